Background: an optimization exercise with open tools, aiming at small area. Do not read the settings as production practice. In this exercise RTL edits were held to simulation tests only and were not proved equivalent to the original. Runs are listed by start time; runs that overlapped did not see each other's results, and the first one shown may already differ from the original design. The series may have gaps, and a smaller design here may also do less where the tests do not look. The clock cells of runs 14 to 20 come from the design's own scripts or RTL, not from TritonCTS. The clock port is modelled as an ideal driver, which makes a skipped or thinned clock tree look cheaper than it is; a real chip needs a root buffer or a tree. Power figures rest on the tool's default switching activity, not on a simulated workload.

===== flow/config.mk =====
export PLATFORM = sky130hd
export DESIGN_NAME = FFT
export DESIGN_NICKNAME = FFT
export VERILOG_FILES = /design/flow/design.v
export SDC_FILE = /design/flow/constraint.sdc
export NUM_CORES = 4
export LEC_CHECK = 0
export CAP_MARGIN = 20
export CORE_MARGIN = 2
export CORE_UTILIZATION = 40
export SLEW_MARGIN = 20

===== flow/constraint.sdc =====
create_clock -name core_clock -period 5.0 [get_ports {Clock}]
set_input_delay 1.0000 -clock core_clock [delete_from_list [all_inputs] [get_ports {Clock}]]
set_output_delay 1.0000 -clock core_clock [all_outputs]
set_load 0.01 [all_outputs]

===== flow/design.v =====
module FFT (input wire [3:0] x_in0, input wire [3:0] x_in1, input wire [3:0] x_in2, input wire [3:0] x_in3,
				input wire [3:0] x_in4, input wire [3:0] x_in5, input wire [3:0] x_in6, input wire [3:0] x_in7,
				input wire Clock, input wire Reset,
output reg [6:0] X_out0, output reg [11:0] X_out1, output reg [11:0] X_out2, output reg [17:0] X_out3,
output reg [9:0] X_out4, output reg [15:0] X_out5, output reg [15:0] X_out6, output reg [21:0] X_out7);
	localparam integer W2 = 16;  
	localparam integer W4 = 4; 
	localparam integer W8 = 2;
	integer i;  
	reg [3:0] x [0:7];  
	reg [3:0] y [0:3];
	reg [3:0] z [0:3];
	reg [3:0] y$ [0:1];
	reg [3:0] y$$ [0:1];
	reg [3:0] z$ [0:1];
	reg [3:0] z$$ [0:1];
	reg [3:0] a,b,c,d,e,f,g,h;
	reg [25:0] A,B,C,D,E,F,G,H;  
	reg [25:0] Y$ [0:1];
	reg [25:0] Y$$ [0:1];
	reg [25:0] Z$ [0:1];
	reg [25:0] Z$$ [0:1];
	reg [25:0] Y [0:3];
	reg [25:0] Z [0:3];
	reg [25:0] X [0:7];
	always @ (posedge Clock or negedge Reset)
		begin
			if (!Reset)
				begin
					X_out0 <= 'b0000;
					X_out1 <= 'b0000;
					X_out2 <= 'b0000;
					X_out3 <= 'b0000;
					X_out4 <= 'b0000;
					X_out5 <= 'b0000;
					X_out6 <= 'b0000;
					X_out7 <= 'b0000;
				end
			else 
				begin			
					x[0] = x_in0;
					x[1] = x_in1;
					x[2] = x_in2;
					x[3] = x_in3;
					x[4] = x_in4;
					x[5] = x_in5;
					x[6] = x_in6;
					x[7] = x_in7;
					for (i=0; i<8; i=i+2)
						y[i/2] = x[i];
					for (i=1; i<8; i=i+2)		
						z[(i-1)/2] = x[i];	
					for (i=0; i<4; i=i+2)
						begin
							y$[i/2] = y[i];
							z$[i/2] = z[i];
						end	
					for (i=1; i<4; i=i+2)
						begin
							y$$[(i-1)/2] = y[i];
							z$$[(i-1)/2] = z[i];
						end
					a = y$[0];
					b = y$[1];
					c = y$$[0];
					d = y$$[1];
					e = z$[0];
					f = z$[1];
					g = z$$[0];
					h = z$$[1];
					A = a;
					B = b;
					C = c;
					D = d;
					E = e;
					F = f;
					G = g;
					H = h;
					for (i=0; i<2; i=i+1)
						begin
							Y$[i] = A + B*(W2**i);
							Y$$[i] = C + D*(W2**i);
							Z$[i] = E + F*(W2**i);
							Z$$[i] = G + H*(W2**i);
						end
					for (i=0; i<4; i=i+1)
						begin
							if (i<2)
								begin
									Y[i] = Y$[i] + Y$$[i]*(W4**i); 
									Z[i] = Z$[i] + Z$$[i]*(W4**i);
								end
							else
								begin
									Y[i] = Y$[i-2] + Y$$[i-2]*(W4**i); 
									Z[i] = Z$[i-2] + Z$$[i-2]*(W4**i);
								end
						end
					for (i=0; i<8; i=i+1)
						begin
							if (i<4)
								X[i] = Y[i] + Z[i]*(W8**i);
							else
								X[i] = Y[i-4] + Z[i-4]*(W8**i); 
						end
					X_out0 = X[0][6:0];
					X_out1 = X[1][11:0];
					X_out2 = X[2][11:0];
					X_out3 = X[3][17:0];
					X_out4 = X[4][9:0];
					X_out5 = X[5][15:0];
					X_out6 = X[6][15:0];
					X_out7 = X[7][21:0];
				end
		end
endmodule

===== flow/run.sh =====
#!/bin/bash
# synth_recipe.tcl (not shown) runs the flow's synth.tcl, then flattens the netlist and writes it again
# the make line also repeats each setting of config.mk as NAME=value (left out here)
make -C /OpenROAD-flow-scripts/flow DESIGN_CONFIG=/design/flow/config.mk WORK_HOME=/design/flow/orfs CLKGATE_MAP_FILE= SYNTH_SCRIPT=/design/flow/synth_recipe.tcl finish

==> impl_metrics.ini, run 1 <==
[timing]
slew_viol_final = 0
tns_ns = 0
fin_crit_ns = 4.52
hold_viol = 0
rsz0062_at_grt = false
fin_ws_ns = 0.476
timing.final.crit_share = 0.905
setup_viol = 0
worst_pin_slew_ns = 0.828
max_freq_ghz = 0.221
max-slew-margin-rel = 0.448

[route]
drt_iter0_markers = 233
first_pass_iters = 4
postRouteAntennaNets = 0
vias = 5309
routedWlPerCell_um = 17.0
post_drt_via_cell_ratio = 5.01
drc_errors = 0
totalWireLength_um = 18000

[floorplanning]
die_h_um = 137
coreArea_um2 = 17400
die_area_um2 = 18800
die_w_um = 137
fp-row-count = 48
pin_count = 147
start_util = 0.409

[clock_tree]
path_clk_slew_ns = 0.08
post-cts-setup-buffer-count = 0
cts_sinks = 105
cts_root_buf = clkbuf_16
cts_resized = 0
cts_max_path_buffers = 2
cts-buffers-inserted = 9
htree_levels = 3
cts_tree = yes
cts_hold_buf = 0

[logic_synthesis]
synthCells = 675
yosysWarnings = 15
yosys.area.top_type = dfrtp_1
synthTopCellsByCount = dfrtp_1, ha_1, xnor2_1
synth_fp_nets = 828
synth-edff-count = 0
async_flop_share = 1.00
synth_top_area_frac = 0.370
synth_area_um2 = 7100
synth.distinct_cells = 55
ys_ff_latch = 105
yosys.cell_count.top_type = dfrtp_1
synth.avg_cell_area_um2 = 10.5
synthFlopType = dfrtp_1
seq_area_frac_synth = 0.370
netlist_top_cells_area = dfrtp_1, ha_1, xnor2_1

[place]
io_buffers = 146
placedCellCount = 1044
dp_slack_ns = 0.193
dpl.hpwl_um = 14700
dpl-instance-area_um2 = 8840
place.gp.congestion = 0.882

[global_route]
overflow = 0
antenna_found_initial = 0
grt_pass1_vias = 5424
grt_max_degree = 67
grt_pass1_wl_um = 28500
grt_usage = 0.200

[setup_path]
crit_path_end_kind = flop
crit_required_ns = 5.25
worstSetupPathType = primary input to flop
start_kind = primary input
path_max_fanout = 6
cp_data_arrival_time_ns = 4.78

[flow_run]
drv_cap = 0

[pwr]
fin_total_pwr_mw = 4.08
irDropWorstVdd_uv = 213
p_leak_nw = 4.18
power.density_nw_per_um2 = 447

[cells_and_area]
area_growth_syn_to_layout_pct = 28.6
final_area_um2 = 9130
final_cells = 1060
n_antenna_cell = 0
drive_gt1_frac = 0.0443
finalNetCount = 983

[min_path]
min_path_type = primary input to asynchronous set/reset pin

[outcome]
outcome = timing/DRC/antenna clean
worst max-delay path: stages:
cell,delay [ns]
clkdlybuf4s50_1,0.54
ha_1,0.29
fa_1,0.62
inv_1,0.10
fa_1,0.46
xor2_1,0.30
inv_1,0.14
ha_1,0.37
a21oi_1,0.26
o21bai_1,0.13
maj3_1,0.40
xor2_1,0.15
per-stage QoR:
step | util | hold slack, ns
after floorplan | - | 0.704
after global placement | 0.509 | 1.14
after detailed placement | 0.509 | 1.15
after CTS | 0.526 | 0.758
after global routing | 0.526 | 0.782
final | 0.526 | 0.711
flip-flops by register name, indices dropped and copies added (netlist names):
signal	cells
X_out7	22
X_out6	16
X_out3	15
X_out5	14
X_out1	11
X_out2	10
X_out4	10
X_out0	7
where the power goes:
part | internal, mW | leakage, nW | switching [mW]
combinational | 1.09 | 2.80 | 1.06
clock | 0.353 | 0.142 | 0.359
sequential | 1.13 | 1.24 | 0.0843
metal layers:
layer,vias up,GRT usage,share of wire
met5,-,0,0
met4,0,0.0693,0.019
met3,22,0.0243,0.037
met2,111,0.320,0.46
met1,2532,0.281,0.48
li1,2644,-,-
worst max path at each step:
stage | cells past startpoint | start | end | slack (ns)
after floorplan | 16 | x_in0[0] | X_out6[14] | 1.07
after global placement | 13 | x_in7[1] | X_out0[6] | 0.27
after detailed placement | 12 | x_in7[0] | X_out0[5] | 0.19
after CTS | 12 | x_in7[0] | X_out0[5] | 0.51
after global routing | 12 | x_in7[0] | X_out0[5] | 0.32
final | 12 | x_in7[0] | X_out0[5] | 0.48
final cells by class:
type,instances,area [µm²]
clock inverters,7,70.1
repair buffers,154,1520
fillers,1568,8230
multi-input cells,508,4210
well taps,225,282
clock buffers,9,225
flip-flops and latches,105,2630
inverters,52,195
kinds of logic after synthesis:
family	after synthesis	synth area share
AOI/OAI and AO/OA	165	0.153
xor gates and xnor gates	100	0.126
adders and majority gates	121	0.231
buffers and inverters	62	0.0370
DFF	105	0.370
muxes	1	0.00141
and+or+nand+nor	121	0.0808
layout by cell type, fill, tap and decap left out, drive strengths merged, types with 9 or more instances in the layout:
| cell | Yosys | final |
|---|---|---|
| o21a | 11 | 11 |
| nand2 | 31 | 31 |
| dfrtp | 105 | 105 |
| inv | 52 | 57 |
| clkdlybuf4s50 | 0 | 145 |
| o21ai | 26 | 26 |
| clkbuf | 1 | 9 |
| xnor2 | 67 | 67 |
| nand3 | 11 | 11 |
| a21o | 31 | 31 |
| ha | 101 | 101 |
| nor2b | 14 | 14 |
| xor2 | 33 | 33 |
| a21oi | 56 | 56 |
| nor2 | 39 | 39 |
| o21bai | 9 | 9 |
| fa | 18 | 18 |
| buf | 9 | 9 |
==> inputs of run 2 (changes only) <==
==> flow/design.v (replaced) <==
module FFT (input wire [3:0] x_in0, input wire [3:0] x_in1, input wire [3:0] x_in2, input wire [3:0] x_in3,
            input wire [3:0] x_in4, input wire [3:0] x_in5, input wire [3:0] x_in6, input wire [3:0] x_in7,
            input wire Clock, input wire Reset,
            output wire [6:0] X_out0, output wire [11:0] X_out1, output wire [11:0] X_out2, output wire [17:0] X_out3,
            output wire [9:0] X_out4, output wire [15:0] X_out5, output wire [15:0] X_out6, output wire [21:0] X_out7);
  reg [3:0] a, b, c, d, e, f, g, h;
  always @(posedge Clock or negedge Reset)
    if (!Reset) begin
      a <= 4'd0; b <= 4'd0; c <= 4'd0; d <= 4'd0; e <= 4'd0; f <= 4'd0; g <= 4'd0; h <= 4'd0;
    end else begin
      a <= x_in0; b <= x_in4; c <= x_in2; d <= x_in6; e <= x_in1; f <= x_in5; g <= x_in3; h <= x_in7;
    end
  wire [4:0] ys0 = a + b, yss0 = c + d, zs0 = e + f, zss0 = g + h;
  wire [7:0] ys1 = {b, a}, yss1 = {d, c}, zs1 = {f, e}, zss1 = {h, g};
  wire [21:0] y0 = ys0 + yss0;
  wire [21:0] y1 = ys1 + (yss1 << 2);
  wire [21:0] y2 = ys0 + (yss0 << 4);
  wire [21:0] y3 = ys1 + (yss1 << 6);
  wire [21:0] z0 = zs0 + zss0;
  wire [21:0] z1 = zs1 + (zss1 << 2);
  wire [21:0] z2 = zs0 + (zss0 << 4);
  wire [21:0] z3 = zs1 + (zss1 << 6);
  wire [21:0] x0 = y0 + z0;
  wire [21:0] x1 = y1 + (z1 << 1);
  wire [21:0] x2 = y2 + (z2 << 2);
  wire [21:0] x3 = y3 + (z3 << 3);
  wire [21:0] x4 = y0 + (z0 << 4);
  wire [21:0] x5 = y1 + (z1 << 5);
  wire [21:0] x6 = y2 + (z2 << 6);
  wire [21:0] x7 = y3 + (z3 << 7);
  assign X_out0 = x0[6:0];
  assign X_out1 = x1[11:0];
  assign X_out2 = x2[11:0];
  assign X_out3 = x3[17:0];
  assign X_out4 = x4[9:0];
  assign X_out5 = x5[15:0];
  assign X_out6 = x6[15:0];
  assign X_out7 = x7[21:0];
endmodule
==> flow/flow/run.sh (new file) <==
#!/bin/bash
# The standard layout, with the smallest buffer on every input and output port
# (the standard flow picks a 10 um2 delay buffer for them).
set -euo pipefail
export BUFFER_PORTS_ARGS="-buffer_cell sky130_fd_sc_hd__buf_1"
bash standard.sh > standard.log 2>&1
==> flow/standard.sh (new file) <==
#!/bin/bash
# synth_recipe.tcl (not shown) runs the flow's synth.tcl, then flattens the netlist and writes it again
# the make line also repeats each setting of config.mk as NAME=value (left out here)
make -C /OpenROAD-flow-scripts/flow DESIGN_CONFIG=/design/flow/config.mk WORK_HOME=/design/flow/orfs CLKGATE_MAP_FILE= SYNTH_SCRIPT=/design/flow/synth_recipe.tcl "${@:-finish}"
removed: flow/run.sh
==> impl_metrics.ini, run 2 <==
[cells_and_area]
n_antenna_cell = 0
area_growth_syn_to_layout_pct = 19.5
drive_gt1_frac = 0.0979
layout_common_cells = buf_1, ha_1, xnor2_1
final_common_cell = buf_1
finalNetCount = 909

[timing]
worst_pin_slew_ns = 0.778
timing.hold.ws_ns = 0.795
max-slew-margin-rel = 0.481
tns_ns = 0
fin_crit_ns = 4.86
max_freq_ghz = 0.206
hold_viol = 0
setup_viol = 0
timing.final.crit_share = 0.972
slew_viol_final = 0

[floorplanning]
die_area_um2 = 14400
die_h_um = 120
die_w_um = 120
coreArea_um2 = 13200
fp-row-count = 42
pin_count = 147
start_util = 0.408

[route]
post_drt_via_cell_ratio = 5.29
vias = 4934
first_pass_iters = 4
totalWireLength_um = 15400
routedWlPerCell_um = 16.5
drc_errors = 0
postRouteAntennaNets = 0
drt_iter0_markers = 214

[logic_synthesis]
seq_area_frac_synth = 0.149
synth.avg_cell_area_um2 = 8.93
yosys.cell_count.top_type = ha_1
synth_fp_nets = 756
synthTopCellsByCount = ha_1, xnor2_1, a21oi_1
ys_ff_latch = 32
yosys.area.top_type = ha_1
synthFlopType = dfrtp_1
synth.distinct_cells = 69
netlist_top_cells_area = ha_1, dfrtp_1, xnor2_1
synthCells = 603
synth_area_um2 = 5380
yosysWarnings = 1
synth-edff-count = 0
synth_top_area_frac = 0.235
async_flop_share = 1.00

[setup_path]
crit_path_end_kind = primary output
start_kind = flop
cp_data_arrival_time_ns = 3.86
worstSetupPathType = flop to primary output
crit_required_ns = 4.00
path_max_fanout = 5

[clock_tree]
cts_root_buf = clkbuf_16
cts_tree = yes
path_clk_slew_ns = 0.05
cts_sinks = 32
htree_levels = 2
cts_max_path_buffers = 2
cts-buffers-inserted = 5

[global_route]
grt_max_degree = 33
overflow = 0
grt_pass1_wl_um = 24500
grt_usage = 0.211
grt_pass1_vias = 4930
antenna_found_initial = 0

[pwr]
seqPwrFrac = 0.118
irDropWorstVdd_uv = 234
switching_share = 0.503
p_leak_nw = 2.97
p_sw_mw = 1.26
p_int_mw = 1.25
power.share.combinational = 0.768
pwr-share-clk = 0.114
power.density_nw_per_um2 = 390

[place]
dpl.hpwl_um = 13300
place.gp.congestion = 0.952
io_buffers = 146

[flow_run]
drv_cap = 0

[min_path]
min_path_type = primary input to asynchronous set/reset pin

[outcome]
outcome = timing/DRC/antenna clean
## run 2: logic make-up (layout without fill, tap and decap cells)
family | count (synthesis) | count (layout) | synth area share
AO/OA/AOI/OAI | 161 | 161 | 0.210
flip-flops | 32 | 32 | 0.149
adder cells (fa/ha/maj) | 119 | 119 | 0.302
multiplexers | 2 | 2 | 0.00465
AND/OR/NAND/NOR | 131 | 131 | 0.120
buffers and inverters | 58 | 211 | 0.0474
XOR/XNOR | 100 | 100 | 0.167
## run 2: per-stage QoR
stage / setup slack (ns) / power (mW) / instances / util / area [µm²]
floorplan: 0.470 / 1.63 / 603 / - / 5380
finish: 0.141 / 2.51 / 932 / 0.488 / 6430
CTS: 0.0378 / 2.49 / 929 / 0.477 / 6300
detailed placement: 0.189 / 2.18 / 922 / 0.466 / 6150
global route: -0.0120 / 2.73 / 932 / 0.488 / 6430
global placement: 0.294 / 2.14 / 922 / 0.466 / 6150
## run 2: timing repair
item	in CTS	in global routing
endpoints found under the hold margin	0	0
resized for setup	3	25
hold buffers	0	0
pin swaps	0	6
setup buffers	0	3
setup endpoints to repair	3	8
## run 2: worst paths after layout
path                          start  slack (ns)         end  depth (start not counted)
max in group asynchronous     Reset        3.66        f[1]                          1
worst min-delay path          Reset        0.79        d[2]                          1
min in group core_clock    x_in4[0]        0.82        b[0]                          1
worst max-delay path           b[0]        0.14  X_out6[10]                         13
## run 2: power by group through the flow
stage / logic [mW] / registers, mW / clock network [mW]
after floorplan: 1.33 / 0.295 / 0
after global placement: 1.84 / 0.299 / 0
after detailed placement: 1.88 / 0.300 / 0
after CTS: 1.90 / 0.296 / 0.293
after global routing: 2.13 / 0.299 / 0.301
final: 1.93 / 0.296 / 0.287
## run 2: layout make-up
cell class	count	area (µm²)
Clock inverter	2	12.5
Inverter	43	161
Timing Repair Buffer	161	663
Multi-Input combinational cell	513	4450
Fill cell	1300	6760
Tap cell	176	220
Sequential cell	32	807
Clock buffer	5	125
## run 2: critical path, stage by stage (launching register included)
cell,delay [ns]
dfrtp_2,0.45
ha_1,0.23
fa_1,0.41
a21o_1,0.17
a21o_1,0.20
ha_1,0.21
ha_1,0.24
xor2_2,0.22
ha_1,0.29
fa_1,0.46
a21o_1,0.19
a21oi_1,0.17
xnor2_1,0.15
buf_1,0.19
## run 2: routing by layer
layer,up-vias,track usage,part of all wire
li1,2446,-,-
met1,2352,0.272,0.45
met5,-,0,0
met4,0,0.0647,0.019
met3,19,0.0176,0.039
met2,117,0.375,0.49
==> inputs of run 3 (changes only) <==
==> flow/design.v (replaced) <==
module FFT (input wire [3:0] x_in0, input wire [3:0] x_in1, input wire [3:0] x_in2, input wire [3:0] x_in3,
            input wire [3:0] x_in4, input wire [3:0] x_in5, input wire [3:0] x_in6, input wire [3:0] x_in7,
            input wire Clock, input wire Reset,
            output wire [6:0] X_out0, output wire [11:0] X_out1, output wire [11:0] X_out2, output wire [17:0] X_out3,
            output wire [9:0] X_out4, output wire [15:0] X_out5, output wire [15:0] X_out6, output wire [21:0] X_out7);
  reg [3:0] a, b, c, d, e, f, g, h;
  always @(posedge Clock or negedge Reset)
    if (!Reset) begin
      a <= 4'd0; b <= 4'd0; c <= 4'd0; d <= 4'd0; e <= 4'd0; f <= 4'd0; g <= 4'd0; h <= 4'd0;
    end else begin
      a <= x_in0; b <= x_in4; c <= x_in2; d <= x_in6; e <= x_in1; f <= x_in5; g <= x_in3; h <= x_in7;
    end
  wire n229, n230; fa1 un229 (.a(a[0]), .b(b[0]), .ci(c[0]), .s(n229), .co(n230));
  wire n231, n232; fa1 un231 (.a(a[1]), .b(b[1]), .ci(c[1]), .s(n231), .co(n232));
  wire n233, n234; fa1 un233 (.a(d[1]), .b(n230), .ci(n231), .s(n233), .co(n234));
  wire n235, n236; fa1 un235 (.a(a[2]), .b(b[2]), .ci(c[2]), .s(n235), .co(n236));
  wire n237, n238; fa1 un237 (.a(d[2]), .b(n232), .ci(n235), .s(n237), .co(n238));
  wire n239, n240; fa1 un239 (.a(a[3]), .b(b[3]), .ci(c[3]), .s(n239), .co(n240));
  wire n241, n242; fa1 un241 (.a(d[3]), .b(n236), .ci(n239), .s(n241), .co(n242));
  wire n243, n244; ha1 un243 (.a(d[0]), .b(n229), .s(n243), .co(n244));
  wire n245; x2 un245 (.a(n233), .b(n244), .y(n245));
  wire n246; nd2 un246 (.a(n233), .b(n244), .y(n246));
  wire n247; x2 un247 (.a(n234), .b(n237), .y(n247));
  wire n248, n249; ng un248 (.a(n234), .b(n237), .gn(n248), .tn(n249));
  wire n250; xn2 un250 (.a(n247), .b(n246), .y(n250));
  wire n251; oai un251 (.a(n249), .b(n246), .c(n248), .y(n251));
  wire n252, n253; ha1 un252 (.a(n238), .b(n241), .s(n252), .co(n253));
  wire n254; x2 un254 (.a(n252), .b(n251), .y(n254));
  wire n255; aoi un255 (.a(n252), .b(n251), .c(n253), .y(n255));
  wire n256; x2 un256 (.a(n240), .b(n242), .y(n256));
  wire n257, n258; ng un257 (.a(n240), .b(n242), .gn(n257), .tn(n258));
  wire n259; xn2 un259 (.a(n256), .b(n255), .y(n259));
  wire n260; oai un260 (.a(n258), .b(n255), .c(n257), .y(n260));
  wire n489, n490; fa1 un489 (.a(e[0]), .b(f[0]), .ci(g[0]), .s(n489), .co(n490));
  wire n491, n492; fa1 un491 (.a(e[1]), .b(f[1]), .ci(g[1]), .s(n491), .co(n492));
  wire n493, n494; fa1 un493 (.a(h[1]), .b(n490), .ci(n491), .s(n493), .co(n494));
  wire n495, n496; fa1 un495 (.a(e[2]), .b(f[2]), .ci(g[2]), .s(n495), .co(n496));
  wire n497, n498; fa1 un497 (.a(h[2]), .b(n492), .ci(n495), .s(n497), .co(n498));
  wire n499, n500; fa1 un499 (.a(e[3]), .b(f[3]), .ci(g[3]), .s(n499), .co(n500));
  wire n501, n502; fa1 un501 (.a(h[3]), .b(n496), .ci(n499), .s(n501), .co(n502));
  wire n503, n504; ha1 un503 (.a(h[0]), .b(n489), .s(n503), .co(n504));
  wire n505; x2 un505 (.a(n493), .b(n504), .y(n505));
  wire n506; nd2 un506 (.a(n493), .b(n504), .y(n506));
  wire n507; x2 un507 (.a(n494), .b(n497), .y(n507));
  wire n508, n509; ng un508 (.a(n494), .b(n497), .gn(n508), .tn(n509));
  wire n510; xn2 un510 (.a(n507), .b(n506), .y(n510));
  wire n511; oai un511 (.a(n509), .b(n506), .c(n508), .y(n511));
  wire n512, n513; ha1 un512 (.a(n498), .b(n501), .s(n512), .co(n513));
  wire n514; x2 un514 (.a(n512), .b(n511), .y(n514));
  wire n515; aoi un515 (.a(n512), .b(n511), .c(n513), .y(n515));
  wire n516; x2 un516 (.a(n500), .b(n502), .y(n516));
  wire n517, n518; ng un517 (.a(n500), .b(n502), .gn(n517), .tn(n518));
  wire n519; xn2 un519 (.a(n516), .b(n515), .y(n519));
  wire n520; oai un520 (.a(n518), .b(n515), .c(n517), .y(n520));
  wire n949; x2 un949 (.a(a[0]), .b(b[0]), .y(n949));
  wire n950; nd2 un950 (.a(a[0]), .b(b[0]), .y(n950));
  wire n951; x2 un951 (.a(a[1]), .b(b[1]), .y(n951));
  wire n952, n953; ng un952 (.a(a[1]), .b(b[1]), .gn(n952), .tn(n953));
  wire n954; xn2 un954 (.a(n951), .b(n950), .y(n954));
  wire n955; oai un955 (.a(n953), .b(n950), .c(n952), .y(n955));
  wire n956, n957; ha1 un956 (.a(a[2]), .b(b[2]), .s(n956), .co(n957));
  wire n958; x2 un958 (.a(n956), .b(n955), .y(n958));
  wire n959; aoi un959 (.a(n956), .b(n955), .c(n957), .y(n959));
  wire n960; x2 un960 (.a(a[3]), .b(b[3]), .y(n960));
  wire n961, n962; ng un961 (.a(a[3]), .b(b[3]), .gn(n961), .tn(n962));
  wire n963; xn2 un963 (.a(n960), .b(n959), .y(n963));
  wire n964; oai un964 (.a(n962), .b(n959), .c(n961), .y(n964));
  wire n965, n966; ha1 un965 (.a(c[0]), .b(d[0]), .s(n965), .co(n966));
  wire n967; x2 un967 (.a(n965), .b(n964), .y(n967));
  wire n968; aoi un968 (.a(n965), .b(n964), .c(n966), .y(n968));
  wire n969; x2 un969 (.a(c[1]), .b(d[1]), .y(n969));
  wire n970, n971; ng un970 (.a(c[1]), .b(d[1]), .gn(n970), .tn(n971));
  wire n972; xn2 un972 (.a(n969), .b(n968), .y(n972));
  wire n973; oai un973 (.a(n971), .b(n968), .c(n970), .y(n973));
  wire n974, n975; ha1 un974 (.a(c[2]), .b(d[2]), .s(n974), .co(n975));
  wire n976; x2 un976 (.a(n974), .b(n973), .y(n976));
  wire n977; aoi un977 (.a(n974), .b(n973), .c(n975), .y(n977));
  wire n978; x2 un978 (.a(c[3]), .b(d[3]), .y(n978));
  wire n979, n980; ng un979 (.a(c[3]), .b(d[3]), .gn(n979), .tn(n980));
  wire n981; xn2 un981 (.a(n978), .b(n977), .y(n981));
  wire n982; oai un982 (.a(n980), .b(n977), .c(n979), .y(n982));
  wire n1411; x2 un1411 (.a(e[0]), .b(f[0]), .y(n1411));
  wire n1412; nd2 un1412 (.a(e[0]), .b(f[0]), .y(n1412));
  wire n1413; x2 un1413 (.a(e[1]), .b(f[1]), .y(n1413));
  wire n1414, n1415; ng un1414 (.a(e[1]), .b(f[1]), .gn(n1414), .tn(n1415));
  wire n1416; xn2 un1416 (.a(n1413), .b(n1412), .y(n1416));
  wire n1417; oai un1417 (.a(n1415), .b(n1412), .c(n1414), .y(n1417));
  wire n1418, n1419; ha1 un1418 (.a(e[2]), .b(f[2]), .s(n1418), .co(n1419));
  wire n1420; x2 un1420 (.a(n1418), .b(n1417), .y(n1420));
  wire n1421; aoi un1421 (.a(n1418), .b(n1417), .c(n1419), .y(n1421));
  wire n1422; x2 un1422 (.a(e[3]), .b(f[3]), .y(n1422));
  wire n1423, n1424; ng un1423 (.a(e[3]), .b(f[3]), .gn(n1423), .tn(n1424));
  wire n1425; xn2 un1425 (.a(n1422), .b(n1421), .y(n1425));
  wire n1426; oai un1426 (.a(n1424), .b(n1421), .c(n1423), .y(n1426));
  wire n1427, n1428; ha1 un1427 (.a(g[0]), .b(h[0]), .s(n1427), .co(n1428));
  wire n1429; x2 un1429 (.a(n1427), .b(n1426), .y(n1429));
  wire n1430; aoi un1430 (.a(n1427), .b(n1426), .c(n1428), .y(n1430));
  wire n1431; x2 un1431 (.a(g[1]), .b(h[1]), .y(n1431));
  wire n1432, n1433; ng un1432 (.a(g[1]), .b(h[1]), .gn(n1432), .tn(n1433));
  wire n1434; xn2 un1434 (.a(n1431), .b(n1430), .y(n1434));
  wire n1435; oai un1435 (.a(n1433), .b(n1430), .c(n1432), .y(n1435));
  wire n1436, n1437; ha1 un1436 (.a(g[2]), .b(h[2]), .s(n1436), .co(n1437));
  wire n1438; x2 un1438 (.a(n1436), .b(n1435), .y(n1438));
  wire n1439; aoi un1439 (.a(n1436), .b(n1435), .c(n1437), .y(n1439));
  wire n1440; x2 un1440 (.a(g[3]), .b(h[3]), .y(n1440));
  wire n1441, n1442; ng un1441 (.a(g[3]), .b(h[3]), .gn(n1441), .tn(n1442));
  wire n1443; xn2 un1443 (.a(n1440), .b(n1439), .y(n1443));
  wire n1444; oai un1444 (.a(n1442), .b(n1439), .c(n1441), .y(n1444));
  wire n1813, n1814; ha1 un1813 (.a(n243), .b(n503), .s(n1813), .co(n1814));
  wire n1815, n1816; fa1 un1815 (.a(n245), .b(n505), .ci(n1814), .s(n1815), .co(n1816));
  wire n1817, n1818; fa1 un1817 (.a(n250), .b(n510), .ci(n1816), .s(n1817), .co(n1818));
  wire n1819, n1820; fa1 un1819 (.a(n254), .b(n514), .ci(n1818), .s(n1819), .co(n1820));
  wire n1821, n1822; ha1 un1821 (.a(n259), .b(n519), .s(n1821), .co(n1822));
  wire n1823; x2 un1823 (.a(n1821), .b(n1820), .y(n1823));
  wire n1824; aoi un1824 (.a(n1821), .b(n1820), .c(n1822), .y(n1824));
  wire n1825; x2 un1825 (.a(n260), .b(n520), .y(n1825));
  wire n1826, n1827; ng un1826 (.a(n260), .b(n520), .gn(n1826), .tn(n1827));
  wire n1828; xn2 un1828 (.a(n1825), .b(n1824), .y(n1828));
  wire n1829; oai un1829 (.a(n1827), .b(n1824), .c(n1826), .y(n1829));
  wire n2066, n2067; ha1 un2066 (.a(n503), .b(n259), .s(n2066), .co(n2067));
  wire n2068, n2069; fa1 un2068 (.a(n505), .b(n260), .ci(n2067), .s(n2068), .co(n2069));
  wire n2070; x2 un2070 (.a(n510), .b(n2069), .y(n2070));
  wire n2071; nd2 un2071 (.a(n510), .b(n2069), .y(n2071));
  wire n2072; iv un2072 (.a(n514), .y(n2072));
  wire n2073; xn2 un2073 (.a(n514), .b(n2071), .y(n2073));
  wire n2074; nr2 un2074 (.a(n2072), .b(n2071), .y(n2074));
  wire n2075; x2 un2075 (.a(n519), .b(n2074), .y(n2075));
  wire n2076; nd2 un2076 (.a(n519), .b(n2074), .y(n2076));
  wire n2077; xn2 un2077 (.a(n520), .b(n2076), .y(n2077));
  wire n3154, n3155; ha1 un3154 (.a(n1411), .b(n958), .s(n3154), .co(n3155));
  wire n3156, n3157; fa1 un3156 (.a(n1416), .b(n963), .ci(n3155), .s(n3156), .co(n3157));
  wire n3158, n3159; fa1 un3158 (.a(n1420), .b(n967), .ci(n3157), .s(n3158), .co(n3159));
  wire n3160, n3161; fa1 un3160 (.a(n1425), .b(n972), .ci(n3159), .s(n3160), .co(n3161));
  wire n3162, n3163; ha1 un3162 (.a(n1429), .b(n976), .s(n3162), .co(n3163));
  wire n3164; x2 un3164 (.a(n3162), .b(n3161), .y(n3164));
  wire n3165; aoi un3165 (.a(n3162), .b(n3161), .c(n3163), .y(n3165));
  wire n3166; x2 un3166 (.a(n1434), .b(n981), .y(n3166));
  wire n3167, n3168; ng un3167 (.a(n1434), .b(n981), .gn(n3167), .tn(n3168));
  wire n3169; xn2 un3169 (.a(n3166), .b(n3165), .y(n3169));
  wire n3170; oai un3170 (.a(n3168), .b(n3165), .c(n3167), .y(n3170));
  wire n3171, n3172; ha1 un3171 (.a(n1438), .b(n982), .s(n3171), .co(n3172));
  wire n3173; x2 un3173 (.a(n3171), .b(n3170), .y(n3173));
  wire n3174; aoi un3174 (.a(n3171), .b(n3170), .c(n3172), .y(n3174));
  wire n3175; iv un3175 (.a(n1443), .y(n3175));
  wire n3176; xn2 un3176 (.a(n1443), .b(n3174), .y(n3176));
  wire n3177; nr2 un3177 (.a(n3175), .b(n3174), .y(n3177));
  wire n3178; x2 un3178 (.a(n1444), .b(n3177), .y(n3178));
  wire n3179; nd2 un3179 (.a(n1444), .b(n3177), .y(n3179));
  wire n3180; iv un3180 (.a(n3179), .y(n3180));
  wire n3859, n3860; ha1 un3859 (.a(n1411), .b(n976), .s(n3859), .co(n3860));
  wire n3861, n3862; fa1 un3861 (.a(n1416), .b(n981), .ci(n3860), .s(n3861), .co(n3862));
  wire n3863, n3864; ha1 un3863 (.a(n1420), .b(n982), .s(n3863), .co(n3864));
  wire n3865; x2 un3865 (.a(n3863), .b(n3862), .y(n3865));
  wire n3866; aoi un3866 (.a(n3863), .b(n3862), .c(n3864), .y(n3866));
  wire n3867; iv un3867 (.a(n1425), .y(n3867));
  wire n3868; xn2 un3868 (.a(n1425), .b(n3866), .y(n3868));
  wire n3869; nr2 un3869 (.a(n3867), .b(n3866), .y(n3869));
  wire n3870; x2 un3870 (.a(n1429), .b(n3869), .y(n3870));
  wire n3871; nd2 un3871 (.a(n1429), .b(n3869), .y(n3871));
  wire n3872; iv un3872 (.a(n1434), .y(n3872));
  wire n3873; xn2 un3873 (.a(n1434), .b(n3871), .y(n3873));
  wire n3874; nr2 un3874 (.a(n3872), .b(n3871), .y(n3874));
  wire n3875; x2 un3875 (.a(n1438), .b(n3874), .y(n3875));
  wire n3876; nd2 un3876 (.a(n1438), .b(n3874), .y(n3876));
  wire n3877; iv un3877 (.a(n1443), .y(n3877));
  wire n3878; xn2 un3878 (.a(n1443), .b(n3876), .y(n3878));
  wire n3879; nr2 un3879 (.a(n3877), .b(n3876), .y(n3879));
  wire n3880; x2 un3880 (.a(n1444), .b(n3879), .y(n3880));
  wire n3881; nd2 un3881 (.a(n1444), .b(n3879), .y(n3881));
  wire n3882; iv un3882 (.a(n3881), .y(n3882));
  wire n5077, n5078; fa1 un5077 (.a(a[2]), .b(c[0]), .ci(e[1]), .s(n5077), .co(n5078));
  wire n5079, n5080; fa1 un5079 (.a(a[3]), .b(c[1]), .ci(e[2]), .s(n5079), .co(n5080));
  wire n5081, n5082; fa1 un5081 (.a(g[0]), .b(n5078), .ci(n5079), .s(n5081), .co(n5082));
  wire n5083, n5084; fa1 un5083 (.a(b[0]), .b(c[2]), .ci(e[3]), .s(n5083), .co(n5084));
  wire n5085, n5086; fa1 un5085 (.a(g[1]), .b(n5080), .ci(n5083), .s(n5085), .co(n5086));
  wire n5087, n5088; fa1 un5087 (.a(b[1]), .b(c[3]), .ci(f[0]), .s(n5087), .co(n5088));
  wire n5089, n5090; fa1 un5089 (.a(g[2]), .b(n5084), .ci(n5087), .s(n5089), .co(n5090));
  wire n5091, n5092; fa1 un5091 (.a(b[2]), .b(d[0]), .ci(f[1]), .s(n5091), .co(n5092));
  wire n5093, n5094; fa1 un5093 (.a(g[3]), .b(n5088), .ci(n5091), .s(n5093), .co(n5094));
  wire n5095, n5096; fa1 un5095 (.a(b[3]), .b(d[1]), .ci(f[2]), .s(n5095), .co(n5096));
  wire n5097, n5098; fa1 un5097 (.a(h[0]), .b(n5092), .ci(n5095), .s(n5097), .co(n5098));
  wire n5099, n5100; fa1 un5099 (.a(d[2]), .b(f[3]), .ci(h[1]), .s(n5099), .co(n5100));
  wire n5101, n5102; fa1 un5101 (.a(n5096), .b(n5099), .ci(n5098), .s(n5101), .co(n5102));
  wire n5103, n5104; fa1 un5103 (.a(d[3]), .b(h[2]), .ci(n5100), .s(n5103), .co(n5104));
  wire n5105, n5106; ha1 un5105 (.a(a[1]), .b(e[0]), .s(n5105), .co(n5106));
  wire n5107, n5108; ha1 un5107 (.a(n5077), .b(n5106), .s(n5107), .co(n5108));
  wire n5109, n5110; ha1 un5109 (.a(n5081), .b(n5108), .s(n5109), .co(n5110));
  wire n5111, n5112; fa1 un5111 (.a(n5082), .b(n5085), .ci(n5110), .s(n5111), .co(n5112));
  wire n5113, n5114; fa1 un5113 (.a(n5086), .b(n5089), .ci(n5112), .s(n5113), .co(n5114));
  wire n5115, n5116; fa1 un5115 (.a(n5090), .b(n5093), .ci(n5114), .s(n5115), .co(n5116));
  wire n5117, n5118; ha1 un5117 (.a(n5094), .b(n5097), .s(n5117), .co(n5118));
  wire n5119; x2 un5119 (.a(n5117), .b(n5116), .y(n5119));
  wire n5120; aoi un5120 (.a(n5117), .b(n5116), .c(n5118), .y(n5120));
  wire n5121; iv un5121 (.a(n5101), .y(n5121));
  wire n5122; xn2 un5122 (.a(n5101), .b(n5120), .y(n5122));
  wire n5123; nr2 un5123 (.a(n5121), .b(n5120), .y(n5123));
  wire n5124, n5125; ha1 un5124 (.a(n5103), .b(n5102), .s(n5124), .co(n5125));
  wire n5126; x2 un5126 (.a(n5124), .b(n5123), .y(n5126));
  wire n5127; aoi un5127 (.a(n5124), .b(n5123), .c(n5125), .y(n5127));
  wire n5128; x2 un5128 (.a(h[3]), .b(n5104), .y(n5128));
  wire n5129, n5130; ng un5129 (.a(h[3]), .b(n5104), .gn(n5129), .tn(n5130));
  wire n5131; xn2 un5131 (.a(n5128), .b(n5127), .y(n5131));
  wire n5132; oai un5132 (.a(n5130), .b(n5127), .c(n5129), .y(n5132));
  wire n7521, n7522; fa1 un7521 (.a(b[1]), .b(c[3]), .ci(e[0]), .s(n7521), .co(n7522));
  wire n7523, n7524; fa1 un7523 (.a(b[2]), .b(d[0]), .ci(e[1]), .s(n7523), .co(n7524));
  wire n7525, n7526; fa1 un7525 (.a(b[3]), .b(d[1]), .ci(e[2]), .s(n7525), .co(n7526));
  wire n7527, n7528; fa1 un7527 (.a(g[0]), .b(n7524), .ci(n7525), .s(n7527), .co(n7528));
  wire n7529, n7530; fa1 un7529 (.a(d[2]), .b(e[3]), .ci(g[1]), .s(n7529), .co(n7530));
  wire n7531, n7532; fa1 un7531 (.a(n7526), .b(n7529), .ci(n7528), .s(n7531), .co(n7532));
  wire n7533, n7534; fa1 un7533 (.a(d[3]), .b(f[0]), .ci(g[2]), .s(n7533), .co(n7534));
  wire n7535, n7536; fa1 un7535 (.a(n7530), .b(n7533), .ci(n7532), .s(n7535), .co(n7536));
  wire n7537, n7538; fa1 un7537 (.a(f[1]), .b(g[3]), .ci(n7534), .s(n7537), .co(n7538));
  wire n7539, n7540; fa1 un7539 (.a(f[2]), .b(h[0]), .ci(n7538), .s(n7539), .co(n7540));
  wire n7541, n7542; fa1 un7541 (.a(f[3]), .b(h[1]), .ci(n7540), .s(n7541), .co(n7542));
  wire n7543, n7544; ha1 un7543 (.a(a[2]), .b(c[0]), .s(n7543), .co(n7544));
  wire n7545, n7546; fa1 un7545 (.a(a[3]), .b(c[1]), .ci(n7544), .s(n7545), .co(n7546));
  wire n7547, n7548; fa1 un7547 (.a(b[0]), .b(c[2]), .ci(n7546), .s(n7547), .co(n7548));
  wire n7549, n7550; ha1 un7549 (.a(n7521), .b(n7548), .s(n7549), .co(n7550));
  wire n7551, n7552; fa1 un7551 (.a(n7522), .b(n7523), .ci(n7550), .s(n7551), .co(n7552));
  wire n7553; x2 un7553 (.a(n7527), .b(n7552), .y(n7553));
  wire n7554; nd2 un7554 (.a(n7527), .b(n7552), .y(n7554));
  wire n7555; iv un7555 (.a(n7531), .y(n7555));
  wire n7556; xn2 un7556 (.a(n7531), .b(n7554), .y(n7556));
  wire n7557; nr2 un7557 (.a(n7555), .b(n7554), .y(n7557));
  wire n7558; x2 un7558 (.a(n7535), .b(n7557), .y(n7558));
  wire n7559; nd2 un7559 (.a(n7535), .b(n7557), .y(n7559));
  wire n7560; iv un7560 (.a(n7559), .y(n7560));
  wire n7561, n7562; fa1 un7561 (.a(n7537), .b(n7536), .ci(n7560), .s(n7561), .co(n7562));
  wire n7563; x2 un7563 (.a(n7539), .b(n7562), .y(n7563));
  wire n7564; nd2 un7564 (.a(n7539), .b(n7562), .y(n7564));
  wire n7565; iv un7565 (.a(n7541), .y(n7565));
  wire n7566; xn2 un7566 (.a(n7541), .b(n7564), .y(n7566));
  wire n7567; nr2 un7567 (.a(n7565), .b(n7564), .y(n7567));
  wire n7568, n7569; ha1 un7568 (.a(h[2]), .b(n7542), .s(n7568), .co(n7569));
  wire n7570; x2 un7570 (.a(n7568), .b(n7567), .y(n7570));
  wire n7571; aoi un7571 (.a(n7568), .b(n7567), .c(n7569), .y(n7571));
  wire n7572; iv un7572 (.a(h[3]), .y(n7572));
  wire n7573; xn2 un7573 (.a(h[3]), .b(n7571), .y(n7573));
  wire n7574; nr2 un7574 (.a(n7572), .b(n7571), .y(n7574));
  wire n11294, n11295; fa1 un11294 (.a(b[2]), .b(c[0]), .ci(e[3]), .s(n11294), .co(n11295));
  wire n11296, n11297; fa1 un11296 (.a(b[3]), .b(c[1]), .ci(f[0]), .s(n11296), .co(n11297));
  wire n11298, n11299; fa1 un11298 (.a(c[2]), .b(f[1]), .ci(n11297), .s(n11298), .co(n11299));
  wire n11300, n11301; fa1 un11300 (.a(c[3]), .b(f[2]), .ci(g[0]), .s(n11300), .co(n11301));
  wire n11302, n11303; fa1 un11302 (.a(d[0]), .b(f[3]), .ci(g[1]), .s(n11302), .co(n11303));
  wire n11304, n11305; fa1 un11304 (.a(d[1]), .b(g[2]), .ci(n11303), .s(n11304), .co(n11305));
  wire n11306, n11307; fa1 un11306 (.a(d[2]), .b(g[3]), .ci(n11305), .s(n11306), .co(n11307));
  wire n11308, n11309; fa1 un11308 (.a(d[3]), .b(h[0]), .ci(n11307), .s(n11308), .co(n11309));
  wire n11310, n11311; ha1 un11310 (.a(a[3]), .b(e[0]), .s(n11310), .co(n11311));
  wire n11312, n11313; fa1 un11312 (.a(b[0]), .b(e[1]), .ci(n11311), .s(n11312), .co(n11313));
  wire n11314, n11315; fa1 un11314 (.a(b[1]), .b(e[2]), .ci(n11313), .s(n11314), .co(n11315));
  wire n11316, n11317; ha1 un11316 (.a(n11294), .b(n11315), .s(n11316), .co(n11317));
  wire n11318, n11319; ha1 un11318 (.a(n11295), .b(n11296), .s(n11318), .co(n11319));
  wire n11320; x2 un11320 (.a(n11318), .b(n11317), .y(n11320));
  wire n11321; aoi un11321 (.a(n11318), .b(n11317), .c(n11319), .y(n11321));
  wire n11322; iv un11322 (.a(n11298), .y(n11322));
  wire n11323; xn2 un11323 (.a(n11298), .b(n11321), .y(n11323));
  wire n11324; nr2 un11324 (.a(n11322), .b(n11321), .y(n11324));
  wire n11325, n11326; ha1 un11325 (.a(n11300), .b(n11299), .s(n11325), .co(n11326));
  wire n11327; x2 un11327 (.a(n11325), .b(n11324), .y(n11327));
  wire n11328; aoi un11328 (.a(n11325), .b(n11324), .c(n11326), .y(n11328));
  wire n11329; x2 un11329 (.a(n11301), .b(n11302), .y(n11329));
  wire n11330, n11331; ng un11330 (.a(n11301), .b(n11302), .gn(n11330), .tn(n11331));
  wire n11332; xn2 un11332 (.a(n11329), .b(n11328), .y(n11332));
  wire n11333; oai un11333 (.a(n11331), .b(n11328), .c(n11330), .y(n11333));
  wire n11334, n11335; ha1 un11334 (.a(n11304), .b(n11333), .s(n11334), .co(n11335));
  wire n11336; x2 un11336 (.a(n11306), .b(n11335), .y(n11336));
  wire n11337; nd2 un11337 (.a(n11306), .b(n11335), .y(n11337));
  wire n11338; iv un11338 (.a(n11308), .y(n11338));
  wire n11339; xn2 un11339 (.a(n11308), .b(n11337), .y(n11339));
  wire n11340; nr2 un11340 (.a(n11338), .b(n11337), .y(n11340));
  wire n11341, n11342; fa1 un11341 (.a(h[1]), .b(n11309), .ci(n11340), .s(n11341), .co(n11342));
  wire n11343; x2 un11343 (.a(h[2]), .b(n11342), .y(n11343));
  wire n11344; nd2 un11344 (.a(h[2]), .b(n11342), .y(n11344));
  wire n11345; iv un11345 (.a(h[3]), .y(n11345));
  wire n11346; xn2 un11346 (.a(h[3]), .b(n11344), .y(n11346));
  wire n11347; nr2 un11347 (.a(n11345), .b(n11344), .y(n11347));
  wire n12838, n12839; ha1 un12838 (.a(b[3]), .b(c[1]), .s(n12838), .co(n12839));
  wire n12840, n12841; ha1 un12840 (.a(c[2]), .b(e[1]), .s(n12840), .co(n12841));
  wire n12842, n12843; ha1 un12842 (.a(c[3]), .b(e[2]), .s(n12842), .co(n12843));
  wire n12844, n12845; ha1 un12844 (.a(d[0]), .b(e[3]), .s(n12844), .co(n12845));
  wire n12846, n12847; ha1 un12846 (.a(d[1]), .b(f[0]), .s(n12846), .co(n12847));
  wire n12848, n12849; ha1 un12848 (.a(d[2]), .b(f[1]), .s(n12848), .co(n12849));
  wire n12850, n12851; fa1 un12850 (.a(d[3]), .b(f[2]), .ci(g[0]), .s(n12850), .co(n12851));
  wire n12852, n12853; ha1 un12852 (.a(f[3]), .b(g[1]), .s(n12852), .co(n12853));
  wire n12854, n12855; ha1 un12854 (.a(b[2]), .b(c[0]), .s(n12854), .co(n12855));
  wire n12856, n12857; fa1 un12856 (.a(e[0]), .b(n12838), .ci(n12855), .s(n12856), .co(n12857));
  wire n12858, n12859; ha1 un12858 (.a(n12839), .b(n12840), .s(n12858), .co(n12859));
  wire n12860; x2 un12860 (.a(n12858), .b(n12857), .y(n12860));
  wire n12861; aoi un12861 (.a(n12858), .b(n12857), .c(n12859), .y(n12861));
  wire n12862; x2 un12862 (.a(n12841), .b(n12842), .y(n12862));
  wire n12863, n12864; ng un12863 (.a(n12841), .b(n12842), .gn(n12863), .tn(n12864));
  wire n12865; xn2 un12865 (.a(n12862), .b(n12861), .y(n12865));
  wire n12866; oai un12866 (.a(n12864), .b(n12861), .c(n12863), .y(n12866));
  wire n12867, n12868; ha1 un12867 (.a(n12843), .b(n12844), .s(n12867), .co(n12868));
  wire n12869; x2 un12869 (.a(n12867), .b(n12866), .y(n12869));
  wire n12870; aoi un12870 (.a(n12867), .b(n12866), .c(n12868), .y(n12870));
  wire n12871; x2 un12871 (.a(n12845), .b(n12846), .y(n12871));
  wire n12872, n12873; ng un12872 (.a(n12845), .b(n12846), .gn(n12872), .tn(n12873));
  wire n12874; xn2 un12874 (.a(n12871), .b(n12870), .y(n12874));
  wire n12875; oai un12875 (.a(n12873), .b(n12870), .c(n12872), .y(n12875));
  wire n12876, n12877; ha1 un12876 (.a(n12847), .b(n12848), .s(n12876), .co(n12877));
  wire n12878; x2 un12878 (.a(n12876), .b(n12875), .y(n12878));
  wire n12879; aoi un12879 (.a(n12876), .b(n12875), .c(n12877), .y(n12879));
  wire n12880; x2 un12880 (.a(n12849), .b(n12850), .y(n12880));
  wire n12881, n12882; ng un12881 (.a(n12849), .b(n12850), .gn(n12881), .tn(n12882));
  wire n12883; xn2 un12883 (.a(n12880), .b(n12879), .y(n12883));
  wire n12884; oai un12884 (.a(n12882), .b(n12879), .c(n12881), .y(n12884));
  wire n12885, n12886; fa1 un12885 (.a(n12852), .b(n12851), .ci(n12884), .s(n12885), .co(n12886));
  wire n12887, n12888; ha1 un12887 (.a(g[2]), .b(n12853), .s(n12887), .co(n12888));
  wire n12889; x2 un12889 (.a(n12887), .b(n12886), .y(n12889));
  wire n12890; aoi un12890 (.a(n12887), .b(n12886), .c(n12888), .y(n12890));
  wire n12891; iv un12891 (.a(g[3]), .y(n12891));
  wire n12892; xn2 un12892 (.a(g[3]), .b(n12890), .y(n12892));
  wire n12893; nr2 un12893 (.a(n12891), .b(n12890), .y(n12893));
  wire n12894; x2 un12894 (.a(h[0]), .b(n12893), .y(n12894));
  wire n12895; nd2 un12895 (.a(h[0]), .b(n12893), .y(n12895));
  wire n12896; iv un12896 (.a(h[1]), .y(n12896));
  wire n12897; xn2 un12897 (.a(h[1]), .b(n12895), .y(n12897));
  wire n12898; nr2 un12898 (.a(n12896), .b(n12895), .y(n12898));
  wire n12899; x2 un12899 (.a(h[2]), .b(n12898), .y(n12899));
  wire n12900; nd2 un12900 (.a(h[2]), .b(n12898), .y(n12900));
  wire n12901; iv un12901 (.a(h[3]), .y(n12901));
  wire n12902; xn2 un12902 (.a(h[3]), .b(n12900), .y(n12902));
  wire n12903; nr2 un12903 (.a(n12901), .b(n12900), .y(n12903));
  assign X_out0 = {n1829, n1828, n1823, n1819, n1817, n1815, n1813};
  assign X_out1 = {n5132, n5131, n5126, n5122, n5119, n5115, n5113, n5111, n5109, n5107, n5105, a[0]};
  assign X_out2 = {n3180, n3178, n3176, n3173, n3169, n3164, n3160, n3158, n3156, n3154, n954, n949};
  assign X_out3 = {n11347, n11346, n11343, n11341, n11339, n11336, n11334, n11332, n11327, n11323, n11320, n11316, n11314, n11312, n11310, a[2], a[1], a[0]};
  assign X_out4 = {n2077, n2075, n2073, n2070, n2068, n2066, n254, n250, n245, n243};
  assign X_out5 = {n7574, n7573, n7570, n7566, n7563, n7561, n7558, n7556, n7553, n7551, n7549, n7547, n7545, n7543, a[1], a[0]};
  assign X_out6 = {n3882, n3880, n3878, n3875, n3873, n3870, n3868, n3865, n3861, n3859, n972, n967, n963, n958, n954, n949};
  assign X_out7 = {n12903, n12902, n12899, n12897, n12894, n12892, n12889, n12885, n12883, n12878, n12874, n12869, n12865, n12860, n12856, n12854, b[1], b[0], a[3], a[2], a[1], a[0]};
endmodule
module fa1 (input wire a, input wire b, input wire ci, output wire s, output wire co);
  assign s = a ^ b ^ ci;
  assign co = (a & b) | (a & ci) | (b & ci);
endmodule
module ha1 (input wire a, input wire b, output wire s, output wire co);
  assign s = a ^ b;
  assign co = a & b;
endmodule
module x2 (input wire a, input wire b, output wire y);
  assign y = a ^ b;
endmodule
module xn2 (input wire a, input wire b, output wire y);
  assign y = ~(a ^ b);
endmodule
module nd2 (input wire a, input wire b, output wire y);
  assign y = ~(a & b);
endmodule
module nr2 (input wire a, input wire b, output wire y);
  assign y = ~(a | b);
endmodule
module iv (input wire a, output wire y);
  assign y = ~a;
endmodule
module ng (input wire a, input wire b, output wire gn, output wire tn);
  assign gn = ~(a & b);
  assign tn = ~(a | b);
endmodule
module aoi (input wire a, input wire b, input wire c, output wire y);
  assign y = ~((a & b) | c);
endmodule
module oai (input wire a, input wire b, input wire c, output wire y);
  assign y = ~((a | b) & c);
endmodule
--- a/flow/config.mk
+++ b/flow/config.mk
@@ -11 +11,2 @@
 export SLEW_MARGIN = 20
+export SYNTH_HIERARCHICAL = 1
==> impl_metrics.ini, run 3 <==
[flow_run]
drv_cap = 0

[cells_and_area]
n_antenna_cell = 0
finalNetCount = 686
drive_gt1_frac = 0.131
final_common_cell = buf_1
area_growth_syn_to_layout_pct = 5.93
final_cells = 689
layout_common_cells = buf_1, fa_1, xor2_1
final_util = 0.435
n_fill_cell = 1186
final_area_um2 = 5230

[route]
first_pass_iters = 4
vias = 3228
postRouteAntennaNets = 0
drc_errors = 0
drt_iter0_markers = 110
totalWireLength_um = 11300
post_drt_via_cell_ratio = 4.69
routedWlPerCell_um = 16.4

[logic_synthesis]
synth_area_um2 = 4930
synthTopCellsByCount = buf_4, fa_1, xor2_1
async_flop_share = 1.00
synth_top_family_by_area = adder cells
yosys.area_share.adder = 0.385
seq_area_frac_synth = 0.162
synthCells = 472
synth_fp_nets = 617
synth.distinct_cells = 11
yosysWarnings = 7
ys_ff_latch = 32
netlist_top_cells_area = fa_1, buf_4, dfrtp_1
synth_compound_area_frac = 0.0566
yosys.area_share.simple = 0.0533
synth_top_area_frac = 0.276
synth.avg_cell_area_um2 = 10.5
synth-xor-area-share = 0.163
synthFlopType = dfrtp_1
yosys.cell_count.top_type = buf_4
synthMuxAreaShare = 0
synth-edff-count = 0
yosys.area.top_type = fa_1

[clock_tree]
cts_max_path_buffers = 2
path_clk_slew_ns = 0.06
cts-buffers-inserted = 5
cts_sinks = 32
cts_root_buf = clkbuf_16
cts_tree = yes
htree_levels = 2
cts_hold_buf = 0

[setup_path]
start_kind = flop
cp_cell_sequence = buf_4, ha_1, fa_1, fa_1, ha_2, a21oi_2, nor2_1, a21oi_2, o21ai_1, ha_1, nand2_1, nor2_1, fa_1, nand2_1, xnor2_1, clkbuf_2
crit_path_end_kind = primary output
cp_data_arrival_time_ns = 3.81
path_max_fanout = 7
cp_slowest_cell = dfrtp_1
crit_required_ns = 4.00
worstSetupPathType = flop to primary output
critPathMostFrequentCell = fa_1
cp_slowest_stage_delay_ns = 0.39

[pwr]
irDropWorstVdd_uv = 201
p_leak_nw = 2.25
power.density_nw_per_um2 = 383
fin_total_pwr_mw = 2.00

[global_route]
grt_pass1_wl_um = 17700
grt_max_degree = 33
antenna_found_initial = 0
grt_pass1_vias = 3407
overflow = 0
grt_usage = 0.176

[timing]
max_freq_ghz = 0.208
hold_viol = 0
max-slew-margin-rel = 0.448
setup_viol = 0
fin_crit_ns = 4.81
worst_pin_slew_ns = 0.828
timing.final.crit_share = 0.962
timing.hold.ws_ns = 0.809
slew_viol_final = 0

[place]
io_buffers = 146
placedCellCount = 672
dpl-instance-area_um2 = 4970
place.gp.congestion = 0.873
dpl.hpwl_um = 9780

[outcome]
outcome = timing/DRC/antenna clean

[floorplanning]
start_util = 0.411
fp-row-count = 40
die_w_um = 115
die_h_um = 115
die_area_um2 = 13200
pin_count = 147
coreArea_um2 = 12000

[min_path]
min_path_type = primary input to asynchronous set/reset pin
run 3: logic make-up after synthesis:
kind of cell,Yosys count
AO/OA/AOI/OAI,40
XOR/XNOR,92
adder cells (fa/ha/maj),111
AND/OR/NAND/NOR,70
buffers and inverters,127
flip-flops,32
run 3: worst paths after layout:
kind	startpoint	slack [ns]	depth (start not counted)	to
max in group asynchronous	Reset	3.61	1	a[2]
min in group core_clock	x_in4[1]	0.82	1	b[1]
setup / recovery	a[3]	0.19	16	X_out3[16]
hold / removal	Reset	0.81	1	d[2]
run 3: area by class of cell:
class,count,area [µm²],share of cell area
clock buffers,5,125,0.0239
clock inverters,3,18.8,0.00359
inverters,18,67.6,0.0129
multi-input cells,313,3270,0.625
flip-flops and latches,32,811,0.155
well taps,147,184,0.0352
repair buffers,171,752,0.144
run 3: where the power goes:
part / internal (mW) / leakage (nW) / switching [mW]
logic: 0.557 / 1.81 / 0.844
clock network: 0.183 / 0.0736 / 0.115
registers: 0.273 / 0.365 / 0.0316
total: 1.01 / 2.25 / 0.991
run 3: routing by layer:
metal	track usage	wire length [µm]	share of wire	up-vias
met5	0	0	0	-
met1	0.236	4930	0.44	1586
met3	0.0264	498	0.044	11
li1	-	-	-	1519
met4	0.0289	126	0.011	0
met2	0.308	5720	0.51	112
run 3: critical path, delay by kind of cell, from the launching register on:
family | cells | cell delay, ns
compound gates | 3 | 0.46
xor+xnor | 1 | 0.13
fa+ha+maj | 6 | 1.80
buf+inv | 2 | 0.33
flops | 1 | 0.39
simple gates | 4 | 0.40
run 3: modules after synthesis, one instance, submodules excluded:
module / cell area [µm²] / cells inside / copies in the design / flops+latches
nr2: 3.75 / 1 / 15 / 0
FFT: 1620 / 141 / 1 / 32
ha1: 12.5 / 1 / 43 / 0
ng: 7.51 / 2 / 19 / 0
fa1: 20.0 / 1 / 68 / 0
iv: 3.75 / 1 / 18 / 0
x2: 8.76 / 1 / 57 / 0
xn2: 8.76 / 1 / 35 / 0
nd2: 3.75 / 1 / 17 / 0
oai: 5.00 / 1 / 19 / 0
aoi: 8.76 / 1 / 21 / 0
run 3: stage by stage:
stage          setup WS (ns)  setup TNS (ns)
3_3_place_gp           0.267               0
6_report               0.192               0
3_5_place_dp           0.239               0
4_1_cts               0.0178               0
2_1_floorplan          0.473               0
5_1_grt              -0.0100         -0.0100
run 3: repair_timing:
| item | CTS | global route |
|---|---|---|
| resized for setup | 1 | 15 |
| pin swaps | 0 | 8 |
| endpoints found under the setup margin | 2 | 12 |
| setup buffers | 0 | 9 |
| gates cloned | 0 | 0 |
==> inputs of run 4 (changes only) <==
--- a/flow/config.mk
+++ b/flow/config.mk
@@ -10,2 +10,5 @@
 export CORE_UTILIZATION = 40
+export CTS_BUF_LIST = sky130_fd_sc_hd__clkbuf_8
+export CTS_CLUSTER_DIAMETER = 200
+export CTS_CLUSTER_SIZE = 40
 export SLEW_MARGIN = 20
==> impl_metrics.ini, run 4 <==
[floorplanning]
die_h_um = 115
coreArea_um2 = 12000
pin_count = 147
die_area_um2 = 13200
start_util = 0.411
fp-row-count = 40
die_w_um = 115

[logic_synthesis]
yosys.area.top_type = fa_1
async_flop_share = 1.00
synthFlopType = dfrtp_1
yosys.cell_count.top_type = buf_4
synth.avg_cell_area_um2 = 10.5
synth_fp_nets = 617
synth_area_um2 = 4930
synth.distinct_cells = 11
netlist_top_cells_area = fa_1, buf_4, dfrtp_1
synthTopCellsByCount = buf_4, fa_1, xor2_1
yosysWarnings = 7
ys_ff_latch = 32
synthCells = 472
synth-edff-count = 0
seq_area_frac_synth = 0.162
synth_top_area_frac = 0.276

[cells_and_area]
final_cells = 689
n_fill_cell = 1192
final_common_cell = buf_1
layout_common_cells = buf_1, fa_1, xor2_1
final_util = 0.431
finalNetCount = 686
drive_gt1_frac = 0.137
area_growth_syn_to_layout_pct = 4.95
n_antenna_cell = 0

[clock_tree]
cts_hold_buf = 0
cts_tree = yes
cts_root_buf = clkbuf_8
cts_sinks = 32
cts-buffers-inserted = 5
cts_max_path_buffers = 2
htree_levels = 2
path_clk_slew_ns = 0.07

[timing]
slew_viol_final = 0
hold_viol = 0
setup_viol = 0
fin_ws_ns = 0.175
worst_pin_slew_ns = 0.823
max-slew-margin-rel = 0.451
max_freq_ghz = 0.207
timing.final.crit_share = 0.965
fin_crit_ns = 4.83
timing.hold.ws_ns = 0.794

[global_route]
antenna_found_initial = 0
grt_pass1_wl_um = 17600
overflow = 0
grt_pass1_vias = 3405
grt_usage = 0.174
grt_max_degree = 33

[route]
drc_errors = 0
post_drt_via_cell_ratio = 4.68
routedWlPerCell_um = 16.3
drt_iter0_markers = 104
postRouteAntennaNets = 0
totalWireLength_um = 11200
first_pass_iters = 4
vias = 3225

[setup_path]
path_max_fanout = 6
cp_data_arrival_time_ns = 3.83
worstSetupPathType = flop to primary output
crit_path_end_kind = primary output
start_kind = flop
crit_required_ns = 4.00

[place]
dp_slack_ns = 0.239
io_buffers = 146
place.gp.congestion = 0.873
dpl.hpwl_um = 9780
placedCellCount = 672

[flow_run]
drv_cap = 0

[pwr]
fin_total_pwr_mw = 1.91
power.density_nw_per_um2 = 368
irDropWorstVdd_uv = 164
p_leak_nw = 2.23

[min_path]
min_path_type = primary input to asynchronous set/reset pin

[outcome]
outcome = timing/DRC/antenna clean
## run 4: cell counts after synthesis
Identical to the previous run, type by type.
## run 4: where the power goes
group | leakage (nW) | internal, mW | switching, mW
Combinational | 1.81 | 0.557 | 0.843
Clock | 0.0479 | 0.0970 | 0.105
Sequential | 0.364 | 0.272 | 0.0316
Total | 2.23 | 0.927 | 0.980
## run 4: repair_timing
item,in CTS,in global routing
setup buffers,0,9
gates resized for setup,2,17
endpoints found under the setup margin,3,14
pin swaps,0,8
## run 4: modules after synthesis, one instance, submodules excluded
module / flops+latches / copies in the design / cell area (µm²) / cells
fa1: 0 / 68 / 20.0 / 1
xn2: 0 / 35 / 8.76 / 1
nd2: 0 / 17 / 3.75 / 1
iv: 0 / 18 / 3.75 / 1
FFT: 32 / 1 / 1620 / 141
ng: 0 / 19 / 7.51 / 2
x2: 0 / 57 / 8.76 / 1
aoi: 0 / 21 / 8.76 / 1
oai: 0 / 19 / 5.00 / 1
nr2: 0 / 15 / 3.75 / 1
ha1: 0 / 43 / 12.5 / 1
## run 4: kinds of logic after synthesis
logic type	synth area share
adders and majority gates	0.385
xor gates and xnor gates	0.163
DFF	0.162
AOI/OAI and AO/OA	0.0566
buffers and inverters	0.180
and+or+nand+nor	0.0533
## run 4: path summary, 6_finish.rpt
check	from	endpoint	depth (start not counted)
min in group core_clock	x_in4[1]	b[1]	1
worst max-delay path	a[2]	X_out1[10]	11
max in group asynchronous	Reset	a[2]	1
worst min-delay path	Reset	d[2]	1
## run 4: layer usage
layer / GRT usage / up-vias / part of all wire
li1: - / 1517 / -
met1: 0.232 / 1580 / 0.44
met2: 0.306 / 116 / 0.50
met3: 0.0274 / 12 / 0.045
met4: 0.0289 / 0 / 0.013
met5: 0 / - / 0
## run 4: critical path: stages, from the launching register on
cell and delay [ns]:
dfrtp_2 0.47, fa_1 0.47, fa_1 0.47, ha_1 0.23, fa_1 0.38, fa_1 0.39
fa_2 0.38, a21oi_2 0.19, nor2_1 0.10, a21oi_2 0.17, xnor2_1 0.13, buf_1 0.17
## run 4: area by class of cell
type	instances	area [µm²]	area share
timing repair buffer	171	752	0.145
sequential	32	812	0.157
clock buffer	5	68.8	0.0133
inverter	18	67.6	0.0130
tap	147	184	0.0355
clock inverter	3	18.8	0.00362
multi-input combinational	313	3270	0.632
## run 4: stage by stage
stage | setup TNS, ns | cell area, µm²
after global placement | 0 | 4970
after floorplan | 0 | 4930
after detailed placement | 0 | 4970
after CTS | 0 | 5060
after global routing | -0.0154 | 5180
final | 0 | 5180
==> inputs of run 5 (changes only) <==
--- a/flow/config.mk
+++ b/flow/config.mk
@@ -10,5 +10,3 @@
 export CORE_UTILIZATION = 40
-export CTS_BUF_LIST = sky130_fd_sc_hd__clkbuf_8
-export CTS_CLUSTER_DIAMETER = 200
-export CTS_CLUSTER_SIZE = 40
+export CTS_BUF_LIST = sky130_fd_sc_hd__clkbuf_4
 export SLEW_MARGIN = 20
==> impl_metrics.ini, run 5 <==
[logic_synthesis]
synth-edff-count = 0
synthFlopType = dfrtp_1
yosysWarnings = 7
synth_top_area_frac = 0.276
seq_area_frac_synth = 0.162
ys_ff_latch = 32
synthCells = 472
async_flop_share = 1.00
synth.avg_cell_area_um2 = 10.5
yosys.cell_count.top_type = buf_4
synth_fp_nets = 617
synth_area_um2 = 4930
netlist_top_cells_area = fa_1, buf_4, dfrtp_1
synth.distinct_cells = 11
yosys.area.top_type = fa_1
synthTopCellsByCount = buf_4, fa_1, xor2_1

[setup_path]
cp_cell_sequence = fa_1, fa_1, ha_1, fa_1, fa_1, fa_2, a21oi_2, nor2_1, a21oi_2, xnor2_1, clkbuf_2
cp_top_family = adder cells
crit_required_ns = 4.00
path_buf_inv = 1
cp_slowest_cell = fa_1
path_max_fanout = 2
critPathMostFrequentCell = fa_1
crit_path_end_kind = primary output
worstSetupPathType = flop to primary output
cp_data_arrival_time_ns = 3.84
cp_slowest_stage_delay_ns = 0.55
start_kind = flop

[global_route]
busiest_layer = met2
grtUsageMet2 = 0.309
overflow = 0
grt_max_degree = 33
antenna_found_initial = 0
grt_use_met1 = 0.232
use_met3 = 0.0269
grt_pass1_wl_um = 17600
grt_usage = 0.175
grt_pass1_vias = 3408

[floorplanning]
fp-row-count = 40
die_h_um = 115
start_util = 0.411
die_area_um2 = 13200
pin_count = 147
die_w_um = 115
coreArea_um2 = 12000

[route]
postRouteAntennaNets = 0
drc_errors = 0
vias = 3265
post_drt_via_cell_ratio = 4.69
first_pass_iters = 4
drt_iter0_markers = 97
totalWireLength_um = 11300
routedWlPerCell_um = 16.2

[timing]
rsz0062_at_grt = true
worst_pin_slew_ns = 0.841
setup_viol = 0
hold_viol = 0
tns_ns = 0
timing.final.crit_share = 0.968
max-slew-margin-rel = 0.440
slew_viol_final = 0
fin_crit_ns = 4.84
max_freq_ghz = 0.207

[place]
place.gp.congestion = 0.873
io_buffers = 146
dpl-instance-area_um2 = 4970
dpl.hpwl_um = 9780

[clock_tree]
cts-buffers-inserted = 5
cts_tree = yes
path_clk_slew_ns = 0.11
cts_hold_buf = 0
cts_root_buf = clkbuf_4
htree_levels = 2
cts_max_path_buffers = 2
cts_sinks = 32

[pwr]
switching_share = 0.520
power.share.combinational = 0.757
power.density_nw_per_um2 = 359
p_sw_mw = 0.978
irDropWorstVdd_uv = 169
seqPwrFrac = 0.161
p_leak_nw = 2.25
pwr-share-clk = 0.082
p_int_mw = 0.901

[cells_and_area]
final_common_cell = buf_1
finalNetCount = 693
layout_common_cells = buf_1, fa_1, xor2_1
drive_gt1_frac = 0.168
final_area_um2 = 5230
n_antenna_cell = 0
area_growth_syn_to_layout_pct = 6.01

[min_path]
min_path_type = primary input to asynchronous set/reset pin

[flow_run]
drv_cap = 0

[outcome]
outcome = timing/DRC/antenna clean
-- run 5: cell counts after synthesis --
Identical to the previous run, type by type.
-- run 5: cell type report --
class | count | area (µm²)
clock inverter | 3 | 18.8
multi-input combinational | 313 | 3300
timing repair buffer | 178 | 807
tap | 147 | 184
fill | 1180 | 6780
inverter | 18 | 67.6
clock buffer | 5 | 37.5
sequential | 32 | 813
-- run 5: what timing repair did --
item / CTS / global route
setup endpoints to repair: 4 / 22
cloned: 0 / 0
resized for setup: 4 / 26
pin swaps: 0 / 9
setup buffers: 3 / 13
hold endpoints to repair: 0 / 0
-- run 5: per-stage QoR --
| step | hold WS (ns) | cells | setup slack, ns | power (mW) | util |
|---|---|---|---|---|---|
| floorplan | 0.704 | 472 | 0.473 | 1.74 | - |
| detailed placement | 1.10 | 672 | 0.239 | 1.70 | 0.414 |
| global route | 0.726 | 696 | -0.0207 | 2.07 | 0.435 |
| global placement | 1.10 | 672 | 0.267 | 1.67 | 0.414 |
| finish | 0.742 | 696 | 0.159 | 1.88 | 0.435 |
| CTS | 0.734 | 683 | 0.000220 | 1.87 | 0.421 |
-- run 5: per-module statistics from Yosys (local to each module, per instance) --
| module | area, µm² | cells inside | flip-flops and latches |
|---|---|---|---|
| FFT | 1620 | 141 | 32 |
| fa1 | 20.0 | 1 | 0 |
| ha1 | 12.5 | 1 | 0 |
| aoi | 8.76 | 1 | 0 |
| x2 | 8.76 | 1 | 0 |
| xn2 | 8.76 | 1 | 0 |
| ng | 7.51 | 2 | 0 |
| oai | 5.00 | 1 | 0 |
| iv | 3.75 | 1 | 0 |
| nd2 | 3.75 | 1 | 0 |
| nr2 | 3.75 | 1 | 0 |
-- run 5: how the worst max path moves through the flow --
stage,endpoint,from,slack [ns],depth (start not counted)
after global placement,X_out6[14],b[0],0.27,17
after CTS,X_out1[10],a[2],0.0002,11
after global routing,X_out6[14],b[2],-0.02,16
after detailed placement,X_out6[14],b[0],0.24,17
final,X_out1[10],a[3],0.16,11
after floorplan,X_out1[10],a[3],0.47,11
-- run 5: per-layer routing --
| layer | wire length (µm) | share of wire |
|---|---|---|
| met5 | 0 | 0 |
| met3 | 568 | 0.050 |
| met2 | 5730 | 0.51 |
| met4 | 102 | 0.0091 |
| met1 | 4860 | 0.43 |
-- run 5: cell families after synthesis --
family	count (synthesis)	synth area share
buffers and inverters	127	0.180
DFF	32	0.162
and+or+nand+nor	70	0.0533
adders and majority gates	111	0.385
xor gates and xnor gates	92	0.163
AOI/OAI and AO/OA	40	0.0566
-- run 5: power by group through the flow --
| stage | Clock, mW | Sequential, mW | Combinational [mW] |
|---|---|---|---|
| after global placement | 0 | 0.310 | 1.36 |
| after detailed placement | 0 | 0.310 | 1.39 |
| after floorplan | 0 | 0.313 | 1.42 |
| after CTS | 0.160 | 0.305 | 1.40 |
| after global routing | 0.171 | 0.308 | 1.59 |
| final | 0.153 | 0.303 | 1.42 |
==> inputs of run 6 (changes only) <==
==> flow/design.v (replaced) <==
module FFT (input wire [3:0] x_in0, input wire [3:0] x_in1, input wire [3:0] x_in2, input wire [3:0] x_in3,
            input wire [3:0] x_in4, input wire [3:0] x_in5, input wire [3:0] x_in6, input wire [3:0] x_in7,
            input wire Clock, input wire Reset,
            output wire [6:0] X_out0, output wire [11:0] X_out1, output wire [11:0] X_out2, output wire [17:0] X_out3,
            output wire [9:0] X_out4, output wire [15:0] X_out5, output wire [15:0] X_out6, output wire [21:0] X_out7);
  reg [3:0] a, b, c, d, e, f, g, h;
  always @(posedge Clock or negedge Reset)
    if (!Reset) begin
      a <= 4'd0; b <= 4'd0; c <= 4'd0; d <= 4'd0; e <= 4'd0; f <= 4'd0; g <= 4'd0; h <= 4'd0;
    end else begin
      a <= x_in0; b <= x_in4; c <= x_in2; d <= x_in6; e <= x_in1; f <= x_in5; g <= x_in3; h <= x_in7;
    end
  wire n153467; x2 un153467 (.a(a[0]), .b(b[0]), .y(n153467));
  wire n153468; nd2 un153468 (.a(a[0]), .b(b[0]), .y(n153468));
  wire n153469; x2 un153469 (.a(a[1]), .b(b[1]), .y(n153469));
  wire n153470, n153471; ng un153470 (.a(a[1]), .b(b[1]), .gn(n153470), .tn(n153471));
  wire n153472; xn2 un153472 (.a(n153469), .b(n153468), .y(n153472));
  wire n153473; oai un153473 (.a(n153471), .b(n153468), .c(n153470), .y(n153473));
  wire n153474, n153475; ha1 un153474 (.a(a[2]), .b(b[2]), .s(n153474), .co(n153475));
  wire n153476; x2 un153476 (.a(n153474), .b(n153473), .y(n153476));
  wire n153477; aoi un153477 (.a(n153474), .b(n153473), .c(n153475), .y(n153477));
  wire n153478; x2 un153478 (.a(a[3]), .b(b[3]), .y(n153478));
  wire n153479, n153480; ng un153479 (.a(a[3]), .b(b[3]), .gn(n153479), .tn(n153480));
  wire n153481; xn2 un153481 (.a(n153478), .b(n153477), .y(n153481));
  wire n153482; oai un153482 (.a(n153480), .b(n153477), .c(n153479), .y(n153482));
  wire n153563; x2 un153563 (.a(c[0]), .b(d[0]), .y(n153563));
  wire n153564; nd2 un153564 (.a(c[0]), .b(d[0]), .y(n153564));
  wire n153565; x2 un153565 (.a(c[1]), .b(d[1]), .y(n153565));
  wire n153566, n153567; ng un153566 (.a(c[1]), .b(d[1]), .gn(n153566), .tn(n153567));
  wire n153568; xn2 un153568 (.a(n153565), .b(n153564), .y(n153568));
  wire n153569; oai un153569 (.a(n153567), .b(n153564), .c(n153566), .y(n153569));
  wire n153570, n153571; ha1 un153570 (.a(c[2]), .b(d[2]), .s(n153570), .co(n153571));
  wire n153572; x2 un153572 (.a(n153570), .b(n153569), .y(n153572));
  wire n153573; aoi un153573 (.a(n153570), .b(n153569), .c(n153571), .y(n153573));
  wire n153574; x2 un153574 (.a(c[3]), .b(d[3]), .y(n153574));
  wire n153575, n153576; ng un153575 (.a(c[3]), .b(d[3]), .gn(n153575), .tn(n153576));
  wire n153577; xn2 un153577 (.a(n153574), .b(n153573), .y(n153577));
  wire n153578; oai un153578 (.a(n153576), .b(n153573), .c(n153575), .y(n153578));
  wire n153659; x2 un153659 (.a(e[0]), .b(f[0]), .y(n153659));
  wire n153660; nd2 un153660 (.a(e[0]), .b(f[0]), .y(n153660));
  wire n153661; x2 un153661 (.a(e[1]), .b(f[1]), .y(n153661));
  wire n153662, n153663; ng un153662 (.a(e[1]), .b(f[1]), .gn(n153662), .tn(n153663));
  wire n153664; xn2 un153664 (.a(n153661), .b(n153660), .y(n153664));
  wire n153665; oai un153665 (.a(n153663), .b(n153660), .c(n153662), .y(n153665));
  wire n153666, n153667; ha1 un153666 (.a(e[2]), .b(f[2]), .s(n153666), .co(n153667));
  wire n153668; x2 un153668 (.a(n153666), .b(n153665), .y(n153668));
  wire n153669; aoi un153669 (.a(n153666), .b(n153665), .c(n153667), .y(n153669));
  wire n153670; x2 un153670 (.a(e[3]), .b(f[3]), .y(n153670));
  wire n153671, n153672; ng un153671 (.a(e[3]), .b(f[3]), .gn(n153671), .tn(n153672));
  wire n153673; xn2 un153673 (.a(n153670), .b(n153669), .y(n153673));
  wire n153674; oai un153674 (.a(n153672), .b(n153669), .c(n153671), .y(n153674));
  wire n153755; x2 un153755 (.a(g[0]), .b(h[0]), .y(n153755));
  wire n153756; nd2 un153756 (.a(g[0]), .b(h[0]), .y(n153756));
  wire n153757; x2 un153757 (.a(g[1]), .b(h[1]), .y(n153757));
  wire n153758, n153759; ng un153758 (.a(g[1]), .b(h[1]), .gn(n153758), .tn(n153759));
  wire n153760; xn2 un153760 (.a(n153757), .b(n153756), .y(n153760));
  wire n153761; oai un153761 (.a(n153759), .b(n153756), .c(n153758), .y(n153761));
  wire n153762, n153763; ha1 un153762 (.a(g[2]), .b(h[2]), .s(n153762), .co(n153763));
  wire n153764; x2 un153764 (.a(n153762), .b(n153761), .y(n153764));
  wire n153765; aoi un153765 (.a(n153762), .b(n153761), .c(n153763), .y(n153765));
  wire n153766; x2 un153766 (.a(g[3]), .b(h[3]), .y(n153766));
  wire n153767, n153768; ng un153767 (.a(g[3]), .b(h[3]), .gn(n153767), .tn(n153768));
  wire n153769; xn2 un153769 (.a(n153766), .b(n153765), .y(n153769));
  wire n153770; oai un153770 (.a(n153768), .b(n153765), .c(n153767), .y(n153770));
  wire n154051, n154052; fa1 un154051 (.a(n153467), .b(n153563), .ci(n153659), .s(n154051), .co(n154052));
  wire n154053, n154054; fa1 un154053 (.a(n153472), .b(n153568), .ci(n153664), .s(n154053), .co(n154054));
  wire n154055, n154056; fa1 un154055 (.a(n153476), .b(n153572), .ci(n153668), .s(n154055), .co(n154056));
  wire n154057, n154058; fa1 un154057 (.a(n153481), .b(n153577), .ci(n153673), .s(n154057), .co(n154058));
  wire n154059, n154060; fa1 un154059 (.a(n153482), .b(n153578), .ci(n153674), .s(n154059), .co(n154060));
  wire n154061, n154062; ha1 un154061 (.a(n153760), .b(n154052), .s(n154061), .co(n154062));
  wire n154063, n154064; fa1 un154063 (.a(n153764), .b(n154054), .ci(n154055), .s(n154063), .co(n154064));
  wire n154065, n154066; fa1 un154065 (.a(n153769), .b(n154056), .ci(n154057), .s(n154065), .co(n154066));
  wire n154067, n154068; fa1 un154067 (.a(n153770), .b(n154058), .ci(n154059), .s(n154067), .co(n154068));
  wire n154069, n154070; ha1 un154069 (.a(n153755), .b(n154051), .s(n154069), .co(n154070));
  wire n154071, n154072; fa1 un154071 (.a(n154053), .b(n154061), .ci(n154070), .s(n154071), .co(n154072));
  wire n154073, n154074; fa1 un154073 (.a(n154062), .b(n154063), .ci(n154072), .s(n154073), .co(n154074));
  wire n154075, n154076; fa1 un154075 (.a(n154064), .b(n154065), .ci(n154074), .s(n154075), .co(n154076));
  wire n154077, n154078; ha1 un154077 (.a(n154066), .b(n154067), .s(n154077), .co(n154078));
  wire n154079; x2 un154079 (.a(n154077), .b(n154076), .y(n154079));
  wire n154080; aoi un154080 (.a(n154077), .b(n154076), .c(n154078), .y(n154080));
  wire n154081; x2 un154081 (.a(n154060), .b(n154068), .y(n154081));
  wire n154082, n154083; ng un154082 (.a(n154060), .b(n154068), .gn(n154082), .tn(n154083));
  wire n154084; xn2 un154084 (.a(n154081), .b(n154080), .y(n154084));
  wire n154085; oai un154085 (.a(n154083), .b(n154080), .c(n154082), .y(n154085));
  wire n154750, n154751; fa1 un154750 (.a(n153659), .b(n153755), .ci(n153482), .s(n154750), .co(n154751));
  wire n154752, n154753; ha1 un154752 (.a(n153664), .b(n153760), .s(n154752), .co(n154753));
  wire n154754, n154755; ha1 un154754 (.a(n153668), .b(n153764), .s(n154754), .co(n154755));
  wire n154756, n154757; ha1 un154756 (.a(n153673), .b(n153769), .s(n154756), .co(n154757));
  wire n154758, n154759; ha1 un154758 (.a(n153674), .b(n153770), .s(n154758), .co(n154759));
  wire n154760, n154761; ha1 un154760 (.a(n153467), .b(n153563), .s(n154760), .co(n154761));
  wire n154762, n154763; fa1 un154762 (.a(n153472), .b(n153568), .ci(n154761), .s(n154762), .co(n154763));
  wire n154764, n154765; fa1 un154764 (.a(n153476), .b(n153572), .ci(n154763), .s(n154764), .co(n154765));
  wire n154766, n154767; ha1 un154766 (.a(n153481), .b(n153577), .s(n154766), .co(n154767));
  wire n154768; x2 un154768 (.a(n154766), .b(n154765), .y(n154768));
  wire n154769; aoi un154769 (.a(n154766), .b(n154765), .c(n154767), .y(n154769));
  wire n154770; x2 un154770 (.a(n153578), .b(n154750), .y(n154770));
  wire n154771, n154772; ng un154771 (.a(n153578), .b(n154750), .gn(n154771), .tn(n154772));
  wire n154773; xn2 un154773 (.a(n154770), .b(n154769), .y(n154773));
  wire n154774; oai un154774 (.a(n154772), .b(n154769), .c(n154771), .y(n154774));
  wire n154775, n154776; ha1 un154775 (.a(n154752), .b(n154751), .s(n154775), .co(n154776));
  wire n154777; x2 un154777 (.a(n154775), .b(n154774), .y(n154777));
  wire n154778; aoi un154778 (.a(n154775), .b(n154774), .c(n154776), .y(n154778));
  wire n154779; x2 un154779 (.a(n154753), .b(n154754), .y(n154779));
  wire n154780, n154781; ng un154780 (.a(n154753), .b(n154754), .gn(n154780), .tn(n154781));
  wire n154782; xn2 un154782 (.a(n154779), .b(n154778), .y(n154782));
  wire n154783; oai un154783 (.a(n154781), .b(n154778), .c(n154780), .y(n154783));
  wire n154784, n154785; fa1 un154784 (.a(n154755), .b(n154756), .ci(n154783), .s(n154784), .co(n154785));
  wire n154786, n154787; ha1 un154786 (.a(n154757), .b(n154758), .s(n154786), .co(n154787));
  wire n154788; x2 un154788 (.a(n154786), .b(n154785), .y(n154788));
  wire n154789; aoi un154789 (.a(n154786), .b(n154785), .c(n154787), .y(n154789));
  wire n154790; xn2 un154790 (.a(n154759), .b(n154789), .y(n154790));
  wire n155561, n155562; fa1 un155561 (.a(n153563), .b(n153668), .ci(n153482), .s(n155561), .co(n155562));
  wire n155563, n155564; fa1 un155563 (.a(n153568), .b(n153673), .ci(n155562), .s(n155563), .co(n155564));
  wire n155565, n155566; fa1 un155565 (.a(n153755), .b(n153572), .ci(n153674), .s(n155565), .co(n155566));
  wire n155567, n155568; fa1 un155567 (.a(n153760), .b(n153577), .ci(n155566), .s(n155567), .co(n155568));
  wire n155569, n155570; fa1 un155569 (.a(n153764), .b(n153578), .ci(n155568), .s(n155569), .co(n155570));
  wire n155571, n155572; ha1 un155571 (.a(n153659), .b(n153476), .s(n155571), .co(n155572));
  wire n155573, n155574; fa1 un155573 (.a(n153664), .b(n153481), .ci(n155572), .s(n155573), .co(n155574));
  wire n155575, n155576; ha1 un155575 (.a(n155561), .b(n155574), .s(n155575), .co(n155576));
  wire n155577; x2 un155577 (.a(n155563), .b(n155576), .y(n155577));
  wire n155578; nd2 un155578 (.a(n155563), .b(n155576), .y(n155578));
  wire n155579; x2 un155579 (.a(n155565), .b(n155564), .y(n155579));
  wire n155580, n155581; ng un155580 (.a(n155565), .b(n155564), .gn(n155580), .tn(n155581));
  wire n155582; xn2 un155582 (.a(n155579), .b(n155578), .y(n155582));
  wire n155583; oai un155583 (.a(n155581), .b(n155578), .c(n155580), .y(n155583));
  wire n155584, n155585; ha1 un155584 (.a(n155567), .b(n155583), .s(n155584), .co(n155585));
  wire n155586; x2 un155586 (.a(n155569), .b(n155585), .y(n155586));
  wire n155587; nd2 un155587 (.a(n155569), .b(n155585), .y(n155587));
  wire n155588; x2 un155588 (.a(n153769), .b(n155570), .y(n155588));
  wire n155589, n155590; ng un155589 (.a(n153769), .b(n155570), .gn(n155589), .tn(n155590));
  wire n155591; xn2 un155591 (.a(n155588), .b(n155587), .y(n155591));
  wire n155592; oai un155592 (.a(n155590), .b(n155587), .c(n155589), .y(n155592));
  wire n155593, n155594; ha1 un155593 (.a(n153770), .b(n155592), .s(n155593), .co(n155594));
  wire n157019; x2 un157019 (.a(n153563), .b(n153482), .y(n157019));
  wire n157020; nd2 un157020 (.a(n153563), .b(n153482), .y(n157020));
  wire n157021; iv un157021 (.a(n153568), .y(n157021));
  wire n157022; xn2 un157022 (.a(n153568), .b(n157020), .y(n157022));
  wire n157023; nr2 un157023 (.a(n157021), .b(n157020), .y(n157023));
  wire n157024, n157025; ha1 un157024 (.a(n153659), .b(n153572), .s(n157024), .co(n157025));
  wire n157026; x2 un157026 (.a(n157024), .b(n157023), .y(n157026));
  wire n157027; aoi un157027 (.a(n157024), .b(n157023), .c(n157025), .y(n157027));
  wire n157028; x2 un157028 (.a(n153664), .b(n153577), .y(n157028));
  wire n157029, n157030; ng un157029 (.a(n153664), .b(n153577), .gn(n157029), .tn(n157030));
  wire n157031; xn2 un157031 (.a(n157028), .b(n157027), .y(n157031));
  wire n157032; oai un157032 (.a(n157030), .b(n157027), .c(n157029), .y(n157032));
  wire n157033, n157034; fa1 un157033 (.a(n153668), .b(n153578), .ci(n157032), .s(n157033), .co(n157034));
  wire n157035; x2 un157035 (.a(n153673), .b(n157034), .y(n157035));
  wire n157036; nd2 un157036 (.a(n153673), .b(n157034), .y(n157036));
  wire n157037; x2 un157037 (.a(n153755), .b(n153674), .y(n157037));
  wire n157038, n157039; ng un157038 (.a(n153755), .b(n153674), .gn(n157038), .tn(n157039));
  wire n157040; xn2 un157040 (.a(n157037), .b(n157036), .y(n157040));
  wire n157041; oai un157041 (.a(n157039), .b(n157036), .c(n157038), .y(n157041));
  wire n157042, n157043; ha1 un157042 (.a(n153760), .b(n157041), .s(n157042), .co(n157043));
  wire n157044, n157045; ha1 un157044 (.a(n153764), .b(n157043), .s(n157044), .co(n157045));
  wire n157046; x2 un157046 (.a(n153769), .b(n157045), .y(n157046));
  wire n157047; nd2 un157047 (.a(n153769), .b(n157045), .y(n157047));
  wire n157048; iv un157048 (.a(n153770), .y(n157048));
  wire n157049; xn2 un157049 (.a(n153770), .b(n157047), .y(n157049));
  wire n157050; nr2 un157050 (.a(n157048), .b(n157047), .y(n157050));
  wire n157365; x2 un157365 (.a(a[2]), .b(c[0]), .y(n157365));
  wire n157366; nd2 un157366 (.a(a[2]), .b(c[0]), .y(n157366));
  wire n157367; x2 un157367 (.a(a[3]), .b(c[1]), .y(n157367));
  wire n157368, n157369; ng un157368 (.a(a[3]), .b(c[1]), .gn(n157368), .tn(n157369));
  wire n157370; xn2 un157370 (.a(n157367), .b(n157366), .y(n157370));
  wire n157371; oai un157371 (.a(n157369), .b(n157366), .c(n157368), .y(n157371));
  wire n157372, n157373; ha1 un157372 (.a(b[0]), .b(c[2]), .s(n157372), .co(n157373));
  wire n157374; x2 un157374 (.a(n157372), .b(n157371), .y(n157374));
  wire n157375; aoi un157375 (.a(n157372), .b(n157371), .c(n157373), .y(n157375));
  wire n157376; x2 un157376 (.a(b[1]), .b(c[3]), .y(n157376));
  wire n157377, n157378; ng un157377 (.a(b[1]), .b(c[3]), .gn(n157377), .tn(n157378));
  wire n157379; xn2 un157379 (.a(n157376), .b(n157375), .y(n157379));
  wire n157380; oai un157380 (.a(n157378), .b(n157375), .c(n157377), .y(n157380));
  wire n157381, n157382; ha1 un157381 (.a(b[2]), .b(d[0]), .s(n157381), .co(n157382));
  wire n157383; x2 un157383 (.a(n157381), .b(n157380), .y(n157383));
  wire n157384; aoi un157384 (.a(n157381), .b(n157380), .c(n157382), .y(n157384));
  wire n157385; x2 un157385 (.a(b[3]), .b(d[1]), .y(n157385));
  wire n157386, n157387; ng un157386 (.a(b[3]), .b(d[1]), .gn(n157386), .tn(n157387));
  wire n157388; xn2 un157388 (.a(n157385), .b(n157384), .y(n157388));
  wire n157389; oai un157389 (.a(n157387), .b(n157384), .c(n157386), .y(n157389));
  wire n157390; x2 un157390 (.a(d[2]), .b(n157389), .y(n157390));
  wire n157391; nd2 un157391 (.a(d[2]), .b(n157389), .y(n157391));
  wire n157392; iv un157392 (.a(d[3]), .y(n157392));
  wire n157393; xn2 un157393 (.a(d[3]), .b(n157391), .y(n157393));
  wire n157394; nr2 un157394 (.a(n157392), .b(n157391), .y(n157394));
  wire n157709; x2 un157709 (.a(e[2]), .b(g[0]), .y(n157709));
  wire n157710; nd2 un157710 (.a(e[2]), .b(g[0]), .y(n157710));
  wire n157711; x2 un157711 (.a(e[3]), .b(g[1]), .y(n157711));
  wire n157712, n157713; ng un157712 (.a(e[3]), .b(g[1]), .gn(n157712), .tn(n157713));
  wire n157714; xn2 un157714 (.a(n157711), .b(n157710), .y(n157714));
  wire n157715; oai un157715 (.a(n157713), .b(n157710), .c(n157712), .y(n157715));
  wire n157716, n157717; ha1 un157716 (.a(f[0]), .b(g[2]), .s(n157716), .co(n157717));
  wire n157718; x2 un157718 (.a(n157716), .b(n157715), .y(n157718));
  wire n157719; aoi un157719 (.a(n157716), .b(n157715), .c(n157717), .y(n157719));
  wire n157720; x2 un157720 (.a(f[1]), .b(g[3]), .y(n157720));
  wire n157721, n157722; ng un157721 (.a(f[1]), .b(g[3]), .gn(n157721), .tn(n157722));
  wire n157723; xn2 un157723 (.a(n157720), .b(n157719), .y(n157723));
  wire n157724; oai un157724 (.a(n157722), .b(n157719), .c(n157721), .y(n157724));
  wire n157725, n157726; ha1 un157725 (.a(f[2]), .b(h[0]), .s(n157725), .co(n157726));
  wire n157727; x2 un157727 (.a(n157725), .b(n157724), .y(n157727));
  wire n157728; aoi un157728 (.a(n157725), .b(n157724), .c(n157726), .y(n157728));
  wire n157729; x2 un157729 (.a(f[3]), .b(h[1]), .y(n157729));
  wire n157730, n157731; ng un157730 (.a(f[3]), .b(h[1]), .gn(n157730), .tn(n157731));
  wire n157732; xn2 un157732 (.a(n157729), .b(n157728), .y(n157732));
  wire n157733; oai un157733 (.a(n157731), .b(n157728), .c(n157730), .y(n157733));
  wire n157734; x2 un157734 (.a(h[2]), .b(n157733), .y(n157734));
  wire n157735; nd2 un157735 (.a(h[2]), .b(n157733), .y(n157735));
  wire n157736; iv un157736 (.a(h[3]), .y(n157736));
  wire n157737; xn2 un157737 (.a(h[3]), .b(n157735), .y(n157737));
  wire n157738; nr2 un157738 (.a(n157736), .b(n157735), .y(n157738));
  wire n159093, n159094; ha1 un159093 (.a(a[1]), .b(e[0]), .s(n159093), .co(n159094));
  wire n159095, n159096; fa1 un159095 (.a(e[1]), .b(n157365), .ci(n159094), .s(n159095), .co(n159096));
  wire n159097, n159098; fa1 un159097 (.a(n157709), .b(n157370), .ci(n159096), .s(n159097), .co(n159098));
  wire n159099, n159100; ha1 un159099 (.a(n157714), .b(n157374), .s(n159099), .co(n159100));
  wire n159101; x2 un159101 (.a(n159099), .b(n159098), .y(n159101));
  wire n159102; aoi un159102 (.a(n159099), .b(n159098), .c(n159100), .y(n159102));
  wire n159103; x2 un159103 (.a(n157718), .b(n157379), .y(n159103));
  wire n159104, n159105; ng un159104 (.a(n157718), .b(n157379), .gn(n159104), .tn(n159105));
  wire n159106; xn2 un159106 (.a(n159103), .b(n159102), .y(n159106));
  wire n159107; oai un159107 (.a(n159105), .b(n159102), .c(n159104), .y(n159107));
  wire n159108, n159109; ha1 un159108 (.a(n157723), .b(n157383), .s(n159108), .co(n159109));
  wire n159110; x2 un159110 (.a(n159108), .b(n159107), .y(n159110));
  wire n159111; aoi un159111 (.a(n159108), .b(n159107), .c(n159109), .y(n159111));
  wire n159112; x2 un159112 (.a(n157727), .b(n157388), .y(n159112));
  wire n159113, n159114; ng un159113 (.a(n157727), .b(n157388), .gn(n159113), .tn(n159114));
  wire n159115; xn2 un159115 (.a(n159112), .b(n159111), .y(n159115));
  wire n159116; oai un159116 (.a(n159114), .b(n159111), .c(n159113), .y(n159116));
  wire n159117, n159118; fa1 un159117 (.a(n157732), .b(n157390), .ci(n159116), .s(n159117), .co(n159118));
  wire n159119, n159120; fa1 un159119 (.a(n157734), .b(n157393), .ci(n159118), .s(n159119), .co(n159120));
  wire n159121, n159122; ha1 un159121 (.a(n157394), .b(n157737), .s(n159121), .co(n159122));
  wire n159123; x2 un159123 (.a(n159121), .b(n159120), .y(n159123));
  wire n159124; aoi un159124 (.a(n159121), .b(n159120), .c(n159122), .y(n159124));
  wire n159125; xn2 un159125 (.a(n157738), .b(n159124), .y(n159125));
  wire n159882, n159883; ha1 un159882 (.a(e[0]), .b(n157379), .s(n159882), .co(n159883));
  wire n159884, n159885; fa1 un159884 (.a(e[1]), .b(n157383), .ci(n159883), .s(n159884), .co(n159885));
  wire n159886, n159887; ha1 un159886 (.a(n157709), .b(n157388), .s(n159886), .co(n159887));
  wire n159888; x2 un159888 (.a(n159886), .b(n159885), .y(n159888));
  wire n159889; aoi un159889 (.a(n159886), .b(n159885), .c(n159887), .y(n159889));
  wire n159890; x2 un159890 (.a(n157714), .b(n157390), .y(n159890));
  wire n159891, n159892; ng un159891 (.a(n157714), .b(n157390), .gn(n159891), .tn(n159892));
  wire n159893; xn2 un159893 (.a(n159890), .b(n159889), .y(n159893));
  wire n159894; oai un159894 (.a(n159892), .b(n159889), .c(n159891), .y(n159894));
  wire n159895, n159896; ha1 un159895 (.a(n157718), .b(n157393), .s(n159895), .co(n159896));
  wire n159897; x2 un159897 (.a(n159895), .b(n159894), .y(n159897));
  wire n159898; aoi un159898 (.a(n159895), .b(n159894), .c(n159896), .y(n159898));
  wire n159899; x2 un159899 (.a(n157723), .b(n157394), .y(n159899));
  wire n159900, n159901; ng un159900 (.a(n157723), .b(n157394), .gn(n159900), .tn(n159901));
  wire n159902; xn2 un159902 (.a(n159899), .b(n159898), .y(n159902));
  wire n159903; oai un159903 (.a(n159901), .b(n159898), .c(n159900), .y(n159903));
  wire n159904, n159905; ha1 un159904 (.a(n157727), .b(n159903), .s(n159904), .co(n159905));
  wire n159906; x2 un159906 (.a(n157732), .b(n159905), .y(n159906));
  wire n159907; nd2 un159907 (.a(n157732), .b(n159905), .y(n159907));
  wire n159908; iv un159908 (.a(n157734), .y(n159908));
  wire n159909; xn2 un159909 (.a(n157734), .b(n159907), .y(n159909));
  wire n159910; nr2 un159910 (.a(n159908), .b(n159907), .y(n159910));
  wire n159911; x2 un159911 (.a(n157737), .b(n159910), .y(n159911));
  wire n159912; nd2 un159912 (.a(n157737), .b(n159910), .y(n159912));
  wire n159913; xn2 un159913 (.a(n157738), .b(n159912), .y(n159913));
  wire n162962, n162963; fa1 un162962 (.a(b[2]), .b(c[0]), .ci(e[3]), .s(n162962), .co(n162963));
  wire n162964, n162965; fa1 un162964 (.a(b[3]), .b(c[1]), .ci(f[0]), .s(n162964), .co(n162965));
  wire n162966, n162967; fa1 un162966 (.a(c[2]), .b(f[1]), .ci(n162965), .s(n162966), .co(n162967));
  wire n162968, n162969; fa1 un162968 (.a(c[3]), .b(f[2]), .ci(g[0]), .s(n162968), .co(n162969));
  wire n162970, n162971; fa1 un162970 (.a(d[0]), .b(f[3]), .ci(g[1]), .s(n162970), .co(n162971));
  wire n162972, n162973; fa1 un162972 (.a(d[1]), .b(g[2]), .ci(n162971), .s(n162972), .co(n162973));
  wire n162974, n162975; fa1 un162974 (.a(d[2]), .b(g[3]), .ci(n162973), .s(n162974), .co(n162975));
  wire n162976, n162977; fa1 un162976 (.a(d[3]), .b(h[0]), .ci(n162975), .s(n162976), .co(n162977));
  wire n162978, n162979; ha1 un162978 (.a(a[3]), .b(e[0]), .s(n162978), .co(n162979));
  wire n162980, n162981; fa1 un162980 (.a(b[0]), .b(e[1]), .ci(n162979), .s(n162980), .co(n162981));
  wire n162982, n162983; fa1 un162982 (.a(b[1]), .b(e[2]), .ci(n162981), .s(n162982), .co(n162983));
  wire n162984; x2 un162984 (.a(n162962), .b(n162983), .y(n162984));
  wire n162985; nd2 un162985 (.a(n162962), .b(n162983), .y(n162985));
  wire n162986; x2 un162986 (.a(n162963), .b(n162964), .y(n162986));
  wire n162987, n162988; ng un162987 (.a(n162963), .b(n162964), .gn(n162987), .tn(n162988));
  wire n162989; xn2 un162989 (.a(n162986), .b(n162985), .y(n162989));
  wire n162990; oai un162990 (.a(n162988), .b(n162985), .c(n162987), .y(n162990));
  wire n162991; x2 un162991 (.a(n162966), .b(n162990), .y(n162991));
  wire n162992; nd2 un162992 (.a(n162966), .b(n162990), .y(n162992));
  wire n162993; x2 un162993 (.a(n162968), .b(n162967), .y(n162993));
  wire n162994, n162995; ng un162994 (.a(n162968), .b(n162967), .gn(n162994), .tn(n162995));
  wire n162996; xn2 un162996 (.a(n162993), .b(n162992), .y(n162996));
  wire n162997; oai un162997 (.a(n162995), .b(n162992), .c(n162994), .y(n162997));
  wire n162998, n162999; fa1 un162998 (.a(n162969), .b(n162970), .ci(n162997), .s(n162998), .co(n162999));
  wire n163000; x2 un163000 (.a(n162972), .b(n162999), .y(n163000));
  wire n163001; nd2 un163001 (.a(n162972), .b(n162999), .y(n163001));
  wire n163002; iv un163002 (.a(n162974), .y(n163002));
  wire n163003; xn2 un163003 (.a(n162974), .b(n163001), .y(n163003));
  wire n163004; nr2 un163004 (.a(n163002), .b(n163001), .y(n163004));
  wire n163005; x2 un163005 (.a(n162976), .b(n163004), .y(n163005));
  wire n163006; nd2 un163006 (.a(n162976), .b(n163004), .y(n163006));
  wire n163007; x2 un163007 (.a(h[1]), .b(n162977), .y(n163007));
  wire n163008, n163009; ng un163008 (.a(h[1]), .b(n162977), .gn(n163008), .tn(n163009));
  wire n163010; xn2 un163010 (.a(n163007), .b(n163006), .y(n163010));
  wire n163011; oai un163011 (.a(n163009), .b(n163006), .c(n163008), .y(n163011));
  wire n163012, n163013; ha1 un163012 (.a(h[2]), .b(n163011), .s(n163012), .co(n163013));
  wire n163014; x2 un163014 (.a(h[3]), .b(n163013), .y(n163014));
  wire n163015; nd2 un163015 (.a(h[3]), .b(n163013), .y(n163015));
  wire n163016; iv un163016 (.a(n163015), .y(n163016));
  wire n164390, n164391; ha1 un164390 (.a(b[3]), .b(c[1]), .s(n164390), .co(n164391));
  wire n164392, n164393; ha1 un164392 (.a(c[2]), .b(e[1]), .s(n164392), .co(n164393));
  wire n164394, n164395; ha1 un164394 (.a(c[3]), .b(e[2]), .s(n164394), .co(n164395));
  wire n164396, n164397; ha1 un164396 (.a(d[0]), .b(e[3]), .s(n164396), .co(n164397));
  wire n164398, n164399; ha1 un164398 (.a(d[1]), .b(f[0]), .s(n164398), .co(n164399));
  wire n164400, n164401; ha1 un164400 (.a(d[2]), .b(f[1]), .s(n164400), .co(n164401));
  wire n164402, n164403; fa1 un164402 (.a(d[3]), .b(f[2]), .ci(g[0]), .s(n164402), .co(n164403));
  wire n164404, n164405; ha1 un164404 (.a(f[3]), .b(g[1]), .s(n164404), .co(n164405));
  wire n164406, n164407; ha1 un164406 (.a(b[2]), .b(c[0]), .s(n164406), .co(n164407));
  wire n164408, n164409; fa1 un164408 (.a(e[0]), .b(n164390), .ci(n164407), .s(n164408), .co(n164409));
  wire n164410, n164411; ha1 un164410 (.a(n164391), .b(n164392), .s(n164410), .co(n164411));
  wire n164412; x2 un164412 (.a(n164410), .b(n164409), .y(n164412));
  wire n164413; aoi un164413 (.a(n164410), .b(n164409), .c(n164411), .y(n164413));
  wire n164414; x2 un164414 (.a(n164393), .b(n164394), .y(n164414));
  wire n164415, n164416; ng un164415 (.a(n164393), .b(n164394), .gn(n164415), .tn(n164416));
  wire n164417; xn2 un164417 (.a(n164414), .b(n164413), .y(n164417));
  wire n164418; oai un164418 (.a(n164416), .b(n164413), .c(n164415), .y(n164418));
  wire n164419, n164420; fa1 un164419 (.a(n164395), .b(n164396), .ci(n164418), .s(n164419), .co(n164420));
  wire n164421, n164422; ha1 un164421 (.a(n164397), .b(n164398), .s(n164421), .co(n164422));
  wire n164423; x2 un164423 (.a(n164421), .b(n164420), .y(n164423));
  wire n164424; aoi un164424 (.a(n164421), .b(n164420), .c(n164422), .y(n164424));
  wire n164425; x2 un164425 (.a(n164399), .b(n164400), .y(n164425));
  wire n164426, n164427; ng un164426 (.a(n164399), .b(n164400), .gn(n164426), .tn(n164427));
  wire n164428; xn2 un164428 (.a(n164425), .b(n164424), .y(n164428));
  wire n164429; oai un164429 (.a(n164427), .b(n164424), .c(n164426), .y(n164429));
  wire n164430, n164431; ha1 un164430 (.a(n164401), .b(n164402), .s(n164430), .co(n164431));
  wire n164432; x2 un164432 (.a(n164430), .b(n164429), .y(n164432));
  wire n164433; aoi un164433 (.a(n164430), .b(n164429), .c(n164431), .y(n164433));
  wire n164434; x2 un164434 (.a(n164404), .b(n164403), .y(n164434));
  wire n164435, n164436; ng un164435 (.a(n164404), .b(n164403), .gn(n164435), .tn(n164436));
  wire n164437; xn2 un164437 (.a(n164434), .b(n164433), .y(n164437));
  wire n164438; oai un164438 (.a(n164436), .b(n164433), .c(n164435), .y(n164438));
  wire n164439, n164440; ha1 un164439 (.a(g[2]), .b(n164405), .s(n164439), .co(n164440));
  wire n164441; x2 un164441 (.a(n164439), .b(n164438), .y(n164441));
  wire n164442; aoi un164442 (.a(n164439), .b(n164438), .c(n164440), .y(n164442));
  wire n164443; iv un164443 (.a(g[3]), .y(n164443));
  wire n164444; xn2 un164444 (.a(g[3]), .b(n164442), .y(n164444));
  wire n164445; nr2 un164445 (.a(n164443), .b(n164442), .y(n164445));
  wire n164446; x2 un164446 (.a(h[0]), .b(n164445), .y(n164446));
  wire n164447; nd2 un164447 (.a(h[0]), .b(n164445), .y(n164447));
  wire n164448; iv un164448 (.a(h[1]), .y(n164448));
  wire n164449; xn2 un164449 (.a(h[1]), .b(n164447), .y(n164449));
  wire n164450; nr2 un164450 (.a(n164448), .b(n164447), .y(n164450));
  wire n164451; x2 un164451 (.a(h[2]), .b(n164450), .y(n164451));
  wire n164452; nd2 un164452 (.a(h[2]), .b(n164450), .y(n164452));
  wire n164453; iv un164453 (.a(h[3]), .y(n164453));
  wire n164454; xn2 un164454 (.a(h[3]), .b(n164452), .y(n164454));
  wire n164455; nr2 un164455 (.a(n164453), .b(n164452), .y(n164455));
  assign X_out0 = {n154085, n154084, n154079, n154075, n154073, n154071, n154069};
  assign X_out1 = {n159125, n159123, n159119, n159117, n159115, n159110, n159106, n159101, n159097, n159095, n159093, a[0]};
  assign X_out2 = {n155594, n155593, n155591, n155586, n155584, n155582, n155577, n155575, n155573, n155571, n153472, n153467};
  assign X_out3 = {n163016, n163014, n163012, n163010, n163005, n163003, n163000, n162998, n162996, n162991, n162989, n162984, n162982, n162980, n162978, a[2], a[1], a[0]};
  assign X_out4 = {n154790, n154788, n154784, n154782, n154777, n154773, n154768, n154764, n154762, n154760};
  assign X_out5 = {n159913, n159911, n159909, n159906, n159904, n159902, n159897, n159893, n159888, n159884, n159882, n157374, n157370, n157365, a[1], a[0]};
  assign X_out6 = {n157050, n157049, n157046, n157044, n157042, n157040, n157035, n157033, n157031, n157026, n157022, n157019, n153481, n153476, n153472, n153467};
  assign X_out7 = {n164455, n164454, n164451, n164449, n164446, n164444, n164441, n164437, n164432, n164428, n164423, n164419, n164417, n164412, n164408, n164406, b[1], b[0], a[3], a[2], a[1], a[0]};
endmodule
module fa1 (input wire a, input wire b, input wire ci, output wire s, output wire co);
  assign s = a ^ b ^ ci;
  assign co = (a & b) | (a & ci) | (b & ci);
endmodule
module ha1 (input wire a, input wire b, output wire s, output wire co);
  assign s = a ^ b;
  assign co = a & b;
endmodule
module x2 (input wire a, input wire b, output wire y);
  assign y = a ^ b;
endmodule
module xn2 (input wire a, input wire b, output wire y);
  assign y = ~(a ^ b);
endmodule
module nd2 (input wire a, input wire b, output wire y);
  assign y = ~(a & b);
endmodule
module nr2 (input wire a, input wire b, output wire y);
  assign y = ~(a | b);
endmodule
module iv (input wire a, output wire y);
  assign y = ~a;
endmodule
module ng (input wire a, input wire b, output wire gn, output wire tn);
  assign gn = ~(a & b);
  assign tn = ~(a | b);
endmodule
module aoi (input wire a, input wire b, input wire c, output wire y);
  assign y = ~((a & b) | c);
endmodule
module oai (input wire a, input wire b, input wire c, output wire y);
  assign y = ~((a | b) & c);
endmodule
--- a/flow/config.mk
+++ b/flow/config.mk
@@ -10,3 +10,5 @@
 export CORE_UTILIZATION = 40
-export CTS_BUF_LIST = sky130_fd_sc_hd__clkbuf_4
+export CTS_BUF_LIST = sky130_fd_sc_hd__clkbuf_8
+export CTS_CLUSTER_DIAMETER = 200
+export CTS_CLUSTER_SIZE = 40
 export SLEW_MARGIN = 20
==> impl_metrics.ini, run 6 <==
[outcome]
outcome = timing/DRC/antenna clean

[floorplanning]
die_h_um = 114
fp-row-count = 40
start_util = 0.405
coreArea_um2 = 11900
die_area_um2 = 12900
pin_count = 147
die_w_um = 114

[pwr]
irDropWorstVdd_uv = 228
p_int_mw = 0.991
switching_share = 0.501
p_leak_nw = 2.19
power.density_nw_per_um2 = 393
fin_total_pwr_mw = 1.99
p_sw_mw = 0.996
power.share.combinational = 0.739
pwr-share-clk = 0.108
seqPwrFrac = 0.153

[setup_path]
path_max_fanout = 5
cp_slowest_stage_delay_ns = 0.50
cp_slowest_cell = dfrtp_1
cp_data_arrival_time_ns = 3.83
path_buf_inv = 1
start_kind = flop
crit_required_ns = 4.00
cp_cell_sequence = nand2_1, o21ai_1, xor2_1, fa_1, fa_1, fa_1, fa_1, a21oi_2, xnor2_1, buf_1
worstSetupPathType = flop to primary output
critPathMostFrequentCell = fa_1
crit_path_end_kind = primary output
cp_top_family = adder cells

[route]
drc_errors = 0
totalWireLength_um = 10800
post_drt_via_cell_ratio = 4.56
postRouteAntennaNets = 0
vias = 3253
drt_iter0_markers = 100
routedWlPerCell_um = 15.1
first_pass_iters = 4

[timing]
slew_viol_final = 0
worst_pin_slew_ns = 0.810
tns_ns = 0
rsz0062_at_grt = true
timing.final.crit_share = 0.966
fin_crit_ns = 4.83
setup_viol = 0
hold_viol = 0
max_freq_ghz = 0.207
timing.hold.ws_ns = 0.793
max-slew-margin-rel = 0.460

[clock_tree]
htree_levels = 2
cts_sinks = 32
cts_hold_buf = 0
cts_max_path_buffers = 2
path_clk_slew_ns = 0.06
cts_root_buf = clkbuf_8
cts-buffers-inserted = 5
cts_tree = yes

[logic_synthesis]
synthMuxAreaShare = 0
yosys.area.top_type = fa_1
yosys.area_share.simple = 0.0726
yosys.area_share.adder = 0.296
synthFlopType = dfrtp_1
synth_fp_nets = 627
synthCells = 504
yosysWarnings = 7
synth-xor-area-share = 0.215
synth_top_area_frac = 0.171
async_flop_share = 1.00
synth.distinct_cells = 11
netlist_top_cells_area = fa_1, buf_4, dfrtp_1
synth_area_um2 = 4810
synth_compound_area_frac = 0.0723
seq_area_frac_synth = 0.167
synth_top_family_by_area = adder cells
synth.avg_cell_area_um2 = 9.54
ys_ff_latch = 32
synth-edff-count = 0
yosys.cell_count.top_type = buf_4
synthTopCellsByCount = buf_4, xor2_1, nand2_1

[place]
io_buffers = 146
place.gp.congestion = 0.897
dpl.hpwl_um = 9380
placedCellCount = 702

[global_route]
overflow = 0
grt_pass1_wl_um = 17300
grt_max_degree = 33
grt_pass1_vias = 3351
grt_usage = 0.174
antenna_found_initial = 0

[cells_and_area]
finalNetCount = 690
final_cells = 714
n_antenna_cell = 0
drive_gt1_frac = 0.118
final_common_cell = buf_1
area_growth_syn_to_layout_pct = 5.07
layout_common_cells = buf_1, xor2_1, nand2_1

[min_path]
min_path_type = primary input to asynchronous set/reset pin

[flow_run]
drv_cap = 0
## run 6: metrics by stage
stage	worst slack, ns	util	cell area, µm²
after floorplan	0.623	-	4810
after global placement	0.360	0.407	4830
after detailed placement	0.261	0.407	4830
after CTS	0.0314	0.416	4940
after global routing	-0.0238	0.426	5050
final	0.171	0.426	5050
## run 6: path summary, 6_finish.rpt
check | start | end | slack, ns | cells after the start
max in group asynchronous | Reset | b[3] | 3.64 | 1
worst max-delay path | b[0] | X_out0[5] | 0.17 | 10
worst min-delay path | Reset | b[1] | 0.79 | 1
min in group core_clock | x_in4[0] | b[0] | 0.81 | 1
## run 6: timing repair
item / CTS / global route
setup endpoints to repair: 1 / 12
pin swaps: 0 / 5
setup buffers: 0 / 5
gates resized for setup: 2 / 16
## run 6: power groups by stage
stage,sequential [mW],combinational (mW),clock (mW)
detailed placement,0.308,1.46,0
CTS,0.303,1.47,0.226
finish,0.304,1.47,0.216
floorplan,0.303,1.51,0
global route,0.307,1.64,0.234
global placement,0.307,1.45,0
## run 6: kinds of logic (layout without fill, tap and decap cells)
group | after synthesis | count (layout)
XOR/XNOR | 118 | 118
buffers and inverters | 119 | 182
AO/OA/AOI/OAI | 53 | 53
flip-flops | 32 | 32
AND/OR/NAND/NOR | 93 | 93
adder cells (fa/ha/maj) | 89 | 89
## run 6: area by class of cell
| class | instances | area, µm² |
|---|---|---|
| Clock buffer | 7 | 96.3 |
| Fill cell | 1194 | 6810 |
| Inverter | 10 | 37.5 |
| Multi-Input combinational cell | 353 | 3240 |
| Sequential cell | 32 | 806 |
| Tap cell | 147 | 184 |
| Timing Repair Buffer | 165 | 692 |
## run 6: Yosys stat by module (local to each module, per instance)
module / times used / area (µm²) / cells
ng: 31 / 7.51 / 2
aoi: 22 / 8.76 / 1
fa1: 41 / 20.0 / 1
iv: 10 / 3.75 / 1
FFT: 1 / 1620 / 141
x2: 75 / 8.76 / 1
nr2: 9 / 3.75 / 1
ha1: 48 / 12.5 / 1
xn2: 43 / 8.76 / 1
oai: 31 / 5.00 / 1
nd2: 22 / 3.75 / 1
## run 6: layer usage
layer	wire (µm)	share of wire	global-route usage
met5	0	0	0
met4	167	0.015	0.0472
met3	447	0.041	0.0244
met2	5250	0.49	0.301
met1	4940	0.46	0.230
==> inputs of run 7 (changes only) <==
==> flow/flow/run.sh (replaced) <==
#!/bin/bash
# The standard layout, with the smallest buffer on every input and output port
# (the standard flow picks a 10 um2 delay buffer for them) and a small clock tree
# without dummy loads.
set -euo pipefail
export BUFFER_PORTS_ARGS="-buffer_cell sky130_fd_sc_hd__buf_1"
export CTS_ARGS="-sink_clustering_enable -repair_clock_nets -dont_use_dummy_load -buf_list sky130_fd_sc_hd__clkbuf_8 -root_buf sky130_fd_sc_hd__clkbuf_8 -sink_clustering_size 32 -sink_clustering_max_diameter 300"
bash standard.sh > standard.log 2>&1
==> impl_metrics.ini, run 7 <==
[logic_synthesis]
ys_ff_latch = 32
synth.distinct_cells = 11
synth_fp_nets = 627
synth-edff-count = 0
synthCells = 504
netlist_top_cells_area = fa_1, buf_4, dfrtp_1
yosysWarnings = 7
synthFlopType = dfrtp_1
synthTopCellsByCount = buf_4, xor2_1, nand2_1
async_flop_share = 1.00
synth.avg_cell_area_um2 = 9.54
synth_top_area_frac = 0.171
synth_area_um2 = 4810
seq_area_frac_synth = 0.167
yosys.area.top_type = fa_1
yosys.cell_count.top_type = buf_4

[place]
place.gp.congestion = 0.897
dpl-instance-area_um2 = 4830
dpl.hpwl_um = 9380
io_buffers = 146
placedCellCount = 702

[global_route]
grt_usage = 0.174
grt_max_degree = 33
grt_pass1_vias = 3348
grt_pass1_wl_um = 17300
overflow = 0
antenna_found_initial = 0

[route]
post_drt_via_cell_ratio = 4.57
first_pass_iters = 4
met3WireLength_um = 446
top_layer_used = met4
wl_met1_um = 4900
drt_iter0_markers = 119
totalWireLength_um = 10800
drc_errors = 0
wl_met2_um = 5270
postRouteAntennaNets = 0
vias = 3253
routedWlPerCell_um = 15.1

[timing]
worst_pin_slew_ns = 0.812
max_freq_ghz = 0.207
timing.hold.ws_ns = 0.792
fin_crit_ns = 4.84
hold_viol = 0
timing.final.crit_share = 0.967
slew_viol_final = 0
setup_viol = 0
rsz0062_at_grt = true
max-slew-margin-rel = 0.458

[flow_run]
drv_cap = 0

[setup_path]
path_buf_inv = 1
worstSetupPathType = flop to primary output
cp_slowest_stage_delay_ns = 0.50
cp_slowest_cell = dfrtp_1
cp_top_family = adder cells
path_max_fanout = 5
crit_path_end_kind = primary output
start_kind = flop
cp_cell_sequence = nand2_1, o21ai_1, xor2_1, fa_1, fa_1, fa_1, fa_1, a21oi_2, xnor2_1, buf_1
cp_data_arrival_time_ns = 3.84
crit_required_ns = 4.00
critPathMostFrequentCell = fa_1

[pwr]
fin_total_pwr_mw = 1.95
p_leak_nw = 2.17
power.density_nw_per_um2 = 388
irDropWorstVdd_uv = 220

[floorplanning]
die_h_um = 114
start_util = 0.405
coreArea_um2 = 11900
fp-row-count = 40
pin_count = 147
die_w_um = 114
die_area_um2 = 12900

[cells_and_area]
ff_latch_area_um2 = 806
n_antenna_cell = 0
final_cells = 712
finalNetCount = 690
final_area_um2 = 5020
final_common_cell = buf_1
final_util = 0.424
multiInputGateArea_um2 = 3240
area_growth_syn_to_layout_pct = 4.50
layout_common_cells = buf_1, xor2_1, nand2_1
n_fill_cell = 1193
drive_gt1_frac = 0.115

[clock_tree]
cts_sinks = 32
cts_max_path_buffers = 2
path_clk_slew_ns = 0.06
cts_tree = yes
htree_levels = 2
cts-buffers-inserted = 5
cts_root_buf = clkbuf_8
cts_hold_buf = 0

[outcome]
outcome = timing/DRC/antenna clean

[min_path]
min_path_type = primary input to asynchronous set/reset pin
-- run 7: changes by cell type in the layout (fill, tap and decap cells not counted) --
cell      previous run  this run
clkbuf_8             7         5
-- run 7: cells by family (layout without fill, tap and decap cells) --
group	Yosys count	in the layout	synth area share
AOI/OAI and AO/OA	53	53	0.0723
xor gates and xnor gates	118	118	0.215
DFF	32	32	0.167
and+or+nand+nor	93	93	0.0726
adders and majority gates	89	89	0.296
buffers and inverters	119	180	0.178
-- run 7: Yosys stat by module (local to each module, per instance), excerpt --
module	cell area, µm²	times used	cells	flip-flops and latches
x2	8.76	75	1	0
nr2	3.75	9	1	0
iv	3.75	10	1	0
fa1	20.0	41	1	0
aoi	8.76	22	1	0
nd2	3.75	22	1	0
FFT	1620	1	141	32
xn2	8.76	43	1	0
ng	7.51	31	2	0
-- run 7: power by group --
group / switching, mW / total, mW / internal [mW]
Combinational: 0.872 / 1.47 / 0.597
Clock: 0.0885 / 0.178 / 0.0895
Sequential: 0.0312 / 0.304 / 0.272
Total: 0.991 / 1.95 / 0.958
-- run 7: routing by layer --
layer | track usage | up-vias
li1 | - | 1622
met2 | 0.301 | 92
met3 | 0.0244 | 12
met4 | 0.0472 | 0
met5 | 0 | -
met1 | 0.229 | 1527
-- run 7: layout make-up --
cell class,count,share of cell area
multi-input combinational,353,0.644
sequential,32,0.160
timing repair buffer,165,0.138
tap,147,0.0366
clock buffer,5,0.0137
inverter,10,0.00747
-- run 7: final timing paths --
check / depth (start not counted) / end / slack, ns / start
max in group asynchronous: 1 / b[3] / 3.64 / Reset
min in group core_clock: 1 / b[0] / 0.80 / x_in4[0]
hold / removal: 1 / b[0] / 0.79 / Reset
setup / recovery: 10 / X_out0[5] / 0.16 / b[0]
-- run 7: timing repair --
action,in CTS,in global routing
buffers inserted,0,5
gates resized for setup,2,16
setup endpoints to repair,1,12
pin swaps,0,5
-- run 7: per-stage QoR --
stage,setup TNS [ns],setup WS [ns]
detailed placement,0,0.261
CTS,0,0.0394
finish,0,0.164
floorplan,0,0.623
global route,-0.0340,-0.0238
global placement,0,0.360
==> inputs of run 8 (changes only) <==
==> flow/flow/run.sh (replaced) <==
#!/bin/bash
# The standard layout, with: the smallest buffer on every input and output port (the standard
# flow picks a 10 um2 delay buffer for them); the synthesized gates at their smallest drive
# strength before floorplanning (repair sizes them up where needed); a small clock tree without
# dummy loads.
set -euo pipefail
export BUFFER_PORTS_ARGS="-buffer_cell sky130_fd_sc_hd__buf_1"
export CTS_ARGS="-sink_clustering_enable -repair_clock_nets -dont_use_dummy_load -buf_list sky130_fd_sc_hd__clkbuf_8 -root_buf sky130_fd_sc_hd__clkbuf_8 -sink_clustering_size 32 -sink_clustering_max_diameter 300"
R=orfs/results/sky130hd/FFT/base
bash standard.sh synth > standard_synth.log 2>&1
DOWNSIZE_ODB=$R/1_synth.odb openroad -no_init -exit flow/downsize.tcl > downsize.log 2>&1
touch $R/1_synth.sdc
bash standard.sh > standard.log 2>&1
==> flow/flow/downsize.tcl (new file) <==
# Give every combinational cell that synthesis sized above _1 its _1 drive strength;
# the later repair steps size up again wherever timing or slew needs it.
set odb $::env(DOWNSIZE_ODB)
read_db $odb
set db [ord::get_db]
set block [ord::get_db_block]
set n 0
foreach inst [$block getInsts] {
  set name [[$inst getMaster] getName]
  if {[regexp {^(sky130_fd_sc_hd__(a21oi|a21o|o21ai|nand2|nor2|xor2|xnor2|inv|and2|or2))_([0-9]+)$} $name -> base kind size] && $size > 1} {
    set m [$db findMaster ${base}_1]
    if {$m ne "NULL" && $m ne ""} { $inst swapMaster $m; incr n }
  }
}
puts "downsized $n cells"
write_db $odb
==> impl_metrics.ini, run 8 <==
[route]
first_pass_iters = 5
drc_errors = 0
postRouteAntennaNets = 0
drt_iter0_markers = 103
routedWlPerCell_um = 15.5
vias = 3346
post_drt_via_cell_ratio = 4.70
totalWireLength_um = 11000

[setup_path]
startpoint = b[0]
crit_required_ns = 4.00
crit_path_end_kind = primary output
worstSetupPathType = flop to primary output
start_kind = flop
path_max_fanout = 5
cp_data_arrival_time_ns = 3.84

[global_route]
antenna_found_initial = 0
overflow = 0
grt_pass1_wl_um = 17800
grt_pass1_vias = 3513
grt_usage = 0.178
grt_max_degree = 33

[timing]
timing.hold.ws_ns = 0.792
setup_viol = 0
max_freq_ghz = 0.207
hold_viol = 0
max-slew-margin-rel = 0.424
fin_crit_ns = 4.84
slew_viol_final = 0
worst_pin_slew_ns = 0.858
timing.final.crit_share = 0.968

[clock_tree]
cts_sinks = 32
cts_root_buf = clkbuf_8
htree_levels = 2
cts-buffers-inserted = 5
path_clk_slew_ns = 0.06
cts_max_path_buffers = 2
cts_tree = yes

[pwr]
p_leak_nw = 2.19
power.density_nw_per_um2 = 389
irDropWorstVdd_uv = 382
fin_total_pwr_mw = 1.95

[floorplanning]
die_area_um2 = 12700
coreArea_um2 = 11500
fp-row-count = 39
die_h_um = 113
die_w_um = 113
start_util = 0.412
pin_count = 147

[place]
place.gp.congestion = 0.874
dpl-instance-area_um2 = 4740
io_buffers = 146
dpl.hpwl_um = 9400
placedCellCount = 698

[outcome]
outcome = timing/DRC/antenna clean

[cells_and_area]
area_growth_syn_to_layout_pct = 6.43
layout_common_cells = buf_1, xor2_1, nand2_1
finalNetCount = 694
n_antenna_cell = 0
final_area_um2 = 5030
drive_gt1_frac = 0.111
final_common_cell = buf_1
final_cells = 712

[flow_run]
drv_cap = 0

[logic_synthesis]
synth_area_um2 = 4730
synthCells = 504
yosysWarnings = 7
synth_fp_nets = 627
synth.avg_cell_area_um2 = 9.38

[min_path]
min_path_type = primary input to asynchronous set/reset pin
-- run 8: area by class of cell --
class                      count  area, µm²
inverter                      10       37.5
tap                          143        179
multi-input combinational    353       3210
sequential                    32        812
clock buffer                   5       68.8
timing repair buffer         169        722
fill                        1137       6440
-- run 8: report_power, final --
group	internal, mW	total, mW	switching, mW	leakage [nW]
Clock	0.0893	0.176	0.0864	0.0359
Combinational	0.594	1.47	0.880	1.79
Sequential	0.273	0.305	0.0320	0.364
Total	0.957	1.95	0.998	2.19
-- run 8: through the flow --
step | TNS (ns) | setup slack, ns | utilization
6_report | 0 | 0.158 | 0.439
3_3_place_gp | 0 | 0.338 | 0.413
4_1_cts | 0 | 0.00615 | 0.420
5_1_grt | -0.102 | -0.0367 | 0.439
3_5_place_dp | 0 | 0.225 | 0.413
2_1_floorplan | 0 | 0.629 | -
-- run 8: worst paths after layout --
| kind | slack [ns] | to | depth (start not counted) |
|---|---|---|---|
| min | 0.79 | a[2] | 1 |
| max | 0.16 | X_out0[5] | 10 |
| max in group asynchronous | 3.64 | d[1] | 1 |
| min in group core_clock | 0.80 | g[3] | 1 |
-- run 8: worst max-delay path, cell delays in order (launching register included) --
cell and delay, ns:
dfrtp_1 0.49, nand2_1 0.16, o21ai_1 0.31, xor2_2 0.25, fa_1 0.44, fa_1 0.47
fa_1 0.42, fa_1 0.41, a21oi_1 0.27, xnor2_1 0.16, buf_1 0.17
-- run 8: timing repair --
action / in CTS / in global routing
hold buffers: 0 / 0
setup buffers: 0 / 9
gates resized for setup: 2 / 33
pin swaps: 0 / 6
endpoints found under the setup margin: 2 / 18
-- run 8: layer usage --
metal	global-route usage	wire, µm
met3	0.0279	523
met4	0.0553	214
met5	0	0
met2	0.298	5400
met1	0.237	4880
==> inputs of run 9 (changes only) <==
--- a/flow/flow/run.sh
+++ b/flow/flow/run.sh
@@ -7,3 +7,3 @@
 export BUFFER_PORTS_ARGS="-buffer_cell sky130_fd_sc_hd__buf_1"
-export CTS_ARGS="-sink_clustering_enable -repair_clock_nets -dont_use_dummy_load -buf_list sky130_fd_sc_hd__clkbuf_8 -root_buf sky130_fd_sc_hd__clkbuf_8 -sink_clustering_size 32 -sink_clustering_max_diameter 300"
+export CTS_ARGS="-repair_clock_nets -dont_use_dummy_load -buf_list sky130_fd_sc_hd__clkbuf_8 -root_buf sky130_fd_sc_hd__clkbuf_16"
 R=orfs/results/sky130hd/FFT/base
--- a/flow/config.mk
+++ b/flow/config.mk
@@ -9,3 +9,3 @@
 export CORE_MARGIN = 2
-export CORE_UTILIZATION = 40
+export CORE_UTILIZATION = 60
 export CTS_BUF_LIST = sky130_fd_sc_hd__clkbuf_8
==> impl_metrics.ini, run 9 <==
[global_route]
grt_pass1_vias = 3226
grt_max_degree = 33
overflow = 0
grt_pass1_wl_um = 15500
antenna_found_initial = 0
grt_usage = 0.235

[floorplanning]
die_area_um2 = 8600
pin_count = 147
start_util = 0.615
die_h_um = 92.8
fp-row-count = 32
die_w_um = 92.8
coreArea_um2 = 7690

[timing]
tns_ns = 0
worst_pin_slew_ns = 0.837
max-slew-margin-rel = 0.442
timing.final.crit_share = 0.965
slew_viol_final = 0
hold_viol = 0
rsz0062_at_grt = false
setup_viol = 0
max_freq_ghz = 0.207
fin_crit_ns = 4.82

[min_path]
min_path_type = primary input to asynchronous set/reset pin

[place]
io_buffers = 146
place.gp.congestion = 0.830
dpl.hpwl_um = 8330

[pwr]
irDropWorstVdd_uv = 231
power.density_nw_per_um2 = 401
p_leak_nw = 2.20

[cells_and_area]
finalNetCount = 692
drive_gt1_frac = 0.0864
final_common_cell = buf_1
final_util = 0.647
layout_common_cells = buf_1, xor2_1, nand2_1
n_antenna_cell = 0
area_growth_syn_to_layout_pct = 5.24

[logic_synthesis]
synth_fp_nets = 627
synth.avg_cell_area_um2 = 9.38
synth_area_um2 = 4730
synthCells = 504
yosysWarnings = 7

[setup_path]
cp_data_arrival_time_ns = 3.82
worstSetupEndpoint = X_out0[5]
cp_cell_sequence = buf_4, xor2_1, xnor2_1, buf_4, fa_1, fa_1, fa_1, fa_1, a21oi_1, xnor2_1, buf_1
startpoint = e[1]
critPathMostFrequentCell = fa_1
crit_required_ns = 4.00
worstSetupPathType = flop to primary output
start_kind = flop
cp_slowest_stage_delay_ns = 0.53
crit_path_end_kind = primary output
path_max_fanout = 6
cp_slowest_cell = dfrtp_1

[flow_run]
drv_cap = 0

[clock_tree]
cts-buffers-inserted = 5
path_clk_slew_ns = 0.06
cts_tree = yes
cts_root_buf = clkbuf_16
cts_hold_buf = 0
cts_max_path_buffers = 2
htree_levels = 2
cts_sinks = 32

[route]
vias = 3260
drt_iter0_markers = 121
drc_errors = 0
post_drt_via_cell_ratio = 4.87
postRouteAntennaNets = 0
totalWireLength_um = 9810
first_pass_iters = 4
routedWlPerCell_um = 14.7

[outcome]
outcome = timing/DRC/antenna clean
## run 9: worst min-delay path by stage
| stage | end | slack, ns | start |
|---|---|---|---|
| floorplan | a[0] | 0.70 | Reset |
| global placement | h[2] | 1.10 | x_in7[2] |
| detailed placement | a[1] | 1.10 | x_in0[1] |
| CTS | b[0] | 0.81 | x_in4[0] |
| global route | b[0] | 0.81 | x_in4[0] |
| finish | b[2] | 0.81 | Reset |
## run 9: cell type report
cell class	count	area, µm²
Multi-Input combinational cell	353	3170
Sequential cell	32	807
Inverter	10	37.5
Tap cell	102	128
Fill cell	691	2710
Timing Repair Buffer	167	707
Clock buffer	5	125
## run 9: per-stage QoR
step                      hold WS, ns  total power, mW  instances  instance area, µm²  worst slack [ns]
final                           0.812             1.99        669                4970             0.176
after global routing            0.809             2.19        669                4970           0.00462
after floorplan                 0.704             1.77        504                4730             0.629
after global placement           1.10             1.68        662                4730             0.321
after detailed placement         1.10             1.70        662                4730             0.214
after CTS                       0.812             1.99        667                4870           0.00975
## run 9: per-layer routing
layer | GRT usage | vias to the layer above | wire length (µm)
li1 | - | 1633 | -
met1 | 0.306 | 1518 | 4280
met2 | 0.420 | 99 | 4870
met3 | 0.0269 | 10 | 548
met4 | 0.0564 | 0 | 116
met5 | 0 | - | 0
## run 9: power breakdown
group | switching, mW | total, mW | leakage, nW | internal (mW)
combinational | 0.841 | 1.41 | 1.77 | 0.571
clock | 0.104 | 0.279 | 0.0616 | 0.176
sequential | 0.0286 | 0.301 | 0.368 | 0.273
total | 0.973 | 1.99 | 2.20 | 1.02
## run 9: timing repair
action,4_1_cts,5_1_grt
resized for setup,2,21
setup endpoints to repair,1,15
setup buffers,0,2
pin swaps,0,5
cloned,0,0
## run 9: critical path, delay by kind of cell, from the launching register on
kind	cells	cell delay, ns
adders and majority gates	4	1.71
xor gates and xnor gates	3	0.52
buffers and inverters	3	0.55
AOI/OAI and AO/OA	1	0.24
DFF	1	0.53
==> inputs of run 10 (changes only) <==
==> flow/flow/run.sh (replaced) <==
#!/bin/bash
# The standard layout, with the smallest buffer on every input and output port
# (the standard flow picks a 10 um2 delay buffer for them) and a small clock tree
# without dummy loads.
set -euo pipefail
export BUFFER_PORTS_ARGS="-buffer_cell sky130_fd_sc_hd__buf_1"
export CTS_ARGS="-sink_clustering_enable -repair_clock_nets -dont_use_dummy_load -buf_list sky130_fd_sc_hd__clkbuf_8 -root_buf sky130_fd_sc_hd__clkbuf_8 -sink_clustering_size 32 -sink_clustering_max_diameter 300"
bash standard.sh > standard.log 2>&1
--- a/flow/config.mk
+++ b/flow/config.mk
@@ -9,6 +9,4 @@
 export CORE_MARGIN = 2
-export CORE_UTILIZATION = 60
-export CTS_BUF_LIST = sky130_fd_sc_hd__clkbuf_8
-export CTS_CLUSTER_DIAMETER = 200
-export CTS_CLUSTER_SIZE = 40
+export CORE_UTILIZATION = 40
+export GPL_TIMING_DRIVEN = 0
 export SLEW_MARGIN = 20
removed: flow/flow/downsize.tcl
==> impl_metrics.ini, run 10 <==
[outcome]
outcome = timing/DRC/antenna clean

[setup_path]
startpoint = c[0]
worstSetupPathType = flop to primary output
path_max_fanout = 6
crit_path_end_kind = primary output
cp_data_arrival_time_ns = 3.84
start_kind = flop
worstSetupEndpoint = X_out1[11]
crit_required_ns = 4.00

[logic_synthesis]
synth_fp_nets = 627
synth_compound_area_frac = 0.0723
synth.distinct_cells = 11
async_flop_share = 1.00
synth-edff-count = 0
yosys.area_share.simple = 0.0726
synth_area_um2 = 4810
synthFlopType = dfrtp_1
yosysWarnings = 7
synthCells = 504
synth.avg_cell_area_um2 = 9.54
synth-xor-area-share = 0.215
yosys.cell_count.top_type = buf_4
seq_area_frac_synth = 0.167
ys_ff_latch = 32
yosys.area.top_type = fa_1
yosys.area_share.adder = 0.296
synth_top_area_frac = 0.171
netlist_top_cells_area = fa_1, buf_4, dfrtp_1
synth_top_family_by_area = adder cells
synthMuxAreaShare = 0
synthTopCellsByCount = buf_4, xor2_1, nand2_1

[timing]
worst_pin_slew_ns = 0.791
fin_crit_ns = 4.84
rsz0062_at_grt = true
timing.hold.ws_ns = 0.753
timing.final.crit_share = 0.968
hold_viol = 0
max-slew-margin-rel = 0.469
slew_viol_final = 0
setup_viol = 0
max_freq_ghz = 0.207

[pwr]
fin_total_pwr_mw = 2.50
power.density_nw_per_um2 = 430
seqPwrFrac = 0.124
p_int_mw = 1.40
switching_share = 0.441
pwr-share-clk = 0.069
p_sw_mw = 1.10
power.share.combinational = 0.807
irDropWorstVdd_uv = 245
p_leak_nw = 2.64

[route]
totalWireLength_um = 10900
routedWlPerCell_um = 13.6
wl_met2_um = 5430
drc_errors = 0
postRouteAntennaNets = 0
vias = 3546
top_layer_used = met4
drt_iter0_markers = 104
first_pass_iters = 4
met3WireLength_um = 441
wl_met1_um = 4890
post_drt_via_cell_ratio = 4.40

[cells_and_area]
n_antenna_cell = 0
layout_common_cells = buf_1, buf_4, xor2_1
drive_gt1_frac = 0.266
n_fill_cell = 1161
area_growth_syn_to_layout_pct = 21.2
final_common_cell = buf_1
finalNetCount = 783

[flow_run]
drv_cap = 0

[global_route]
grt_max_degree = 33
grt_pass1_vias = 3544
antenna_found_initial = 0
overflow = 0
grt_pass1_wl_um = 17500
grt_usage = 0.174

[floorplanning]
pin_count = 147
start_util = 0.405
coreArea_um2 = 11900
die_area_um2 = 12900
die_h_um = 114
fp-row-count = 40
die_w_um = 114

[min_path]
min_path_type = primary input to asynchronous set/reset pin

[place]
dpl.hpwl_um = 9250
place.gp.congestion = 0.814
io_buffers = 146

[clock_tree]
cts_hold_buf = 0
cts_sinks = 32
cts_max_path_buffers = 2
cts_tree = yes
cts_root_buf = clkbuf_8
htree_levels = 2
cts-buffers-inserted = 5
path_clk_slew_ns = 0.06
## run 10: power groups by stage
stage / combinational, mW / sequential (mW) / clock [mW]
finish: 2.02 / 0.311 / 0.174
global route: 2.23 / 0.315 / 0.195
CTS: 2.02 / 0.310 / 0.183
detailed placement: 1.99 / 0.315 / 0
global placement: 1.96 / 0.314 / 0
floorplan: 1.51 / 0.303 / 0
## run 10: worst min-delay path by stage
stage / end / cells after the start / start / slack, ns
3_3_place_gp: h[3] / 1 / x_in7[3] / 1.10
3_5_place_dp: b[0] / 1 / Reset / 1.08
6_report: b[2] / 1 / Reset / 0.75
2_1_floorplan: a[0] / 0 / Reset / 0.70
5_1_grt: e[1] / 1 / x_in1[1] / 0.80
4_1_cts: b[0] / 1 / Reset / 0.78
## run 10: layer usage
| layer | track usage | vias up |
|---|---|---|
| li1 | - | 1805 |
| met1 | 0.231 | 1644 |
| met2 | 0.303 | 89 |
| met3 | 0.0128 | 8 |
| met4 | 0.0602 | 0 |
| met5 | 0 | - |
## run 10: cell families (layout without fill, tap and decap cells)
group,count (synthesis),in the layout
XOR/XNOR,118,118
AO/OA/AOI/OAI,53,53
flip-flops,32,32
buffers and inverters,119,273
AND/OR/NAND/NOR,93,93
adder cells (fa/ha/maj),89,89
## run 10: what timing repair did
item                       4_1_cts  5_1_grt
buffers inserted                 1        2
gates resized for setup         12       27
pin swaps                        2        4
setup endpoints to repair        5       15
## run 10: metrics by stage
step                      utilization  instance area [µm²]   TNS, ns  worst slack (ns)  instances
after floorplan                     -                 4810         0             0.623        504
after global placement          0.467                 5540         0            0.0913        797
after detailed placement        0.467                 5540         0            0.0579        797
after CTS                       0.479                 5680  -0.00952          -0.00952        803
after global routing            0.491                 5830   -0.0986           -0.0548        805
final                           0.491                 5830         0             0.158        805
## run 10: worst max-delay path, stage by stage, from the launching register on
cell	delay (ns)
dfrtp_2	0.47
xor2_1	0.21
fa_1	0.44
fa_1	0.45
a21oi_2	0.19
o21ai_1	0.14
a21oi_2	0.18
o21ai_1	0.12
fa_1	0.40
fa_1	0.42
a21oi_2	0.15
xnor2_1	0.13
buf_4	0.12
buf_1	0.14
## run 10: final cells by class
type                            instances  area [µm²]  area share
Multi-Input combinational cell        353        3330       0.572
Timing Repair Buffer                  149         572      0.0982
Inverter                               10        37.5     0.00644
Tap cell                              147         184      0.0316
Sequential cell                        32         815       0.140
Buffer                                109         818       0.140
Clock buffer                            5        68.8      0.0118
## run 10: per-module statistics from Yosys (local to each module, per instance)
module | times used | cells | cell area (µm²) | flip-flops and latches
ha1 | 48 | 1 | 12.5 | 0
xn2 | 43 | 1 | 8.76 | 0
nd2 | 22 | 1 | 3.75 | 0
iv | 10 | 1 | 3.75 | 0
ng | 31 | 2 | 7.51 | 0
fa1 | 41 | 1 | 20.0 | 0
oai | 31 | 1 | 5.00 | 0
x2 | 75 | 1 | 8.76 | 0
FFT | 1 | 141 | 1620 | 32
nr2 | 9 | 1 | 3.75 | 0
aoi | 22 | 1 | 8.76 | 0
==> inputs of run 11 (changes only) <==
--- a/flow/config.mk
+++ b/flow/config.mk
@@ -7,7 +7,6 @@
 export LEC_CHECK = 0
-export CAP_MARGIN = 20
+export CAP_MARGIN = 5
 export CORE_MARGIN = 2
 export CORE_UTILIZATION = 40
-export GPL_TIMING_DRIVEN = 0
-export SLEW_MARGIN = 20
+export SLEW_MARGIN = 5
 export SYNTH_HIERARCHICAL = 1
==> impl_metrics.ini, run 11 <==
[outcome]
outcome = timing/DRC/antenna clean

[pwr]
pwr-share-clk = 0.091
switching_share = 0.508
seqPwrFrac = 0.156
fin_total_pwr_mw = 1.95
p_leak_nw = 2.17
power.density_nw_per_um2 = 388
power.share.combinational = 0.753
irDropWorstVdd_uv = 220
p_int_mw = 0.958
p_sw_mw = 0.991

[logic_synthesis]
synth-edff-count = 0
synthTopCellsByCount = buf_4, xor2_1, nand2_1
synth.avg_cell_area_um2 = 9.54
synth_area_um2 = 4810
synth_fp_nets = 627
seq_area_frac_synth = 0.167
yosysWarnings = 7
synth_top_area_frac = 0.171
yosys.cell_count.top_type = buf_4
synth.distinct_cells = 11
yosys.area.top_type = fa_1
synthFlopType = dfrtp_1
ys_ff_latch = 32
async_flop_share = 1.00
synthCells = 504
netlist_top_cells_area = fa_1, buf_4, dfrtp_1

[cells_and_area]
final_area_um2 = 5020
finalNetCount = 690
final_cells = 712
area_growth_syn_to_layout_pct = 4.50
n_antenna_cell = 0
drive_gt1_frac = 0.115
layout_common_cells = buf_1, xor2_1, nand2_1
final_common_cell = buf_1

[clock_tree]
htree_levels = 2
path_clk_slew_ns = 0.06
cts_hold_buf = 0
cts_root_buf = clkbuf_8
cts_sinks = 32
cts_max_path_buffers = 2
cts-buffers-inserted = 5
cts_tree = yes

[place]
dp_slack_ns = 0.261
placedCellCount = 702
dpl-instance-area_um2 = 4830
place.gp.congestion = 0.897
dpl.hpwl_um = 9380
io_buffers = 146

[setup_path]
start_kind = flop
worstSetupPathType = flop to primary output
path_max_fanout = 5
cp_data_arrival_time_ns = 3.84
crit_required_ns = 4.00
crit_path_end_kind = primary output

[route]
routedWlPerCell_um = 15.1
post_drt_via_cell_ratio = 4.57
first_pass_iters = 4
vias = 3253
drt_iter0_markers = 119
totalWireLength_um = 10800
postRouteAntennaNets = 0
drc_errors = 0

[timing]
rsz0062_at_grt = true
worst_pin_slew_ns = 0.812
slew_viol_final = 0
timing.hold.ws_ns = 0.792
hold_viol = 0
max_freq_ghz = 0.207
setup_viol = 0
max-slew-margin-rel = 0.458
fin_ws_ns = 0.164
fin_crit_ns = 4.84
timing.final.crit_share = 0.967

[flow_run]
drv_cap = 0

[global_route]
grt_pass1_vias = 3348
grt_usage = 0.174
grt_pass1_wl_um = 17300
overflow = 0
antenna_found_initial = 0
grt_max_degree = 33

[floorplanning]
fp-row-count = 40
die_area_um2 = 12900
pin_count = 147
die_w_um = 114
start_util = 0.405
coreArea_um2 = 11900
die_h_um = 114

[min_path]
min_path_type = primary input to asynchronous set/reset pin
==> run 11: cell counts after synthesis <==
No cell type changed its count.
==> run 11: final timing paths <==
kind                          start         to  slack, ns  cells past startpoint
worst min-delay path          Reset       b[0]       0.79                      1
min in group core_clock    x_in4[0]       b[0]       0.80                      1
max in group asynchronous     Reset       b[3]       3.64                      1
worst max-delay path           b[0]  X_out0[5]       0.16                     10
==> run 11: repair_timing <==
item | in CTS | in global routing
pin swaps | 0 | 5
setup endpoints to repair | 1 | 12
setup buffers | 0 | 5
resized for setup | 2 | 16
==> run 11: cells by family (layout without fill, tap and decap cells) <==
| kind of cell | after synthesis | in the layout | synth area share |
|---|---|---|---|
| buffers and inverters | 119 | 180 | 0.178 |
| and+or+nand+nor | 93 | 93 | 0.0726 |
| AOI/OAI and AO/OA | 53 | 53 | 0.0723 |
| DFF | 32 | 32 | 0.167 |
| adders and majority gates | 89 | 89 | 0.296 |
| xor gates and xnor gates | 118 | 118 | 0.215 |
==> run 11: layout make-up <==
class                   count  area [µm²]
multi-input cells         353        3240
clock buffers               5        68.8
inverters                  10        37.5
repair buffers            165         692
well taps                 147         184
fillers                  1193        6840
flip-flops and latches     32         806
==> run 11: per-module statistics from Yosys, one instance, submodules excluded <==
| module | area [µm²] | flip-flops and latches | times used | cells |
|---|---|---|---|---|
| FFT | 1620 | 32 | 1 | 141 |
| fa1 | 20.0 | 0 | 41 | 1 |
| ha1 | 12.5 | 0 | 48 | 1 |
| aoi | 8.76 | 0 | 22 | 1 |
| x2 | 8.76 | 0 | 75 | 1 |
| xn2 | 8.76 | 0 | 43 | 1 |
| ng | 7.51 | 0 | 31 | 2 |
| oai | 5.00 | 0 | 31 | 1 |
| iv | 3.75 | 0 | 10 | 1 |
| nd2 | 3.75 | 0 | 22 | 1 |
| nr2 | 3.75 | 0 | 9 | 1 |
==> run 11: through the flow <==
stage / util / TNS [ns]
6_report: 0.424 / 0
3_3_place_gp: 0.407 / 0
5_1_grt: 0.424 / -0.0340
3_5_place_dp: 0.407 / 0
4_1_cts: 0.414 / 0
2_1_floorplan: - / 0
==> run 11: worst max-delay path: stages (launching register included) <==
cell and delay, ns:
dfrtp_1 0.50, nand2_1 0.16, o21ai_1 0.26, xor2_1 0.35
fa_1 0.47, fa_1 0.46, fa_1 0.42, fa_1 0.43
a21oi_2 0.18, xnor2_1 0.13, buf_1 0.16
==> run 11: power by group through the flow <==
stage	clock network [mW]	logic, mW	registers [mW]
floorplan	0	1.51	0.303
global placement	0	1.45	0.307
detailed placement	0	1.46	0.308
CTS	0.187	1.47	0.303
global route	0.195	1.64	0.307
finish	0.178	1.47	0.304
==> run 11: per-layer routing <==
layer / share of wire / up-vias / wire length (µm) / GRT usage
met4: 0.015 / 0 / 165 / 0.0472
met5: 0 / - / 0 / 0
li1: - / 1622 / - / -
met2: 0.49 / 92 / 5270 / 0.301
met3: 0.041 / 12 / 446 / 0.0244
met1: 0.45 / 1527 / 4900 / 0.229
==> inputs of run 12 (changes only) <==
==> flow/flow/run.sh (replaced) <==
#!/bin/bash
# The standard layout, with the smallest buffer on every input and output port
# (the standard flow picks a 10 um2 delay buffer for them) and a small clock tree
# without dummy loads.
set -euo pipefail
export BUFFER_PORTS_ARGS="-buffer_cell sky130_fd_sc_hd__buf_1"
export CTS_ARGS="-sink_clustering_enable -repair_clock_nets -dont_use_dummy_load -buf_list sky130_fd_sc_hd__clkbuf_16 -root_buf sky130_fd_sc_hd__clkbuf_16 -sink_clustering_size 50 -sink_clustering_max_diameter 2000"
bash standard.sh > standard.log 2>&1
--- a/flow/config.mk
+++ b/flow/config.mk
@@ -7,6 +7,9 @@
 export LEC_CHECK = 0
-export CAP_MARGIN = 5
+export CAP_MARGIN = 20
 export CORE_MARGIN = 2
 export CORE_UTILIZATION = 40
-export SLEW_MARGIN = 5
+export CTS_BUF_LIST = sky130_fd_sc_hd__clkbuf_8
+export CTS_CLUSTER_DIAMETER = 200
+export CTS_CLUSTER_SIZE = 40
+export SLEW_MARGIN = 20
 export SYNTH_HIERARCHICAL = 1
==> impl_metrics.ini, run 12 <==
[outcome]
outcome = timing/DRC/antenna clean

[place]
dpl.hpwl_um = 9380
place.gp.congestion = 0.897
io_buffers = 146

[setup_path]
crit_required_ns = 4.00
critPathMostFrequentCell = fa_1
path_max_fanout = 5
cp_data_arrival_time_ns = 3.80
worstSetupPathType = flop to primary output
cp_cell_sequence = nand2_1, o21ai_1, xor2_1, fa_1, fa_1, fa_1, fa_1, a21oi_2, xnor2_1, buf_1
cp_slowest_stage_delay_ns = 0.49
start_kind = flop
crit_path_end_kind = primary output
cp_slowest_cell = dfrtp_1

[route]
totalWireLength_um = 10700
post_drt_via_cell_ratio = 4.57
postRouteAntennaNets = 0
drt_iter0_markers = 120
routedWlPerCell_um = 15.1
drc_errors = 0
vias = 3248
first_pass_iters = 4

[pwr]
power.density_nw_per_um2 = 403
switching_share = 0.490
power.share.combinational = 0.717
p_leak_nw = 2.18
p_sw_mw = 0.998
irDropWorstVdd_uv = 242
pwr-share-clk = 0.134
p_int_mw = 1.04
seqPwrFrac = 0.149

[timing]
tns_ns = 0
hold_viol = 0
timing.final.crit_share = 0.960
max_freq_ghz = 0.208
slew_viol_final = 0
fin_crit_ns = 4.80
rsz0062_at_grt = false
max-slew-margin-rel = 0.467
setup_viol = 0
timing.hold.ws_ns = 0.802
worst_pin_slew_ns = 0.799

[min_path]
min_path_type = primary input to asynchronous set/reset pin

[clock_tree]
cts-buffers-inserted = 5
cts_tree = yes
path_clk_slew_ns = 0.05
cts_max_path_buffers = 2
cts_sinks = 32
cts_root_buf = clkbuf_16
htree_levels = 2

[logic_synthesis]
synthCells = 504
ys_ff_latch = 32
synth-edff-count = 0
synth_top_area_frac = 0.171
synthFlopType = dfrtp_1
synth.avg_cell_area_um2 = 9.54
synth_area_um2 = 4810
yosys.area.top_type = fa_1
yosys.cell_count.top_type = buf_4
synthTopCellsByCount = buf_4, xor2_1, nand2_1
seq_area_frac_synth = 0.167
yosysWarnings = 7
synth.distinct_cells = 11
synth_fp_nets = 627
async_flop_share = 1.00
netlist_top_cells_area = fa_1, buf_4, dfrtp_1

[floorplanning]
coreArea_um2 = 11900
die_area_um2 = 12900
die_w_um = 114
die_h_um = 114
pin_count = 147
fp-row-count = 40
start_util = 0.405

[cells_and_area]
layout_common_cells = buf_1, xor2_1, nand2_1
area_growth_syn_to_layout_pct = 5.05
finalNetCount = 688
drive_gt1_frac = 0.105
n_fill_cell = 1189
final_common_cell = buf_1
n_antenna_cell = 0

[global_route]
grt_usage = 0.174
grt_pass1_vias = 3341
overflow = 0
grt_pass1_wl_um = 17300
antenna_found_initial = 0
grt_max_degree = 33

[flow_run]
drv_cap = 0
run 12: layer usage:
layer  global-route usage  up-vias  part of all wire
li1                     -     1621                 -
met1                0.231     1528              0.46
met2                0.301       90              0.49
met3               0.0244        9             0.040
met4               0.0472        0             0.014
met5                    0        -                 0
run 12: worst paths after layout:
check,start,endpoint,slack (ns)
worst max-delay path,b[0],X_out0[5],0.20
worst min-delay path,Reset,b[0],0.80
max in group asynchronous,Reset,b[3],3.63
min in group core_clock,x_in4[0],b[0],0.82
run 12: worst max-delay path, delay by kind of cell (launching register included):
kind	cells	cell delay [ns]
xor+xnor	2	0.47
compound gates	2	0.44
flops	1	0.49
simple gates	1	0.16
fa+ha+maj	4	1.78
buf+inv	1	0.16
run 12: logic make-up after synthesis:
| group | after synthesis | share of synthesized area |
|---|---|---|
| AO/OA/AOI/OAI | 53 | 0.0723 |
| flip-flops | 32 | 0.167 |
| AND/OR/NAND/NOR | 93 | 0.0726 |
| XOR/XNOR | 118 | 0.215 |
| adder cells (fa/ha/maj) | 89 | 0.296 |
| buffers and inverters | 119 | 0.178 |
run 12: layout make-up:
type / count / area, µm² / area share
inverters: 10 / 37.5 / 0.00743
flip-flops and latches: 32 / 802 / 0.159
repair buffers: 163 / 677 / 0.134
clock buffers: 5 / 125 / 0.0248
multi-input cells: 353 / 3230 / 0.639
well taps: 147 / 184 / 0.0364
run 12: modules after synthesis, one instance, submodules excluded, excerpt:
module  cell area (µm²)  copies in the design  cells
fa1                20.0                    41      1
nd2                3.75                    22      1
nr2                3.75                     9      1
aoi                8.76                    22      1
oai                5.00                    31      1
ng                 7.51                    31      2
x2                 8.76                    75      1
iv                 3.75                    10      1
FFT                1620                     1    141
xn2                8.76                    43      1
run 12: stage by stage:
stage / setup WS (ns) / cell area, µm² / std cells / power (mW) / util
after floorplan: 0.623 / 4810 / 504 / 1.81 / -
final: 0.198 / 5050 / 710 / 2.04 / 0.426
after CTS: 0.0228 / 4960 / 707 / 2.05 / 0.418
after global routing: 0.00307 / 5050 / 710 / 2.23 / 0.426
after detailed placement: 0.261 / 4830 / 702 / 1.77 / 0.407
after global placement: 0.360 / 4830 / 702 / 1.75 / 0.407
run 12: power by group through the flow:
| stage | clock network [mW] | registers [mW] | logic, mW |
|---|---|---|---|
| after floorplan | 0 | 0.303 | 1.51 |
| after global placement | 0 | 0.307 | 1.45 |
| after detailed placement | 0 | 0.308 | 1.46 |
| after CTS | 0.282 | 0.304 | 1.47 |
| after global routing | 0.292 | 0.308 | 1.63 |
| final | 0.272 | 0.304 | 1.46 |
run 12: timing repair:
action / CTS / global route
setup endpoints to repair: 1 / 12
gates cloned: 0 / 0
buffers inserted: 0 / 3
hold buffers: 0 / 0
pin swaps: 0 / 3
resized for setup: 1 / 13
==> inputs of run 13 (changes only) <==
==> flow/design.v (replaced) <==
module FFT (input wire [3:0] x_in0, input wire [3:0] x_in1, input wire [3:0] x_in2, input wire [3:0] x_in3,
            input wire [3:0] x_in4, input wire [3:0] x_in5, input wire [3:0] x_in6, input wire [3:0] x_in7,
            input wire Clock, input wire Reset,
            output wire [6:0] X_out0, output wire [11:0] X_out1, output wire [11:0] X_out2, output wire [17:0] X_out3,
            output wire [9:0] X_out4, output wire [15:0] X_out5, output wire [15:0] X_out6, output wire [21:0] X_out7);
  reg [3:0] a, b, c, d, e, f, g, h;
  always @(posedge Clock or negedge Reset)
    if (!Reset) begin
      a <= 4'd0; b <= 4'd0; c <= 4'd0; d <= 4'd0; e <= 4'd0; f <= 4'd0; g <= 4'd0; h <= 4'd0;
    end else begin
      a <= x_in0; b <= x_in4; c <= x_in2; d <= x_in6; e <= x_in1; f <= x_in5; g <= x_in3; h <= x_in7;
    end
  wire n144914, n144915; fa1 un144914 (.a(a[0]), .b(b[0]), .ci(c[0]), .s(n144914), .co(n144915));
  wire n144916, n144917; fa1 un144916 (.a(a[1]), .b(b[1]), .ci(c[1]), .s(n144916), .co(n144917));
  wire n144918, n144919; fa1 un144918 (.a(d[1]), .b(n144915), .ci(n144916), .s(n144918), .co(n144919));
  wire n144920, n144921; fa1 un144920 (.a(a[2]), .b(b[2]), .ci(c[2]), .s(n144920), .co(n144921));
  wire n144922, n144923; fa1 un144922 (.a(d[2]), .b(n144917), .ci(n144920), .s(n144922), .co(n144923));
  wire n144924, n144925; fa1 un144924 (.a(a[3]), .b(b[3]), .ci(c[3]), .s(n144924), .co(n144925));
  wire n144926, n144927; fa1 un144926 (.a(d[3]), .b(n144921), .ci(n144924), .s(n144926), .co(n144927));
  wire n144928, n144929; ha1 un144928 (.a(d[0]), .b(n144914), .s(n144928), .co(n144929));
  wire n144930; x2 un144930 (.a(n144918), .b(n144929), .y(n144930));
  wire n144931; nd2 un144931 (.a(n144918), .b(n144929), .y(n144931));
  wire n144932; x2 un144932 (.a(n144919), .b(n144922), .y(n144932));
  wire n144933, n144934; ng un144933 (.a(n144919), .b(n144922), .gn(n144933), .tn(n144934));
  wire n144935; xn2 un144935 (.a(n144932), .b(n144931), .y(n144935));
  wire n144936; oai un144936 (.a(n144934), .b(n144931), .c(n144933), .y(n144936));
  wire n144937, n144938; ha1 un144937 (.a(n144923), .b(n144926), .s(n144937), .co(n144938));
  wire n144939; x2 un144939 (.a(n144937), .b(n144936), .y(n144939));
  wire n144940; aoi un144940 (.a(n144937), .b(n144936), .c(n144938), .y(n144940));
  wire n144941; x2 un144941 (.a(n144925), .b(n144927), .y(n144941));
  wire n144942, n144943; ng un144942 (.a(n144925), .b(n144927), .gn(n144942), .tn(n144943));
  wire n144944; xn2 un144944 (.a(n144941), .b(n144940), .y(n144944));
  wire n144945; oai un144945 (.a(n144943), .b(n144940), .c(n144942), .y(n144945));
  wire n145202, n145203; fa1 un145202 (.a(e[0]), .b(f[0]), .ci(g[0]), .s(n145202), .co(n145203));
  wire n145204, n145205; fa1 un145204 (.a(e[1]), .b(f[1]), .ci(g[1]), .s(n145204), .co(n145205));
  wire n145206, n145207; fa1 un145206 (.a(h[1]), .b(n145203), .ci(n145204), .s(n145206), .co(n145207));
  wire n145208, n145209; fa1 un145208 (.a(e[2]), .b(f[2]), .ci(g[2]), .s(n145208), .co(n145209));
  wire n145210, n145211; fa1 un145210 (.a(h[2]), .b(n145205), .ci(n145208), .s(n145210), .co(n145211));
  wire n145212, n145213; fa1 un145212 (.a(e[3]), .b(f[3]), .ci(g[3]), .s(n145212), .co(n145213));
  wire n145214, n145215; fa1 un145214 (.a(h[3]), .b(n145209), .ci(n145212), .s(n145214), .co(n145215));
  wire n145216, n145217; ha1 un145216 (.a(h[0]), .b(n145202), .s(n145216), .co(n145217));
  wire n145218; x2 un145218 (.a(n145206), .b(n145217), .y(n145218));
  wire n145219; nd2 un145219 (.a(n145206), .b(n145217), .y(n145219));
  wire n145220; x2 un145220 (.a(n145207), .b(n145210), .y(n145220));
  wire n145221, n145222; ng un145221 (.a(n145207), .b(n145210), .gn(n145221), .tn(n145222));
  wire n145223; xn2 un145223 (.a(n145220), .b(n145219), .y(n145223));
  wire n145224; oai un145224 (.a(n145222), .b(n145219), .c(n145221), .y(n145224));
  wire n145225, n145226; ha1 un145225 (.a(n145211), .b(n145214), .s(n145225), .co(n145226));
  wire n145227; x2 un145227 (.a(n145225), .b(n145224), .y(n145227));
  wire n145228; aoi un145228 (.a(n145225), .b(n145224), .c(n145226), .y(n145228));
  wire n145229; x2 un145229 (.a(n145213), .b(n145215), .y(n145229));
  wire n145230, n145231; ng un145230 (.a(n145213), .b(n145215), .gn(n145230), .tn(n145231));
  wire n145232; xn2 un145232 (.a(n145229), .b(n145228), .y(n145232));
  wire n145233; oai un145233 (.a(n145231), .b(n145228), .c(n145230), .y(n145233));
  wire n145578, n145579; ha1 un145578 (.a(n144928), .b(n145216), .s(n145578), .co(n145579));
  wire n145580, n145581; fa1 un145580 (.a(n144930), .b(n145218), .ci(n145579), .s(n145580), .co(n145581));
  wire n145582, n145583; fa1 un145582 (.a(n144935), .b(n145223), .ci(n145581), .s(n145582), .co(n145583));
  wire n145584, n145585; fa1 un145584 (.a(n144939), .b(n145227), .ci(n145583), .s(n145584), .co(n145585));
  wire n145586, n145587; ha1 un145586 (.a(n144944), .b(n145232), .s(n145586), .co(n145587));
  wire n145588; x2 un145588 (.a(n145586), .b(n145585), .y(n145588));
  wire n145589; aoi un145589 (.a(n145586), .b(n145585), .c(n145587), .y(n145589));
  wire n145590; x2 un145590 (.a(n144945), .b(n145233), .y(n145590));
  wire n145591, n145592; ng un145591 (.a(n144945), .b(n145233), .gn(n145591), .tn(n145592));
  wire n145593; xn2 un145593 (.a(n145590), .b(n145589), .y(n145593));
  wire n145594; oai un145594 (.a(n145592), .b(n145589), .c(n145591), .y(n145594));
  wire n145829; x2 un145829 (.a(n145216), .b(n144944), .y(n145829));
  wire n145830; nd2 un145830 (.a(n145216), .b(n144944), .y(n145830));
  wire n145831; x2 un145831 (.a(n145218), .b(n144945), .y(n145831));
  wire n145832, n145833; ng un145832 (.a(n145218), .b(n144945), .gn(n145832), .tn(n145833));
  wire n145834; xn2 un145834 (.a(n145831), .b(n145830), .y(n145834));
  wire n145835; oai un145835 (.a(n145833), .b(n145830), .c(n145832), .y(n145835));
  wire n145836, n145837; ha1 un145836 (.a(n145223), .b(n145835), .s(n145836), .co(n145837));
  wire n145838, n145839; ha1 un145838 (.a(n145227), .b(n145837), .s(n145838), .co(n145839));
  wire n145840; x2 un145840 (.a(n145232), .b(n145839), .y(n145840));
  wire n145841; nd2 un145841 (.a(n145232), .b(n145839), .y(n145841));
  wire n145842; xn2 un145842 (.a(n145233), .b(n145841), .y(n145842));
  wire n146203; x2 un146203 (.a(a[0]), .b(b[0]), .y(n146203));
  wire n146204; nd2 un146204 (.a(a[0]), .b(b[0]), .y(n146204));
  wire n146205; x2 un146205 (.a(a[1]), .b(b[1]), .y(n146205));
  wire n146206, n146207; ng un146206 (.a(a[1]), .b(b[1]), .gn(n146206), .tn(n146207));
  wire n146208; xn2 un146208 (.a(n146205), .b(n146204), .y(n146208));
  wire n146209; oai un146209 (.a(n146207), .b(n146204), .c(n146206), .y(n146209));
  wire n146210, n146211; ha1 un146210 (.a(a[2]), .b(b[2]), .s(n146210), .co(n146211));
  wire n146212; x2 un146212 (.a(n146210), .b(n146209), .y(n146212));
  wire n146213; aoi un146213 (.a(n146210), .b(n146209), .c(n146211), .y(n146213));
  wire n146214; x2 un146214 (.a(a[3]), .b(b[3]), .y(n146214));
  wire n146215, n146216; ng un146215 (.a(a[3]), .b(b[3]), .gn(n146215), .tn(n146216));
  wire n146217; xn2 un146217 (.a(n146214), .b(n146213), .y(n146217));
  wire n146218; oai un146218 (.a(n146216), .b(n146213), .c(n146215), .y(n146218));
  wire n146219, n146220; ha1 un146219 (.a(c[0]), .b(d[0]), .s(n146219), .co(n146220));
  wire n146221; x2 un146221 (.a(n146219), .b(n146218), .y(n146221));
  wire n146222; aoi un146222 (.a(n146219), .b(n146218), .c(n146220), .y(n146222));
  wire n146223; x2 un146223 (.a(c[1]), .b(d[1]), .y(n146223));
  wire n146224, n146225; ng un146224 (.a(c[1]), .b(d[1]), .gn(n146224), .tn(n146225));
  wire n146226; xn2 un146226 (.a(n146223), .b(n146222), .y(n146226));
  wire n146227; oai un146227 (.a(n146225), .b(n146222), .c(n146224), .y(n146227));
  wire n146228, n146229; ha1 un146228 (.a(c[2]), .b(d[2]), .s(n146228), .co(n146229));
  wire n146230; x2 un146230 (.a(n146228), .b(n146227), .y(n146230));
  wire n146231; aoi un146231 (.a(n146228), .b(n146227), .c(n146229), .y(n146231));
  wire n146232; x2 un146232 (.a(c[3]), .b(d[3]), .y(n146232));
  wire n146233, n146234; ng un146233 (.a(c[3]), .b(d[3]), .gn(n146233), .tn(n146234));
  wire n146235; xn2 un146235 (.a(n146232), .b(n146231), .y(n146235));
  wire n146236; oai un146236 (.a(n146234), .b(n146231), .c(n146233), .y(n146236));
  wire n146597; x2 un146597 (.a(e[0]), .b(f[0]), .y(n146597));
  wire n146598; nd2 un146598 (.a(e[0]), .b(f[0]), .y(n146598));
  wire n146599; x2 un146599 (.a(e[1]), .b(f[1]), .y(n146599));
  wire n146600, n146601; ng un146600 (.a(e[1]), .b(f[1]), .gn(n146600), .tn(n146601));
  wire n146602; xn2 un146602 (.a(n146599), .b(n146598), .y(n146602));
  wire n146603; oai un146603 (.a(n146601), .b(n146598), .c(n146600), .y(n146603));
  wire n146604, n146605; ha1 un146604 (.a(e[2]), .b(f[2]), .s(n146604), .co(n146605));
  wire n146606; x2 un146606 (.a(n146604), .b(n146603), .y(n146606));
  wire n146607; aoi un146607 (.a(n146604), .b(n146603), .c(n146605), .y(n146607));
  wire n146608; x2 un146608 (.a(e[3]), .b(f[3]), .y(n146608));
  wire n146609, n146610; ng un146609 (.a(e[3]), .b(f[3]), .gn(n146609), .tn(n146610));
  wire n146611; xn2 un146611 (.a(n146608), .b(n146607), .y(n146611));
  wire n146612; oai un146612 (.a(n146610), .b(n146607), .c(n146609), .y(n146612));
  wire n146613, n146614; ha1 un146613 (.a(g[0]), .b(h[0]), .s(n146613), .co(n146614));
  wire n146615; x2 un146615 (.a(n146613), .b(n146612), .y(n146615));
  wire n146616; aoi un146616 (.a(n146613), .b(n146612), .c(n146614), .y(n146616));
  wire n146617; x2 un146617 (.a(g[1]), .b(h[1]), .y(n146617));
  wire n146618, n146619; ng un146618 (.a(g[1]), .b(h[1]), .gn(n146618), .tn(n146619));
  wire n146620; xn2 un146620 (.a(n146617), .b(n146616), .y(n146620));
  wire n146621; oai un146621 (.a(n146619), .b(n146616), .c(n146618), .y(n146621));
  wire n146622, n146623; ha1 un146622 (.a(g[2]), .b(h[2]), .s(n146622), .co(n146623));
  wire n146624; x2 un146624 (.a(n146622), .b(n146621), .y(n146624));
  wire n146625; aoi un146625 (.a(n146622), .b(n146621), .c(n146623), .y(n146625));
  wire n146626; x2 un146626 (.a(g[3]), .b(h[3]), .y(n146626));
  wire n146627, n146628; ng un146627 (.a(g[3]), .b(h[3]), .gn(n146627), .tn(n146628));
  wire n146629; xn2 un146629 (.a(n146626), .b(n146625), .y(n146629));
  wire n146630; oai un146630 (.a(n146628), .b(n146625), .c(n146627), .y(n146630));
  wire n147629, n147630; ha1 un147629 (.a(n146597), .b(n146212), .s(n147629), .co(n147630));
  wire n147631, n147632; fa1 un147631 (.a(n146602), .b(n146217), .ci(n147630), .s(n147631), .co(n147632));
  wire n147633, n147634; fa1 un147633 (.a(n146606), .b(n146221), .ci(n147632), .s(n147633), .co(n147634));
  wire n147635, n147636; ha1 un147635 (.a(n146611), .b(n146226), .s(n147635), .co(n147636));
  wire n147637; x2 un147637 (.a(n147635), .b(n147634), .y(n147637));
  wire n147638; aoi un147638 (.a(n147635), .b(n147634), .c(n147636), .y(n147638));
  wire n147639; x2 un147639 (.a(n146615), .b(n146230), .y(n147639));
  wire n147640, n147641; ng un147640 (.a(n146615), .b(n146230), .gn(n147640), .tn(n147641));
  wire n147642; xn2 un147642 (.a(n147639), .b(n147638), .y(n147642));
  wire n147643; oai un147643 (.a(n147641), .b(n147638), .c(n147640), .y(n147643));
  wire n147644, n147645; ha1 un147644 (.a(n146620), .b(n146235), .s(n147644), .co(n147645));
  wire n147646; x2 un147646 (.a(n147644), .b(n147643), .y(n147646));
  wire n147647; aoi un147647 (.a(n147644), .b(n147643), .c(n147645), .y(n147647));
  wire n147648; x2 un147648 (.a(n146624), .b(n146236), .y(n147648));
  wire n147649, n147650; ng un147649 (.a(n146624), .b(n146236), .gn(n147649), .tn(n147650));
  wire n147651; xn2 un147651 (.a(n147648), .b(n147647), .y(n147651));
  wire n147652; oai un147652 (.a(n147650), .b(n147647), .c(n147649), .y(n147652));
  wire n147653, n147654; ha1 un147653 (.a(n146629), .b(n147652), .s(n147653), .co(n147654));
  wire n147655, n147656; ha1 un147655 (.a(n146630), .b(n147654), .s(n147655), .co(n147656));
  wire n148291; x2 un148291 (.a(n146597), .b(n146230), .y(n148291));
  wire n148292; nd2 un148292 (.a(n146597), .b(n146230), .y(n148292));
  wire n148293; x2 un148293 (.a(n146602), .b(n146235), .y(n148293));
  wire n148294, n148295; ng un148294 (.a(n146602), .b(n146235), .gn(n148294), .tn(n148295));
  wire n148296; xn2 un148296 (.a(n148293), .b(n148292), .y(n148296));
  wire n148297; oai un148297 (.a(n148295), .b(n148292), .c(n148294), .y(n148297));
  wire n148298, n148299; ha1 un148298 (.a(n146606), .b(n146236), .s(n148298), .co(n148299));
  wire n148300; x2 un148300 (.a(n148298), .b(n148297), .y(n148300));
  wire n148301; aoi un148301 (.a(n148298), .b(n148297), .c(n148299), .y(n148301));
  wire n148302; iv un148302 (.a(n146611), .y(n148302));
  wire n148303; xn2 un148303 (.a(n146611), .b(n148301), .y(n148303));
  wire n148304; nr2 un148304 (.a(n148302), .b(n148301), .y(n148304));
  wire n148305; x2 un148305 (.a(n146615), .b(n148304), .y(n148305));
  wire n148306; nd2 un148306 (.a(n146615), .b(n148304), .y(n148306));
  wire n148307; iv un148307 (.a(n146620), .y(n148307));
  wire n148308; xn2 un148308 (.a(n146620), .b(n148306), .y(n148308));
  wire n148309; nr2 un148309 (.a(n148307), .b(n148306), .y(n148309));
  wire n148310; x2 un148310 (.a(n146624), .b(n148309), .y(n148310));
  wire n148311; nd2 un148311 (.a(n146624), .b(n148309), .y(n148311));
  wire n148312; iv un148312 (.a(n146629), .y(n148312));
  wire n148313; xn2 un148313 (.a(n146629), .b(n148311), .y(n148313));
  wire n148314; nr2 un148314 (.a(n148312), .b(n148311), .y(n148314));
  wire n148315; x2 un148315 (.a(n146630), .b(n148314), .y(n148315));
  wire n148316; nd2 un148316 (.a(n146630), .b(n148314), .y(n148316));
  wire n148317; iv un148317 (.a(n148316), .y(n148317));
  wire n148632; x2 un148632 (.a(a[2]), .b(c[0]), .y(n148632));
  wire n148633; nd2 un148633 (.a(a[2]), .b(c[0]), .y(n148633));
  wire n148634; x2 un148634 (.a(a[3]), .b(c[1]), .y(n148634));
  wire n148635, n148636; ng un148635 (.a(a[3]), .b(c[1]), .gn(n148635), .tn(n148636));
  wire n148637; xn2 un148637 (.a(n148634), .b(n148633), .y(n148637));
  wire n148638; oai un148638 (.a(n148636), .b(n148633), .c(n148635), .y(n148638));
  wire n148639, n148640; ha1 un148639 (.a(b[0]), .b(c[2]), .s(n148639), .co(n148640));
  wire n148641; x2 un148641 (.a(n148639), .b(n148638), .y(n148641));
  wire n148642; aoi un148642 (.a(n148639), .b(n148638), .c(n148640), .y(n148642));
  wire n148643; x2 un148643 (.a(b[1]), .b(c[3]), .y(n148643));
  wire n148644, n148645; ng un148644 (.a(b[1]), .b(c[3]), .gn(n148644), .tn(n148645));
  wire n148646; xn2 un148646 (.a(n148643), .b(n148642), .y(n148646));
  wire n148647; oai un148647 (.a(n148645), .b(n148642), .c(n148644), .y(n148647));
  wire n148648, n148649; ha1 un148648 (.a(b[2]), .b(d[0]), .s(n148648), .co(n148649));
  wire n148650; x2 un148650 (.a(n148648), .b(n148647), .y(n148650));
  wire n148651; aoi un148651 (.a(n148648), .b(n148647), .c(n148649), .y(n148651));
  wire n148652; x2 un148652 (.a(b[3]), .b(d[1]), .y(n148652));
  wire n148653, n148654; ng un148653 (.a(b[3]), .b(d[1]), .gn(n148653), .tn(n148654));
  wire n148655; xn2 un148655 (.a(n148652), .b(n148651), .y(n148655));
  wire n148656; oai un148656 (.a(n148654), .b(n148651), .c(n148653), .y(n148656));
  wire n148657; x2 un148657 (.a(d[2]), .b(n148656), .y(n148657));
  wire n148658; nd2 un148658 (.a(d[2]), .b(n148656), .y(n148658));
  wire n148659; iv un148659 (.a(d[3]), .y(n148659));
  wire n148660; xn2 un148660 (.a(d[3]), .b(n148658), .y(n148660));
  wire n148661; nr2 un148661 (.a(n148659), .b(n148658), .y(n148661));
  wire n148976; x2 un148976 (.a(e[2]), .b(g[0]), .y(n148976));
  wire n148977; nd2 un148977 (.a(e[2]), .b(g[0]), .y(n148977));
  wire n148978; x2 un148978 (.a(e[3]), .b(g[1]), .y(n148978));
  wire n148979, n148980; ng un148979 (.a(e[3]), .b(g[1]), .gn(n148979), .tn(n148980));
  wire n148981; xn2 un148981 (.a(n148978), .b(n148977), .y(n148981));
  wire n148982; oai un148982 (.a(n148980), .b(n148977), .c(n148979), .y(n148982));
  wire n148983, n148984; ha1 un148983 (.a(f[0]), .b(g[2]), .s(n148983), .co(n148984));
  wire n148985; x2 un148985 (.a(n148983), .b(n148982), .y(n148985));
  wire n148986; aoi un148986 (.a(n148983), .b(n148982), .c(n148984), .y(n148986));
  wire n148987; x2 un148987 (.a(f[1]), .b(g[3]), .y(n148987));
  wire n148988, n148989; ng un148988 (.a(f[1]), .b(g[3]), .gn(n148988), .tn(n148989));
  wire n148990; xn2 un148990 (.a(n148987), .b(n148986), .y(n148990));
  wire n148991; oai un148991 (.a(n148989), .b(n148986), .c(n148988), .y(n148991));
  wire n148992, n148993; ha1 un148992 (.a(f[2]), .b(h[0]), .s(n148992), .co(n148993));
  wire n148994; x2 un148994 (.a(n148992), .b(n148991), .y(n148994));
  wire n148995; aoi un148995 (.a(n148992), .b(n148991), .c(n148993), .y(n148995));
  wire n148996; x2 un148996 (.a(f[3]), .b(h[1]), .y(n148996));
  wire n148997, n148998; ng un148997 (.a(f[3]), .b(h[1]), .gn(n148997), .tn(n148998));
  wire n148999; xn2 un148999 (.a(n148996), .b(n148995), .y(n148999));
  wire n149000; oai un149000 (.a(n148998), .b(n148995), .c(n148997), .y(n149000));
  wire n149001; x2 un149001 (.a(h[2]), .b(n149000), .y(n149001));
  wire n149002; nd2 un149002 (.a(h[2]), .b(n149000), .y(n149002));
  wire n149003; iv un149003 (.a(h[3]), .y(n149003));
  wire n149004; xn2 un149004 (.a(h[3]), .b(n149002), .y(n149004));
  wire n149005; nr2 un149005 (.a(n149003), .b(n149002), .y(n149005));
  wire n150320, n150321; ha1 un150320 (.a(a[1]), .b(e[0]), .s(n150320), .co(n150321));
  wire n150322, n150323; fa1 un150322 (.a(e[1]), .b(n148632), .ci(n150321), .s(n150322), .co(n150323));
  wire n150324, n150325; fa1 un150324 (.a(n148976), .b(n148637), .ci(n150323), .s(n150324), .co(n150325));
  wire n150326, n150327; ha1 un150326 (.a(n148981), .b(n148641), .s(n150326), .co(n150327));
  wire n150328; x2 un150328 (.a(n150326), .b(n150325), .y(n150328));
  wire n150329; aoi un150329 (.a(n150326), .b(n150325), .c(n150327), .y(n150329));
  wire n150330; x2 un150330 (.a(n148985), .b(n148646), .y(n150330));
  wire n150331, n150332; ng un150331 (.a(n148985), .b(n148646), .gn(n150331), .tn(n150332));
  wire n150333; xn2 un150333 (.a(n150330), .b(n150329), .y(n150333));
  wire n150334; oai un150334 (.a(n150332), .b(n150329), .c(n150331), .y(n150334));
  wire n150335, n150336; ha1 un150335 (.a(n148990), .b(n148650), .s(n150335), .co(n150336));
  wire n150337; x2 un150337 (.a(n150335), .b(n150334), .y(n150337));
  wire n150338; aoi un150338 (.a(n150335), .b(n150334), .c(n150336), .y(n150338));
  wire n150339; x2 un150339 (.a(n148994), .b(n148655), .y(n150339));
  wire n150340, n150341; ng un150340 (.a(n148994), .b(n148655), .gn(n150340), .tn(n150341));
  wire n150342; xn2 un150342 (.a(n150339), .b(n150338), .y(n150342));
  wire n150343; oai un150343 (.a(n150341), .b(n150338), .c(n150340), .y(n150343));
  wire n150344, n150345; fa1 un150344 (.a(n148999), .b(n148657), .ci(n150343), .s(n150344), .co(n150345));
  wire n150346, n150347; ha1 un150346 (.a(n149001), .b(n148660), .s(n150346), .co(n150347));
  wire n150348; x2 un150348 (.a(n150346), .b(n150345), .y(n150348));
  wire n150349; aoi un150349 (.a(n150346), .b(n150345), .c(n150347), .y(n150349));
  wire n150350; x2 un150350 (.a(n148661), .b(n149004), .y(n150350));
  wire n150351, n150352; ng un150351 (.a(n148661), .b(n149004), .gn(n150351), .tn(n150352));
  wire n150353; xn2 un150353 (.a(n150350), .b(n150349), .y(n150353));
  wire n150354; oai un150354 (.a(n150352), .b(n150349), .c(n150351), .y(n150354));
  wire n150355; x2 un150355 (.a(n149005), .b(n150354), .y(n150355));
  wire n151068, n151069; ha1 un151068 (.a(e[0]), .b(n148646), .s(n151068), .co(n151069));
  wire n151070, n151071; fa1 un151070 (.a(e[1]), .b(n148650), .ci(n151069), .s(n151070), .co(n151071));
  wire n151072, n151073; ha1 un151072 (.a(n148976), .b(n148655), .s(n151072), .co(n151073));
  wire n151074; x2 un151074 (.a(n151072), .b(n151071), .y(n151074));
  wire n151075; aoi un151075 (.a(n151072), .b(n151071), .c(n151073), .y(n151075));
  wire n151076; x2 un151076 (.a(n148981), .b(n148657), .y(n151076));
  wire n151077, n151078; ng un151077 (.a(n148981), .b(n148657), .gn(n151077), .tn(n151078));
  wire n151079; xn2 un151079 (.a(n151076), .b(n151075), .y(n151079));
  wire n151080; oai un151080 (.a(n151078), .b(n151075), .c(n151077), .y(n151080));
  wire n151081, n151082; ha1 un151081 (.a(n148985), .b(n148660), .s(n151081), .co(n151082));
  wire n151083; x2 un151083 (.a(n151081), .b(n151080), .y(n151083));
  wire n151084; aoi un151084 (.a(n151081), .b(n151080), .c(n151082), .y(n151084));
  wire n151085; x2 un151085 (.a(n148990), .b(n148661), .y(n151085));
  wire n151086, n151087; ng un151086 (.a(n148990), .b(n148661), .gn(n151086), .tn(n151087));
  wire n151088; xn2 un151088 (.a(n151085), .b(n151084), .y(n151088));
  wire n151089; oai un151089 (.a(n151087), .b(n151084), .c(n151086), .y(n151089));
  wire n151090; x2 un151090 (.a(n148994), .b(n151089), .y(n151090));
  wire n151091; nd2 un151091 (.a(n148994), .b(n151089), .y(n151091));
  wire n151092; iv un151092 (.a(n148999), .y(n151092));
  wire n151093; xn2 un151093 (.a(n148999), .b(n151091), .y(n151093));
  wire n151094; nr2 un151094 (.a(n151092), .b(n151091), .y(n151094));
  wire n151095; x2 un151095 (.a(n149001), .b(n151094), .y(n151095));
  wire n151096; nd2 un151096 (.a(n149001), .b(n151094), .y(n151096));
  wire n151097; iv un151097 (.a(n149004), .y(n151097));
  wire n151098; xn2 un151098 (.a(n149004), .b(n151096), .y(n151098));
  wire n151099; nr2 un151099 (.a(n151097), .b(n151096), .y(n151099));
  wire n151100; x2 un151100 (.a(n149005), .b(n151099), .y(n151100));
  wire n154019, n154020; fa1 un154019 (.a(b[2]), .b(c[0]), .ci(e[3]), .s(n154019), .co(n154020));
  wire n154021, n154022; fa1 un154021 (.a(b[3]), .b(c[1]), .ci(f[0]), .s(n154021), .co(n154022));
  wire n154023, n154024; fa1 un154023 (.a(c[2]), .b(f[1]), .ci(n154022), .s(n154023), .co(n154024));
  wire n154025, n154026; fa1 un154025 (.a(c[3]), .b(f[2]), .ci(g[0]), .s(n154025), .co(n154026));
  wire n154027, n154028; fa1 un154027 (.a(d[0]), .b(f[3]), .ci(g[1]), .s(n154027), .co(n154028));
  wire n154029, n154030; fa1 un154029 (.a(d[1]), .b(g[2]), .ci(n154028), .s(n154029), .co(n154030));
  wire n154031, n154032; fa1 un154031 (.a(d[2]), .b(g[3]), .ci(n154030), .s(n154031), .co(n154032));
  wire n154033, n154034; fa1 un154033 (.a(d[3]), .b(h[0]), .ci(n154032), .s(n154033), .co(n154034));
  wire n154035; x2 un154035 (.a(a[3]), .b(e[0]), .y(n154035));
  wire n154036; nd2 un154036 (.a(a[3]), .b(e[0]), .y(n154036));
  wire n154037; iv un154037 (.a(n154036), .y(n154037));
  wire n154038, n154039; fa1 un154038 (.a(b[0]), .b(e[1]), .ci(n154037), .s(n154038), .co(n154039));
  wire n154040, n154041; fa1 un154040 (.a(b[1]), .b(e[2]), .ci(n154039), .s(n154040), .co(n154041));
  wire n154042; x2 un154042 (.a(n154019), .b(n154041), .y(n154042));
  wire n154043; nd2 un154043 (.a(n154019), .b(n154041), .y(n154043));
  wire n154044; x2 un154044 (.a(n154020), .b(n154021), .y(n154044));
  wire n154045, n154046; ng un154045 (.a(n154020), .b(n154021), .gn(n154045), .tn(n154046));
  wire n154047; xn2 un154047 (.a(n154044), .b(n154043), .y(n154047));
  wire n154048; oai un154048 (.a(n154046), .b(n154043), .c(n154045), .y(n154048));
  wire n154049; x2 un154049 (.a(n154023), .b(n154048), .y(n154049));
  wire n154050; nd2 un154050 (.a(n154023), .b(n154048), .y(n154050));
  wire n154051; x2 un154051 (.a(n154025), .b(n154024), .y(n154051));
  wire n154052, n154053; ng un154052 (.a(n154025), .b(n154024), .gn(n154052), .tn(n154053));
  wire n154054; xn2 un154054 (.a(n154051), .b(n154050), .y(n154054));
  wire n154055; oai un154055 (.a(n154053), .b(n154050), .c(n154052), .y(n154055));
  wire n154056, n154057; fa1 un154056 (.a(n154026), .b(n154027), .ci(n154055), .s(n154056), .co(n154057));
  wire n154058; x2 un154058 (.a(n154029), .b(n154057), .y(n154058));
  wire n154059; nd2 un154059 (.a(n154029), .b(n154057), .y(n154059));
  wire n154060; iv un154060 (.a(n154031), .y(n154060));
  wire n154061; xn2 un154061 (.a(n154031), .b(n154059), .y(n154061));
  wire n154062; nr2 un154062 (.a(n154060), .b(n154059), .y(n154062));
  wire n154063; x2 un154063 (.a(n154033), .b(n154062), .y(n154063));
  wire n154064; nd2 un154064 (.a(n154033), .b(n154062), .y(n154064));
  wire n154065; x2 un154065 (.a(h[1]), .b(n154034), .y(n154065));
  wire n154066, n154067; ng un154066 (.a(h[1]), .b(n154034), .gn(n154066), .tn(n154067));
  wire n154068; xn2 un154068 (.a(n154065), .b(n154064), .y(n154068));
  wire n154069; oai un154069 (.a(n154067), .b(n154064), .c(n154066), .y(n154069));
  wire n154070; x2 un154070 (.a(h[2]), .b(n154069), .y(n154070));
  wire n154071; nd2 un154071 (.a(h[2]), .b(n154069), .y(n154071));
  wire n154072; iv un154072 (.a(h[3]), .y(n154072));
  wire n154073; xn2 un154073 (.a(h[3]), .b(n154071), .y(n154073));
  wire n154074; nr2 un154074 (.a(n154072), .b(n154071), .y(n154074));
  wire n155439, n155440; ha1 un155439 (.a(b[3]), .b(c[1]), .s(n155439), .co(n155440));
  wire n155441, n155442; ha1 un155441 (.a(c[2]), .b(e[1]), .s(n155441), .co(n155442));
  wire n155443, n155444; ha1 un155443 (.a(c[3]), .b(e[2]), .s(n155443), .co(n155444));
  wire n155445, n155446; ha1 un155445 (.a(d[0]), .b(e[3]), .s(n155445), .co(n155446));
  wire n155447, n155448; ha1 un155447 (.a(d[1]), .b(f[0]), .s(n155447), .co(n155448));
  wire n155449, n155450; ha1 un155449 (.a(d[2]), .b(f[1]), .s(n155449), .co(n155450));
  wire n155451, n155452; fa1 un155451 (.a(d[3]), .b(f[2]), .ci(g[0]), .s(n155451), .co(n155452));
  wire n155453, n155454; ha1 un155453 (.a(f[3]), .b(g[1]), .s(n155453), .co(n155454));
  wire n155455, n155456; ha1 un155455 (.a(b[2]), .b(c[0]), .s(n155455), .co(n155456));
  wire n155457, n155458; fa1 un155457 (.a(e[0]), .b(n155439), .ci(n155456), .s(n155457), .co(n155458));
  wire n155459, n155460; ha1 un155459 (.a(n155440), .b(n155441), .s(n155459), .co(n155460));
  wire n155461; x2 un155461 (.a(n155459), .b(n155458), .y(n155461));
  wire n155462; aoi un155462 (.a(n155459), .b(n155458), .c(n155460), .y(n155462));
  wire n155463; x2 un155463 (.a(n155442), .b(n155443), .y(n155463));
  wire n155464, n155465; ng un155464 (.a(n155442), .b(n155443), .gn(n155464), .tn(n155465));
  wire n155466; xn2 un155466 (.a(n155463), .b(n155462), .y(n155466));
  wire n155467; oai un155467 (.a(n155465), .b(n155462), .c(n155464), .y(n155467));
  wire n155468, n155469; ha1 un155468 (.a(n155444), .b(n155445), .s(n155468), .co(n155469));
  wire n155470; x2 un155470 (.a(n155468), .b(n155467), .y(n155470));
  wire n155471; aoi un155471 (.a(n155468), .b(n155467), .c(n155469), .y(n155471));
  wire n155472; x2 un155472 (.a(n155446), .b(n155447), .y(n155472));
  wire n155473, n155474; ng un155473 (.a(n155446), .b(n155447), .gn(n155473), .tn(n155474));
  wire n155475; xn2 un155475 (.a(n155472), .b(n155471), .y(n155475));
  wire n155476; oai un155476 (.a(n155474), .b(n155471), .c(n155473), .y(n155476));
  wire n155477, n155478; ha1 un155477 (.a(n155448), .b(n155449), .s(n155477), .co(n155478));
  wire n155479; x2 un155479 (.a(n155477), .b(n155476), .y(n155479));
  wire n155480; aoi un155480 (.a(n155477), .b(n155476), .c(n155478), .y(n155480));
  wire n155481; x2 un155481 (.a(n155450), .b(n155451), .y(n155481));
  wire n155482, n155483; ng un155482 (.a(n155450), .b(n155451), .gn(n155482), .tn(n155483));
  wire n155484; xn2 un155484 (.a(n155481), .b(n155480), .y(n155484));
  wire n155485; oai un155485 (.a(n155483), .b(n155480), .c(n155482), .y(n155485));
  wire n155486, n155487; ha1 un155486 (.a(n155453), .b(n155452), .s(n155486), .co(n155487));
  wire n155488; x2 un155488 (.a(n155486), .b(n155485), .y(n155488));
  wire n155489; aoi un155489 (.a(n155486), .b(n155485), .c(n155487), .y(n155489));
  wire n155490; x2 un155490 (.a(g[2]), .b(n155454), .y(n155490));
  wire n155491, n155492; ng un155491 (.a(g[2]), .b(n155454), .gn(n155491), .tn(n155492));
  wire n155493; xn2 un155493 (.a(n155490), .b(n155489), .y(n155493));
  wire n155494; oai un155494 (.a(n155492), .b(n155489), .c(n155491), .y(n155494));
  wire n155495, n155496; ha1 un155495 (.a(g[3]), .b(n155494), .s(n155495), .co(n155496));
  wire n155497; x2 un155497 (.a(h[0]), .b(n155496), .y(n155497));
  wire n155498; nd2 un155498 (.a(h[0]), .b(n155496), .y(n155498));
  wire n155499; iv un155499 (.a(h[1]), .y(n155499));
  wire n155500; xn2 un155500 (.a(h[1]), .b(n155498), .y(n155500));
  wire n155501; nr2 un155501 (.a(n155499), .b(n155498), .y(n155501));
  wire n155502; x2 un155502 (.a(h[2]), .b(n155501), .y(n155502));
  wire n155503; nd2 un155503 (.a(h[2]), .b(n155501), .y(n155503));
  wire n155504; iv un155504 (.a(h[3]), .y(n155504));
  wire n155505; xn2 un155505 (.a(h[3]), .b(n155503), .y(n155505));
  wire n155506; nr2 un155506 (.a(n155504), .b(n155503), .y(n155506));
  assign X_out0 = {n145594, n145593, n145588, n145584, n145582, n145580, n145578};
  assign X_out1 = {n150355, n150353, n150348, n150344, n150342, n150337, n150333, n150328, n150324, n150322, n150320, a[0]};
  assign X_out2 = {n147656, n147655, n147653, n147651, n147646, n147642, n147637, n147633, n147631, n147629, n146208, n146203};
  assign X_out3 = {n154074, n154073, n154070, n154068, n154063, n154061, n154058, n154056, n154054, n154049, n154047, n154042, n154040, n154038, n154035, a[2], a[1], a[0]};
  assign X_out4 = {n145842, n145840, n145838, n145836, n145834, n145829, n144939, n144935, n144930, n144928};
  assign X_out5 = {n151100, n151098, n151095, n151093, n151090, n151088, n151083, n151079, n151074, n151070, n151068, n148641, n148637, n148632, a[1], a[0]};
  assign X_out6 = {n148317, n148315, n148313, n148310, n148308, n148305, n148303, n148300, n148296, n148291, n146226, n146221, n146217, n146212, n146208, n146203};
  assign X_out7 = {n155506, n155505, n155502, n155500, n155497, n155495, n155493, n155488, n155484, n155479, n155475, n155470, n155466, n155461, n155457, n155455, b[1], b[0], a[3], a[2], a[1], a[0]};
endmodule
module fa1 (input wire a, input wire b, input wire ci, output wire s, output wire co);
  assign s = a ^ b ^ ci;
  assign co = (a & b) | (a & ci) | (b & ci);
endmodule
module ha1 (input wire a, input wire b, output wire s, output wire co);
  assign s = a ^ b;
  assign co = a & b;
endmodule
module x2 (input wire a, input wire b, output wire y);
  assign y = a ^ b;
endmodule
module xn2 (input wire a, input wire b, output wire y);
  assign y = ~(a ^ b);
endmodule
module nd2 (input wire a, input wire b, output wire y);
  assign y = ~(a & b);
endmodule
module nr2 (input wire a, input wire b, output wire y);
  assign y = ~(a | b);
endmodule
module iv (input wire a, output wire y);
  assign y = ~a;
endmodule
module ng (input wire a, input wire b, output wire gn, output wire tn);
  assign gn = ~(a & b);
  assign tn = ~(a | b);
endmodule
module aoi (input wire a, input wire b, input wire c, output wire y);
  assign y = ~((a & b) | c);
endmodule
module oai (input wire a, input wire b, input wire c, output wire y);
  assign y = ~((a | b) & c);
endmodule
==> flow/flow/run.sh (replaced) <==
#!/bin/bash
# The standard layout, with the smallest buffer on every input and output port
# (the standard flow picks a 10 um2 delay buffer for them) and a small clock tree
# without dummy loads.
set -euo pipefail
export BUFFER_PORTS_ARGS="-buffer_cell sky130_fd_sc_hd__buf_1"
export CTS_ARGS="-sink_clustering_enable -repair_clock_nets -dont_use_dummy_load -buf_list sky130_fd_sc_hd__clkbuf_8 -root_buf sky130_fd_sc_hd__clkbuf_8 -sink_clustering_size 32 -sink_clustering_max_diameter 300"
bash standard.sh > standard.log 2>&1
==> impl_metrics.ini, run 13 <==
[outcome]
outcome = timing/DRC/antenna clean

[global_route]
grt_pass1_wl_um = 17400
grt_max_degree = 33
grt_pass1_vias = 3458
overflow = 0
grt_usage = 0.175
antenna_found_initial = 0

[setup_path]
start_kind = flop
cp_slowest_cell = dfrtp_1
critPathMostFrequentCell = fa_1
path_buf_inv = 1
crit_required_ns = 4.00
cp_top_family = adder cells
crit_path_end_kind = primary output
cp_cell_sequence = fa_1, fa_1, xor2_1, fa_1, fa_1, fa_1, a21oi_2, xnor2_1, buf_1
cp_slowest_stage_delay_ns = 0.56
path_max_fanout = 9
worstSetupPathType = flop to primary output
cp_data_arrival_time_ns = 3.80

[floorplanning]
coreArea_um2 = 12000
start_util = 0.409
fp-row-count = 40
die_w_um = 115
pin_count = 147
die_area_um2 = 13100
die_h_um = 115

[place]
dpl.hpwl_um = 9650
dpl-instance-area_um2 = 4870
io_buffers = 146
place.gp.congestion = 0.863

[timing]
hold_viol = 0
slew_viol_final = 0
max_freq_ghz = 0.208
setup_viol = 0
timing.final.crit_share = 0.959
rsz0062_at_grt = false
worst_pin_slew_ns = 0.790
max-slew-margin-rel = 0.473
fin_crit_ns = 4.80
tns_ns = 0

[cells_and_area]
finalNetCount = 699
final_util = 0.417
area_growth_syn_to_layout_pct = 1.92
drive_gt1_frac = 0.0926
n_antenna_cell = 0
layout_common_cells = buf_1, xor2_1, nand2_1
final_common_cell = buf_1
final_area_um2 = 4990

[route]
vias = 3427
totalWireLength_um = 11300
routedWlPerCell_um = 15.5
post_drt_via_cell_ratio = 4.69
first_pass_iters = 4
postRouteAntennaNets = 0
drc_errors = 0
drt_iter0_markers = 145

[clock_tree]
post-cts-setup-buffer-count = 0
cts-buffers-inserted = 5
cts_tree = yes
cts_max_path_buffers = 2
cts_sinks = 32
htree_levels = 2
cts_root_buf = clkbuf_8
path_clk_slew_ns = 0.06

[flow_run]
drv_cap = 0

[min_path]
min_path_type = primary input to asynchronous set/reset pin

[logic_synthesis]
synth.avg_cell_area_um2 = 9.20
ys_ff_latch = 32
yosysWarnings = 7
yosys.area.top_type = buf_4
synthFlopType = dfrtp_1
async_flop_share = 1.00
synth_fp_nets = 646
synth_area_um2 = 4890
seq_area_frac_synth = 0.164
synth-edff-count = 0
yosys.cell_count.top_type = buf_4
netlist_top_cells_area = buf_4, dfrtp_1, xor2_1
synthCells = 532
synth_top_area_frac = 0.167
synthTopCellsByCount = buf_4, xor2_1, nand2_1
synth.distinct_cells = 11

[pwr]
p_leak_nw = 2.13
power.density_nw_per_um2 = 381
irDropWorstVdd_uv = 362
==> run 13: worst paths after layout <==
path                          start   endpoint  cells past startpoint
worst max-delay path           g[1]  X_out0[5]                      9
worst min-delay path          Reset       g[3]                      1
max in group asynchronous     Reset       b[3]                      1
min in group core_clock    x_in4[2]       b[2]                      1
==> run 13: cells by family (layout without fill, tap and decap cells) <==
kind of cell / after synthesis / after routing / synth area share
xor+xnor: 133 / 133 / 0.238
buf+inv: 122 / 173 / 0.177
compound gates: 60 / 60 / 0.0806
simple gates: 105 / 105 / 0.0806
fa+ha+maj: 80 / 80 / 0.260
flops: 32 / 32 / 0.164
==> run 13: per-layer routing <==
layer  vias to the layer above  share of wire  track usage
li1                       1688              -            -
met1                      1625           0.44        0.221
met2                        96           0.50        0.308
met3                        18          0.039       0.0196
met4                         0          0.025       0.0659
met5                         -              0            0
==> run 13: per-module statistics from Yosys (local to each module, per instance) <==
module	cells	area (µm²)	times used	flip-flops and latches
FFT	141	1620	1	32
aoi	1	8.76	25	0
fa1	1	20.0	36	0
ha1	1	12.5	44	0
iv	1	3.75	13	0
nd2	1	3.75	24	0
ng	2	7.51	35	0
nr2	1	3.75	11	0
oai	1	5.00	35	0
x2	1	8.76	86	0
xn2	1	8.76	47	0
==> run 13: timing repair <==
| action | CTS | global route |
|---|---|---|
| setup endpoints to repair | 0 | 8 |
| hold buffers | 0 | 0 |
| resized for setup | 0 | 14 |
==> run 13: metrics by stage <==
step                setup WS, ns  power, mW  cells  hold WS, ns
finish                     0.203       1.90    730        0.793
global route             0.00546       2.09    730        0.802
global placement           0.490       1.72    725         1.10
floorplan                  0.667       1.80    532        0.704
CTS                       0.0950       1.92    730        0.804
detailed placement         0.405       1.74    725         1.10
==> run 13: report_power, final <==
group	switching (mW)	total (mW)	internal, mW	leakage, nW
clock	0.0814	0.171	0.0893	0.0359
combinational	0.859	1.42	0.556	1.73
sequential	0.0412	0.314	0.273	0.366
==> run 13: layout make-up <==
type | count | area (µm²)
well taps | 147 | 184
multi-input cells | 378 | 3260
inverters | 13 | 48.8
repair buffers | 155 | 617
fillers | 1205 | 6980
clock buffers | 5 | 68.8
flip-flops and latches | 32 | 810
==> inputs of run 14 (changes only) <==
==> flow/flow/run.sh (replaced) <==
#!/bin/bash
# The standard layout, with the smallest buffer on every input and output port (the standard
# flow picks a 10 um2 delay buffer for them) and a one-buffer clock tree (flow/onebuf.tcl).
set -euo pipefail
export BUFFER_PORTS_ARGS="-buffer_cell sky130_fd_sc_hd__buf_1"
export PRE_CTS_TCL="$PWD/flow/onebuf.tcl"
bash standard.sh > standard.log 2>&1
==> flow/flow/onebuf.tcl (new file) <==
# Sourced before CTS (PRE_CTS_TCL). With only 32 flip-flops one clkbuf_16 can drive every clock
# pin, so the clock tree is a single buffer between the clock port and the flip-flops, placed at
# their centre (detailed placement legalizes it), instead of TritonCTS's root-plus-four tree.
proc clock_tree_synthesis { args } {
  set db [ord::get_db]
  set block [ord::get_db_block]
  set port_net [$block findNet Clock]
  set master [$db findMaster sky130_fd_sc_hd__clkbuf_16]
  set buf [odb::dbInst_create $block $master clkbuf_0_Clock]
  set net [odb::dbNet_create $block clknet_0_Clock]
  $net setSigType CLOCK
  $port_net setSigType CLOCK
  set sx 0; set sy 0; set n 0
  foreach it [$port_net getITerms] {
    set inst [$it getInst]
    $it disconnect
    $it connect $net
    set box [$inst getBBox]
    set sx [expr {$sx + ([$box xMin] + [$box xMax]) / 2}]
    set sy [expr {$sy + ([$box yMin] + [$box yMax]) / 2}]
    incr n
  }
  [$buf findITerm A] connect $port_net
  [$buf findITerm X] connect $net
  $buf setLocation [expr {$sx / $n}] [expr {$sy / $n}]
  $buf setPlacementStatus PLACED
  puts "one clock buffer drives $n clock pins"
  set_propagated_clock [all_clocks]
}
==> impl_metrics.ini, run 14 <==
[global_route]
grt_usage = 0.169
grt_pass1_vias = 3428
antenna_found_initial = 0
grt_pass1_wl_um = 17300
grt_max_degree = 33
overflow = 0

[setup_path]
crit_path_end_kind = primary output
start_kind = flop
cp_cell_sequence = ha_1, fa_1, a21oi_2, o21ai_1, a21oi_2, o21ai_1, a21oi_2, o21ai_1, a21oi_2, o21ai_1, ha_1, nand2_1, nor2_1, nand2_1, xnor2_1, buf_1
cp_top_family = compound AO/OA/AOI/OAI gates
cp_data_arrival_time_ns = 3.76
path_buf_inv = 1
worstSetupPathType = flop to primary output
cp_slowest_stage_delay_ns = 0.71
crit_required_ns = 4.00
cp_slowest_cell = dfrtp_1
path_max_fanout = 9

[route]
post_drt_via_cell_ratio = 4.70
first_pass_iters = 4
postRouteAntennaNets = 0
drt_iter0_markers = 151
vias = 3409
drc_errors = 0
totalWireLength_um = 11200
routedWlPerCell_um = 15.4

[cells_and_area]
layout_common_cells = buf_1, xor2_1, nand2_1
n_fill_cell = 1211
final_cells = 726
drive_gt1_frac = 0.0760
final_common_cell = buf_1
final_area_um2 = 4920
area_growth_syn_to_layout_pct = 0.665
final_util = 0.412
finalNetCount = 695
n_antenna_cell = 0

[logic_synthesis]
synth.distinct_cells = 11
async_flop_share = 1.00
synth_area_um2 = 4890
ys_ff_latch = 32
synth.avg_cell_area_um2 = 9.20
synth_top_area_frac = 0.167
yosys.cell_count.top_type = buf_4
seq_area_frac_synth = 0.164
synthTopCellsByCount = buf_4, xor2_1, nand2_1
synthCells = 532
synthFlopType = dfrtp_1
synth_fp_nets = 646
yosysWarnings = 7
netlist_top_cells_area = buf_4, dfrtp_1, xor2_1
yosys.area.top_type = buf_4
synth-edff-count = 0

[place]
io_buffers = 146
dpl.hpwl_um = 9650
place.gp.congestion = 0.863
dpl-instance-area_um2 = 4870
placedCellCount = 725

[floorplanning]
start_util = 0.409
coreArea_um2 = 12000
die_area_um2 = 13100
die_h_um = 115
pin_count = 147
fp-row-count = 40
die_w_um = 115

[timing]
max-slew-margin-rel = 0.482
timing.final.crit_share = 0.952
max_freq_ghz = 0.210
worst_pin_slew_ns = 0.777
setup_viol = 0
fin_crit_ns = 4.76
timing.hold.ws_ns = 0.879
rsz0062_at_grt = false
tns_ns = 0
slew_viol_final = 0
hold_viol = 0

[pwr]
irDropWorstVdd_uv = 374
p_leak_nw = 2.11
power.density_nw_per_um2 = 371

[clock_tree]
path_clk_slew_ns = 0.11
cts_resized = 0
post-cts-setup-buffer-count = 0
cts_hold_buf = 0

[outcome]
outcome = timing/DRC/antenna clean

[flow_run]
drv_cap = 0

[min_path]
min_path_type = primary input to asynchronous set/reset pin
## run 14: cell counts after synthesis
No cell type changed its count.
## run 14: metal layers
layer  track usage  wire (µm)  part of all wire  vias up
met5             0          0                 0        -
met4        0.0317        219             0.020        0
li1              -          -                 -     1677
met3       0.00900        418             0.037       15
met1         0.222       4960              0.44     1626
met2         0.308       5600              0.50       91
## run 14: where the power goes
| part | switching (mW) | internal (mW) | leakage [nW] | total (mW) |
|---|---|---|---|---|
| clock network | 0.0622 | 0.0374 | 0.0123 | 0.0996 |
| logic | 0.859 | 0.555 | 1.73 | 1.41 |
| registers | 0.0411 | 0.272 | 0.368 | 0.313 |
| total | 0.962 | 0.864 | 2.11 | 1.83 |
## run 14: per-stage QoR
stage	worst slack, ns	power (mW)
after detailed placement	0.405	1.74
after CTS	0.187	1.85
after global placement	0.490	1.72
final	0.239	1.83
after global routing	0.000534	2.02
after floorplan	0.667	1.80
## run 14: area by class of cell
cell class	instances	area, µm²	area share
timing repair buffer	155	617	0.125
inverter	13	48.8	0.00991
multi-input combinational	378	3240	0.659
buffer	1	25.0	0.00508
sequential	32	807	0.164
tap	147	184	0.0373
## run 14: how the worst max path moves through the flow
stage	endpoint	slack, ns	start	cells past startpoint
floorplan	X_out0[5]	0.67	e[1]	9
global placement	X_out6[14]	0.49	b[0]	18
detailed placement	X_out6[14]	0.40	b[0]	18
CTS	X_out6[14]	0.19	b[0]	18
global route	X_out6[14]	0.0005	b[2]	16
finish	X_out7[20]	0.24	b[3]	16
## run 14: cells by family after synthesis
kind of cell / synth area share
compound gates: 0.0806
fa+ha+maj: 0.260
buf+inv: 0.177
flops: 0.164
xor+xnor: 0.238
simple gates: 0.0806
## run 14: Yosys stat by module (local to each module, per instance), excerpt
module	cell area (µm²)	times used	cells	flops+latches
iv	3.75	13	1	0
aoi	8.76	25	1	0
nd2	3.75	24	1	0
ha1	12.5	44	1	0
x2	8.76	86	1	0
nr2	3.75	11	1	0
ng	7.51	35	2	0
xn2	8.76	47	1	0
==> inputs of run 15 (changes only) <==
==> flow/flow/run.sh (replaced) <==
#!/bin/bash
# The standard layout, with the smallest buffer on every input and output port (the standard
# flow picks a 10 um2 delay buffer for them) and a one-level clock tree of two buffers (flow/onebuf.tcl).
set -euo pipefail
export BUFFER_PORTS_ARGS="-buffer_cell sky130_fd_sc_hd__buf_1"
export PRE_CTS_TCL="$PWD/flow/onebuf.tcl"
bash standard.sh > standard.log 2>&1
==> flow/flow/onebuf.tcl (replaced) <==
# Sourced before CTS (PRE_CTS_TCL). With only 32 flip-flops, two clkbuf_8 can drive every clock
# pin, so the clock tree is one level: the clock port drives two buffers, each driving the clock
# pins of one half of the flip-flops (split by x) from the centre of that half (detailed
# placement legalizes them). This replaces TritonCTS's root-plus-four-leaves tree.
proc clock_tree_synthesis { args } {
  set db [ord::get_db]
  set block [ord::get_db_block]
  set port_net [$block findNet Clock]
  set master [$db findMaster sky130_fd_sc_hd__clkbuf_8]
  $port_net setSigType CLOCK
  set sinks {}
  foreach it [$port_net getITerms] {
    set box [[$it getInst] getBBox]
    lappend sinks [list [expr {([$box xMin] + [$box xMax]) / 2}] [expr {([$box yMin] + [$box yMax]) / 2}] $it]
  }
  set sinks [lsort -integer -index 0 $sinks]
  set half [expr {[llength $sinks] / 2}]
  set groups [list [lrange $sinks 0 [expr {$half - 1}]] [lrange $sinks $half end]]
  set k 0
  foreach grp $groups {
    set buf [odb::dbInst_create $block $master clkbuf_${k}_Clock]
    set net [odb::dbNet_create $block clknet_${k}_Clock]
    $net setSigType CLOCK
    set sx 0; set sy 0
    foreach s $grp {
      lassign $s x y it
      $it disconnect
      $it connect $net
      incr sx $x; incr sy $y
    }
    [$buf findITerm A] connect $port_net
    [$buf findITerm X] connect $net
    $buf setLocation [expr {$sx / [llength $grp]}] [expr {$sy / [llength $grp]}]
    $buf setPlacementStatus PLACED
    puts "clock buffer $k drives [llength $grp] clock pins"
    incr k
  }
  set_propagated_clock [all_clocks]
}
==> impl_metrics.ini, run 15 <==
[logic_synthesis]
yosysWarnings = 7
yosys.area.top_type = buf_4
synth.distinct_cells = 11
synth_top_area_frac = 0.167
synth.avg_cell_area_um2 = 9.20
ys_ff_latch = 32
async_flop_share = 1.00
synth-edff-count = 0
yosys.cell_count.top_type = buf_4
synthCells = 532
synthTopCellsByCount = buf_4, xor2_1, nand2_1
netlist_top_cells_area = buf_4, dfrtp_1, xor2_1
synth_fp_nets = 646
synthFlopType = dfrtp_1
seq_area_frac_synth = 0.164
synth_area_um2 = 4890

[setup_path]
cp_top_family = compound AO/OA/AOI/OAI gates
start_kind = flop
crit_required_ns = 4.00
cp_data_arrival_time_ns = 3.74
crit_path_end_kind = primary output
cp_slowest_stage_delay_ns = 0.71
path_buf_inv = 1
cp_slowest_cell = dfrtp_1
path_max_fanout = 9
cp_cell_sequence = ha_1, fa_1, a21oi_2, o21ai_1, a21oi_2, o21ai_1, a21oi_2, o21ai_1, a21oi_2, o21ai_1, ha_1, nand2_1, nor2_1, nand2_1, xnor2_1, buf_1
worstSetupPathType = flop to primary output

[clock_tree]
post-cts-setup-buffer-count = 0
path_clk_slew_ns = 0.10

[timing]
tns_ns = 0
timing.hold.ws_ns = 0.898
hold_viol = 0
rsz0062_at_grt = false
max_freq_ghz = 0.211
timing.final.crit_share = 0.948
slew_viol_final = 0
max-slew-margin-rel = 0.481
worst_pin_slew_ns = 0.778
fin_crit_ns = 4.74
setup_viol = 0

[cells_and_area]
area_growth_syn_to_layout_pct = 0.588
drive_gt1_frac = 0.0724
ff_latch_area_um2 = 805
n_fill_cell = 1211
final_common_cell = buf_1
n_antenna_cell = 0
finalNetCount = 696
layout_common_cells = buf_1, xor2_1, nand2_1
multiInputGateArea_um2 = 3240

[global_route]
grt_pass1_vias = 3451
antenna_found_initial = 0
grt_usage = 0.170
grt_max_degree = 33
grt_pass1_wl_um = 17300
overflow = 0

[place]
dpl.hpwl_um = 9650
io_buffers = 146
place.gp.congestion = 0.863

[floorplanning]
die_w_um = 115
die_area_um2 = 13100
pin_count = 147
die_h_um = 115
start_util = 0.409
coreArea_um2 = 12000
fp-row-count = 40

[route]
vias = 3383
first_pass_iters = 4
totalWireLength_um = 11200
drt_iter0_markers = 123
post_drt_via_cell_ratio = 4.65
drc_errors = 0
routedWlPerCell_um = 15.4
postRouteAntennaNets = 0

[pwr]
power.density_nw_per_um2 = 371
irDropWorstVdd_uv = 456
p_leak_nw = 2.11

[min_path]
min_path_type = primary input to asynchronous set/reset pin

[outcome]
outcome = timing/DRC/antenna clean

[flow_run]
drv_cap = 0
-- run 15: changes by cell type in the layout (fill, tap and decap cells not counted) --
cell       before  now
clkbuf_16       1    0
o21ai_2         1    0
clkbuf_8        0    2
o21ai_1        34   35
dfrtp_2         5    3
dfrtp_1        27   29
-- run 15: area by class of cell --
class / instances / area share
inverter: 13 / 0.00992
sequential: 32 / 0.163
tap: 147 / 0.0374
multi-input combinational: 378 / 0.658
buffer: 2 / 0.00559
timing repair buffer: 155 / 0.125
-- run 15: power breakdown --
part / leakage [nW] / switching (mW) / total [mW] / internal [mW]
clock: 0.0144 / 0.0639 / 0.101 / 0.0371
sequential: 0.370 / 0.0413 / 0.313 / 0.272
combinational: 1.73 / 0.858 / 1.41 / 0.554
-- run 15: what timing repair did --
item | in CTS | in global routing
hold buffers | 0 | 0
endpoints found under the setup margin | 0 | 4
resized for setup | 0 | 5
-- run 15: routing by layer --
| metal | vias to the layer above | global-route usage | share of wire | routed length (µm) |
|---|---|---|---|---|
| met3 | 15 | 0.00953 | 0.032 | 354 |
| met5 | - | 0 | 0 | 0 |
| li1 | 1680 | - | - | - |
| met2 | 78 | 0.312 | 0.51 | 5660 |
| met1 | 1610 | 0.220 | 0.44 | 4970 |
| met4 | 0 | 0.0317 | 0.020 | 219 |
-- run 15: through the flow --
stage                     cell area [µm²]  std cells  power [mW]  setup slack, ns  utilization
after detailed placement             4870        725        1.74            0.405        0.408
after global placement               4870        725        1.72            0.490        0.408
after CTS                            4900        727        1.85            0.213        0.410
after floorplan                      4890        532        1.80            0.667            -
after global routing                 4920        727        2.02           0.0184        0.411
final                                4920        727        1.83            0.258        0.411
-- run 15: final timing paths --
kind                       startpoint         end  cells after the start
worst max-delay path             b[3]  X_out7[20]                     16
worst min-delay path            Reset        g[3]                      1
max in group asynchronous       Reset        b[0]                      1
min in group core_clock      x_in0[3]        a[3]                      1
-- run 15: kinds of logic after synthesis --
group,after synthesis,share of synthesized area
xor+xnor,133,0.238
buf+inv,122,0.177
simple gates,105,0.0806
fa+ha+maj,80,0.260
compound gates,60,0.0806
flops,32,0.164
-- run 15: per-module statistics from Yosys (local to each module, per instance), a selection --
module	flip-flops and latches	copies in the design	cells
xn2	0	47	1
nr2	0	11	1
ha1	0	44	1
aoi	0	25	1
iv	0	13	1
fa1	0	36	1
==> inputs of run 16 (changes only) <==
==> flow/design.v: back to that of run 6 <==
==> impl_metrics.ini, run 16 <==
[route]
postRouteAntennaNets = 0
drt_iter0_markers = 95
vias = 3213
post_drt_via_cell_ratio = 4.56
drc_errors = 0
totalWireLength_um = 10600
routedWlPerCell_um = 15.1
first_pass_iters = 4

[timing]
max-slew-margin-rel = 0.464
timing.final.crit_share = 0.953
worst_pin_slew_ns = 0.798
slew_viol_final = 0
setup_viol = 0
fin_crit_ns = 4.76
hold_viol = 0
fin_ws_ns = 0.236
max_freq_ghz = 0.210

[global_route]
grt_pass1_vias = 3321
use_met3 = 0.0117
grtUsageMet2 = 0.301
grt_use_met1 = 0.229
grt_max_degree = 33
grt_usage = 0.167
grt_pass1_wl_um = 17100
antenna_found_initial = 0
busiest_layer = met2
overflow = 0

[logic_synthesis]
synth_fp_nets = 627
synthTopCellsByCount = buf_4, xor2_1, nand2_1
synth-edff-count = 0
synth.avg_cell_area_um2 = 9.54
synthFlopType = dfrtp_1
synth_top_area_frac = 0.171
yosys.area.top_type = fa_1
ys_ff_latch = 32
yosysWarnings = 7
synth.distinct_cells = 11
async_flop_share = 1.00
yosys.cell_count.top_type = buf_4
synth_area_um2 = 4810
synthCells = 504
seq_area_frac_synth = 0.167
netlist_top_cells_area = fa_1, buf_4, dfrtp_1

[pwr]
irDropWorstVdd_uv = 199
power.density_nw_per_um2 = 379
p_leak_nw = 2.11

[floorplanning]
fp-row-count = 40
pin_count = 147
die_w_um = 114
start_util = 0.405
coreArea_um2 = 11900
die_h_um = 114
die_area_um2 = 12900

[place]
dpl.hpwl_um = 9380
placedCellCount = 702
dpl-instance-area_um2 = 4830
dp_slack_ns = 0.261
io_buffers = 146
place.gp.congestion = 0.897

[cells_and_area]
final_area_um2 = 4900
layout_common_cells = buf_1, xor2_1, nand2_1
n_antenna_cell = 0
finalNetCount = 682
drive_gt1_frac = 0.0808
final_cells = 704
area_growth_syn_to_layout_pct = 1.85
n_fill_cell = 1203
final_common_cell = buf_1

[setup_path]
crit_path_end_kind = primary output
critPathMostFrequentCell = fa_1
path_max_fanout = 5
cp_data_arrival_time_ns = 3.76
start_kind = flop
cp_cell_sequence = nand2_1, o21ai_1, xor2_2, fa_1, fa_1, fa_1, fa_1, a21oi_2, xnor2_1, buf_1
path_buf_inv = 1
worstSetupPathType = flop to primary output
cp_slowest_cell = fa_1
cp_top_family = adder cells
cp_slowest_stage_delay_ns = 0.50
crit_required_ns = 4.00
startpoint = d[0]

[clock_tree]
path_clk_slew_ns = 0.10
post-cts-setup-buffer-count = 0
cts_hold_buf = 0

[flow_run]
drv_cap = 0

[outcome]
outcome = timing/DRC/antenna clean

[min_path]
min_path_type = primary input to asynchronous set/reset pin
[run 16: timing repair]
action / in CTS / in global routing
hold endpoints to repair: 0 / 0
endpoints found under the setup margin: 0 / 6
resized for setup: 0 / 6
[run 16: metrics by stage]
step	hold WS (ns)	power (mW)	TNS (ns)	util
floorplan	0.704	1.81	0	-
global placement	1.10	1.75	0	0.407
detailed placement	1.10	1.77	0	0.407
CTS	0.921	1.88	0	0.409
global route	0.917	2.05	-0.00777	0.413
finish	0.907	1.86	0	0.413
[run 16: cell type report]
cell class                      count  area (µm²)  share of cell area
Multi-Input combinational cell    353        3190               0.652
Sequential cell                    32         801               0.164
Timing Repair Buffer              160         654               0.134
Tap cell                          147         184              0.0376
Inverter                           10        37.5             0.00766
Buffer                              2        27.5             0.00562
[run 16: worst max-delay path by stage]
stage	endpoint	slack, ns	cells after the start
after detailed placement	X_out0[5]	0.26	10
final	X_out0[5]	0.24	10
after CTS	X_out0[5]	0.07	10
after floorplan	X_out0[5]	0.62	10
after global routing	X_out0[5]	-0.008	10
after global placement	X_out0[5]	0.36	10
[run 16: power by group]
| part | total (mW) | leakage [nW] | internal [mW] | switching (mW) |
|---|---|---|---|---|
| clock | 0.106 | 0.0144 | 0.0372 | 0.0683 |
| sequential | 0.303 | 0.373 | 0.272 | 0.0311 |
| combinational | 1.45 | 1.72 | 0.583 | 0.866 |
| total | 1.86 | 2.11 | 0.892 | 0.966 |
[run 16: kinds of logic after synthesis]
kind of cell / share of synthesized area
simple gates: 0.0726
xor+xnor: 0.215
buf+inv: 0.178
compound gates: 0.0723
flops: 0.167
fa+ha+maj: 0.296
[run 16: per-layer routing]
layer / part of all wire / vias up
met2: 0.49 / 87
li1: - / 1602
met4: 0.0057 / 0
met1: 0.46 / 1520
met3: 0.042 / 4
met5: 0 / -
[run 16: per-module statistics from Yosys, one instance, submodules excluded, a selection]
module  cells inside  cell area (µm²)  copies in the design
xn2                1             8.76                    43
ha1                1             12.5                    48
fa1                1             20.0                    41
iv                 1             3.75                    10
oai                1             5.00                    31
nr2                1             3.75                     9
aoi                1             8.76                    22
==> inputs of run 17 (changes only) <==
==> flow/flow/run.sh (replaced) <==
#!/bin/bash
# The standard layout, with: the smallest buffer on every input and output port (the standard
# flow picks a 10 um2 delay buffer for them); the synthesized gates at their smallest drive
# strength before floorplanning (repair sizes them up where needed); a one-level clock tree of
# two buffers (flow/onebuf.tcl).
set -euo pipefail
export BUFFER_PORTS_ARGS="-buffer_cell sky130_fd_sc_hd__buf_1"
export PRE_CTS_TCL="$PWD/flow/onebuf.tcl"
R=orfs/results/sky130hd/FFT/base
bash standard.sh synth > standard_synth.log 2>&1
DOWNSIZE_ODB=$R/1_synth.odb openroad -no_init -exit flow/downsize.tcl > downsize.log 2>&1
touch $R/1_synth.sdc
bash standard.sh > standard.log 2>&1
==> flow/flow/downsize.tcl (new file) <==
# Give every combinational cell that synthesis sized above _1 its _1 drive strength;
# the later repair steps size up again wherever timing or slew needs it.
set odb $::env(DOWNSIZE_ODB)
read_db $odb
set db [ord::get_db]
set block [ord::get_db_block]
set n 0
foreach inst [$block getInsts] {
  set name [[$inst getMaster] getName]
  if {[regexp {^(sky130_fd_sc_hd__(a21oi|a21o|o21ai|nand2|nor2|xor2|xnor2|inv|and2|or2))_([0-9]+)$} $name -> base kind size] && $size > 1} {
    set m [$db findMaster ${base}_1]
    if {$m ne "NULL" && $m ne ""} { $inst swapMaster $m; incr n }
  }
}
puts "downsized $n cells"
write_db $odb
==> impl_metrics.ini, run 17 <==
[setup_path]
crit_path_end_kind = primary output
cp_cell_sequence = xor2_1, fa_1, ha_1, fa_1, fa_1, fa_1, a21oi_1, xnor2_1, buf_1
crit_required_ns = 4.00
cp_slowest_stage_delay_ns = 0.58
cp_data_arrival_time_ns = 3.78
start_kind = flop
cp_slowest_cell = xor2_1
critPathMostFrequentCell = fa_1
path_max_fanout = 6
worstSetupPathType = flop to primary output
startpoint = c[0]

[floorplanning]
coreArea_um2 = 11500
die_h_um = 113
pin_count = 147
fp-row-count = 39
die_area_um2 = 12700
start_util = 0.412
die_w_um = 113

[timing]
fin_crit_ns = 4.78
hold_viol = 0
max-slew-margin-rel = 0.420
timing.final.crit_share = 0.957
tns_ns = 0
worst_pin_slew_ns = 0.864
setup_viol = 0
slew_viol_final = 0
max_freq_ghz = 0.209
timing.hold.ws_ns = 0.898
rsz0062_at_grt = true

[cells_and_area]
n_fill_cell = 1150
drive_gt1_frac = 0.0679
multiInputGateArea_um2 = 3160
area_growth_syn_to_layout_pct = 3.34
finalNetCount = 685
ff_latch_area_um2 = 803
layout_common_cells = buf_1, xor2_1, nand2_1
final_common_cell = buf_1
n_antenna_cell = 0

[place]
dpl.hpwl_um = 9400
io_buffers = 146
place.gp.congestion = 0.874

[global_route]
antenna_found_initial = 0
overflow = 0
grt_pass1_vias = 3496
grt_pass1_wl_um = 17800
grt_usage = 0.171
grt_max_degree = 33

[pwr]
p_leak_nw = 2.13
p_sw_mw = 0.973
power.share.combinational = 0.779
switching_share = 0.523
irDropWorstVdd_uv = 381
seqPwrFrac = 0.163
power.density_nw_per_um2 = 381
fin_total_pwr_mw = 1.86
pwr-share-clk = 0.058
p_int_mw = 0.888

[route]
drc_errors = 0
postRouteAntennaNets = 0
totalWireLength_um = 10900
first_pass_iters = 4
vias = 3278
drt_iter0_markers = 113
routedWlPerCell_um = 15.4
post_drt_via_cell_ratio = 4.66

[min_path]
min_path_type = primary input to asynchronous set/reset pin

[logic_synthesis]
synth.avg_cell_area_um2 = 9.38
synth_area_um2 = 4730
synth_fp_nets = 627
synthCells = 504
yosysWarnings = 7

[flow_run]
drv_cap = 0

[outcome]
outcome = timing/DRC/antenna clean

[clock_tree]
path_clk_slew_ns = 0.11
==> run 17: worst paths after layout <==
path | to | slack, ns | cells after the start
hold / removal | a[3] | 0.90 | 1
max in group asynchronous | b[3] | 3.56 | 1
min in group core_clock | a[3] | 0.92 | 1
setup / recovery | X_out0[5] | 0.22 | 9
==> run 17: area by class of cell <==
| class | instances | area share |
|---|---|---|
| timing repair buffer | 163 | 0.139 |
| buffer | 2 | 0.00564 |
| sequential | 32 | 0.164 |
| tap | 143 | 0.0366 |
| inverter | 10 | 0.00769 |
| multi-input combinational | 353 | 0.647 |
==> run 17: power groups by stage <==
stage	Combinational, mW	Clock (mW)	Sequential [mW]
after floorplan	1.47	0	0.303
final	1.45	0.107	0.303
after CTS	1.44	0.113	0.304
after global placement	1.42	0	0.308
after global routing	1.62	0.119	0.307
after detailed placement	1.43	0	0.309
==> run 17: timing repair <==
item | CTS | global route
endpoints found under the setup margin | 0 | 14
gates resized for setup | 0 | 18
hold buffers | 0 | 0
buffers inserted | 0 | 3
==> run 17: routing by layer <==
layer,wire length (µm),share of wire,track usage,up-vias
li1,-,-,-,1615
met5,0,0,0,-
met4,137,0.013,0.0195,0
met3,464,0.043,0.0139,9
met1,4860,0.45,0.236,1571
met2,5400,0.50,0.304,83
==> run 17: worst max-delay path, delay by kind of cell (launching register included) <==
kind            cells  cell delay, ns
fa+ha+maj           5            1.94
xor+xnor            2            0.74
flops               1            0.51
compound gates      1            0.26
buf+inv             1            0.17
==> run 17: stage by stage <==
stage | util | cell area (µm²) | instances | setup WS, ns
after floorplan | - | 4730 | 504 | 0.629
after global placement | 0.413 | 4740 | 698 | 0.338
after detailed placement | 0.413 | 4740 | 698 | 0.225
after CTS | 0.416 | 4770 | 700 | 0.0302
after global routing | 0.426 | 4880 | 703 | -0.00793
final | 0.426 | 4880 | 703 | 0.217
==> inputs of run 18 (changes only) <==
==> flow/design.v: back to that of run 13 <==
==> flow/flow/run.sh (replaced) <==
#!/bin/bash
# The standard layout, with the smallest buffer on every input and output port (the standard
# flow picks a 10 um2 delay buffer for them) and a one-level clock tree of two buffers (flow/onebuf.tcl).
set -euo pipefail
export BUFFER_PORTS_ARGS="-buffer_cell sky130_fd_sc_hd__buf_1"
export PRE_CTS_TCL="$PWD/flow/onebuf.tcl"
bash standard.sh > standard.log 2>&1
--- a/flow/config.mk
+++ b/flow/config.mk
@@ -10,5 +10,3 @@
 export CORE_UTILIZATION = 40
-export CTS_BUF_LIST = sky130_fd_sc_hd__clkbuf_8
-export CTS_CLUSTER_DIAMETER = 200
-export CTS_CLUSTER_SIZE = 40
+export GPL_TIMING_DRIVEN = 0
 export SLEW_MARGIN = 20
removed: flow/flow/downsize.tcl
==> impl_metrics.ini, run 18 <==
[place]
place.gp.congestion = 0.818
io_buffers = 146
dp_slack_ns = 0.213
dpl.hpwl_um = 9410

[floorplanning]
die_h_um = 115
start_util = 0.409
die_area_um2 = 13100
pin_count = 147
coreArea_um2 = 12000
die_w_um = 115
fp-row-count = 40

[setup_path]
path_max_fanout = 9
cp_data_arrival_time_ns = 3.76
crit_path_end_kind = primary output
worstSetupPathType = flop to primary output
crit_required_ns = 4.00
start_kind = flop

[route]
routedWlPerCell_um = 13.6
drt_iter0_markers = 121
post_drt_via_cell_ratio = 4.39
vias = 3638
postRouteAntennaNets = 0
totalWireLength_um = 11200
first_pass_iters = 4
drc_errors = 0

[pwr]
p_leak_nw = 2.61
irDropWorstVdd_uv = 578
power.density_nw_per_um2 = 410

[logic_synthesis]
netlist_top_cells_area = buf_4, dfrtp_1, xor2_1
synth.avg_cell_area_um2 = 9.20
synth_top_area_frac = 0.167
synthTopCellsByCount = buf_4, xor2_1, nand2_1
async_flop_share = 1.00
yosys.area.top_type = buf_4
synth_fp_nets = 646
ys_ff_latch = 32
yosysWarnings = 7
seq_area_frac_synth = 0.164
synth-edff-count = 0
yosys.cell_count.top_type = buf_4
synthFlopType = dfrtp_1
synthCells = 532
synth_area_um2 = 4890
synth.distinct_cells = 11

[timing]
worst_pin_slew_ns = 0.698
hold_viol = 0
setup_viol = 0
fin_ws_ns = 0.244
rsz0062_at_grt = false
max-slew-margin-rel = 0.535
timing.final.crit_share = 0.951
max_freq_ghz = 0.210
fin_crit_ns = 4.76
tns_ns = 0
slew_viol_final = 0

[global_route]
grt_usage = 0.170
grt_pass1_vias = 3677
overflow = 0
antenna_found_initial = 0
grt_pass1_wl_um = 17700
grt_max_degree = 33

[min_path]
min_path_type = primary input to asynchronous set/reset pin

[cells_and_area]
n_antenna_cell = 0
layout_common_cells = buf_1, buf_4, xor2_1
finalNetCount = 797
area_growth_syn_to_layout_pct = 17.4
final_common_cell = buf_1
drive_gt1_frac = 0.242
n_fill_cell = 1163

[flow_run]
drv_cap = 0

[clock_tree]
cts_hold_buf = 0
path_clk_slew_ns = 0.10

[outcome]
outcome = timing/DRC/antenna clean
[run 18: changes by cell type in the layout (fill, tap and decap cells not counted), sizes merged, moves of 3 or more]
cell,change
buf,+94
a21oi,+3
o21ai,+4
xor2,+11
nor2,+6
inv,+3
ha,-4
fa,-5
nand2,+6
xnor2,+4
[run 18: critical path, stage by stage, from the launching register on]
cell and delay [ns]:
dfrtp_2 0.51, fa_1 0.58, fa_1 0.46, xor2_1 0.20
fa_1 0.45, fa_1 0.40, fa_1 0.42, a21oi_2 0.18
xnor2_1 0.14, buf_4 0.12, buf_1 0.14
[run 18: through the flow]
stage                      util  hold WS, ns  cells  total power [mW]  area (µm²)
after CTS                 0.473        0.900    827              2.37        5650
after floorplan               -        0.704    532              1.80        4890
final                     0.480        0.875    828              2.35        5740
after detailed placement  0.470         1.09    825              2.25        5630
after global placement    0.470         1.10    825              2.23        5620
after global routing      0.480        0.914    828              2.58        5740
[run 18: what timing repair did]
item	in CTS	in global routing
resized for setup	0	27
endpoints found under the setup margin	0	12
buffers inserted	0	1
[run 18: layout make-up]
| class | count | area (µm²) | share of cell area |
|---|---|---|---|
| Inverter | 13 | 48.8 | 0.00849 |
| Sequential cell | 32 | 818 | 0.142 |
| Multi-Input combinational cell | 378 | 3290 | 0.573 |
| Tap cell | 147 | 184 | 0.0320 |
| Timing Repair Buffer | 147 | 557 | 0.0969 |
| Buffer | 111 | 846 | 0.147 |
[run 18: modules after synthesis, one instance, submodules excluded, excerpt]
module,flops+latches,copies in the design,cells,area [µm²]
nd2,0,24,1,3.75
nr2,0,11,1,3.75
FFT,32,1,141,1620
ha1,0,44,1,12.5
x2,0,86,1,8.76
ng,0,35,2,7.51
xn2,0,47,1,8.76
aoi,0,25,1,8.76
oai,0,35,1,5.00
[run 18: logic make-up after synthesis]
| kind of cell | share of synthesized area |
|---|---|
| buffers and inverters | 0.177 |
| xor gates and xnor gates | 0.238 |
| and+or+nand+nor | 0.0806 |
| AOI/OAI and AO/OA | 0.0806 |
| adders and majority gates | 0.260 |
| DFF | 0.164 |
[run 18: worst paths after layout]
check                             to  cells past startpoint  slack [ns]      from
min in group core_clock         h[2]                      1        0.93  x_in7[2]
worst max-delay path       X_out0[5]                     10        0.24      b[1]
worst min-delay path            f[3]                      1        0.88     Reset
max in group asynchronous       c[1]                      1        3.63     Reset
[run 18: routing by layer]
layer | track usage | vias up | share of wire
li1 | - | 1891 | -
met3 | 0.0106 | 6 | 0.037
met4 | 0.0114 | 0 | 0.0068
met1 | 0.218 | 1661 | 0.43
met5 | 0 | - | 0
met2 | 0.326 | 80 | 0.52
[run 18: power by group]
group	switching (mW)	internal, mW	total, mW
registers	0.0476	0.272	0.320
logic	0.935	0.994	1.93
clock network	0.0664	0.0372	0.104
total	1.05	1.30	2.35
==> inputs of run 19 (changes only) <==
==> flow/design.v: back to that of run 6 <==
==> flow/flow/run.sh (replaced) <==
#!/bin/bash
# The standard layout, with: the smallest buffer on every input and output port (the standard
# flow picks a 10 um2 delay buffer for them); the synthesized gates at their smallest drive
# strength before floorplanning (repair sizes them up where needed); a one-level clock tree of
# two buffers (flow/onebuf.tcl).
set -euo pipefail
export BUFFER_PORTS_ARGS="-buffer_cell sky130_fd_sc_hd__buf_1"
export PRE_CTS_TCL="$PWD/flow/onebuf.tcl"
R=orfs/results/sky130hd/FFT/base
bash standard.sh synth > standard_synth.log 2>&1
DOWNSIZE_ODB=$R/1_synth.odb openroad -no_init -exit flow/downsize.tcl > downsize.log 2>&1
touch $R/1_synth.sdc
bash standard.sh > standard.log 2>&1
==> flow/flow/downsize.tcl (new file) <==
set odb $::env(DOWNSIZE_ODB)
read_db $odb
set db [ord::get_db]
set block [ord::get_db_block]
set down 0
set up 0
foreach inst [$block getInsts] {
  set name [[$inst getMaster] getName]
  if {[regexp {^(sky130_fd_sc_hd__(a21oi|o21ai|nand2|nor2|xor2|xnor2|inv))_([0-9]+)$} $name -> base kind size] && $size > 1} {
    set m [$db findMaster ${base}_1]
    if {$m ne "NULL" && $m ne ""} { $inst swapMaster $m; incr down }
    continue
  }
  if {[regexp {^(sky130_fd_sc_hd__(dfrtp|ha|fa))_1$} $name -> base kind]} {
    set loads 0
    foreach it [$inst getITerms] {
      if {[$it isOutputSignal]} {
        set net [$it getNet]
        if {$net ne "NULL" && $net ne ""} { set loads [expr {max($loads, [llength [$net getITerms]] - 1)}] }
      }
    }
    if {$loads >= 4} { $inst swapMaster [$db findMaster ${base}_2]; incr up }
  }
}
puts "downsized $down cells, upsized $up drivers"
write_db $odb
--- a/flow/config.mk
+++ b/flow/config.mk
@@ -10,3 +10,5 @@
 export CORE_UTILIZATION = 40
-export GPL_TIMING_DRIVEN = 0
+export CTS_BUF_LIST = sky130_fd_sc_hd__clkbuf_8
+export CTS_CLUSTER_DIAMETER = 200
+export CTS_CLUSTER_SIZE = 40
 export SLEW_MARGIN = 20
==> impl_metrics.ini, run 19 <==
[min_path]
min_path_type = primary input to asynchronous set/reset pin

[floorplanning]
coreArea_um2 = 11500
die_area_um2 = 12800
start_util = 0.414
fp-row-count = 39
die_h_um = 113
pin_count = 147
die_w_um = 113

[clock_tree]
cts_resized = 0
path_clk_slew_ns = 0.11
cts_hold_buf = 0
post-cts-setup-buffer-count = 0

[logic_synthesis]
synth_top_family_by_area = adder cells
synth_top_area_frac = 0.171
async_flop_share = 1.00
yosys.area_share.adder = 0.296
yosys.cell_count.top_type = buf_4
yosys_area_um2 = 4810
yosys.area_share.simple = 0.0726
synthCells = 504
seq_area_frac_synth = 0.167
synthTopCellsByCount = buf_4, xor2_1, nand2_1
synthMuxAreaShare = 0
synth-edff-count = 0
synth-xor-area-share = 0.215
ys_ff_latch = 32
synth.distinct_cells = 11
synthFlopType = dfrtp_1
yosysWarnings = 7
yosys.area.top_type = fa_1
netlist_top_cells_area = fa_1, buf_4, dfrtp_1
synth_compound_area_frac = 0.0723
synth_fp_nets = 627
synth_area_um2 = 4770
synth.avg_cell_area_um2 = 9.46

[timing]
setup_viol = 0
slew_viol_final = 0
tns_ns = 0
max_freq_ghz = 0.207
max-slew-margin-rel = 0.448
hold_viol = 0
timing.final.crit_share = 0.966
fin_crit_ns = 4.83
worst_pin_slew_ns = 0.828
rsz0062_at_grt = false

[setup_path]
crit_path_end_kind = primary output
crit_required_ns = 4.00
cp_slowest_stage_delay_ns = 0.50
cp_cell_sequence = xor2_1, xnor2_1, ha_1, a21oi_1, o21ai_1, a21oi_1, o21ai_1, fa_1, fa_1, a21oi_1, xnor2_1, buf_1
worstSetupPathType = flop to primary output
path_max_fanout = 8
cp_data_arrival_time_ns = 3.83
critPathMostFrequentCell = a21oi_1
cp_slowest_cell = dfrtp_2
start_kind = flop

[pwr]
irDropWorstVdd_uv = 160
power.density_nw_per_um2 = 382
p_leak_nw = 2.06

[global_route]
grt_pass1_vias = 3682
grt_max_degree = 33
antenna_found_initial = 0
overflow = 0
grt_usage = 0.173
grt_pass1_wl_um = 18200

[place]
place.gp.congestion = 0.897
io_buffers = 146
dpl.hpwl_um = 9680
dpl-instance-area_um2 = 4760

[route]
top_layer_used = met4
wl_met1_um = 4750
totalWireLength_um = 11200
first_pass_iters = 17
postRouteAntennaNets = 0
met3WireLength_um = 514
routedWlPerCell_um = 16.0
wl_met2_um = 5610
drt_iter0_markers = 125
drc_errors = 0
post_drt_via_cell_ratio = 4.78
vias = 3335

[cells_and_area]
finalNetCount = 679
final_common_cell = buf_1
drive_gt1_frac = 0.105
n_fill_cell = 1160
n_antenna_cell = 0
final_area_um2 = 4850
layout_common_cells = buf_1, xor2_1, nand2_1
area_growth_syn_to_layout_pct = 1.84

[outcome]
outcome = timing/DRC/antenna clean

[flow_run]
drv_cap = 0
-- run 19: cell types whose count changed after synthesis --
| cell | before | now |
|---|---|---|
| xnor2_1 | 47 | 43 |
| ha_1 | 44 | 48 |
| inv_1 | 13 | 10 |
| a21oi_2 | 25 | 22 |
| nand2_1 | 59 | 53 |
| nor2_1 | 46 | 40 |
| fa_1 | 36 | 41 |
| o21ai_1 | 35 | 31 |
| xor2_1 | 86 | 75 |
-- run 19: area by class of cell --
class	instances	area, µm²	share of cell area
flip-flops and latches	32	841	0.173
repair buffers	157	632	0.130
plain buffers	2	27.5	0.00567
well taps	143	179	0.0369
multi-input cells	353	3140	0.646
inverters	10	37.5	0.00773
-- run 19: per-module statistics from Yosys, one instance, submodules excluded --
module	cells	flip-flops and latches	area [µm²]
FFT	141	32	1620
aoi	1	0	8.76
fa1	1	0	20.0
ha1	1	0	12.5
iv	1	0	3.75
nd2	1	0	3.75
ng	2	0	7.51
nr2	1	0	3.75
oai	1	0	5.00
x2	1	0	8.76
xn2	1	0	8.76
-- run 19: path summary, 6_finish.rpt --
check,startpoint,to,slack [ns]
worst max-delay path,g[1],X_out1[11],0.17
worst min-delay path,Reset,g[3],0.90
max in group asynchronous,Reset,b[1],3.51
min in group core_clock,x_in0[2],a[2],0.92
-- run 19: per-layer routing --
metal / global-route usage / vias up
met2: 0.316 / 106
met3: 0.0129 / 18
met1: 0.225 / 1605
met4: 0.0374 / 0
li1: - / 1606
met5: 0 / -
-- run 19: logic make-up (layout without fill, tap and decap cells) --
group | after synthesis | count (layout)
buf+inv | 119 | 169
compound gates | 53 | 53
xor+xnor | 118 | 118
flops | 32 | 32
fa+ha+maj | 89 | 89
simple gates | 93 | 93
-- run 19: stage by stage --
step	utilization	std cells	hold slack (ns)	setup WS (ns)	power, mW
6_report	0.421	697	0.901	0.168	1.86
5_1_grt	0.421	697	0.909	0.0210	2.04
2_1_floorplan	-	504	0.704	0.647	1.77
3_5_place_dp	0.413	695	1.10	0.331	1.75
3_3_place_gp	0.413	695	1.10	0.418	1.73
4_1_cts	0.416	697	0.917	0.126	1.87
-- run 19: critical path, delay by kind of cell (launching register included) --
kind                       cells  cell delay, ns
AOI/OAI and AO/OA              5            1.03
xor gates and xnor gates       3            0.81
adders and majority gates      3            1.15
buffers and inverters          1            0.16
DFF                            1            0.50
-- run 19: power breakdown --
group	internal, mW	total (mW)	leakage [nW]	switching [mW]
clock network	0.0374	0.111	0.0144	0.0737
logic	0.569	1.43	1.71	0.865
registers	0.274	0.310	0.341	0.0358
==> inputs of run 20 (changes only) <==
--- a/flow/flow/downsize.tcl
+++ b/flow/flow/downsize.tcl
@@ -13,3 +13,3 @@
   }
-  if {[regexp {^(sky130_fd_sc_hd__(dfrtp|ha|fa))_1$} $name -> base kind]} {
+  if {[regexp {^(sky130_fd_sc_hd__(dfrtp))_1$} $name -> base kind]} {
     set loads 0
==> impl_metrics.ini, run 20 <==
[outcome]
outcome = timing/DRC/antenna clean

[route]
post_drt_via_cell_ratio = 4.78
vias = 3335
drc_errors = 0
first_pass_iters = 17
postRouteAntennaNets = 0
totalWireLength_um = 11200
drt_iter0_markers = 125
routedWlPerCell_um = 16.0

[logic_synthesis]
yosys_area_um2 = 4810
synth_area_um2 = 4770
yosys.area.top_type = fa_1
netlist_top_cells_area = fa_1, buf_4, dfrtp_1
yosysWarnings = 7
seq_area_frac_synth = 0.167
synth-edff-count = 0
yosys.cell_count.top_type = buf_4
async_flop_share = 1.00
synth_fp_nets = 627
synthCells = 504
synth.distinct_cells = 11
synth_top_area_frac = 0.171
synthTopCellsByCount = buf_4, xor2_1, nand2_1
synth.avg_cell_area_um2 = 9.46
synthFlopType = dfrtp_1
ys_ff_latch = 32

[setup_path]
cp_cell_sequence = xor2_1, xnor2_1, ha_1, a21oi_1, o21ai_1, a21oi_1, o21ai_1, fa_1, fa_1, a21oi_1, xnor2_1, buf_1
start_kind = flop
cp_slowest_stage_delay_ns = 0.50
cp_slowest_cell = dfrtp_2
worstSetupPathType = flop to primary output
path_max_fanout = 8
crit_path_end_kind = primary output
critPathMostFrequentCell = a21oi_1
cp_data_arrival_time_ns = 3.83
path_buf_inv = 1
crit_required_ns = 4.00
cp_top_family = adder cells

[cells_and_area]
multiInputGateArea_um2 = 3140
final_common_cell = buf_1
layout_common_cells = buf_1, xor2_1, nand2_1
area_growth_syn_to_layout_pct = 1.84
n_fill_cell = 1160
finalNetCount = 679
n_antenna_cell = 0
drive_gt1_frac = 0.105
ff_latch_area_um2 = 841

[global_route]
overflow = 0
grt_usage = 0.173
grt_pass1_wl_um = 18200
grt_max_degree = 33
antenna_found_initial = 0
grt_pass1_vias = 3682

[timing]
hold_viol = 0
max-slew-margin-rel = 0.448
max_freq_ghz = 0.207
timing.final.crit_share = 0.966
worst_pin_slew_ns = 0.828
slew_viol_final = 0
fin_ws_ns = 0.168
fin_crit_ns = 4.83
setup_viol = 0
tns_ns = 0
rsz0062_at_grt = false

[place]
dp_slack_ns = 0.331
io_buffers = 146
dpl.hpwl_um = 9680
place.gp.congestion = 0.897

[floorplanning]
start_util = 0.414
die_w_um = 113
coreArea_um2 = 11500
pin_count = 147
fp-row-count = 39
die_h_um = 113
die_area_um2 = 12800

[pwr]
irDropWorstVdd_uv = 160
power.density_nw_per_um2 = 382
p_leak_nw = 2.06

[clock_tree]
path_clk_slew_ns = 0.11
cts_hold_buf = 0

[min_path]
min_path_type = primary input to asynchronous set/reset pin

[flow_run]
drv_cap = 0
-- run 20: cell counts in the layout (fill, tap and decap cells not counted) --
Identical to the previous run, type by type.
-- run 20: cell families (layout without fill, tap and decap cells) --
kind of cell / count (synthesis) / after routing / synth area share
buffers and inverters: 119 / 169 / 0.178
XOR/XNOR: 118 / 118 / 0.215
AND/OR/NAND/NOR: 93 / 93 / 0.0726
adder cells (fa/ha/maj): 89 / 89 / 0.296
AO/OA/AOI/OAI: 53 / 53 / 0.0723
flip-flops: 32 / 32 / 0.167
-- run 20: power by group --
group | leakage, nW | switching [mW] | internal, mW | total [mW]
Sequential | 0.341 | 0.0358 | 0.274 | 0.310
Combinational | 1.71 | 0.865 | 0.569 | 1.43
Clock | 0.0144 | 0.0737 | 0.0374 | 0.111
Total | 2.06 | 0.975 | 0.881 | 1.86
-- run 20: metal layers --
| metal | vias up | track usage | share of wire | routed length, µm |
|---|---|---|---|---|
| met5 | - | 0 | 0 | 0 |
| met3 | 18 | 0.0129 | 0.046 | 514 |
| met4 | 0 | 0.0374 | 0.027 | 303 |
| met1 | 1605 | 0.225 | 0.43 | 4750 |
| met2 | 106 | 0.316 | 0.50 | 5610 |
| li1 | 1606 | - | - | - |
-- run 20: worst max path at each step --
stage | start | end | depth (start not counted)
after floorplan | d[2] | X_out0[5] | 9
after global placement | d[0] | X_out0[5] | 10
after detailed placement | e[0] | X_out0[5] | 10
after CTS | e[0] | X_out0[5] | 10
after global routing | g[1] | X_out1[11] | 12
final | g[1] | X_out1[11] | 12
-- run 20: layout make-up --
type	count	area share
tap	143	0.0369
timing repair buffer	157	0.130
inverter	10	0.00773
multi-input combinational	353	0.646
buffer	2	0.00567
sequential	32	0.173
-- run 20: repair_timing --
item | CTS | global route
gates resized for setup | 0 | 12
setup buffers | 0 | 0
setup endpoints to repair | 0 | 9
-- run 20: modules after synthesis, one instance, submodules excluded --
module	cell area [µm²]	flip-flops and latches
x2	8.76	0
nr2	3.75	0
iv	3.75	0
nd2	3.75	0
ng	7.51	0
ha1	12.5	0
fa1	20.0	0
xn2	8.76	0
aoi	8.76	0
oai	5.00	0
FFT	1620	32
-- run 20: metrics by stage --
stage	utilization	cell area [µm²]	power (mW)	hold WS, ns	instances
2_1_floorplan	-	4770	1.77	0.704	504
3_3_place_gp	0.413	4760	1.73	1.10	695
3_5_place_dp	0.413	4760	1.75	1.10	695
4_1_cts	0.416	4790	1.87	0.917	697
5_1_grt	0.421	4850	2.04	0.909	697
6_report	0.421	4850	1.86	0.901	697

## separate check: timing with driven ports
How much do the figures lean on ideal ports? The routed layouts below were timed once more, with nothing changed but the port constraints.
Step 1: set_driving_cell puts a clkbuf_16 on Clock and a buf_2 on each other input, an assumption about the parent block.
Step 2 also shifts input and output timing later by t, the mid clock arrival at the registers, as if the neighbouring blocks saw the same clock.
Slacks: ideal / step 1 / step 2; pairs: ideal / step 1.
run | shift t [ns] | slack for setup (ns) | worst setup path at the end | latest minus earliest clock arrival (ns) | worst data-port slew with drivers (ns)
run 1 | 0.400 | 0.476 / 0.484 / 0.085 | input to register | 0.009 / 0.009 | 0.06
run 2 | 0.307 | 0.141 / 0.107 / 0.414 | register to output | 0.003 / 0.003 | 0.04
run 3 | 0.308 | 0.192 / 0.159 / 0.467 | register to output | 0.007 / 0.006 | 0.04
run 4 | 0.312 | 0.175 / 0.147 / 0.459 | register to output | 0.006 / 0.006 | 0.04
run 5 | 0.357 | 0.159 / 0.132 / 0.489 | register to output | 0.009 / 0.010 | 0.04
run 6 | 0.314 | 0.171 / 0.142 / 0.456 | register to output | 0.004 / 0.004 | 0.04
run 7 | 0.312 | 0.164 / 0.134 / 0.446 | register to output | 0.010 / 0.010 | 0.04
run 8 | 0.313 | 0.158 / 0.130 / 0.443 | register to output | 0.016 / 0.016 | 0.04
run 9 | 0.305 | 0.176 / 0.139 / 0.445 | register to output | 0.017 / 0.017 | 0.04
run 10 | 0.311 | 0.158 / 0.128 / 0.439 | register to output | 0.004 / 0.004 | 0.04
run 11 | 0.312 | 0.164 / 0.134 / 0.446 | register to output | 0.010 / 0.010 | 0.04
run 12 | 0.304 | 0.198 / 0.165 / 0.469 | register to output | 0.008 / 0.008 | 0.04
run 13 | 0.305 | 0.203 / 0.175 / 0.481 | register to output | 0.007 / 0.007 | 0.04
run 14 | 0.203 | 0.239 / 0.206 / 0.408 | register to output | 0.003 / 0.003 | 0.04
run 15 | 0.190 | 0.258 / 0.222 / 0.412 | register to output | 0.007 / 0.007 | 0.04
run 16 | 0.194 | 0.236 / 0.200 / 0.394 | register to output | 0.005 / 0.004 | 0.04
run 17 | 0.197 | 0.217 / 0.180 / 0.377 | register to output | 0.006 / 0.006 | 0.04
run 18 | 0.193 | 0.244 / 0.207 / 0.400 | register to output | 0.002 / 0.002 | 0.04
run 19 | 0.203 | 0.168 / 0.127 / 0.330 | register to output | 0.009 / 0.010 | 0.04
run 20 | 0.203 | 0.168 / 0.127 / 0.330 | register to output | 0.009 / 0.010 | 0.04
After both steps setup and hold are still met in every run listed. The setup slack of run 1, which loses most, moves by +0.008 ns with the drivers and by -0.391 ns with both steps.
